What follows belongs to an exercise in optimizing a design on an open flow for small area, a short achievable clock period and few clock cycles per item; a production flow would make more cautious choices. Function was checked by simulation only, so behaviour that the tests miss may differ from the original. Runs are listed by start time; runs that overlapped did not see each other's results, and the first one shown may already differ from the original design. Not every run is shown, and edits may drop behaviour that the tests do not exercise. The clock port is modelled as an ideal driver; clocking choices that lean on that would not hold on a real chip. Power and IR drop assume default switching activity.

$ cat flow/constraint.sdc
create_clock -name core_clock -period 100.0 [get_ports {clk}]
set_input_delay 20.0000 -clock core_clock [delete_from_list [all_inputs] [get_ports {clk}]]
set_output_delay 20.0000 -clock core_clock [all_outputs]
set_load 0.01 [all_outputs]
$ cat flow/run.sh
#!/bin/bash
# synth_recipe.tcl (not shown) runs the flow's synth.tcl, then flattens the netlist and writes it again
# the make line also repeats each setting of config.mk as NAME=value (left out here)
make -C /OpenROAD-flow-scripts/flow DESIGN_CONFIG=/design/flow/config.mk WORK_HOME=/design/flow/orfs CLKGATE_MAP_FILE= SYNTH_SCRIPT=/design/flow/synth_recipe.tcl finish
$ cat flow/design.v
`timescale 1ns / 1ps
`default_nettype none
module MUX2_1(
    input wire S,
    input wire D0,
    input wire D1,
    output wire Out
);
    assign Out = (S == 0) ? D0 : D1;
endmodule
module MUX2_5(
    input wire S,
    input wire [4:0] D0,
    input wire [4:0] D1,
    output wire [4:0] Out
);
    assign Out = (S == 0) ? D0 : D1;
endmodule
module MUX2_32(
    input wire S,
    input wire [31:0] D0,
    input wire [31:0] D1,
    output wire [31:0] Out
);
    assign Out = (S == 0) ? D0 : D1;
endmodule
module MUX4_5(
    input wire [1:0] S,
    input wire [4:0] D0,
    input wire [4:0] D1,
    input wire [4:0] D2,
    input wire [4:0] D3,
    output wire [4:0] Out
);
    assign Out = (S[0] == 0 && S[1] == 0) ? D0 :
    (S[0] == 1 && S[1] == 0) ? D1 :
    (S[0] == 0 && S[1] == 1) ? D2 :
    D3 ;
endmodule
module MUX4_32(
    input wire [1:0] S,
    input wire [31:0] D0,
    input wire [31:0] D1,
    input wire [31:0] D2,
    input wire [31:0] D3,
    output wire [31:0] Out
);
    assign Out = (S[0] == 0 && S[1] == 0) ? D0 :
    (S[0] == 1 && S[1] == 0) ? D1 :
    (S[0] == 0 && S[1] == 1) ? D2 :
    D3 ;
endmodule
`timescale 1ns / 1ps
`default_nettype none
module F_PC(input wire clk,
          input wire reset,
          input wire en,
          input wire [31:0] NPC,
          output reg [31:0] PC);
    always @(posedge clk) begin
        if (reset == 1) begin
            PC <= 32'h0000_3000;
        end
        else begin
            if (en == 1) begin
                PC <= NPC;
            end
        end
    end
endmodule
`timescale 1ns / 1ps
`default_nettype none
module D_REG(input wire clk,
             input wire reset,
             input wire WE,
             input wire [31:0] IR_in,
             input wire [31:0] WPC_in,
             input wire [31:0] PC4_in,
             output reg [31:0] IR_out,
             output reg [31:0] WPC_out,
             output reg [31:0] PC4_out);
    always @(posedge clk) begin
        if (reset) begin
            IR_out  <= 0;
            WPC_out <= 0;
            PC4_out <= 0;
        end
        else begin
            if (WE) begin
                IR_out  <= IR_in;
                WPC_out <= WPC_in;
                PC4_out <= PC4_in;
            end
        end
    end
endmodule
`timescale 1ns / 1ps
`default_nettype none
module D_GRF(input wire [4:0] A1,
           input wire [4:0] A2,
           input wire [4:0] A3,
           input wire [31:0] WD,
           output wire [31:0] RD1,
           output wire [31:0] RD2,
           input wire clk,
           input wire reset,
           input wire WE,
           input wire [31:0] WPC);
reg [31:0] rf [0:31];
assign RD1 = rf[A1];
assign RD2 = rf[A2];
integer i;
always @(posedge clk) begin
    if (reset == 1) begin
        for(i = 0;i<32;i = i+1) begin
            rf[i] <= 32'b0;
        end
    end
    else begin
        if (WE == 1 && A3 != 0) begin
            rf[A3]             <= WD;
        end
    end
end
endmodule
`timescale 1ns / 1ps
`default_nettype none
module D_EXT(input wire [15:0] imm16,
           input wire [1:0] EXTop,
           output reg [31:0] ext_imm16);
always @(*) begin
    case(EXTop)
        2'b00: ext_imm16 = {{16{1'b0}},imm16[15:0]};
        2'b01: ext_imm16 = {{16{imm16[15]}},imm16[15:0]};
        2'b10: ext_imm16 = {imm16[15:0],{16{1'b0}}};
        default: ext_imm16 = 32'b0;
    endcase
end
endmodule
`timescale 1ns / 1ps
`default_nettype none
module D_NPC(input wire [31:0] PC_F,
             input wire [31:0] PC4_D,
             input wire [15:0] I16,
             input wire [25:0] I26,
             input wire [2:0] D_NPC_sel,
             input wire b_jump,
             output reg [31:0] NPC_out);
    wire [31:0] PC_D;
    assign PC_D = PC4_D - 4;
    always @(*) begin
        case(D_NPC_sel)
            3'b001: begin
                NPC_out = {PC_D[31:28], I26, 2'b0};
            end
            3'b010: begin
                if(b_jump) begin
                    NPC_out = PC_D + 4 + {{14{I16[15]}}, I16, 2'b0};
                end
                else begin
                    NPC_out = PC_F + 4;
                end
            end
            default: NPC_out = PC_F + 4;
        endcase
    end
endmodule
`timescale 1ns / 1ps
`default_nettype none
module D_CMP(input wire [31:0] D1,
             input wire [31:0] D2,
             input wire [2:0] cmp_type,
             output reg b_jump);
always @(*) begin
    b_jump = 0;
    case(cmp_type)
        3'd1: begin
            if(D1 == D2) begin
                b_jump = 1;
            end
            else begin
                b_jump = 0;
            end
        end
        3'd2: begin
            if(D1 != D2) begin
                b_jump = 1;
            end
            else begin
                b_jump = 0;
            end
        end
        3'd3: begin
            if($signed(D1) <= 0) begin
                b_jump = 1;
            end
            else begin
                b_jump = 0;
            end
        end
        3'd4: begin
            if($signed(D1) > 0) begin
                b_jump = 1;
            end
            else begin
                b_jump = 0;
            end
        end
        3'd5: begin
            if($signed(D1) < 0) begin
                b_jump = 1;
            end
            else begin
                b_jump = 0;
            end
        end
        3'd6: begin
            if($signed(D1) >= 0) begin
                b_jump = 1;
            end
            else begin
                b_jump = 0;
            end
        end
    endcase
end
endmodule
`timescale 1ns / 1ps
`default_nettype none
module Control_Unit(input wire [5:0] opcode,
                    input wire [5:0] funct,
                    input wire [4:0] rt,
                    output reg RegWrite,
                    output reg [2:0] DMop_R,
                    output reg [2:0] DMop_S,
                    output reg [3:0] ALU_Control,
                    output reg [2:0] CMP_type,
                    output reg [2:0] NPC_sel,
                    output reg [1:0] EXTop,
                    output reg [1:0] PC_sel,
                    output reg ALU_Asel,
                    output reg ALU_Bsel,
                    output reg start,
                    output reg M_D_sel,
                    output reg [1:0] A3_RFsel,
                    output reg [1:0] RF_WDsel
            );
always@(*) begin
    RegWrite         = 1'b0;
    DMop_R           = 3'b000;
    DMop_S           = 3'b000;
    ALU_Control      = 4'b0010;
    CMP_type         = 3'b000;
    NPC_sel          = 3'b000;
    EXTop            = 2'b00;
    PC_sel           = 2'b00;
    ALU_Asel         = 1'b0;
    ALU_Bsel         = 1'b0;
    start            = 1'b0;
    M_D_sel          = 1'b0;
    A3_RFsel         = 2'b00;
    RF_WDsel         = 2'b00;
    case(opcode)
        6'b000000: begin
            case(funct)
                6'b100000: begin
                    RegWrite         = 1'b1;
                    DMop_S           = 3'b000;
                    ALU_Control      = 4'b0010;
                    PC_sel           = 2'b00;
                    ALU_Asel         = 1'b0;
                    ALU_Bsel         = 1'b0;
                    M_D_sel          = 1'b0;
                    A3_RFsel         = 2'b01;
                    RF_WDsel         = 2'b00;
                end
                6'b100001: begin
                    RegWrite         = 1'b1;
                    DMop_S           = 3'b000;
                    ALU_Control      = 4'b0010;
                    PC_sel           = 2'b00;
                    ALU_Asel         = 1'b0;
                    ALU_Bsel         = 1'b0;
                    M_D_sel          = 1'b0;
                    A3_RFsel         = 2'b01;
                    RF_WDsel         = 2'b00;
                end
                6'b100010: begin
                    RegWrite         = 1'b1;
                    DMop_S           = 3'b000;
                    ALU_Control      = 4'b0110;
                    PC_sel           = 2'b00;
                    ALU_Asel         = 1'b0;
                    ALU_Bsel         = 1'b0;
                    M_D_sel          = 1'b0;
                    A3_RFsel         = 2'b01;
                    RF_WDsel         = 2'b00;
                end
                6'b100011: begin
                    RegWrite         = 1'b1;
                    DMop_S           = 3'b000;
                    ALU_Control      = 4'b0110;
                    PC_sel           = 2'b00;
                    ALU_Asel         = 1'b0;
                    ALU_Bsel         = 1'b0;
                    M_D_sel          = 1'b0;
                    A3_RFsel         = 2'b01;
                    RF_WDsel         = 2'b00;
                end
                6'b100100: begin
                    RegWrite         = 1'b1;
                    DMop_S           = 3'b000;
                    ALU_Control      = 4'b0000;
                    PC_sel           = 2'b00;
                    ALU_Asel         = 1'b0;
                    ALU_Bsel         = 1'b0;
                    M_D_sel          = 1'b0;
                    A3_RFsel         = 2'b01;
                    RF_WDsel         = 2'b00;
                end
                6'b100101: begin
                    RegWrite         = 1'b1;
                    DMop_S           = 3'b000;
                    ALU_Control      = 4'b0001;
                    PC_sel           = 2'b00;
                    ALU_Asel         = 1'b0;
                    ALU_Bsel         = 1'b0;
                    M_D_sel          = 1'b0;
                    A3_RFsel         = 2'b01;
                    RF_WDsel         = 2'b00;
                end
                6'b100110: begin
                    RegWrite         = 1'b1;
                    DMop_S           = 3'b000;
                    ALU_Control      = 4'b0011;
                    PC_sel           = 2'b00;
                    ALU_Asel         = 1'b0;
                    ALU_Bsel         = 1'b0;
                    M_D_sel          = 1'b0;
                    A3_RFsel         = 2'b01;
                    RF_WDsel         = 2'b00;
                end
                6'b100111: begin
                    RegWrite         = 1'b1;
                    DMop_S           = 3'b000;
                    ALU_Control      = 4'b0100;
                    PC_sel           = 2'b00;
                    ALU_Asel         = 1'b0;
                    ALU_Bsel         = 1'b0;
                    M_D_sel          = 1'b0;
                    A3_RFsel         = 2'b01;
                    RF_WDsel         = 2'b00;
                end
                6'b101010: begin
                    RegWrite         = 1'b1;
                    DMop_S           = 3'b000;
                    ALU_Control      = 4'b0101;
                    PC_sel           = 2'b00;
                    ALU_Asel         = 1'b0;
                    ALU_Bsel         = 1'b0;
                    M_D_sel          = 1'b0;
                    A3_RFsel         = 2'b01;
                    RF_WDsel         = 2'b00;
                end
                6'b101011: begin
                    RegWrite         = 1'b1;
                    DMop_S           = 3'b000;
                    ALU_Control      = 4'b0111;
                    PC_sel           = 2'b00;
                    ALU_Asel         = 1'b0;
                    ALU_Bsel         = 1'b0;
                    M_D_sel          = 1'b0;
                    A3_RFsel         = 2'b01;
                    RF_WDsel         = 2'b00;
                end
                6'b001000: begin
                    RegWrite         = 1'b0;
                    DMop_S           = 3'b000;
                    ALU_Control      = 4'b0010;
                    PC_sel           = 2'b10;
                end
                6'b001001: begin
                    RegWrite         = 1'b1;
                    DMop_S           = 3'b000;
                    PC_sel           = 2'b10;
                    ALU_Asel         = 1'b0;
                    ALU_Bsel         = 1'b0;
                    M_D_sel          = 1'b0;
                    A3_RFsel         = 2'b01;
                    RF_WDsel         = 2'b10;
                end
                6'b000000: begin
                    RegWrite         = 1'b1;
                    DMop_S           = 3'b000;
                    ALU_Control      = 4'b1001;
                    PC_sel           = 2'b00;
                    ALU_Asel         = 1'b1;
                    ALU_Bsel         = 1'b0;
                    M_D_sel          = 1'b0;
                    A3_RFsel         = 2'b01;
                    RF_WDsel         = 2'b00;
                end
                6'b000010: begin
                    RegWrite         = 1'b1;
                    DMop_S           = 3'b000;
                    ALU_Control      = 4'b1010;
                    PC_sel           = 2'b00;
                    ALU_Asel         = 1'b1;
                    ALU_Bsel         = 1'b0;
                    M_D_sel          = 1'b0;
                    A3_RFsel         = 2'b01;
                    RF_WDsel         = 2'b00;
                end
                6'b000011: begin
                    RegWrite         = 1'b1;
                    DMop_S           = 3'b000;
                    ALU_Control      = 4'b1011;
                    PC_sel           = 2'b00;
                    ALU_Asel         = 1'b1;
                    ALU_Bsel         = 1'b0;
                    M_D_sel          = 1'b0;
                    A3_RFsel         = 2'b01;
                    RF_WDsel         = 2'b00;
                end
                6'b000100: begin
                    RegWrite         = 1'b1;
                    DMop_S           = 3'b000;
                    ALU_Control      = 4'b1001;
                    PC_sel           = 2'b00;
                    ALU_Asel         = 1'b0;
                    ALU_Bsel         = 1'b0;
                    M_D_sel          = 1'b0;
                    A3_RFsel         = 2'b01;
                    RF_WDsel         = 2'b00;
                end
                6'b000110: begin
                    RegWrite         = 1'b1;
                    DMop_S           = 3'b000;
                    ALU_Control      = 4'b1010;
                    PC_sel           = 2'b00;
                    ALU_Asel         = 1'b0;
                    ALU_Bsel         = 1'b0;
                    M_D_sel          = 1'b0;
                    A3_RFsel         = 2'b01;
                    RF_WDsel         = 2'b00;
                end
                6'b000111: begin
                    RegWrite         = 1'b1;
                    DMop_S           = 3'b000;
                    ALU_Control      = 4'b1011;
                    PC_sel           = 2'b00;
                    ALU_Asel         = 1'b0;
                    ALU_Bsel         = 1'b0;
                    M_D_sel          = 1'b0;
                    A3_RFsel         = 2'b01;
                    RF_WDsel         = 2'b00;
                end
                6'b010001: begin
                    RegWrite         = 1'b0;
                    DMop_S           = 3'b000;
                    PC_sel           = 2'b00;
                    start            = 1'b0;
                end
                6'b010011: begin
                    RegWrite         = 1'b0;
                    DMop_S           = 3'b000;
                    PC_sel           = 2'b00;
                    start            = 1'b0;
                end
                6'b010000: begin
                    RegWrite         = 1'b1;
                    DMop_S           = 3'b000;
                    PC_sel           = 2'b00;
                    start            = 1'b0;
                    M_D_sel          = 1'b1;
                    A3_RFsel         = 2'b01;
                    RF_WDsel         = 2'b00;
                end
                6'b010010: begin
                    RegWrite         = 1'b1;
                    DMop_S           = 3'b000;
                    PC_sel           = 2'b00;
                    start            = 1'b0;
                    M_D_sel          = 1'b1;
                    A3_RFsel         = 2'b01;
                    RF_WDsel         = 2'b00;
                end
                6'b011000: begin
                    RegWrite         = 1'b0;
                    DMop_S           = 3'b000;
                    PC_sel           = 2'b00;
                    start            = 1'b1;
                end
                6'b011001: begin
                    RegWrite         = 1'b0;
                    DMop_S           = 3'b000;
                    PC_sel           = 2'b00;
                    start            = 1'b1;
                end
                6'b011010: begin
                    RegWrite         = 1'b0;
                    DMop_S           = 3'b000;
                    PC_sel           = 2'b00;
                    start            = 1'b1;
                end
                6'b011011: begin
                    RegWrite         = 1'b0;
                    DMop_S           = 3'b000;
                    PC_sel           = 2'b00;
                    start            = 1'b1;
                end
                default: begin
                    RegWrite         = 1'b0;
                    DMop_R           = 3'b000;
                    DMop_S           = 3'b000;
                    ALU_Control      = 4'b0010;
                    CMP_type         = 3'b000;
                    NPC_sel          = 3'b000;
                    EXTop            = 2'b00;
                    PC_sel           = 2'b00;
                    ALU_Asel         = 1'b0;
                    ALU_Bsel         = 1'b0;
                    start            = 1'b0;
                    M_D_sel          = 1'b0;
                    A3_RFsel         = 2'b00;
                    RF_WDsel         = 2'b00;
                end    
            endcase
        end
        6'b100011: begin
            RegWrite         = 1'b1;
            DMop_R           = 3'b000;
            DMop_S           = 3'b000;
            ALU_Control      = 4'b0010;
            EXTop            = 2'b01;
            PC_sel           = 2'b00;
            ALU_Asel         = 1'b0;
            ALU_Bsel         = 1'b1;
            M_D_sel          = 1'b0;
            A3_RFsel         = 2'b00;
            RF_WDsel         = 2'b01;
        end
        6'b100000: begin
            RegWrite         = 1'b1;
            DMop_R           = 3'b010;
            DMop_S           = 3'b000;
            ALU_Control      = 4'b0010;
            EXTop            = 2'b01;
            PC_sel           = 2'b00;
            ALU_Asel         = 1'b0;
            ALU_Bsel         = 1'b1;
            M_D_sel          = 1'b0;
            A3_RFsel         = 2'b00;
            RF_WDsel         = 2'b01;
        end
        6'b100100: begin
            RegWrite         = 1'b1;
            DMop_R           = 3'b001;
            DMop_S           = 3'b000;
            ALU_Control      = 4'b0010;
            EXTop            = 2'b01;
            PC_sel           = 2'b00;
            ALU_Asel         = 1'b0;
            ALU_Bsel         = 1'b1;
            M_D_sel          = 1'b0;
            A3_RFsel         = 2'b00;
            RF_WDsel         = 2'b01;
        end
        6'b100001: begin
            RegWrite         = 1'b1;
            DMop_R           = 3'b100;
            DMop_S           = 3'b000;
            ALU_Control      = 4'b0010;
            EXTop            = 2'b01;
            PC_sel           = 2'b00;
            ALU_Asel         = 1'b0;
            ALU_Bsel         = 1'b1;
            M_D_sel          = 1'b0;
            A3_RFsel         = 2'b00;
            RF_WDsel         = 2'b01;
        end
        6'b100101: begin
            RegWrite         = 1'b1;
            DMop_R           = 3'b011;
            DMop_S           = 3'b000;
            ALU_Control      = 4'b0010;
            EXTop            = 2'b01;
            PC_sel           = 2'b00;
            ALU_Asel         = 1'b0;
            ALU_Bsel         = 1'b1;
            M_D_sel          = 1'b0;
            A3_RFsel         = 2'b00;
            RF_WDsel         = 2'b01;
        end
        6'b101011: begin
            RegWrite         = 1'b0;
            DMop_S           = 3'b001;
            ALU_Control      = 4'b0010;
            EXTop            = 2'b01;
            PC_sel           = 2'b00;
            ALU_Asel         = 1'b0;
            ALU_Bsel         = 1'b1;
            M_D_sel          = 1'b0;
        end
        6'b101000: begin
            RegWrite         = 1'b0;
            DMop_S           = 3'b010;
            ALU_Control      = 4'b0010;
            EXTop            = 2'b01;
            PC_sel           = 2'b00;
            ALU_Asel         = 1'b0;
            ALU_Bsel         = 1'b1;
            M_D_sel          = 1'b0;
        end
        6'b101001: begin
            RegWrite         = 1'b0;
            DMop_S           = 3'b011;
            ALU_Control      = 4'b0010;
            EXTop            = 2'b01;
            PC_sel           = 2'b00;
            ALU_Asel         = 1'b0;
            ALU_Bsel         = 1'b1;
            M_D_sel          = 1'b0;
        end
        6'b001111: begin
            RegWrite         = 1'b1;
            DMop_S           = 3'b000;
            ALU_Control      = 4'b1000;
            EXTop            = 2'b10;
            PC_sel           = 2'b00;
            ALU_Asel         = 1'b0;
            ALU_Bsel         = 1'b1;
            M_D_sel          = 1'b0;
            A3_RFsel         = 2'b00;
            RF_WDsel         = 2'b00;
        end
        6'b000100: begin
            RegWrite         = 1'b0;
            DMop_S           = 3'b000;
            CMP_type         = 3'd1;
            NPC_sel          = 3'b010;
            PC_sel           = 2'b01;
        end
        6'b000101: begin
            RegWrite         = 1'b0;
            DMop_S           = 3'b000;
            CMP_type         = 3'd2;
            NPC_sel          = 3'b010;
            PC_sel           = 2'b01;
        end
        6'b000110: begin
            RegWrite         = 1'b0;
            DMop_S           = 3'b000;
            CMP_type         = 3'd3;
            NPC_sel          = 3'b010;
            PC_sel           = 2'b01;
        end
        6'b000111: begin
            RegWrite         = 1'b0;
            DMop_S           = 3'b000;
            CMP_type         = 3'd4;
            NPC_sel          = 3'b010;
            PC_sel           = 2'b01;
        end
        6'b000001: begin
            if(rt == 5'b00000) begin
                RegWrite         = 1'b0;
                DMop_S           = 3'b000;
                CMP_type         = 3'd5;
                NPC_sel          = 3'b010;
                PC_sel           = 2'b01;
            end
            else if(rt == 5'b00001) begin
                RegWrite         = 1'b0;
                DMop_S           = 3'b000;
                CMP_type         = 3'd6;
                NPC_sel          = 3'b010;
                PC_sel           = 2'b01;
            end
        end
        6'b001000: begin
            RegWrite         = 1'b1;
            DMop_S           = 3'b000;
            ALU_Control      = 4'b0010;
            EXTop            = 2'b01;
            PC_sel           = 2'b00;
            ALU_Asel         = 1'b0;
            ALU_Bsel         = 1'b1;
            M_D_sel          = 1'b0;
            A3_RFsel         = 2'b00;
            RF_WDsel         = 2'b00;
        end
        6'b001001: begin
            RegWrite         = 1'b1;
            DMop_S           = 3'b000;
            ALU_Control      = 4'b0010;
            EXTop            = 2'b01;
            PC_sel           = 2'b00;
            ALU_Asel         = 1'b0;
            ALU_Bsel         = 1'b1;
            M_D_sel          = 1'b0;
            A3_RFsel         = 2'b00;
            RF_WDsel         = 2'b00;
        end
        6'b001100: begin
            RegWrite         = 1'b1;
            DMop_S           = 3'b000;
            ALU_Control      = 4'b0000;
            EXTop            = 2'b00;
            PC_sel           = 2'b00;
            ALU_Asel         = 1'b0;
            ALU_Bsel         = 1'b1;
            M_D_sel          = 1'b0;
            A3_RFsel         = 2'b00;
            RF_WDsel         = 2'b00;
        end
        6'b001101: begin
            RegWrite         = 1'b1;
            DMop_S           = 3'b000;
            ALU_Control      = 4'b0001;
            EXTop            = 2'b00;
            PC_sel           = 2'b00;
            ALU_Asel         = 1'b0;
            ALU_Bsel         = 1'b1;
            M_D_sel          = 1'b0;
            A3_RFsel         = 2'b00;
            RF_WDsel         = 2'b00;
        end
        6'b001110: begin
            RegWrite         = 1'b1;
            DMop_S           = 3'b000;
            ALU_Control      = 4'b0011;
            EXTop            = 2'b00;
            PC_sel           = 2'b00;
            ALU_Asel         = 1'b0;
            ALU_Bsel         = 1'b1;
            M_D_sel          = 1'b0;
            A3_RFsel         = 2'b00;
            RF_WDsel         = 2'b00;
        end
        6'b001010: begin
            RegWrite         = 1'b1;
            DMop_S           = 3'b000;
            ALU_Control      = 4'b0101;
            EXTop            = 2'b01;
            PC_sel           = 2'b00;
            ALU_Asel         = 1'b0;
            ALU_Bsel         = 1'b1;
            M_D_sel          = 1'b0;
            A3_RFsel         = 2'b00;
            RF_WDsel         = 2'b00;
        end
        6'b001011: begin
            RegWrite         = 1'b1;
            DMop_S           = 3'b000;
            ALU_Control      = 4'b0111;
            EXTop            = 2'b01;
            PC_sel           = 2'b00;
            ALU_Asel         = 1'b0;
            ALU_Bsel         = 1'b1;
            M_D_sel          = 1'b0;
            A3_RFsel         = 2'b00;
            RF_WDsel         = 2'b00;
        end
        6'b000010: begin
            RegWrite         = 1'b0;
            DMop_S           = 3'b000;
            NPC_sel          = 3'b001;
            PC_sel           = 2'b01;	
        end
        6'b000011: begin
            RegWrite         = 1'b1;
            DMop_S           = 3'b000;
            NPC_sel          = 3'b001;
            PC_sel           = 2'b01;
            A3_RFsel         = 2'b10;
            RF_WDsel         = 2'b10;
        end
        default: begin
            RegWrite         = 1'b0;
            DMop_R           = 3'b000;
            DMop_S           = 3'b000;
            ALU_Control      = 4'b0010;
            CMP_type         = 3'b000;
            NPC_sel          = 3'b000;
            EXTop            = 2'b00;
            PC_sel           = 2'b00;
            ALU_Asel         =  1'b0;
            ALU_Bsel         = 1'b0;
            start            = 1'b0;
            M_D_sel          = 1'b0;
            A3_RFsel         = 2'b00;
            RF_WDsel         = 2'b00;
        end    
    endcase
end	
endmodule
`timescale 1ns / 1ps
`default_nettype none
module E_REG(input wire clk,
             input wire reset,
             input wire WE,
             input wire clr,
             input wire [31:0] V1_in,
             input wire [31:0] V2_in,
             input wire [31:0] IR_in,
             input wire [31:0] E32_in,
             input wire [31:0] WPC_in,
             input wire [31:0] PC4_in,
             output reg [31:0] V1_out,
             output reg [31:0] V2_out,
             output reg [31:0] IR_out,
             output reg [31:0] E32_out,
             output reg [31:0] WPC_out,
             output reg [31:0] PC4_out);
    always @(posedge clk) begin
        if (reset || clr) begin
            V1_out  <= 0;
            V2_out  <= 0;
            IR_out  <= 0;
            E32_out <= 0;
            WPC_out <= 0;
            PC4_out <= 0;
        end
        else begin
            if (WE) begin
                V1_out  <= V1_in;
                V2_out  <= V2_in;
                IR_out  <= IR_in;
                E32_out <= E32_in;
                WPC_out <= WPC_in;
                PC4_out <= PC4_in;
            end
        end
    end
endmodule
`timescale 1ns / 1ps
`default_nettype none
module E_ALU(
        input wire [31:0] SrcA,
        input wire [31:0] SrcB,
        input wire [3:0] ALU_Control,
        output reg [31:0] ALU_Result
    );
always @(*) begin
    case(ALU_Control)
        4'b0000: ALU_Result = SrcA & SrcB;
        4'b0001: ALU_Result = SrcA | SrcB;
        4'b0010: ALU_Result = SrcA + SrcB;
        4'b0011: ALU_Result = SrcA ^ SrcB;
        4'b0100: ALU_Result = ~(SrcA | SrcB);
        4'b0101: ALU_Result = ($signed(SrcA)<$signed(SrcB)) ? 32'b1 : 32'b0;
        4'b0110: ALU_Result = SrcA - SrcB;
        4'b0111: ALU_Result = (SrcA < SrcB) ? 32'b1 : 32'b0;
        4'b1000: ALU_Result = SrcB;  
        4'b1001: ALU_Result = SrcB << SrcA[4:0];
        4'b1010: ALU_Result = SrcB >> SrcA[4:0];
        4'b1011: ALU_Result = $signed($signed(SrcB) >>> SrcA[4:0]);
        4'b1100: ALU_Result = 32'b0;
        4'b1101: ALU_Result = 32'b0;
        4'b1110: ALU_Result = 32'b0;
        4'b1111: ALU_Result = 32'b0;
    endcase
end
endmodule
`timescale 1ns / 1ps
`default_nettype none
module E_Mult_Div(
	    input wire clk,
	    input wire reset,
        input wire [31:0] IR,
        input wire [31:0] SrcA,
        input wire [31:0] SrcB,
        input wire start,
        output reg Busy,
        output reg [31:0] M_D
    );
reg [31:0] Hi;
reg [31:0] Lo;
reg [31:0] cnt;
reg [63:0] Result;
always @(*) begin
    if(IR[31:26]==6'b000000 & IR[5:0]==6'b010000) begin
        M_D = Hi;
    end
    else if(IR[31:26]==6'b000000 & IR[5:0]==6'b010010) begin
        M_D = Lo;
    end
    else begin
        M_D = 32'b0;
    end
end
always @(posedge clk) begin
    if(reset) begin
        Hi <= 0;
        Lo <= 0;
        cnt <= 32'b0;
        Result <= 64'b0;
        Busy <= 1'b0;
    end
    else if(Busy != 1'b1) begin
        if(IR[31:26]==6'b000000 & IR[5:0]==6'b010001) begin
            Hi <= SrcA;
        end
        if(IR[31:26]==6'b000000 & IR[5:0]==6'b010011) begin
            Lo <= SrcA;
        end
        if(start == 1'b1) begin
            if(IR[31:26]==6'b000000 & IR[5:0]==6'b011000) begin 
                Result <= $signed(SrcA)*$signed(SrcB);
                cnt <= 5;
            end
            if(IR[31:26]==6'b000000 & IR[5:0]==6'b011001) begin 
                Result <= SrcA*SrcB;
                cnt <= 5;
            end
            if(IR[31:26]==6'b000000 & IR[5:0]==6'b011010) begin 
                Result <= {$signed(SrcA)%$signed(SrcB),$signed(SrcA)/$signed(SrcB)};
                cnt <= 10;
            end
            if(IR[31:26]==6'b000000 & IR[5:0]==6'b011011) begin 
                Result <= {SrcA%SrcB,SrcA/SrcB};
                cnt <= 10;
            end
            Busy <= 1;
        end
    end
    else if(Busy == 1) begin
        if(cnt > 0) begin
            if(cnt == 1) begin
                {Hi,Lo} <= Result;
                Busy <= 0;
            end
            cnt <= cnt - 1;
        end
    end
end
endmodule
`timescale 1ns / 1ps
`default_nettype none
module Forward_MUX(
	input wire [31:0] RF_RD1,
	input wire [31:0] RF_RD2,
	input wire [31:0] V1_E,
	input wire [31:0] V2_E,
	input wire [31:0] V2_M,
    input wire [31:0] AO_M,
	input wire [31:0] M4,
	input wire [31:0] PC8_E,
	input wire [31:0] PC8_M,
	input wire [31:0] PC8_W,
	input wire [2:0] F_RS_sel,	
	input wire [2:0] F_RT_sel,	
	input wire [2:0] F_ALUA_Esel,
	input wire [2:0] F_ALUB_Esel,	
	input wire [2:0] F_WD_Msel,
	output reg[31:0] MF_RS_D,
    output reg[31:0] MF_RT_D,
    output reg[31:0] MF_ALUA_E,
    output reg[31:0] MF_ALUB_E,
    output reg[31:0] MF_WD_M
    );
	always@(*) begin
		MF_RS_D = 0;
		MF_RT_D = 0;
		MF_ALUA_E = 0;
		MF_ALUB_E = 0;
		MF_WD_M = 0;
		case(F_RS_sel) 
			3'b000: MF_RS_D = RF_RD1;
			3'b001: MF_RS_D = AO_M;
			3'b010: MF_RS_D = M4;
			3'b011: MF_RS_D = PC8_E;
			3'b100: MF_RS_D = PC8_M;
			3'b101: MF_RS_D = PC8_W;
			default : MF_RS_D = 0;
		endcase
		case(F_RT_sel) 
			3'b000: MF_RT_D = RF_RD2;
			3'b001: MF_RT_D = AO_M;
			3'b010: MF_RT_D = M4;
			3'b011: MF_RT_D = PC8_E;
			3'b100: MF_RT_D = PC8_M;
			3'b101: MF_RT_D = PC8_W;
			default : MF_RT_D = 0;
		endcase
		case(F_ALUA_Esel) 
			3'b000: MF_ALUA_E = V1_E;
			3'b001: MF_ALUA_E = AO_M;
			3'b010: MF_ALUA_E = M4;
			3'b011: MF_ALUA_E = 32'b0;
			3'b100: MF_ALUA_E = PC8_M;
			3'b101: MF_ALUA_E = PC8_W;
			default : MF_ALUA_E = 0;
		endcase
		case(F_ALUB_Esel) 
			3'b000: MF_ALUB_E = V2_E;
			3'b001: MF_ALUB_E = AO_M;
			3'b010: MF_ALUB_E = M4;
			3'b011: MF_ALUB_E = 32'b0;
			3'b100: MF_ALUB_E = PC8_M;
			3'b101: MF_ALUB_E = PC8_W;
			default : MF_ALUB_E = 0;
		endcase
		case(F_WD_Msel) 
			3'b000 : MF_WD_M = V2_M;
			3'b001 : MF_WD_M = 32'b0;
			3'b010 : MF_WD_M = M4;
			3'b011 : MF_WD_M = 32'b0;
			3'b100 : MF_WD_M = 32'b0;
			3'b101 : MF_WD_M = PC8_W;
			default : MF_WD_M = 0;
		endcase
	end
endmodule
`timescale 1ns / 1ps
`default_nettype none
module Hazard_Unit(
		input wire clk,
    	input wire reset,
        input wire [31:0] IR_D,
	    input wire [31:0] IR_E,
	    input wire [31:0] IR_M,
	    input wire [31:0] IR_W,
		input wire start,
		input wire Busy,
	    output wire StallF,
	    output wire StallD,
	    output wire FlushE,
	    output wire [2:0] F_RS_sel,	
	    output wire [2:0] F_RT_sel,
	    output wire [2:0] F_ALUA_Esel,	
	    output wire [2:0] F_ALUB_Esel,	
	    output wire [2:0] F_WD_Msel
    );
wire cal_r_D, cal_r_E, cal_r_M, cal_r_W;
wire cal_i_D, cal_i_E, cal_i_M, cal_i_W;
wire load_D, load_E, load_M, load_W;
wire store_D, store_E, store_M, store_W;
wire b_D, b_E, b_M, b_W;
wire jal_D, jal_E, jal_M, jal_W;
wire jalr_D, jalr_E, jalr_M, jalr_W;
wire jr_D, jr_E, jr_M, jr_W;
wire mf_D, mf_E, mf_M, mf_W;
assign cal_r_D = (IR_D[31:26]==6'b000000 & IR_D[5:0]!=6'b001001 & IR_D[5:0]!=6'b001000 & IR_D!=0);
assign cal_r_E = (IR_E[31:26]==6'b000000 & IR_E[5:0]!=6'b001001 & IR_E[5:0]!=6'b001000 & IR_E!=0);
assign cal_r_M = (IR_M[31:26]==6'b000000 & IR_M[5:0]!=6'b001001 & IR_M[5:0]!=6'b001000 & IR_M!=0);
assign cal_r_W = (IR_W[31:26]==6'b000000 & IR_W[5:0]!=6'b001001 & IR_W[5:0]!=6'b001000 & IR_W!=0);
assign cal_i_D = (IR_D[31:26]==6'b001101 | IR_D[31:26]==6'b001000 | IR_D[31:26]==6'b001001 | IR_D[31:26]==6'b001100 | IR_D[31:26]==6'b001110 | IR_D[31:26]==6'b001010 | IR_D[31:26]==6'b001111 | IR_D[31:26]==6'b001011);
assign cal_i_E = (IR_E[31:26]==6'b001101 | IR_E[31:26]==6'b001000 | IR_E[31:26]==6'b001001 | IR_E[31:26]==6'b001100 | IR_E[31:26]==6'b001110 | IR_E[31:26]==6'b001010 | IR_E[31:26]==6'b001111 | IR_E[31:26]==6'b001011);
assign cal_i_M = (IR_M[31:26]==6'b001101 | IR_M[31:26]==6'b001000 | IR_M[31:26]==6'b001001 | IR_M[31:26]==6'b001100 | IR_M[31:26]==6'b001110 | IR_M[31:26]==6'b001010 | IR_M[31:26]==6'b001111 | IR_M[31:26]==6'b001011);
assign cal_i_W = (IR_W[31:26]==6'b001101 | IR_W[31:26]==6'b001000 | IR_W[31:26]==6'b001001 | IR_W[31:26]==6'b001100 | IR_W[31:26]==6'b001110 | IR_W[31:26]==6'b001010 | IR_W[31:26]==6'b001111 | IR_W[31:26]==6'b001011);
assign load_D = (IR_D[31:26]==6'b100011 | IR_D[31:26]==6'b100000 | IR_D[31:26]==6'b100100 | IR_D[31:26]==6'b100001 | IR_D[31:26]==6'b100101);
assign load_E = (IR_E[31:26]==6'b100011 | IR_E[31:26]==6'b100000 | IR_E[31:26]==6'b100100 | IR_E[31:26]==6'b100001 | IR_E[31:26]==6'b100101);
assign load_M = (IR_M[31:26]==6'b100011 | IR_M[31:26]==6'b100000 | IR_M[31:26]==6'b100100 | IR_M[31:26]==6'b100001 | IR_M[31:26]==6'b100101);
assign load_W = (IR_W[31:26]==6'b100011 | IR_W[31:26]==6'b100000 | IR_W[31:26]==6'b100100 | IR_W[31:26]==6'b100001 | IR_W[31:26]==6'b100101);
assign store_D = (IR_D[31:26]==6'b101011 | IR_D[31:26]==6'b101001 | IR_D[31:26]==6'b101000);
assign store_E = (IR_E[31:26]==6'b101011 | IR_E[31:26]==6'b101001 | IR_E[31:26]==6'b101000);
assign store_M = (IR_M[31:26]==6'b101011 | IR_M[31:26]==6'b101001 | IR_M[31:26]==6'b101000);
assign store_W = (IR_W[31:26]==6'b101011 | IR_W[31:26]==6'b101001 | IR_W[31:26]==6'b101000);
assign b_D = (IR_D[31:26]==6'b000100 | IR_D[31:26]==6'b000101 | IR_D[31:26]==6'b000110 | IR_D[31:26]==6'b000111 | (IR_D[31:26]==6'b000001&&(IR_D[20:16]==5'b00000 | IR_D[20:16]==5'b00001)));
assign b_E = (IR_E[31:26]==6'b000100 | IR_E[31:26]==6'b000101 | IR_E[31:26]==6'b000110 | IR_E[31:26]==6'b000111 | (IR_E[31:26]==6'b000001&&(IR_E[20:16]==5'b00000 | IR_E[20:16]==5'b00001)));
assign b_M = (IR_M[31:26]==6'b000100 | IR_M[31:26]==6'b000101 | IR_M[31:26]==6'b000110 | IR_M[31:26]==6'b000111 | (IR_M[31:26]==6'b000001&&(IR_M[20:16]==5'b00000 | IR_M[20:16]==5'b00001)));
assign b_W = (IR_W[31:26]==6'b000100 | IR_W[31:26]==6'b000101 | IR_W[31:26]==6'b000110 | IR_W[31:26]==6'b000111 | (IR_W[31:26]==6'b000001&&(IR_W[20:16]==5'b00000 | IR_W[20:16]==5'b00001)));
assign jal_D = (IR_D[31:26]==6'b000011);
assign jal_E = (IR_E[31:26]==6'b000011);
assign jal_M = (IR_M[31:26]==6'b000011);
assign jal_W = (IR_W[31:26]==6'b000011);
assign jalr_D = (IR_D[31:26]==6'b000000 & IR_D[5:0]==6'b001001);
assign jalr_E = (IR_E[31:26]==6'b000000 & IR_E[5:0]==6'b001001);
assign jalr_M = (IR_M[31:26]==6'b000000 & IR_M[5:0]==6'b001001);
assign jalr_W = (IR_W[31:26]==6'b000000 & IR_W[5:0]==6'b001001);
assign jr_D = (IR_D[31:26]==6'b000000 & IR_D[5:0]==6'b001000);
assign jr_E = (IR_E[31:26]==6'b000000 & IR_E[5:0]==6'b001000);
assign jr_M = (IR_M[31:26]==6'b000000 & IR_M[5:0]==6'b001000);
assign jr_W = (IR_W[31:26]==6'b000000 & IR_W[5:0]==6'b001000);
wire stall_b,stall_cal_r,stall_cal_i,stall_load,stall_store,stall_jr,stall_jalr,stall_busy;
assign stall_b = (b_D & cal_r_E & (IR_D[25:21]==IR_E[15:11] | IR_D[20:16]==IR_E[15:11])) | 
						(b_D & cal_i_E & (IR_D[25:21]==IR_E[20:16] | IR_D[20:16]==IR_E[20:16])) | 
						(b_D & load_E & (IR_D[25:21]==IR_E[20:16] | IR_D[20:16]==IR_E[20:16])) | 
						(b_D & load_M & (IR_D[25:21]==IR_M[20:16] | IR_D[20:16]==IR_M[20:16]));
assign stall_cal_r = cal_r_D & load_E & (IR_D[25:21]==IR_E[20:16] | IR_D[20:16]==IR_E[20:16]);
assign stall_cal_i = cal_i_D & load_E & IR_D[25:21]==IR_E[20:16];
assign stall_load = load_D & load_E & IR_D[25:21]==IR_E[20:16];
assign stall_store = store_D & load_E & IR_D[25:21]==IR_E[20:16];
assign stall_jr = (jr_D & cal_r_E & IR_D[25:21]==IR_E[15:11]) | 
					(jr_D & cal_i_E & IR_D[25:21]==IR_E[20:16]) | 
					(jr_D & load_E & IR_D[25:21]==IR_E[20:16]) | 
					(jr_D & load_M & IR_D[25:21]==IR_M[20:16]);
assign stall_jalr =  (jalr_D & cal_r_E & IR_D[25:21]==IR_E[15:11]) | 
					(jalr_D & cal_i_E & IR_D[25:21]==IR_E[20:16]) | 
					(jalr_D & load_E & IR_D[25:21]==IR_E[20:16]) | 
					(jalr_D & load_M & IR_D[25:21]==IR_M[20:16]);
assign stall_busy = (IR_D[31:26]==6'b000000 & (IR_D[5:0]==6'b011000 | IR_D[5:0]==6'b011001 | IR_D[5:0]==6'b011010 | IR_D[5:0]==6'b011011 | 
					IR_D[5:0]==6'b010011 | IR_D[5:0]==6'b010001 | IR_D[5:0]==6'b010000 | IR_D[5:0]==6'b010010)) & (Busy | start);
wire stall;							
assign stall = stall_b | stall_cal_r | stall_cal_i | stall_load | stall_store | stall_jr | stall_jalr | stall_busy;
assign StallF = stall;
assign StallD = stall;
assign FlushE = stall;
wire RS_D, RT_D, RS_E, RT_E, RT_M;
assign RS_D = (cal_r_D | cal_i_D | load_D | store_D | b_D  | (IR_D[31:26]==6'b000000 & (IR_D[5:0]==6'b001000 | IR_D[5:0]==6'b001001)));
assign RT_D = (cal_r_D | store_D | b_D);
assign RS_E = (cal_r_E | cal_i_E | load_E | store_E);
assign RT_E = (cal_r_E | store_E);
assign RT_M = (store_M);
assign F_RS_sel = (RS_D & jal_E & IR_D[25:21]==31 & IR_D[25:21]!=0) ? 3 :
				(RS_D & jalr_E & IR_D[25:21]==IR_E[15:11] & IR_D[25:21]!=0) ? 3 :
				(RS_D & cal_r_M & IR_D[25:21]==IR_M[15:11] & IR_D[25:21]!=0) ? 1 :
				(RS_D & cal_i_M & IR_D[25:21]==IR_M[20:16] & IR_D[25:21]!=0) ? 1 :
				(RS_D & jal_M & IR_D[25:21]==31 & IR_D[25:21]!=0) ? 4 :
				(RS_D & jalr_M & IR_D[25:21]==IR_M[15:11] & IR_D[25:21]!=0) ? 4 :
				(RS_D & cal_r_W & IR_D[25:21]==IR_W[15:11] & IR_D[25:21]!=0) ? 2 :
				(RS_D & cal_i_W & IR_D[25:21]==IR_W[20:16] & IR_D[25:21]!=0) ? 2 :
				(RS_D & load_W & IR_D[25:21]==IR_W[20:16] & IR_D[25:21]!=0) ? 2 :
				(RS_D & jal_W & IR_D[25:21]==31 & IR_D[25:21]!=0) ? 5 :
				(RS_D & jalr_W & IR_D[25:21]==IR_W[15:11] & IR_D[25:21]!=0) ? 5 :
				0 ;
assign F_RT_sel = (RT_D & jal_E & IR_D[20:16]==31 & IR_D[20:16]!=0) ? 3 :
				(RT_D & jalr_E & IR_D[20:16]==IR_E[15:11] & IR_D[20:16]!=0) ? 3 :
				(RT_D & cal_r_M & IR_D[20:16]==IR_M[15:11] & IR_D[20:16]!=0) ? 1 :
				(RT_D & cal_i_M & IR_D[20:16]==IR_M[20:16] & IR_D[20:16]!=0) ? 1 :
				(RT_D & jal_M & IR_D[20:16]==31 & IR_D[20:16]!=0) ? 4 :
				(RT_D & jalr_M & IR_D[20:16]==IR_M[15:11] & IR_D[20:16]!=0) ? 4 :
				(RT_D & cal_r_W & IR_D[20:16]==IR_W[15:11] & IR_D[20:16]!=0) ? 2 :
				(RT_D & cal_i_W & IR_D[20:16]==IR_W[20:16] & IR_D[20:16]!=0) ? 2 :
				(RT_D & load_W & IR_D[20:16]==IR_W[20:16] & IR_D[20:16]!=0) ? 2 :
				(RT_D & jal_W & IR_D[20:16]==31 & IR_D[20:16]!=0) ? 5 :
				(RT_D & jalr_W & IR_D[20:16]==IR_W[15:11] & IR_D[20:16]!=0) ? 5 :
				0; 
assign F_ALUA_Esel = (RS_E & cal_r_M & IR_E[25:21]==IR_M[15:11] & IR_E[25:21]!=0) ? 1 :
				(RS_E & cal_i_M & IR_E[25:21]==IR_M[20:16] & IR_E[25:21]!=0) ? 1 :
				(RS_E & jal_M & IR_E[25:21]==31 & IR_E[25:21]!=0) ? 4 :
				(RS_E & jalr_M & IR_E[25:21]==IR_M[15:11] & IR_E[25:21]!=0) ? 4 :
				(RS_E & cal_r_W & IR_E[25:21]==IR_W[15:11] & IR_E[25:21]!=0) ? 2 :
				(RS_E & cal_i_W & IR_E[25:21]==IR_W[20:16] & IR_E[25:21]!=0) ? 2 :
				(RS_E & load_W & IR_E[25:21]==IR_W[20:16] & IR_E[25:21]!=0) ? 2 :
				(RS_E & jal_W & IR_E[25:21]==31 & IR_E[25:21]!=0) ? 5 :
				(RS_E & jalr_W & IR_E[25:21]==IR_W[15:11] & IR_E[25:21]!=0) ? 5 :
				0;
assign F_ALUB_Esel = (RT_E & cal_r_M & IR_E[20:16]==IR_M[15:11] & IR_E[20:16]!=0) ? 1 :
				(RT_E & cal_i_M & IR_E[20:16]==IR_M[20:16] & IR_E[20:16]!=0) ? 1 :
				(RT_E & jal_M & IR_E[20:16]==31 & IR_E[20:16]!=0) ? 4 :
				(RT_E & jalr_M & IR_E[20:16]==IR_M[15:11] & IR_E[20:16]!=0) ? 4 :
				(RT_E & cal_r_W & IR_E[20:16]==IR_W[15:11] & IR_E[20:16]!=0) ? 2 :
				(RT_E & cal_i_W & IR_E[20:16]==IR_W[20:16] & IR_E[20:16]!=0) ? 2 :
				(RT_E & load_W & IR_E[20:16]==IR_W[20:16] & IR_E[20:16]!=0) ? 2 :
				(RT_E & jal_W & IR_E[20:16]==31 & IR_E[20:16]!=0) ? 5 :
				(RT_E & jalr_W & IR_E[20:16]==IR_W[15:11] & IR_E[20:16]!=0) ? 5 :
				0;
assign F_WD_Msel = (RT_M & cal_r_W & IR_M[20:16]==IR_W[15:11] & IR_M[20:16]!=0) ? 2 :
				(RT_M & cal_i_W & IR_M[20:16]==IR_W[20:16] & IR_M[20:16]!=0) ? 2 :
				(RT_M & load_W & IR_M[20:16]==IR_W[20:16] & IR_M[20:16]!=0) ? 2 :
				(RT_M & jal_W & IR_M[20:16]==31 & IR_M[20:16]!=0) ? 5 :
				(RT_M & jalr_W & IR_M[20:16]==IR_W[15:11] & IR_M[20:16]!=0) ? 5 :
				0;
endmodule
`timescale 1ns / 1ps
module M_REG(input wire clk,
             input wire reset,
             input wire WE,
             input wire [31:0] V2_in,
             input wire [31:0] AO_in,
             input wire [31:0] IR_in,
             input wire [31:0] WPC_in,
             input wire [31:0] PC4_in,
             output reg [31:0] V2_out,
             output reg [31:0] AO_out,
             output reg [31:0] IR_out,
             output reg [31:0] WPC_out,
             output reg [31:0] PC4_out);
    always @(posedge clk) begin
        if (reset) begin
            V2_out  <= 0;
            AO_out  <= 0;
            IR_out  <= 0;
            WPC_out <= 0;
            PC4_out <= 0;
        end
        else begin
            if (WE) begin
                V2_out  <= V2_in;
                AO_out  <= AO_in;
                IR_out  <= IR_in;
                WPC_out <= WPC_in;
                PC4_out <= PC4_in;
            end
        end
    end
endmodule
`timescale 1ns / 1ps
`default_nettype none
module BE(
        input wire [1:0] data,
        input wire [31:0] WriteData_in,
        input wire [2:0] Op,
        output reg [3:0] DM_control,
        output reg [31:0] WriteData_out
    );
always @(*) begin
    WriteData_out = 32'b0;
    DM_control = 4'b0000;
    if(Op == 3'b000) begin
        DM_control = 4'b0000;
    end
    else if(Op == 3'b001) begin
        WriteData_out = WriteData_in;
        DM_control = 4'b1111;
    end
    else if(Op == 3'b010) begin
        WriteData_out = {4{WriteData_in[7:0]}};
        case(data)
            2'b00: begin
                DM_control = 4'b0001;
            end
            2'b01: begin
                DM_control = 4'b0010;
            end
            2'b10: begin
                DM_control = 4'b0100;
            end
            2'b11: begin
                DM_control = 4'b1000;
            end
        endcase
    end
    else if(Op == 3'b011) begin
        WriteData_out = {2{WriteData_in[15:0]}};
        casex(data)
            2'b0x: begin
                DM_control = 4'b0011;
            end
            2'b1x: begin
                DM_control = 4'b1100;
            end
        endcase
    end
end
endmodule
`timescale 1ns / 1ps
`default_nettype none
module DataEXT(
        input wire [1:0] A,
        input wire [31:0] Din,
        input wire [2:0] Op,
        output reg [31:0] Dout
    );
always @(*) begin
    Dout = 32'b0;
    if(Op == 3'b000) begin
        Dout = Din;
    end
    else if(Op == 3'b001) begin
        Dout = {{24{1'b0}},Din[(A*8)+:8]};
    end
    else if(Op == 3'b010) begin
        Dout = {{24{Din[(A*8)+7]}},Din[(A*8)+:8]};
    end
    else if(Op == 3'b011) begin
        Dout = {{16{1'b0}},Din[(A[1]*16)+:16]};
    end
    else if(Op == 3'b100) begin
        Dout = {{16{Din[(A[1]*16)+15]}},Din[(A[1]*16)+:16]};
    end
end
endmodule
`timescale 1ns / 1ps
module W_REG(input wire clk,
             input wire reset,
             input wire WE,
             input wire [31:0] IR_in,
             input wire [31:0] AO_in,
             input wire [31:0] DR_in,
             input wire [31:0] WPC_in,
             input wire [31:0] PC4_in,
             output reg [31:0] IR_out,
             output reg [31:0] AO_out,
             output reg [31:0] DR_out,
             output reg [31:0] WPC_out,
             output reg [31:0] PC4_out);
    always @(posedge clk) begin
        if (reset) begin
            IR_out  <= 0;
            AO_out  <= 0;
            DR_out  <= 0;
            WPC_out <= 0;
            PC4_out <= 0;
        end
        else begin
            if (WE) begin
                IR_out  <= IR_in;
                AO_out  <= AO_in;
                DR_out  <= DR_in;
                WPC_out <= WPC_in;
                PC4_out <= PC4_in;
            end
        end
    end
endmodule
`timescale 1ns / 1ps
`default_nettype none
module mips(input wire clk,
            input wire reset,
            input wire [31:0] i_inst_rdata,
            input wire [31:0] m_data_rdata,
            output wire [31:0] i_inst_addr,
            output wire [31:0] m_data_addr,
            output wire [31:0] m_data_wdata,
            output wire [3:0] m_data_byteen,
            output wire [31:0] m_inst_addr,
            output wire w_grf_we,
            output wire [4:0] w_grf_addr,
            output wire [31:0] w_grf_wdata,
            output wire [31:0] w_inst_addr
        );
    wire RegWrite;
    wire [2:0] DMop_R;
    wire [2:0] DMop_S;
    wire [3:0] DM_control;
    wire [1:0] EXTop;
    wire [3:0] ALU_Control;
    wire [2:0] NPC_sel;
    wire [2:0] CMP_type;
    wire [31:0] PC;
    wire [31:0] IM;
    wire [31:0] ADD4;
    wire [31:0] IR_D;
    wire [31:0] WPC_D;
    wire [31:0] PC4_D;
    wire [31:0] RF_RD1;
    wire [31:0] RF_RD2;
    wire [31:0] EXT;
    wire [31:0] NPC;
    wire b_jump;
    wire [31:0] V1_E;
    wire [31:0] V2_E;
    wire [31:0] IR_E;
    wire [31:0] E32_E;
    wire [31:0] WPC_E;
    wire [31:0] PC4_E;
    wire [31:0] ALU;
    wire [31:0] V2_M;
    wire [31:0] AO_M;
    wire [31:0] IR_M;
    wire [31:0] E32_M;
    wire [31:0] WPC_M;
    wire [31:0] PC4_M;
    wire [31:0] WriteData;
    wire [31:0] D; 
    wire [31:0] DM;
    wire [31:0] IR_W;
    wire [31:0] AO_W;
    wire start;
    wire Busy;
    wire [31:0] M_D;
    wire [31:0] E32_W;
    wire [31:0] DR_W;
    wire [31:0] WPC_W;
    wire [31:0] PC4_W;
    wire [1:0] PC_sel;
    wire ALU_Asel;
    wire ALU_Bsel;
    wire M_D_sel;
    wire [1:0] RF_WDsel;
    wire [1:0] A3_RFsel;
    wire [31:0] M_PC;
    wire [31:0] M_ALU_A;
    wire [31:0] M_ALU_B;
    wire [31:0] M_M_D;
    wire [4:0] M_A3_RF;
    wire [31:0] M_RF_WD;
    wire [2:0] F_RS_sel;	
	wire [2:0] F_RT_sel;	
	wire [2:0] F_ALUA_Esel;
	wire [2:0] F_ALUB_Esel;
	wire [2:0] F_WD_Msel;
    wire [31:0] MF_RS_D;
    wire [31:0] MF_RT_D;
    wire [31:0] MF_ALUA_E;
    wire [31:0] MF_ALUB_E;
    wire [31:0] MF_WD_M;
    wire StallF;
    wire StallD;
    wire FlushE;
    MUX4_32 my_M_PC(
        .S(PC_sel),
        .D0(ADD4),
        .D1(NPC),
        .D2(MF_RS_D),
        .D3(32'b0),
        .Out(M_PC)
    );
    MUX2_32 my_M_ALU_A(
        .S(ALU_Asel),
        .D0(MF_ALUA_E),
        .D1({{27{1'b0}},IR_E[10:6]}),
        .Out(M_ALU_A)
    );
    MUX2_32 my_M_ALU_B(
        .S(ALU_Bsel),
        .D0(MF_ALUB_E),
        .D1(E32_E),
        .Out(M_ALU_B)
    );
    MUX2_32 my_M_M_D(
        .S(M_D_sel),
        .D0(ALU),
        .D1(M_D),
        .Out(M_M_D)
    );
    MUX4_5 my_M_A3_RF(
        .S(A3_RFsel),
        .D0(IR_W[20:16]),
        .D1(IR_W[15:11]),
        .D2(5'h1f),
        .D3(5'b0),
        .Out(M_A3_RF)
    );
    MUX4_32 my_M_RF_WD(
        .S(RF_WDsel),
        .D0(AO_W),
        .D1(DR_W),
        .D2(PC4_W + 4),
        .D3(32'b0),
        .Out(M_RF_WD)
    );
    Forward_MUX my_Forward_MUX (
        .RF_RD1(RF_RD1),
        .RF_RD2(RF_RD2),
        .V1_E(V1_E),
        .V2_E(V2_E),
        .V2_M(V2_M),
        .AO_M(AO_M),
        .M4(M_RF_WD),
        .PC8_E(PC4_E + 4),
        .PC8_M(PC4_M + 4),
        .PC8_W(PC4_W + 4),
        .F_RS_sel(F_RS_sel),	
        .F_RT_sel(F_RT_sel),	
        .F_ALUA_Esel(F_ALUA_Esel),
        .F_ALUB_Esel(F_ALUB_Esel),	
        .F_WD_Msel(F_WD_Msel),
        .MF_RS_D(MF_RS_D),
        .MF_RT_D(MF_RT_D),
        .MF_ALUA_E(MF_ALUA_E),
        .MF_ALUB_E(MF_ALUB_E),
        .MF_WD_M(MF_WD_M)
    );
    Hazard_Unit my_Hazard_Unit(
        .clk(clk),
        .reset(reset),
        .IR_D(IR_D),
	    .IR_E(IR_E),
	    .IR_M(IR_M),
	    .IR_W(IR_W),
		.start(start),
		.Busy(Busy),
	    .StallF(StallF),
	    .StallD(StallD),
	    .FlushE(FlushE),
	    .F_RS_sel(F_RS_sel),	
        .F_RT_sel(F_RT_sel),	
        .F_ALUA_Esel(F_ALUA_Esel),
        .F_ALUB_Esel(F_ALUB_Esel),	
        .F_WD_Msel(F_WD_Msel)
    );
    F_PC my_PC(
        .clk(clk),
        .reset(reset),
        .en(!StallF),
        .NPC(M_PC),
        .PC(PC)
    );
    assign i_inst_addr = PC;
    assign IM = i_inst_rdata;
    assign ADD4 = PC + 4;
    D_REG my_D_REG(
        .clk(clk),
        .reset(reset),
        .WE(!StallD),
        .IR_in(IM),
        .WPC_in(PC),
        .PC4_in(ADD4),
        .IR_out(IR_D),
        .WPC_out(WPC_D),
        .PC4_out(PC4_D)
    );
    D_GRF my_RF(
        .A1(IR_D[25:21]),
        .A2(IR_D[20:16]),
        .A3(M_A3_RF),
        .WD(M_RF_WD),
        .RD1(RF_RD1),
        .RD2(RF_RD2),
        .clk(clk),
        .reset(reset),
        .WE(RegWrite),
        .WPC(WPC_W)
    );
    assign w_grf_we = RegWrite;
    assign w_grf_addr = M_A3_RF;
    assign w_grf_wdata = M_RF_WD;
    assign w_inst_addr = WPC_W;
    D_EXT my_EXT(
        .imm16(IR_D[15:0]),
        .EXTop(EXTop),
        .ext_imm16(EXT)
    );
    D_NPC my_NPC(
        .PC_F(PC),
        .PC4_D(PC4_D),
        .I16(IR_D[15:0]),
        .I26(IR_D[25:0]),
        .D_NPC_sel(NPC_sel),
        .b_jump(b_jump),
        .NPC_out(NPC)
    );
    D_CMP my_CMP(
        .D1(MF_RS_D),
        .D2(MF_RT_D),
        .cmp_type(CMP_type),
        .b_jump(b_jump)
    );
    Control_Unit my_Control_Unit_D(
        .opcode(IR_D[31:26]),
        .funct(IR_D[5:0]),
        .rt(IR_D[20:16]),
        .CMP_type(CMP_type),
        .NPC_sel(NPC_sel),
        .EXTop(EXTop),
        .PC_sel(PC_sel)
    );
    E_REG my_E_REG(
        .clk(clk),
        .reset(reset),
        .WE(1'b1),
        .clr(FlushE),
        .V1_in(MF_RS_D),
        .V2_in(MF_RT_D),
        .IR_in(IR_D),
        .E32_in(EXT),
        .WPC_in(WPC_D),
        .PC4_in(PC4_D),
        .V1_out(V1_E),
        .V2_out(V2_E),
        .IR_out(IR_E),
        .E32_out(E32_E),
        .WPC_out(WPC_E),
        .PC4_out(PC4_E)
    );
    E_ALU my_ALU(
        .SrcA(M_ALU_A),
        .SrcB(M_ALU_B),
        .ALU_Control(ALU_Control),
        .ALU_Result(ALU)
    );
    E_Mult_Div my_E_Mult_Div(
	    .clk(clk),
	    .reset(reset),
        .IR(IR_E),
        .SrcA(M_ALU_A),
        .SrcB(M_ALU_B),
        .start(start),
        .Busy(Busy),
        .M_D(M_D)
    );
    Control_Unit my_Control_Unit_E(
        .opcode(IR_E[31:26]),
        .funct(IR_E[5:0]),
        .ALU_Control(ALU_Control),
        .ALU_Asel(ALU_Asel),
        .ALU_Bsel(ALU_Bsel),
        .start(start),
        .M_D_sel(M_D_sel)
    );
    M_REG my_M_REG(
        .clk(clk),
        .reset(reset),
        .WE(1'b1),
        .V2_in(MF_ALUB_E),
        .AO_in(M_M_D),
        .IR_in(IR_E),
        .WPC_in(WPC_E),
        .PC4_in(PC4_E),
        .V2_out(V2_M),
        .AO_out(AO_M),
        .IR_out(IR_M),
        .WPC_out(WPC_M),
        .PC4_out(PC4_M)
    );
    BE my_BE(
        .data(AO_M[1:0]),
        .WriteData_in(MF_WD_M),
        .Op(DMop_S),
        .DM_control(DM_control),
        .WriteData_out(WriteData)
    );
    assign m_data_addr = AO_M;
    assign m_data_wdata = WriteData;
    assign m_data_byteen = DM_control;
    assign m_inst_addr = WPC_M;
    assign D = m_data_rdata;
    DataEXT my_DataEXT(
        .A(AO_M[1:0]),
        .Din(D),
        .Op(DMop_R),
        .Dout(DM)
    );
    Control_Unit my_Control_Unit_M(
        .opcode(IR_M[31:26]),
        .funct(IR_M[5:0]),
        .DMop_R(DMop_R),
        .DMop_S(DMop_S)
    );
    W_REG my_W_REG(
        .clk(clk),
        .reset(reset),
        .WE(1'b1),
        .IR_in(IR_M),
        .AO_in(AO_M),
        .WPC_in(WPC_M),
        .PC4_in(PC4_M),
        .DR_in(DM),
        .IR_out(IR_W),
        .AO_out(AO_W),
        .PC4_out(PC4_W),
        .WPC_out(WPC_W),
        .DR_out(DR_W)
    );
    Control_Unit my_Control_Unit_W(
        .opcode(IR_W[31:26]),
        .funct(IR_W[5:0]),
        .RegWrite(RegWrite),
        .A3_RFsel(A3_RFsel),
        .RF_WDsel(RF_WDsel)
    );
endmodule
$ cat flow/config.mk
export PLATFORM = sky130hd
export DESIGN_NAME = mips
export DESIGN_NICKNAME = mips
export VERILOG_FILES = /design/flow/design.v
export SDC_FILE = /design/flow/constraint.sdc
export NUM_CORES = 8
export LEC_CHECK = 0
export CAP_MARGIN = 20
export CORE_MARGIN = 2
export CORE_UTILIZATION = 40
export SLEW_MARGIN = 20
==> flow_metrics.py, run 1 <==
metrics = {
    "run_status": {
        "outcome": "complete, no violations",
    },
    "die": {
        "initial_utilization_pct": 40.20,
        "core_area_um2": 521200,
        "ioPinCount": 268,
        "die_area_um2": 529700,
        "die_w_um": 727.8,
        "fp.dieH_um": 727.8,
        "rows": 265,
    },
    "route": {
        "via_per_inst": 6.148,
        "wl_um": 1146000,
        "drc": 0,
        "drtIter0Drc": 26530,
        "ant_nets": 0,
        "drt-wirelength-per-cell_um": 33.21,
        "first_pass_iters": 10,
        "vias": 212100,
    },
    "worst_hold_path": {
        "holdPathEnd": "my_M_REG.WPC_out[22]",
        "hp-class": "register to register",
        "hold_path.startpoint": "my_E_REG.WPC_out[22]",
        "hold_path_depth": 1,
    },
    "clock_network": {
        "clockBufferDepth": 4,
        "cts-buffers-inserted": 203,
        "cts_sinks": 1837,
        "cts_hold_buf": 0,
        "path_clk_slew_ns": 0.07,
        "cts_root_buf": "clkbuf_16",
        "cts.htree.levels": 4,
        "clkLatencyLatePin_ns": 0.99,
        "cts_tree": "done",
    },
    "critical_path": {
        "r2r_end": "my_E_Mult_Div.Result[24]",
        "worstPathMaxFanout": 35,
        "rrSetupSlack_ns": 4.74,
        "required_ns": 100.84,
        "rr_startpoint": "my_W_REG.IR_out[29]",
        "slowest_stage": "o21ai_4",
        "endpoint_kind": "register",
        "worst_ep_arrival_time_ns": 96.10,
        "crit_start": "my_W_REG.IR_out[29]",
        "start_kind": "register",
        "r2r_cells": 493,
        "slowest_delay_ns": 0.86,
        "crit_path_frequent_cell": "o21a_1",
        "path_class": "register to register",
    },
    "sta": {
        "setup_viol": 0,
        "tightest_slew_ns": 1.391,
        "fin_skew_ns": 0.1249,
        "fin_crit_sh_pct": 95.26,
        "slew_viol_final": 0,
        "period_minus_slack_ns": 95.26,
        "layout_setup_ws_ns": 4.739,
        "max_slew_margin_pct": 6.581,
        "hold_viol": 0,
        "max_freq_ghz": 0.01050,
        "setup_tns_ns": 0,
    },
    "place": {
        "hpwl_um": 881200,
        "gp_congestion": 1.109,
        "placed_cells": 34000,
        "pre_cts_slack_ns": -1.714,
        "io_buffer_count": 267,
    },
    "synthesis": {
        "synth-async-reset-ratio_pct": 0,
        "ys_warn_count": 25,
        "ys_types": 150,
        "syn_avg_cell_area_um2": 8.744,
        "synth_seq_area_share_pct": 22.44,
        "syn_area_um2": 209600,
        "synth_edf_count": 1024,
        "synth.ff_latch_count": 1837,
        "synth_cells": 23970,
        "ys.flop_type": "edfxtp_1",
    },
    "layout": {
        "final_cell_mix": "4,134 x buf_4, 2,996 x nor2_1, 2,480 x nand2_1",
        "nets": 30460,
        "final_layout_size_suffix_gt1_share_pct": 22.71,
        "area_growth_pct": 23.07,
        "stdcell_count": 34510,
        "fin_util_pct": 49.48,
        "final_common_cell": "buf_4",
    },
    "global_route": {
        "globalRouteTotalUtil_pct": 42.14,
        "grt_pass1_vias": 206100,
        "antenna_found_initial": 180,
        "grt_overflow_total": 0,
        "grt_max_degree": 129,
        "grt_pass1_wl_um": 1581000,
    },
    "job": {
        "maxCapViolations": 0,
    },
}
==> routing by layer <==
layer  share of wire, %  vias to the layer above  track usage (%)
met1                 37                   105100            51.60
met4                8.7                       92            29.68
met5              0.056                        -          0.02721
met2                 42                    12630            62.45
li1                   -                    90980                -
met3                 12                     3300            13.93
==> worst max-delay path by stage <==
stage          cells after the start                        to
2_1_floorplan                    505  my_E_Mult_Div.Result[63]
3_5_place_dp                     497  my_E_Mult_Div.Result[22]
3_3_place_gp                     499  my_E_Mult_Div.Result[57]
6_report                         493  my_E_Mult_Div.Result[24]
==> through the flow <==
stage / hold slack (ns) / cell area (um^2)
final: 0.4339 / 257900
after global routing: 0.4494 / 257700
after CTS: 0.4320 / 256000
after detailed placement: 0.4212 / 249000
after global placement: 0.4170 / 249000
after floorplan: 0.4138 / 209700
==> cell families (layout without fill, tap and decap cells) <==
kind of cell	after synthesis	after routing	synth area share, %
simple gates	8373	8373	18.02
compound gates	5144	5144	16.23
buf+inv	3433	6904	6.240
fa+ha+maj	3098	3098	23.79
flops	1837	1837	22.44
xor+xnor	1094	1094	4.596
mux	985	985	8.680
other cells	1	129	0.001790
==> Yosys cell counts (all sizes together), types with 142 or more instances <==
master,count,area (um^2)
nand2,2540,9547
a21oi,1449,7293
nand4,186,1197
mux2,205,2316
a31oi,220,1416
mux4,644,14500
a21o,301,2260
nor2b,375,2346
or3,197,1242
edfxtp,1024,30750
and3,211,1320
ha,1621,20280
dfxtp,813,16280
buf,309,1348
nand3,415,2087
a211oi,201,1546
clkbuf,1055,3960
o21a,421,3161
nor3,653,3324
o211ai,142,1104
inv,2045,7679
xnor2,684,6040
fa,1477,29570
o21ai,1042,5226
nor2,3037,11420
and2,162,1016
xor2,410,3591
==> flip-flops by register name, summed over array words and instances, names as in the netlist, 32 cells and up, named ones only <==
| register | count |
|---|---|
| my_M_REG.IR_out | 32 |
| my_E_Mult_Div.Lo | 32 |
| my_M_REG.PC4_out | 32 |
| my_E_REG.E32_out | 32 |
| my_E_REG.V1_out | 32 |
| my_E_REG.PC4_out | 32 |
| my_W_REG.IR_out | 32 |
| my_E_Mult_Div.Hi | 32 |
| my_M_REG.V2_out | 32 |
| my_D_REG.PC4_out | 32 |
| my_W_REG.DR_out | 32 |
| my_E_REG.V2_out | 32 |
| my_M_REG.AO_out | 32 |
| my_PC.PC | 32 |
| my_E_Mult_Div.Result | 64 |
| my_RF.rf | 1024 |
| my_W_REG.AO_out | 32 |
| my_E_Mult_Div.cnt | 32 |
| my_W_REG.WPC_out | 32 |
| my_E_REG.IR_out | 32 |
| my_D_REG.IR_out | 32 |
==> what timing repair did <==
item | 4_1_cts | 5_1_grt
resized for setup | 47 | 394
endpoints found under the setup margin | 64 | 64
buffers inserted | 1 | 37
pin swaps | 3 | 85
gates cloned | 0 | 0
endpoints found under the hold margin | 0 | 0
==> final cells by class <==
cell class | count | area (um^2)
Timing Repair Buffer | 4462 | 34750
Multi-Input combinational cell | 18730 | 152600
Fill cell | 50020 | 263300
Clock inverter | 123 | 1413
Antenna cell | 97 | 242.7
Sequential cell | 1837 | 47070
Tap cell | 6942 | 8686
Clock buffer | 250 | 5398
Inverter | 2069 | 7787
==> critical path: cells and delay by family, from the launching register on <==
family / cells / cell delay [ns]
flip-flops: 1 / 0.36
AO/OA/AOI/OAI: 282 / 54.96
AND/OR/NAND/NOR: 116 / 19.36
buffers and inverters: 51 / 8.30
adder cells (fa/ha/maj): 33 / 9.21
multiplexers: 10 / 2.46
XOR/XNOR: 1 / 0.32
Testbench counts, summed over its fixed seeds: cycles 212,367, programs 64.
Power of run 1 is left out: the tool's default activity adds up to more than one toggle a clock period on the data nets, which glitch-free logic cannot reach.
==> run 2, diff against run 1 <==
==> flow/design.v (replaced) <==
`timescale 1ns / 1ps
`default_nettype none
module D_GRF(input wire clk,
             input wire reset,
             input wire [4:0] ra,
             input wire [4:0] rb,
             output wire [31:0] qa,
             output wire [31:0] qb,
             input wire we,
             input wire [4:0] wa,
             input wire [31:0] wd);
    reg [31:0] rf [1:31];
    reg [31:1] valid;
    always @(posedge clk) begin
        if (reset) valid <= 31'b0;
        else if (we) valid[wa] <= 1'b1;
    end
    always @(posedge clk) begin
        if (we) rf[wa] <= wd;
    end
    wire [31:0] valid0 = {valid, 1'b0};
    assign qa = valid0[ra] ? rf[ra] : 32'b0;
    assign qb = valid0[rb] ? rf[rb] : 32'b0;
endmodule
`timescale 1ns / 1ps
`default_nettype none
module E_Mult_Div(input wire clk,
                  input wire reset,
                  input wire start,
                  input wire [1:0] op,        
                  input wire [31:0] a,
                  input wire [31:0] b,
                  input wire wr_hi,
                  input wire wr_lo,
                  output wire busy,
                  output wire [31:0] hi,
                  output wire [31:0] lo);
    reg [32:0] H;        
    reg [31:0] L;        
    reg [31:0] M;        
    reg [3:0]  cnt;
    reg        run, isdiv, sgn, negq, negr;
    assign busy = run;
    assign hi = H[31:0];
    assign lo = L;
    wire [32:0] mext = {sgn & M[31], M};
    wire last = cnt == 4'd0;
    wire [33:0] p0 = {H[32], H};
    wire [33:0] s0 = p0 + (L[0] ? {mext[32], mext} : 34'b0);
    wire [33:0] p1 = {s0[33], s0[33:1]};
    wire [33:0] s1 = p1 + (L[1] ? {mext[32], mext} : 34'b0);
    wire [33:0] p2 = {s1[33], s1[33:1]};
    wire [33:0] s2 = p2 + (L[2] ? {mext[32], mext} : 34'b0);
    wire [33:0] p3 = {s2[33], s2[33:1]};
    wire msub = last & sgn;
    wire [33:0] y3 = L[3] ? {mext[32], mext} : 34'b0;
    wire [33:0] s3 = msub ? p3 - y3 : p3 + y3;
    wire [32:0] d0 = {H[31:0], L[31]};
    wire [33:0] t0 = {1'b0, d0} - {2'b0, M};
    wire        q0 = ~t0[33];
    wire [31:0] r0 = q0 ? t0[31:0] : d0[31:0];
    wire [32:0] d1 = {r0, L[30]};
    wire [33:0] t1 = {1'b0, d1} - {2'b0, M};
    wire        q1 = ~t1[33];
    wire [31:0] r1 = q1 ? t1[31:0] : d1[31:0];
    wire [31:0] qv = {L[29:0], q0, q1};
    wire [31:0] na = (op[1] & ~op[0] & a[31]) ? -a : a;
    wire [31:0] nb = (op[1] & ~op[0] & b[31]) ? -b : b;
    always @(posedge clk) begin
        if (reset) begin
            H <= 33'b0;
            L <= 32'b0;
            run <= 1'b0;
        end else if (start) begin
            H <= 33'b0;
            L <= op[1] ? na : b;
            M <= op[1] ? nb : a;
            sgn <= ~op[0];
            isdiv <= op[1];
            negq <= ~op[0] & (a[31] ^ b[31]);
            negr <= ~op[0] & a[31];
            cnt <= op[1] ? 4'd15 : 4'd7;
            run <= 1'b1;
        end else if (run) begin
            cnt <= cnt - 4'd1;
            if (last) run <= 1'b0;
            if (isdiv) begin
                if (last) begin
                    H <= {1'b0, negr ? -r1 : r1};
                    L <= negq ? -qv : qv;
                end else begin
                    H <= {1'b0, r1};
                    L <= qv;
                end
            end else begin
                H <= s3[33:1];
                L <= {s3[0], s2[0], s1[0], s0[0], L[31:4]};
            end
        end else begin
            if (wr_hi) H <= {1'b0, a};
            if (wr_lo) L <= a;
        end
    end
endmodule
`timescale 1ns / 1ps
`default_nettype none
module mips(input wire clk,
            input wire reset,
            input wire [31:0] i_inst_rdata,
            input wire [31:0] m_data_rdata,
            output wire [31:0] i_inst_addr,
            output wire [31:0] m_data_addr,
            output wire [31:0] m_data_wdata,
            output wire [3:0] m_data_byteen,
            output wire [31:0] m_inst_addr,
            output wire w_grf_we,
            output wire [4:0] w_grf_addr,
            output wire [31:0] w_grf_wdata,
            output wire [31:0] w_inst_addr
        );
    reg [31:2] pc;           
    reg [31:0] ir;           
    reg [31:2] xpc;          
    reg        m_we;         
    reg        m_load;
    reg [2:0]  m_lt;         
    reg [4:0]  m_rd;
    reg [31:0] m_res;        
    reg [31:2] m_pc;
    reg [3:0]  m_be;
    reg [31:0] m_wd;
    reg        w_we;
    reg [4:0]  w_rd;
    reg [31:0] w_wd;
    reg [31:2] w_pc;
    assign i_inst_addr   = {pc, 2'b00};
    assign m_data_addr   = m_res;
    assign m_data_wdata  = m_wd;
    assign m_data_byteen = m_be;
    assign m_inst_addr   = {m_pc, 2'b00};
    assign w_grf_we      = w_we;
    assign w_grf_addr    = w_rd;
    assign w_grf_wdata   = w_wd;
    assign w_inst_addr   = {w_pc, 2'b00};
    wire [5:0] op = ir[31:26];
    wire [5:0] fn = ir[5:0];
    wire [4:0] rs = ir[25:21];
    wire [4:0] rt = ir[20:16];
    wire [4:0] rd = ir[15:11];
    wire [15:0] imm = ir[15:0];
    wire r_type  = op == 6'b000000;
    wire f_shift = r_type & fn[5:3] == 3'b000;           
    wire f_jr    = r_type & fn == 6'b001000;
    wire f_jalr  = r_type & fn == 6'b001001;
    wire f_mfhi  = r_type & fn == 6'b010000;
    wire f_mthi  = r_type & fn == 6'b010001;
    wire f_mflo  = r_type & fn == 6'b010010;
    wire f_mtlo  = r_type & fn == 6'b010011;
    wire f_md    = r_type & fn[5:2] == 4'b0110;         
    wire f_alu   = r_type & fn[5] == 1'b1;               
    wire o_regimm = op == 6'b000001;
    wire o_j     = op == 6'b000010;
    wire o_jal   = op == 6'b000011;
    wire o_beq   = op == 6'b000100;
    wire o_bne   = op == 6'b000101;
    wire o_blez  = op == 6'b000110;
    wire o_bgtz  = op == 6'b000111;
    wire o_alui  = op[5:3] == 3'b001;                    
    wire o_load  = op[5:3] == 3'b100;
    wire o_store = op[5:3] == 3'b101;
    wire use_rs = ~(r_type & fn[5:2] == 4'b0000) & ~f_mfhi & ~f_mflo & ~o_j & ~o_jal;
    wire use_rt = r_type | o_store | o_beq | o_bne;
    wire [4:0] dst = (f_shift | f_alu | f_jalr | f_mfhi | f_mflo) ? rd :
                     (o_alui | o_load) ? rt :
                     o_jal ? 5'd31 : 5'd0;
    wire [31:0] rf_a, rf_b;
    D_GRF grf(.clk(clk), .reset(reset),
              .ra(rs), .rb(rt), .qa(rf_a), .qb(rf_b),
              .we(w_we), .wa(w_rd), .wd(w_wd));
    wire a_m = m_we & m_rd == rs;
    wire b_m = m_we & m_rd == rt;
    wire a_w = w_we & w_rd == rs;
    wire b_w = w_we & w_rd == rt;
    wire [31:0] va = a_m ? m_res : a_w ? w_wd : rf_a;
    wire [31:0] vb = b_m ? m_res : b_w ? w_wd : rf_b;
    wire md_busy;
    wire [31:0] hi, lo;
    wire hilo_op = f_mfhi | f_mflo | f_mthi | f_mtlo;
    wire stall = (m_load & ((use_rs & a_m) | (use_rt & b_m))) | (hilo_op & md_busy);
    wire go = ~stall;
    E_Mult_Div md(.clk(clk), .reset(reset),
                  .start(go & f_md), .op(fn[1:0]), .a(va), .b(vb),
                  .wr_hi(go & f_mthi), .wr_lo(go & f_mtlo),
                  .busy(md_busy), .hi(hi), .lo(lo));
    wire [31:0] simm = {{16{imm[15]}}, imm};
    wire [31:0] zimm = {16'b0, imm};
    wire [2:0] aop = o_alui ? op[2:0] : fn[2:0];
    wire logic_imm = o_alui & op[2];                     
    wire [31:0] bsrc = (o_alui | o_load | o_store) ? (logic_imm ? zimm : simm) : vb;
    wire is_sub = r_type ? (fn[1] | fn[3]) : (o_alui & op[1]);    
    wire [32:0] addb = {1'b0, is_sub ? ~bsrc : bsrc};
    wire [32:0] sum = {1'b0, va} + addb + {32'b0, is_sub};
    wire lt_s = (va[31] ^ bsrc[31]) ? va[31] : sum[31];
    wire lt_u = ~sum[32];
    wire slt_u = o_alui ? op[0] : fn[0];
    reg [31:0] logic_res;
    always @(*) begin
        case (aop[1:0])
            2'b00: logic_res = va & bsrc;
            2'b01: logic_res = va | bsrc;
            2'b10: logic_res = va ^ bsrc;
            default: logic_res = o_alui ? {imm, 16'b0} : ~(va | bsrc);    
        endcase
    end
    wire [4:0] sa = fn[2] ? va[4:0] : ir[10:6];
    wire [31:0] shl = vb << sa;
    wire [31:0] shr = $signed({fn[0] & vb[31], vb}) >>> sa;
    wire is_alu_r = f_alu;
    wire cmp_sel = (r_type & fn[3]) | (o_alui & op[2:1] == 2'b01);   
    wire log_sel = (r_type & fn[2]) | (o_alui & op[2]);               
    wire [31:2] pc_inc = pc + 30'd1;     
    reg [31:0] res;
    always @(*) begin
        if (f_shift) res = fn[1] ? shr : shl;
        else if (f_mfhi) res = hi;
        else if (f_mflo) res = lo;
        else if (f_jalr | o_jal) res = {pc_inc, 2'b00};
        else if (cmp_sel) res = {31'b0, slt_u ? lt_u : lt_s};
        else if (log_sel) res = logic_res;
        else res = sum[31:0];
    end
    wire eq = va == vb;
    wire cond = o_beq ? eq :
                o_bne ? ~eq :
                o_blez ? (va[31] | va == 32'b0) :
                o_bgtz ? ~(va[31] | va == 32'b0) :
                (va[31] ^ rt[0]);                         
    wire br = (o_beq | o_bne | o_blez | o_bgtz | o_regimm) & cond;
    wire [31:2] br_tgt = pc + simm[29:0];
    wire [31:2] npc = (f_jr | f_jalr) ? va[31:2] :
                      (o_j | o_jal) ? {pc[31:28], ir[25:0]} :
                      br ? br_tgt : pc_inc;
    wire [1:0] ea = sum[1:0];
    wire [3:0] be = ~o_store ? 4'b0000 :
                    op[1] ? 4'b1111 :
                    op[0] ? (ea[1] ? 4'b1100 : 4'b0011) :
                    (4'b0001 << ea);
    wire [31:0] sdata = op[1] ? vb : op[0] ? {2{vb[15:0]}} : {4{vb[7:0]}};
    wire [31:0] ld_w = m_data_rdata;
    wire [15:0] ld_h = m_res[1] ? ld_w[31:16] : ld_w[15:0];
    wire [7:0]  ld_b = m_res[0] ? ld_h[15:8] : ld_h[7:0];
    wire [31:0] ld_v = m_lt[0] ? {{24{~m_lt[2] & ld_b[7]}}, ld_b} :
                       m_lt[1] ? {{16{~m_lt[2] & ld_h[15]}}, ld_h} : ld_w;
    always @(posedge clk) begin
        if (reset) begin
            pc <= 30'h0000_0c00;
            ir <= 32'b0;
            m_we <= 1'b0;
            m_load <= 1'b0;
            m_be <= 4'b0;
            w_we <= 1'b0;
        end else begin
            if (go) begin
                pc <= npc;
                ir <= i_inst_rdata;
                xpc <= pc;
            end
            m_we <= go & dst != 5'd0;
            m_load <= go & o_load;
            m_be <= go ? be : 4'b0;
            w_we <= m_we;
        end
        m_lt <= {op[2], op[1:0] == 2'b01, op[1:0] == 2'b00};
        m_rd <= dst;
        m_res <= res;
        m_pc <= xpc;
        m_wd <= sdata;
        w_rd <= m_rd;
        w_wd <= m_load ? ld_v : m_res;
        w_pc <= m_pc;
    end
endmodule
==> flow_metrics.py, run 2 <==
metrics = {
    "run_status": {
        "outcome": "complete, no violations",
    },
    "pwr": {
        "leakage_nw": 37.45,
        "irDropWorstVdd_v": 0.00001667,
        "p_per_area_nw_per_um2": 15.96,
    },
    "critical_path": {
        "endpoint_kind": "output pin",
        "slowest_stage": "dfxtp_1",
        "slowest_delay_ns": 1.02,
        "start_kind": "register",
        "path_class": "register to output pin",
        "path_buf_inv": 1,
        "worstPathMaxFanout": 6,
        "required_ns": 80.00,
        "critical_path.cell_chain": "clkdlybuf4s50_1",
        "worst_ep_arrival_time_ns": 2.60,
        "crit_family": "flip-flops",
    },
    "route": {
        "wl_um": 416300,
        "drtIter0Drc": 10820,
        "vias": 78820,
        "drc": 0,
        "drt-wirelength-per-cell_um": 35.09,
        "ant_nets": 0,
        "first_pass_iters": 9,
        "via_per_inst": 6.644,
    },
    "layout": {
        "nets": 9138,
        "fin_util_pct": 45.49,
        "reg.largest.list": "grf.rf x992, md.H x33",
        "multiInputGateArea_um2": 49440,
        "final_common_cell": "edfxtp_1",
        "largest_reg_flops": 992,
        "fillers": 20960,
        "final_cell_mix": "1,062 x edfxtp_1, 673 x nand2_1, 658 x a21oi_1",
        "area_growth_pct": 13.28,
        "final_layout_size_suffix_gt1_share_pct": 14.98,
        "top_register": "grf.rf",
        "regArea_um2": 38840,
    },
    "synthesis": {
        "synth.ff_latch_count": 1407,
        "synth-async-reset-ratio_pct": 0,
        "synth-xor-area-share_pct": 4.255,
        "yosys-mux-area-fraction_pct": 16.48,
        "syn_area_um2": 91190,
        "synth_cells": 8566,
        "yosysMostFrequentCell": "edfxtp_1",
        "ys.flop_type": "edfxtp_1",
        "yosys-top-cells-area": "edfxtp_1 35%, mux4_2 10%, dfxtp_1 7.6%",
        "yosysTopAreaCell": "edfxtp_1",
        "synth_common_cells": "1,062 x edfxtp_1, 673 x nand2_1, 664 x a21oi_1, 626 x nor2_1, 443 x o21ai_0",
        "synth_seq_area_share_pct": 42.55,
        "synth_edf_count": 1062,
        "synth_top_family_by_area": "compound AO/OA/AOI/OAI gates",
        "netlist.area_leader.share_pct": 34.97,
        "syn_avg_cell_area_um2": 10.65,
        "yosys.area_share.simple_pct": 11.20,
        "ys_warn_count": 3,
        "synth_compound_area_share_pct": 16.78,
        "ys_types": 105,
        "synthAdderAreaFrac_pct": 4.937,
    },
    "clock_network": {
        "cts_sinks": 1407,
        "cts-resized-gates": 0,
        "cts-buffers-inserted": 151,
        "cts_hold_buf": 0,
        "path_clk_slew_ns": 0.06,
        "cts_root_buf": "clkbuf_16",
        "clkLatencyLatePin_ns": 0.87,
        "cts_tree": "done",
        "clockBufferDepth": 3,
        "cts_setup_buffers": 0,
        "cts.htree.levels": 4,
    },
    "global_route": {
        "antenna_found_initial": 40,
        "grt_overflow_total": 0,
        "met3_usage_pct": 9.344,
        "grtUsageMet2_pct": 53.70,
        "grt_pass1_vias": 75160,
        "grt_max_degree": 91,
        "met1_usage_pct": 43.18,
        "grt_pass1_wl_um": 576900,
        "globalRouteTotalUtil_pct": 34.97,
        "grt_most_used_layer": "met2",
    },
    "die": {
        "die_w_um": 481.5,
        "core_area_um2": 227100,
        "rows": 175,
        "initial_utilization_pct": 40.16,
        "die_area_um2": 231800,
        "fp.dieH_um": 481.5,
        "ioPinCount": 268,
    },
    "sta": {
        "period_minus_slack_ns": 22.60,
        "max_slew_margin_pct": 11.19,
        "slew_viol_final": 0,
        "setup_viol": 0,
        "fin_skew_ns": 0.09298,
        "rsz0062_at_grt": "no",
        "tightest_slew_ns": 1.332,
        "setup_tns_ns": 0,
        "max_freq_ghz": 0.04425,
        "fin_crit_sh_pct": 22.60,
        "hold_viol": 0,
    },
    "place": {
        "io_buffer_count": 261,
        "gp_congestion": 1.035,
        "hpwl_um": 285600,
    },
    "job": {
        "maxCapViolations": 0,
    },
    "worst_hold_path": {
        "hp-class": "register to register",
    },
}
-- run 2: layout make-up --
class / count / share of cell area (%)
antenna: 18 / 0.04361
clock buffer: 191 / 3.903
clock inverter: 82 / 1.028
inverter: 251 / 0.9133
multi-input combinational: 6315 / 47.86
sequential: 1407 / 37.60
tap: 3009 / 3.645
timing repair buffer: 591 / 5.005
-- run 2: routing by layer --
metal | vias up | wire length, um
met5 | - | 198
met4 | 26 | 32650
met3 | 1332 | 47020
met2 | 5344 | 184300
met1 | 39040 | 152100
li1 | 33080 | -
-- run 2: path summary, 6_finish.rpt --
path	start	to	slack, ns	cells past startpoint
worst max register to register	md.M[2]	md.L[30]	89.43	37
worst min register to register	m_pc[3]	w_pc[3]	0.32	0
worst min-delay path	m_pc[3]	w_pc[3]	0.32	0
worst max-delay path	w_wd[4]	w_grf_wdata[4]	77.40	1
-- run 2: power by group --
| part | internal, mW | switching (mW) |
|---|---|---|
| combinational | 0.116 | 0.246 |
| clock | 0.329 | 0.255 |
| sequential | 0.674 | 0.0276 |
-- run 2: logic make-up (layout without fill, tap and decap cells) --
group,Yosys count,in the layout
adder cells (fa/ha/maj),355,355
flip-flops,1407,1407
XOR/XNOR,443,443
other,1,24
AO/OA/AOI/OAI,2356,2356
multiplexers,969,969
buffers and inverters,849,1115
AND/OR/NAND/NOR,2186,2186
-- run 2: per-stage QoR --
| step | hold slack (ns) | setup slack [ns] | area, um^2 | power (mW) | instances |
|---|---|---|---|---|---|
| after floorplan | 0.3233 | 77.60 | 91210 | 0.8815 | 8571 |
| after global placement | 0.3236 | 77.95 | 98080 | 1.055 | 11570 |
| after detailed placement | 0.3269 | 77.89 | 98100 | 1.058 | 11570 |
| after CTS | 0.3150 | 77.41 | 103200 | 1.635 | 11840 |
| after global routing | 0.3158 | 77.34 | 103300 | 1.683 | 11850 |
| final | 0.3172 | 77.40 | 103300 | 1.648 | 11860 |
Testbench counts for the RTL of run 2, summed over its fixed seeds: cycles 198,629, programs 64.
==> run 3, diff against run 2 <==
--- a/flow/design.v
+++ b/flow/design.v
@@ -2,2 +2,73 @@
 `default_nettype none
+module rca #(parameter W = 32)
+           (input wire [W-1:0] a,
+            input wire [W-1:0] b,
+            input wire ci,
+            output wire [W-1:0] s,
+            output wire co);
+    wire [W:0] c;
+    assign c[0] = ci;
+    genvar i;
+    generate
+        for (i = 0; i < W; i = i + 1) begin : bit_
+            assign s[i] = a[i] ^ b[i] ^ c[i];
+            assign c[i + 1] = (a[i] & b[i]) | (c[i] & (a[i] ^ b[i]));
+        end
+    endgenerate
+    assign co = c[W];
+endmodule
+module rinc #(parameter W = 32)
+            (input wire [W-1:0] a,
+             input wire ci,
+             output wire [W-1:0] s);
+    wire [W:0] c;
+    assign c[0] = ci;
+    genvar i;
+    generate
+        for (i = 0; i < W; i = i + 1) begin : bit_
+            assign s[i] = a[i] ^ c[i];
+            assign c[i + 1] = a[i] & c[i];
+        end
+    endgenerate
+endmodule
+module cneg #(parameter W = 32)
+            (input wire [W-1:0] a,
+             input wire n,
+             output wire [W-1:0] s);
+    rinc #(W) inc(.a(a ^ {W{n}}), .ci(n), .s(s));
+endmodule
+`timescale 1ns / 1ps
+`default_nettype none
+module aoi222(input wire a, input wire b, input wire c, input wire d,
+              input wire e, input wire f, output wire y);
+    assign y = ~((a & b) | (c & d) | (e & f));
+endmodule
+module nand4x(input wire a, input wire b, input wire c, input wire d, output wire y);
+    assign y = ~(a & b & c & d);
+endmodule
+module nand3x(input wire a, input wire b, input wire c, output wire y);
+    assign y = ~(a & b & c);
+endmodule
+module sel33(input wire [32:0] sel,
+             input wire [33*32-1:0] d,
+             output wire [31:0] q);
+    genvar b, k;
+    generate
+        for (b = 0; b < 32; b = b + 1) begin : bit_
+            wire [10:0] y;
+            for (k = 0; k < 11; k = k + 1) begin : grp
+                aoi222 g(.a(d[(3*k)*32+b]), .b(sel[3*k]),
+                         .c(d[(3*k+1)*32+b]), .d(sel[3*k+1]),
+                         .e(d[(3*k+2)*32+b]), .f(sel[3*k+2]), .y(y[k]));
+            end
+            wire p0, p1, p2;
+            nand4x n0(.a(y[0]), .b(y[1]), .c(y[2]), .d(y[3]), .y(p0));
+            nand4x n1(.a(y[4]), .b(y[5]), .c(y[6]), .d(y[7]), .y(p1));
+            nand3x n2(.a(y[8]), .b(y[9]), .c(y[10]), .y(p2));
+            assign q[b] = p0 | p1 | p2;
+        end
+    endgenerate
+endmodule
+`timescale 1ns / 1ps
+`default_nettype none
 module D_GRF(input wire clk,
@@ -6,2 +77,7 @@
              input wire [4:0] rb,
+             input wire a_m,             
+             input wire a_w,             
+             input wire b_m,
+             input wire b_w,
+             input wire [31:0] m_val,
              output wire [31:0] qa,
@@ -20,5 +96,20 @@
     end
-    wire [31:0] valid0 = {valid, 1'b0};
-    assign qa = valid0[ra] ? rf[ra] : 32'b0;
-    assign qb = valid0[rb] ? rf[rb] : 32'b0;
+    wire [32:0] sa, sb;
+    wire [33*32-1:0] d;
+    assign sa[0] = a_m;
+    assign sa[1] = a_w & ~a_m;
+    assign sb[0] = b_m;
+    assign sb[1] = b_w & ~b_m;
+    assign d[31:0] = m_val;
+    assign d[63:32] = wd;
+    genvar i;
+    generate
+        for (i = 1; i < 32; i = i + 1) begin : reg_
+            assign sa[i + 1] = valid[i] & ra == i & ~a_m & ~a_w;
+            assign sb[i + 1] = valid[i] & rb == i & ~b_m & ~b_w;
+            assign d[(i + 1) * 32 + 31:(i + 1) * 32] = rf[i];
+        end
+    endgenerate
+    sel33 pa(.sel(sa), .d(d), .q(qa));
+    sel33 pb(.sel(sb), .d(d), .q(qb));
 endmodule
@@ -36,3 +127,5 @@
                   output wire [31:0] hi,
-                  output wire [31:0] lo);
+                  output wire [31:0] lo,
+                  output reg hi_neg,
+                  output reg lo_neg);
     reg [32:0] H;        
@@ -41,3 +134,3 @@
     reg [3:0]  cnt;
-    reg        run, isdiv, sgn, negq, negr;
+    reg        run, isdiv, sgn;
     assign busy = run;
@@ -45,25 +138,25 @@
     assign lo = L;
-    wire [32:0] mext = {sgn & M[31], M};
-    wire last = cnt == 4'd0;
-    wire [33:0] p0 = {H[32], H};
-    wire [33:0] s0 = p0 + (L[0] ? {mext[32], mext} : 34'b0);
-    wire [33:0] p1 = {s0[33], s0[33:1]};
-    wire [33:0] s1 = p1 + (L[1] ? {mext[32], mext} : 34'b0);
-    wire [33:0] p2 = {s1[33], s1[33:1]};
-    wire [33:0] s2 = p2 + (L[2] ? {mext[32], mext} : 34'b0);
-    wire [33:0] p3 = {s2[33], s2[33:1]};
+    wire sdiv = op == 2'b10;
+    wire [31:0] a_in, b_in;
+    cneg #(32) na(.a(a), .n(sdiv & a[31]), .s(a_in));
+    cneg #(32) nb(.a(b), .n(sdiv & b[31]), .s(b_in));
+    wire [33:0] mext = {{2{sgn & M[31]}}, M};
+    wire last = cnt == 4'd7;             
     wire msub = last & sgn;
-    wire [33:0] y3 = L[3] ? {mext[32], mext} : 34'b0;
-    wire [33:0] s3 = msub ? p3 - y3 : p3 + y3;
-    wire [32:0] d0 = {H[31:0], L[31]};
-    wire [33:0] t0 = {1'b0, d0} - {2'b0, M};
-    wire        q0 = ~t0[33];
-    wire [31:0] r0 = q0 ? t0[31:0] : d0[31:0];
-    wire [32:0] d1 = {r0, L[30]};
-    wire [33:0] t1 = {1'b0, d1} - {2'b0, M};
-    wire        q1 = ~t1[33];
-    wire [31:0] r1 = q1 ? t1[31:0] : d1[31:0];
-    wire [31:0] qv = {L[29:0], q0, q1};
-    wire [31:0] na = (op[1] & ~op[0] & a[31]) ? -a : a;
-    wire [31:0] nb = (op[1] & ~op[0] & b[31]) ? -b : b;
+    wire [33:0] s0, s1, s2, s3;
+    rca #(34) m0(.a({H[32], H}), .b(mext & {34{L[0]}}), .ci(1'b0), .s(s0), .co());
+    rca #(34) m1(.a({s0[33], s0[33:1]}), .b(mext & {34{L[1]}}), .ci(1'b0), .s(s1), .co());
+    rca #(34) m2(.a({s1[33], s1[33:1]}), .b(mext & {34{L[2]}}), .ci(1'b0), .s(s2), .co());
+    rca #(34) m3(.a({s2[33], s2[33:1]}), .b((mext & {34{L[3]}}) ^ {34{msub}}), .ci(msub), .s(s3), .co());
+    wire [32:0] x0  = {H[31:0], L[31]};
+    wire [33:0] t0;
+    rca #(34) d0(.a({1'b0, x0}), .b(~{2'b0, M}), .ci(1'b1), .s(t0), .co());
+    wire q0 = ~t0[33];
+    wire [32:0] x1a = {t0[31:0], L[30]};
+    wire [32:0] x1b = {x0[31:0], L[30]};
+    wire [33:0] t1a, t1b;
+    rca #(34) d1a(.a({1'b0, x1a}), .b(~{2'b0, M}), .ci(1'b1), .s(t1a), .co());
+    rca #(34) d1b(.a({1'b0, x1b}), .b(~{2'b0, M}), .ci(1'b1), .s(t1b), .co());
+    wire q1 = q0 ? ~t1a[33] : ~t1b[33];
+    wire [31:0] r1 = q0 ? (q1 ? t1a[31:0] : x1a[31:0]) : (q1 ? t1b[31:0] : x1b[31:0]);
     always @(posedge clk) begin
@@ -73,23 +166,20 @@
             run <= 1'b0;
+            hi_neg <= 1'b0;
+            lo_neg <= 1'b0;
         end else if (start) begin
             H <= 33'b0;
-            L <= op[1] ? na : b;
-            M <= op[1] ? nb : a;
+            L <= a_in;
+            M <= b_in;
             sgn <= ~op[0];
             isdiv <= op[1];
-            negq <= ~op[0] & (a[31] ^ b[31]);
-            negr <= ~op[0] & a[31];
-            cnt <= op[1] ? 4'd15 : 4'd7;
+            hi_neg <= sdiv & a[31];
+            lo_neg <= sdiv & (a[31] ^ b[31]);
+            cnt <= 4'd0;
             run <= 1'b1;
         end else if (run) begin
-            cnt <= cnt - 4'd1;
-            if (last) run <= 1'b0;
+            cnt <= cnt + 4'd1;
             if (isdiv) begin
-                if (last) begin
-                    H <= {1'b0, negr ? -r1 : r1};
-                    L <= negq ? -qv : qv;
-                end else begin
-                    H <= {1'b0, r1};
-                    L <= qv;
-                end
+                H <= {1'b0, r1};
+                L <= {L[29:0], q0, q1};
+                if (cnt == 4'd15) run <= 1'b0;
             end else begin
@@ -97,6 +187,13 @@
                 L <= {s3[0], s2[0], s1[0], s0[0], L[31:4]};
+                if (last) run <= 1'b0;
             end
         end else begin
-            if (wr_hi) H <= {1'b0, a};
-            if (wr_lo) L <= a;
+            if (wr_hi) begin
+                H <= {1'b0, a};
+                hi_neg <= 1'b0;
+            end
+            if (wr_lo) begin
+                L <= a;
+                lo_neg <= 1'b0;
+            end
         end
@@ -175,6 +272,2 @@
                      o_jal ? 5'd31 : 5'd0;
-    wire [31:0] rf_a, rf_b;
-    D_GRF grf(.clk(clk), .reset(reset),
-              .ra(rs), .rb(rt), .qa(rf_a), .qb(rf_b),
-              .we(w_we), .wa(w_rd), .wd(w_wd));
     wire a_m = m_we & m_rd == rs;
@@ -183,6 +276,10 @@
     wire b_w = w_we & w_rd == rt;
-    wire [31:0] va = a_m ? m_res : a_w ? w_wd : rf_a;
-    wire [31:0] vb = b_m ? m_res : b_w ? w_wd : rf_b;
+    wire [31:0] va, vb;
+    D_GRF grf(.clk(clk), .reset(reset),
+              .ra(rs), .rb(rt), .a_m(a_m), .a_w(a_w), .b_m(b_m), .b_w(b_w),
+              .m_val(m_res), .qa(va), .qb(vb),
+              .we(w_we), .wa(w_rd), .wd(w_wd));
     wire md_busy;
     wire [31:0] hi, lo;
+    wire hi_neg, lo_neg;
     wire hilo_op = f_mfhi | f_mflo | f_mthi | f_mtlo;
@@ -193,3 +290,5 @@
                   .wr_hi(go & f_mthi), .wr_lo(go & f_mtlo),
-                  .busy(md_busy), .hi(hi), .lo(lo));
+                  .busy(md_busy), .hi(hi), .lo(lo), .hi_neg(hi_neg), .lo_neg(lo_neg));
+    wire [31:0] mf_val;
+    cneg #(32) mfn(.a(fn[1] ? lo : hi), .n(fn[1] ? lo_neg : hi_neg), .s(mf_val));
     wire [31:0] simm = {{16{imm[15]}}, imm};
@@ -200,4 +299,4 @@
     wire is_sub = r_type ? (fn[1] | fn[3]) : (o_alui & op[1]);    
-    wire [32:0] addb = {1'b0, is_sub ? ~bsrc : bsrc};
-    wire [32:0] sum = {1'b0, va} + addb + {32'b0, is_sub};
+    wire [32:0] sum;
+    rca #(32) alu_add(.a(va), .b(is_sub ? ~bsrc : bsrc), .ci(is_sub), .s(sum[31:0]), .co(sum[32]));
     wire lt_s = (va[31] ^ bsrc[31]) ? va[31] : sum[31];
@@ -220,3 +319,4 @@
     wire log_sel = (r_type & fn[2]) | (o_alui & op[2]);               
-    wire [31:2] pc_inc = pc + 30'd1;     
+    wire [31:2] pc_inc;
+    rinc #(30) pc_add(.a(pc), .ci(1'b1), .s(pc_inc));     
     reg [31:0] res;
@@ -224,4 +324,3 @@
         if (f_shift) res = fn[1] ? shr : shl;
-        else if (f_mfhi) res = hi;
-        else if (f_mflo) res = lo;
+        else if (f_mfhi | f_mflo) res = mf_val;
         else if (f_jalr | o_jal) res = {pc_inc, 2'b00};
@@ -238,3 +337,4 @@
     wire br = (o_beq | o_bne | o_blez | o_bgtz | o_regimm) & cond;
-    wire [31:2] br_tgt = pc + simm[29:0];
+    wire [31:2] br_tgt;
+    rca #(30) br_add(.a(pc), .b(simm[29:0]), .ci(1'b0), .s(br_tgt), .co());
     wire [31:2] npc = (f_jr | f_jalr) ? va[31:2] :
@@ -256,3 +356,4 @@
             pc <= 30'h0000_0c00;
-            ir <= 32'b0;
+            ir[31:26] <= 6'b001111;      
+            ir[20:16] <= 5'd0;
             m_we <= 1'b0;
@@ -264,4 +365,4 @@
                 pc <= npc;
-                ir <= i_inst_rdata;
-                xpc <= pc;
+                ir[31:26] <= i_inst_rdata[31:26];
+                ir[20:16] <= i_inst_rdata[20:16];
             end
@@ -272,2 +373,9 @@
         end
+    end
+    always @(posedge clk) begin
+        if (go) begin
+            ir[25:21] <= i_inst_rdata[25:21];
+            ir[15:0] <= i_inst_rdata[15:0];
+            xpc <= pc;
+        end
         m_lt <= {op[2], op[1:0] == 2'b01, op[1:0] == 2'b00};
--- a/flow/config.mk
+++ b/flow/config.mk
@@ -11 +11,3 @@
 export SLEW_MARGIN = 20
+export SYNTH_HIERARCHICAL = 1
+export SYNTH_MINIMUM_KEEP_SIZE = 0
==> flow_metrics.py, run 3 <==
metrics = {
    "critical_path": {
        "slowest_delay_ns": 0.64,
        "worstPathMaxFanout": 34,
        "start_kind": "register",
        "required_ns": 80.00,
        "slowest_stage": "clkdlybuf4s50_1",
        "rr_startpoint": "ir[19]",
        "path_class": "register to output pin",
        "worst_ep_arrival_time_ns": 2.45,
        "critical_path.cell_chain": "buf_4 -> clkdlybuf4s50_1",
        "r2r_end": "m_res[0]",
        "r2r_cells": 56,
        "endpoint_kind": "output pin",
        "rrSetupSlack_ns": 80.58,
    },
    "sta": {
        "layout_setup_ws_ns": 77.55,
        "max_freq_ghz": 0.04455,
        "setup_viol": 0,
        "hold_viol": 0,
        "slew_viol_final": 0,
        "max_slew_margin_pct": 24.53,
        "fin_crit_sh_pct": 22.45,
        "period_minus_slack_ns": 22.45,
        "tightest_slew_ns": 1.129,
        "fin_skew_ns": 0.08270,
        "setup_tns_ns": 0,
        "rsz0062_at_grt": "no",
    },
    "layout": {
        "final_cell_mix": "1,081 x edfxtp_1, 706 x a222oi_1, 339 x buf_4",
        "final_common_cell": "edfxtp_1",
        "top_register": "grf.rf",
        "area_growth_pct": 16.29,
        "reg.largest.list": "grf.rf x992, md.H x33",
        "nets": 6745,
        "final_layout_size_suffix_gt1_share_pct": 13.23,
        "fin_util_pct": 46.72,
        "largest_reg_flops": 992,
    },
    "die": {
        "initial_utilization_pct": 40.18,
        "ioPinCount": 268,
        "die_area_um2": 191700,
        "die_w_um": 437.9,
        "rows": 159,
        "fp.dieH_um": 437.9,
        "core_area_um2": 187400,
    },
    "global_route": {
        "grt_pass1_vias": 58090,
        "globalRouteTotalUtil_pct": 31.86,
        "antenna_found_initial": 25,
        "grt_pass1_wl_um": 438900,
        "grt_max_degree": 77,
        "grt_overflow_total": 0,
    },
    "worst_hold_path": {
        "hold_path.startpoint": "xpc[19]",
        "hp-class": "register to register",
        "hold_path_depth": 0,
        "holdPathEnd": "m_pc[19]",
    },
    "place": {
        "pre_cts_slack_ns": 77.84,
        "io_buffer_count": 261,
        "hpwl_um": 211500,
        "gp_congestion": 0.9911,
    },
    "route": {
        "drt-wirelength-per-cell_um": 35.53,
        "vias": 60560,
        "first_pass_iters": 14,
        "via_per_inst": 6.870,
        "wl_um": 313300,
        "ant_nets": 0,
        "drc": 0,
        "drtIter0Drc": 11980,
    },
    "clock_network": {
        "cts-resized-gates": 0,
        "clockBufferDepth": 3,
        "cts-buffers-inserted": 153,
        "cts.htree.levels": 4,
        "path_clk_slew_ns": 0.06,
        "cts_root_buf": "clkbuf_16",
        "cts_hold_buf": 0,
        "cts_setup_buffers": 0,
        "cts_tree": "done",
        "clkLatencyLatePin_ns": 0.87,
        "cts_sinks": 1397,
    },
    "synthesis": {
        "synth_cells": 5751,
        "ys_warn_count": 9,
        "syn_avg_cell_area_um2": 13.09,
        "syn_area_um2": 75290,
    },
    "pwr": {
        "p_per_area_nw_per_um2": 16.51,
        "total_power_mw": 1.446,
        "swShare_pct": 26.87,
        "p_int_mw": 1.057,
        "power.clock.fraction_pct": 40.9,
        "p_comb_share_pct": 12.3,
        "power.share.sequential_pct": 46.8,
        "leakage_nw": 32.97,
        "irDropWorstVdd_v": 0.00001445,
        "switchingPower_mw": 0.3885,
    },
    "job": {
        "maxCapViolations": 0,
    },
    "run_status": {
        "outcome": "complete, no violations",
    },
}
## run 3: through the flow
| stage | hold WS [ns] | area [um^2] | instances |
|---|---|---|---|
| floorplan | 0.3233 | 75360 | 5770 |
| global placement | 0.3236 | 82160 | 8518 |
| detailed placement | 0.3269 | 82160 | 8518 |
| CTS | 0.3358 | 87460 | 8799 |
| global route | 0.3382 | 87520 | 8803 |
| finish | 0.3394 | 87550 | 8816 |
## run 3: layer usage
metal	part of all wire (%)	global-route usage, %	vias to the layer above
met5	0.036	0	-
met4	8.0	21.91	16
met3	13	9.630	1090
met2	45	49.22	4838
met1	34	38.22	30120
li1	-	-	24500
## run 3: worst max-delay path: cells and delay by family (launching register included)
kind,cells,cell delay [ns]
buf+inv,2,1.07
flops,1,0.51
## run 3: worst max-delay path by stage
stage	startpoint	to	slack, ns	depth (start not counted)
after floorplan	reset	md.M[0]	77.80	2
after global placement	m_data_rdata[23]	w_wd[28]	77.49	6
after detailed placement	reset	md.H[2]	77.84	5
after CTS	w_rd[0]	w_grf_addr[0]	77.60	1
after global routing	w_wd[13]	w_grf_wdata[13]	77.54	2
final	w_wd[13]	w_grf_wdata[13]	77.55	2
## run 3: power by group through the flow
stage                     Combinational (mW)  Clock (mW)  Sequential, mW
after floorplan                       0.0678           0           0.701
after global placement                 0.168           0           0.688
after detailed placement               0.170           0           0.689
after CTS                              0.171       0.596           0.677
after global routing                   0.185       0.620           0.678
final                                  0.178       0.591           0.677
## run 3: layout make-up
type	instances	area [um^2]
clock inverters	80	1062
repair buffers	602	5215
multi-input cells	3798	34240
clock buffers	201	4235
diodes	15	37.54
flip-flops and latches	1397	38790
well taps	2495	3122
inverters	228	855.8
fillers	16690	99850
Testbench counts for the RTL of run 3, summed over its fixed seeds: cycles 198,629, programs 64.
==> run 4, diff against run 3 <==
==> flow/flow/run.sh (new file) <==
#!/bin/bash
# Layout flow: the standard ORFS flow (standard.sh, unchanged synthesis), with two changes
# to how the layout is made:
#  - the port buffers are sky130_fd_sc_hd__buf_4 instead of the delay-cell buffers that
#    buffer_ports picks by default;
#  - timing repair aims at a setup slack margin, so that it optimises the paths that set the
#    achieved period (period less worst slack) instead of stopping at zero slack.
# The clock, the SDC and every other setting are the standard flow's.
set -euo pipefail
MARGIN=79
bash standard.sh "BUFFER_PORTS_ARGS=-buffer_cell sky130_fd_sc_hd__buf_4" \
    "SETUP_SLACK_MARGIN=$MARGIN" finish > flow_make.log 2>&1
==> flow/standard.sh (new file) <==
#!/bin/bash
# synth_recipe.tcl (not shown) runs the flow's synth.tcl, then flattens the netlist and writes it again
# the make line also repeats each setting of config.mk as NAME=value (left out here)
make -C /OpenROAD-flow-scripts/flow DESIGN_CONFIG=/design/flow/config.mk WORK_HOME=/design/flow/orfs CLKGATE_MAP_FILE= SYNTH_SCRIPT=/design/flow/synth_recipe.tcl "${@:-finish}"
removed: flow/run.sh
==> flow_metrics.py, run 4 <==
metrics = {
    "worst_hold_path": {
        "hold_path_depth": 0,
        "holdPathEnd": "m_pc[26]",
        "hold_path.startpoint": "xpc[26]",
        "hp-class": "register to register",
    },
    "global_route": {
        "antenna_found_initial": 32,
        "globalRouteTotalUtil_pct": 34.20,
        "grt_max_degree": 75,
        "grt_pass1_vias": 60030,
        "grt_pass1_wl_um": 465300,
        "grt_overflow_total": 0,
    },
    "critical_path": {
        "worst_ep_arrival_time_ns": 1.51,
        "start_kind": "register",
        "worstPathMaxFanout": 3,
        "crit_family": "flip-flops",
        "endpoint_kind": "output pin",
        "path_class": "register to output pin",
        "path_buf_inv": 2,
        "r2r_end": "m_res[31]",
        "r2r_cells": 53,
        "slowest_stage": "dfxtp_4",
        "slowest_delay_ns": 0.35,
        "rr_startpoint": "ir[18]",
        "required_ns": 80.00,
        "critical_path.cell_chain": "buf_12 -> buf_8",
        "rrSetupSlack_ns": 80.74,
    },
    "synthesis": {
        "syn_avg_cell_area_um2": 13.09,
        "synth_cells": 5751,
        "ys_warn_count": 9,
        "syn_area_um2": 75290,
    },
    "layout": {
        "final_cell_mix": "1,081 x edfxtp_1, 706 x a222oi_1, 507 x buf_4",
        "reg.largest.list": "grf.rf x992, md.H x33",
        "top_register": "grf.rf",
        "area_growth_pct": 19.83,
        "final_layout_size_suffix_gt1_share_pct": 22.20,
        "final_common_cell": "edfxtp_1",
        "fin_util_pct": 48.14,
        "nets": 6907,
        "largest_reg_flops": 992,
    },
    "job": {
        "maxCapViolations": 0,
    },
    "run_status": {
        "outcome": "complete, no violations",
    },
    "sta": {
        "setup_viol": 0,
        "rsz0062_at_grt": "yes",
        "fin_skew_ns": 0.06190,
        "hold_viol": 0,
        "fin_crit_sh_pct": 21.51,
        "setup_tns_ns": 0,
        "tightest_slew_ns": 1.429,
        "period_minus_slack_ns": 21.51,
        "hold_ws_ns": 0.3355,
        "slew_viol_final": 0,
        "max_freq_ghz": 0.04649,
        "max_slew_margin_pct": 4.742,
    },
    "pwr": {
        "irDropWorstVdd_v": 0.00001438,
        "total_power_mw": 1.510,
        "leakage_nw": 34.80,
        "p_per_area_nw_per_um2": 16.74,
    },
    "die": {
        "ioPinCount": 268,
        "core_area_um2": 187400,
        "fp.dieH_um": 437.9,
        "initial_utilization_pct": 40.18,
        "die_w_um": 437.9,
        "die_area_um2": 191700,
        "rows": 159,
    },
    "clock_network": {
        "cts-buffers-inserted": 151,
        "cts.htree.levels": 4,
        "cts_hold_buf": 0,
        "clockBufferDepth": 3,
        "path_clk_slew_ns": 0.06,
        "cts_tree": "done",
        "cts_sinks": 1397,
        "cts_root_buf": "clkbuf_16",
        "clkLatencyLatePin_ns": 0.87,
    },
    "route": {
        "drtIter0Drc": 12330,
        "via_per_inst": 6.949,
        "drt-wirelength-per-cell_um": 37.36,
        "vias": 62400,
        "drc": 0,
        "first_pass_iters": 15,
        "wl_um": 335500,
        "ant_nets": 0,
    },
    "place": {
        "io_buffer_count": 261,
        "hpwl_um": 217700,
        "gp_congestion": 1.001,
    },
}
## run 4: routing by layer
layer	global-route usage (%)	part of all wire, %	wire length, um	up-vias
li1	-	-	-	24830
met1	41.11	34	113200	31260
met2	52.06	44	147600	5078
met3	10.78	13	45240	1208
met4	24.22	8.7	29200	24
met5	0	0.050	169	-
## run 4: worst reg2reg max path: cells and delay by family (launching register included)
family	cells	cell delay, ns
fa+ha+maj	32	12.96
simple gates	8	2.27
compound gates	3	1.31
buf+inv	7	1.06
flops	1	0.83
mux	1	0.42
xor+xnor	2	0.31
## run 4: power by group
part	leakage [nW]	switching, mW	internal, mW
logic	19.8	0.150	0.0991
clock network	2.44	0.254	0.326
registers	12.6	0.0165	0.664
## run 4: final cells by class
class                   instances  area, um^2
fillers                     16530       97180
flip-flops and latches       1397       39270
multi-input cells            3799       34260
repair buffers                765        7576
clock buffers                 208        4105
well taps                    2495        3122
clock inverters                71       980.9
inverters                     228       857.1
diodes                         17       42.54
## run 4: per-stage QoR
stage | worst slack (ns) | instance area, um^2 | std cells
2_1_floorplan | 78.90 | 75420 | 5770
3_3_place_gp | 78.10 | 81480 | 8513
3_5_place_dp | 78.07 | 81480 | 8513
4_1_cts | 78.45 | 90040 | 8956
5_1_grt | 78.45 | 90180 | 8964
6_report | 78.49 | 90220 | 8980
## run 4: repair_timing
item	CTS	global route
resized for setup	562	30
setup buffers	137	7
setup endpoints to repair	217	217
cloned	27	0
endpoints found under the hold margin	0	0
## run 4: worst max path at each step
stage	startpoint	end	slack, ns	cells past startpoint
after floorplan	m_data_rdata[31]	w_wd[11]	78.90	5
after global placement	reset	md.M[16]	78.10	3
after detailed placement	reset	md.M[13]	78.07	3
after CTS	w_wd[5]	w_grf_wdata[5]	78.45	2
after global routing	w_wd[5]	w_grf_wdata[5]	78.45	2
final	w_wd[5]	w_grf_wdata[5]	78.49	2
==> run 5, diff against run 4 <==
--- a/flow/design.v
+++ b/flow/design.v
@@ -39,2 +39,21 @@
 endmodule
+module booth_pp(input wire [34:0] m,
+                input wire b2,
+                input wire b1,
+                input wire b0,
+                output wire [34:0] pp,
+                output wire neg);
+    wire one = b1 ^ b0;
+    wire two = (b2 & ~b1 & ~b0) | (~b2 & b1 & b0);
+    assign neg = b2 & ~(b1 & b0);
+    wire [34:0] m2 = {m[33:0], 1'b0};
+    genvar i;
+    generate
+        for (i = 0; i < 35; i = i + 1) begin : bit_
+            wire y;
+            a22oi_c g(.a(m[i]), .b(one), .c(m2[i]), .d(two), .y(y));
+            xnor2_c x(.a(y), .b(neg), .y(pp[i]));
+        end
+    endgenerate
+endmodule
 `timescale 1ns / 1ps
@@ -51,4 +70,4 @@
 endmodule
-module sel33(input wire [32:0] sel,
-             input wire [33*32-1:0] d,
+module sel32(input wire [31:0] sel,
+             input wire [32*32-1:0] d,
              output wire [31:0] q);
@@ -58,3 +77,3 @@
             wire [10:0] y;
-            for (k = 0; k < 11; k = k + 1) begin : grp
+            for (k = 0; k < 10; k = k + 1) begin : grp
                 aoi222 g(.a(d[(3*k)*32+b]), .b(sel[3*k]),
@@ -63,2 +82,3 @@
             end
+            a22oi_c g10(.a(d[30*32+b]), .b(sel[30]), .c(d[31*32+b]), .d(sel[31]), .y(y[10]));
             wire p0, p1, p2;
@@ -71,2 +91,27 @@
 endmodule
+module mux2i_c(input wire a0, input wire a1, input wire s, output wire y);
+    assign y = ~(s ? a1 : a0);
+endmodule
+module mux4_c(input wire a0, input wire a1, input wire a2, input wire a3,
+              input wire s0, input wire s1, output wire y);
+    assign y = s1 ? (s0 ? a3 : a2) : (s0 ? a1 : a0);
+endmodule
+module a22oi_c(input wire a, input wire b, input wire c, input wire d, output wire y);
+    assign y = ~((a & b) | (c & d));
+endmodule
+module o21ai_c(input wire a, input wire b, input wire c, output wire y);
+    assign y = ~((a | b) & c);
+endmodule
+module nand2_c(input wire a, input wire b, output wire y);
+    assign y = ~(a & b);
+endmodule
+module xnor2_c(input wire a, input wire b, output wire y);
+    assign y = ~(a ^ b);
+endmodule
+module rgate #(parameter W = 1, parameter [W-1:0] INIT = {W{1'b0}})
+             (input wire [W-1:0] d,
+              input wire rst,
+              output wire [W-1:0] y);
+    assign y = rst ? INIT : d;
+endmodule
 `timescale 1ns / 1ps
@@ -78,5 +123,3 @@
              input wire a_m,             
-             input wire a_w,             
              input wire b_m,
-             input wire b_w,
              input wire [31:0] m_val,
@@ -89,27 +132,77 @@
     reg [31:1] valid;
+    wire [31:1] valid_d;
+    genvar i;
+    generate
+        for (i = 1; i < 32; i = i + 1) begin : v_
+            rgate #(1) r(.d(valid[i] | (we & wa == i)), .rst(reset), .y(valid_d[i]));
+        end
+    endgenerate
     always @(posedge clk) begin
-        if (reset) valid <= 31'b0;
-        else if (we) valid[wa] <= 1'b1;
-    end
-    always @(posedge clk) begin
+        valid <= valid_d;
         if (we) rf[wa] <= wd;
     end
-    wire [32:0] sa, sb;
-    wire [33*32-1:0] d;
+    wire [31:0] sa, sb;
+    wire [32*32-1:0] d;
     assign sa[0] = a_m;
-    assign sa[1] = a_w & ~a_m;
     assign sb[0] = b_m;
-    assign sb[1] = b_w & ~b_m;
     assign d[31:0] = m_val;
-    assign d[63:32] = wd;
-    genvar i;
     generate
         for (i = 1; i < 32; i = i + 1) begin : reg_
-            assign sa[i + 1] = valid[i] & ra == i & ~a_m & ~a_w;
-            assign sb[i + 1] = valid[i] & rb == i & ~b_m & ~b_w;
-            assign d[(i + 1) * 32 + 31:(i + 1) * 32] = rf[i];
+            assign sa[i] = valid[i] & ra == i & ~a_m;
+            assign sb[i] = valid[i] & rb == i & ~b_m;
+            assign d[i * 32 + 31:i * 32] = rf[i];
+        end
+    endgenerate
+    sel32 pa(.sel(sa), .d(d), .q(qa));
+    sel32 pb(.sel(sb), .d(d), .q(qb));
+endmodule
+`timescale 1ns / 1ps
+`default_nettype none
+module E_SHIFT(input wire [31:0] x,
+               input wire [4:0] sa,
+               input wire right,
+               input wire arith,
+               output wire [31:0] y);
+    wire [4:0] ra = right ? sa : (~sa + 5'd1);
+    wire [31:0] r [0:5];
+    assign r[0] = x;
+    genvar k, i;
+    generate
+        for (k = 0; k < 5; k = k + 1) begin : lvl
+            for (i = 0; i < 32; i = i + 1) begin : bit_
+                wire [31:0] p = r[k];
+                mux2i_c m(.a0(p[i]), .a1(p[(i + (1 << k)) % 32]), .s(ra[k]), .y(r[k + 1][i]));
+            end
+        end
+    endgenerate
+    wire [31:0] top = ~(32'hffffffff >> sa);     
+    wire [31:0] low = ~(32'hffffffff << sa);     
+    wire [31:0] m = right ? top : low;
+    wire fill = right & arith & x[31];
+    generate
+        for (i = 0; i < 32; i = i + 1) begin : out_
+            o21ai_c o(.a(r[5][i]), .b(m[i]), .c(~(fill & m[i])), .y(y[i]));
+        end
+    endgenerate
+endmodule
+module E_ALU(input wire [31:0] a,
+             input wire [31:0] b,
+             input wire sub,             
+             input wire [3:0] lt,        
+             input wire slt_u,           
+             output wire [31:0] sum,
+             output wire [31:0] lg,
+             output wire slt,
+             output wire zero);
+    wire co;
+    rca #(32) add(.a(a), .b(b ^ {32{sub}}), .ci(sub), .s(sum), .co(co));
+    wire lt_s = (a[31] ^ b[31]) ? a[31] : sum[31];
+    assign slt = slt_u ? ~co : lt_s;
+    genvar i;
+    generate
+        for (i = 0; i < 32; i = i + 1) begin : lg_
+            mux4_c m(.a0(lt[0]), .a1(lt[1]), .a2(lt[2]), .a3(lt[3]), .s0(b[i]), .s1(a[i]), .y(lg[i]));
         end
     endgenerate
-    sel33 pa(.sel(sa), .d(d), .q(qa));
-    sel33 pb(.sel(sb), .d(d), .q(qb));
+    assign zero = sum == 32'b0;
 endmodule
@@ -129,3 +222,5 @@
                   output reg hi_neg,
-                  output reg lo_neg);
+                  output reg lo_neg,
+                  output reg hi_z,        
+                  output reg lo_z);
     reg [32:0] H;        
@@ -134,3 +229,3 @@
     reg [3:0]  cnt;
-    reg        run, isdiv, sgn;
+    reg        run, isdiv, sgn, lb, fix;
     assign busy = run;
@@ -142,10 +237,11 @@
     cneg #(32) nb(.a(b), .n(sdiv & b[31]), .s(b_in));
-    wire [33:0] mext = {{2{sgn & M[31]}}, M};
+    wire [34:0] mx = {{3{sgn & M[31]}}, M};
+    wire [34:0] s0, s1;
+    wire n0, n1;
+    wire [34:0] pp0, pp1;
+    booth_pp bp0(.m(mx), .b2(L[1] & ~fix), .b1(L[0] & ~fix), .b0(lb | fix), .pp(pp0), .neg(n0));
+    booth_pp bp1(.m(mx), .b2(L[3]), .b1(L[2]), .b0(L[1]), .pp(pp1), .neg(n1));
+    rca #(35) m0(.a({H[32], H[32], H}), .b(pp0), .ci(n0), .s(s0), .co());
+    rca #(35) m1(.a({s0[34], s0[34], s0[34:2]}), .b(pp1), .ci(n1), .s(s1), .co());
     wire last = cnt == 4'd7;             
-    wire msub = last & sgn;
-    wire [33:0] s0, s1, s2, s3;
-    rca #(34) m0(.a({H[32], H}), .b(mext & {34{L[0]}}), .ci(1'b0), .s(s0), .co());
-    rca #(34) m1(.a({s0[33], s0[33:1]}), .b(mext & {34{L[1]}}), .ci(1'b0), .s(s1), .co());
-    rca #(34) m2(.a({s1[33], s1[33:1]}), .b(mext & {34{L[2]}}), .ci(1'b0), .s(s2), .co());
-    rca #(34) m3(.a({s2[33], s2[33:1]}), .b((mext & {34{L[3]}}) ^ {34{msub}}), .ci(msub), .s(s3), .co());
     wire [32:0] x0  = {H[31:0], L[31]};
@@ -161,10 +257,41 @@
     wire [31:0] r1 = q0 ? (q1 ? t1a[31:0] : x1a[31:0]) : (q1 ? t1b[31:0] : x1b[31:0]);
+    reg run_n, hneg_n, lneg_n, hz_n, lz_n;
+    always @(*) begin
+        run_n = run;
+        hneg_n = hi_neg;
+        lneg_n = lo_neg;
+        hz_n = hi_z;
+        lz_n = lo_z;
+        if (start) begin
+            run_n = 1'b1;
+            hneg_n = sdiv & a[31];
+            lneg_n = sdiv & (a[31] ^ b[31]);
+            hz_n = 1'b0;
+            lz_n = 1'b0;
+        end else if (run) begin
+            if (isdiv) begin
+                if (cnt == 4'd15) run_n = 1'b0;
+            end else if (fix) begin
+                run_n = 1'b0;
+            end else if (last) begin
+                run_n = ~sgn & L[3];     
+            end
+        end else begin
+            if (wr_hi) begin
+                hneg_n = 1'b0;
+                hz_n = 1'b0;
+            end
+            if (wr_lo) begin
+                lneg_n = 1'b0;
+                lz_n = 1'b0;
+            end
+        end
+    end
+    wire [4:0] st_d;
+    rgate #(5, 5'b00011) r_st(.d({run_n, hneg_n, lneg_n, hz_n, lz_n}), .rst(reset), .y(st_d));
     always @(posedge clk) begin
-        if (reset) begin
-            H <= 33'b0;
-            L <= 32'b0;
-            run <= 1'b0;
-            hi_neg <= 1'b0;
-            lo_neg <= 1'b0;
-        end else if (start) begin
+        {run, hi_neg, lo_neg, hi_z, lo_z} <= st_d;
+    end
+    always @(posedge clk) begin
+        if (start) begin
             H <= 33'b0;
@@ -174,6 +301,5 @@
             isdiv <= op[1];
-            hi_neg <= sdiv & a[31];
-            lo_neg <= sdiv & (a[31] ^ b[31]);
             cnt <= 4'd0;
-            run <= 1'b1;
+            lb <= 1'b0;
+            fix <= 1'b0;
         end else if (run) begin
@@ -183,17 +309,14 @@
                 L <= {L[29:0], q0, q1};
-                if (cnt == 4'd15) run <= 1'b0;
+            end else if (fix) begin
+                H <= s0[32:0];
+                fix <= 1'b0;
             end else begin
-                H <= s3[33:1];
-                L <= {s3[0], s2[0], s1[0], s0[0], L[31:4]};
-                if (last) run <= 1'b0;
+                H <= s1[34:2];
+                L <= {s1[1:0], s0[1:0], L[31:4]};
+                lb <= L[3];
+                if (last) fix <= ~sgn & L[3];
             end
         end else begin
-            if (wr_hi) begin
-                H <= {1'b0, a};
-                hi_neg <= 1'b0;
-            end
-            if (wr_lo) begin
-                L <= a;
-                lo_neg <= 1'b0;
-            end
+            if (wr_hi) H <= {1'b0, a};
+            if (wr_lo) L <= a;
         end
@@ -274,12 +397,11 @@
     wire b_m = m_we & m_rd == rt;
-    wire a_w = w_we & w_rd == rs;
-    wire b_w = w_we & w_rd == rt;
     wire [31:0] va, vb;
+    wire [31:0] m_wdata;
     D_GRF grf(.clk(clk), .reset(reset),
-              .ra(rs), .rb(rt), .a_m(a_m), .a_w(a_w), .b_m(b_m), .b_w(b_w),
+              .ra(rs), .rb(rt), .a_m(a_m), .b_m(b_m),
               .m_val(m_res), .qa(va), .qb(vb),
-              .we(w_we), .wa(w_rd), .wd(w_wd));
+              .we(m_we), .wa(m_rd), .wd(m_wdata));
     wire md_busy;
     wire [31:0] hi, lo;
-    wire hi_neg, lo_neg;
+    wire hi_neg, lo_neg, hi_z, lo_z;
     wire hilo_op = f_mfhi | f_mflo | f_mthi | f_mtlo;
@@ -290,49 +412,54 @@
                   .wr_hi(go & f_mthi), .wr_lo(go & f_mtlo),
-                  .busy(md_busy), .hi(hi), .lo(lo), .hi_neg(hi_neg), .lo_neg(lo_neg));
+                  .busy(md_busy), .hi(hi), .lo(lo), .hi_neg(hi_neg), .lo_neg(lo_neg),
+                  .hi_z(hi_z), .lo_z(lo_z));
     wire [31:0] mf_val;
-    cneg #(32) mfn(.a(fn[1] ? lo : hi), .n(fn[1] ? lo_neg : hi_neg), .s(mf_val));
-    wire [31:0] simm = {{16{imm[15]}}, imm};
-    wire [31:0] zimm = {16'b0, imm};
-    wire [2:0] aop = o_alui ? op[2:0] : fn[2:0];
+    cneg #(32) mfn(.a(fn[1] ? (lo & {32{~lo_z}}) : (hi & {32{~hi_z}})), .n(fn[1] ? lo_neg : hi_neg), .s(mf_val));
+    wire o_lui = op == 6'b001111;
     wire logic_imm = o_alui & op[2];                     
-    wire [31:0] bsrc = (o_alui | o_load | o_store) ? (logic_imm ? zimm : simm) : vb;
-    wire is_sub = r_type ? (fn[1] | fn[3]) : (o_alui & op[1]);    
-    wire [32:0] sum;
-    rca #(32) alu_add(.a(va), .b(is_sub ? ~bsrc : bsrc), .ci(is_sub), .s(sum[31:0]), .co(sum[32]));
-    wire lt_s = (va[31] ^ bsrc[31]) ? va[31] : sum[31];
-    wire lt_u = ~sum[32];
-    wire slt_u = o_alui ? op[0] : fn[0];
-    reg [31:0] logic_res;
-    always @(*) begin
-        case (aop[1:0])
-            2'b00: logic_res = va & bsrc;
-            2'b01: logic_res = va | bsrc;
-            2'b10: logic_res = va ^ bsrc;
-            default: logic_res = o_alui ? {imm, 16'b0} : ~(va | bsrc);    
-        endcase
-    end
-    wire [4:0] sa = fn[2] ? va[4:0] : ir[10:6];
-    wire [31:0] shl = vb << sa;
-    wire [31:0] shr = $signed({fn[0] & vb[31], vb}) >>> sa;
-    wire is_alu_r = f_alu;
+    wire [31:0] bsrc = o_lui ? {imm, 16'b0} :
+                       (o_alui | o_load | o_store) ? {{16{~logic_imm & imm[15]}}, imm} : vb;
+    wire is_sub = r_type ? fn[1] : ((o_alui & op[1]) | o_beq | o_bne);
     wire cmp_sel = (r_type & fn[3]) | (o_alui & op[2:1] == 2'b01);   
     wire log_sel = (r_type & fn[2]) | (o_alui & op[2]);               
+    wire [1:0] lop = o_alui ? op[1:0] : fn[1:0];
+    wire [3:0] ltab = lop == 2'b00 ? 4'b1000 :
+                      lop == 2'b01 ? 4'b1110 :
+                      lop == 2'b10 ? 4'b0110 :
+                      o_alui ? 4'b1010 : 4'b0001;
+    wire [31:0] sum, lg;
+    wire slt, zero;
+    E_ALU alu(.a(va), .b(bsrc), .sub(is_sub), .lt(ltab), .slt_u(o_alui ? op[0] : fn[0]),
+              .sum(sum), .lg(lg), .slt(slt), .zero(zero));
+    wire [31:0] sh_y;
+    E_SHIFT shf(.x(vb), .sa(fn[2] ? va[4:0] : ir[10:6]), .right(fn[1]), .arith(fn[0]), .y(sh_y));
     wire [31:2] pc_inc;
     rinc #(30) pc_add(.a(pc), .ci(1'b1), .s(pc_inc));     
-    reg [31:0] res;
-    always @(*) begin
-        if (f_shift) res = fn[1] ? shr : shl;
-        else if (f_mfhi | f_mflo) res = mf_val;
-        else if (f_jalr | o_jal) res = {pc_inc, 2'b00};
-        else if (cmp_sel) res = {31'b0, slt_u ? lt_u : lt_s};
-        else if (log_sel) res = logic_res;
-        else res = sum[31:0];
-    end
-    wire eq = va == vb;
-    wire cond = o_beq ? eq :
-                o_bne ? ~eq :
-                o_blez ? (va[31] | va == 32'b0) :
-                o_bgtz ? ~(va[31] | va == 32'b0) :
+    wire s_sh = f_shift;
+    wire s_mf = f_mfhi | f_mflo;
+    wire s_lk = f_jalr | o_jal;
+    wire s_cmp = cmp_sel & ~s_sh & ~s_mf & ~s_lk;
+    wire s_lg = log_sel & ~cmp_sel & ~s_sh & ~s_mf & ~s_lk;
+    wire s_sum = ~log_sel & ~cmp_sel & ~s_sh & ~s_mf & ~s_lk;
+    wire [31:0] lk = {pc_inc, 2'b00};
+    wire [31:0] res;
+    genvar gi;
+    generate
+        for (gi = 0; gi < 32; gi = gi + 1) begin : res_
+            wire y0, y1;
+            aoi222 g0(.a(sum[gi]), .b(s_sum), .c(lg[gi]), .d(s_lg), .e(sh_y[gi]), .f(s_sh), .y(y0));
+            if (gi == 0) begin : b0
+                a22oi_c g1(.a(mf_val[gi]), .b(s_mf), .c(slt), .d(s_cmp), .y(y1));
+            end else begin : bn
+                a22oi_c g1(.a(mf_val[gi]), .b(s_mf), .c(lk[gi]), .d(s_lk), .y(y1));
+            end
+            nand2_c g2(.a(y0), .b(y1), .y(res[gi]));
+        end
+    endgenerate
+    wire cond = o_beq ? zero :
+                o_bne ? ~zero :
+                o_blez ? (va[31] | zero) :
+                o_bgtz ? ~(va[31] | zero) :
                 (va[31] ^ rt[0]);                         
     wire br = (o_beq | o_bne | o_blez | o_bgtz | o_regimm) & cond;
+    wire [31:0] simm = {{16{imm[15]}}, imm};
     wire [31:2] br_tgt;
@@ -353,24 +480,21 @@
                        m_lt[1] ? {{16{~m_lt[2] & ld_h[15]}}, ld_h} : ld_w;
+    assign m_wdata = m_load ? ld_v : m_res;
+    wire [31:2] pc_d;
+    wire [10:0] irc_d;
+    wire m_we_d, m_load_d, w_we_d;
+    wire [3:0] m_be_d;
+    rgate #(30, 30'h0000_0c00) r_pc(.d(go ? npc : pc), .rst(reset), .y(pc_d));
+    rgate #(11, 11'b001111_00000) r_ir(.d(go ? {i_inst_rdata[31:26], i_inst_rdata[20:16]} : {ir[31:26], ir[20:16]}),
+                                      .rst(reset), .y(irc_d));
+    rgate #(1) r_mwe(.d(go & dst != 5'd0), .rst(reset), .y(m_we_d));
+    rgate #(1) r_mld(.d(go & o_load), .rst(reset), .y(m_load_d));
+    rgate #(4) r_mbe(.d(go ? be : 4'b0), .rst(reset), .y(m_be_d));
+    rgate #(1) r_wwe(.d(m_we), .rst(reset), .y(w_we_d));
     always @(posedge clk) begin
-        if (reset) begin
-            pc <= 30'h0000_0c00;
-            ir[31:26] <= 6'b001111;      
-            ir[20:16] <= 5'd0;
-            m_we <= 1'b0;
-            m_load <= 1'b0;
-            m_be <= 4'b0;
-            w_we <= 1'b0;
-        end else begin
-            if (go) begin
-                pc <= npc;
-                ir[31:26] <= i_inst_rdata[31:26];
-                ir[20:16] <= i_inst_rdata[20:16];
-            end
-            m_we <= go & dst != 5'd0;
-            m_load <= go & o_load;
-            m_be <= go ? be : 4'b0;
-            w_we <= m_we;
-        end
-    end
-    always @(posedge clk) begin
+        pc <= pc_d;
+        {ir[31:26], ir[20:16]} <= irc_d;
+        m_we <= m_we_d;
+        m_load <= m_load_d;
+        m_be <= m_be_d;
+        w_we <= w_we_d;
         if (go) begin
@@ -386,3 +510,3 @@
         w_rd <= m_rd;
-        w_wd <= m_load ? ld_v : m_res;
+        w_wd <= m_wdata;
         w_pc <= m_pc;
==> flow/flow/run.sh (replaced) <==
#!/bin/bash
# Layout flow: the standard ORFS flow (standard.sh, with its synthesis unchanged), with two
# changes to how the layout is made:
#  - the port buffers are sky130_fd_sc_hd__buf_1 instead of the delay cells that buffer_ports
#    picks by default (repair may upsize them);
set -euo pipefail
MARGIN=78.6
bash standard.sh "BUFFER_PORTS_ARGS=-buffer_cell sky130_fd_sc_hd__buf_1" \
    "SETUP_SLACK_MARGIN=$MARGIN" finish > flow_make.log 2>&1
--- a/flow/config.mk
+++ b/flow/config.mk
@@ -10,2 +10,4 @@
 export CORE_UTILIZATION = 40
+export CTS_CLUSTER_DIAMETER = 70
+export CTS_CLUSTER_SIZE = 22
 export SLEW_MARGIN = 20
==> flow_metrics.py, run 5 <==
metrics = {
    "place": {
        "io_buffer_count": 261,
        "placed_cells": 7873,
        "dpl-instance-area_um2": 77820,
        "pre_cts_slack_ns": 77.59,
        "hpwl_um": 219200,
        "gp_congestion": 1.077,
    },
    "route": {
        "via_per_inst": 7.250,
        "ant_nets": 0,
        "first_pass_iters": 14,
        "vias": 58740,
        "drt-wirelength-per-cell_um": 41.84,
        "drc": 0,
        "wl_um": 339000,
        "drtIter0Drc": 12440,
    },
    "worst_hold_path": {
        "hold_path.startpoint": "xpc[6]",
        "holdPathEnd": "m_pc[6]",
        "hold_path_depth": 0,
        "hp-class": "register to register",
    },
    "global_route": {
        "grt_pass1_wl_um": 459100,
        "globalRouteTotalUtil_pct": 36.00,
        "antenna_found_initial": 39,
        "grt_max_degree": 87,
        "grt_pass1_vias": 55920,
        "grt_overflow_total": 0,
    },
    "critical_path": {
        "worstPathMaxFanout": 32,
        "worst_ep_arrival_time_ns": 21.95,
        "rrSetupSlack_ns": 79.75,
        "r2r_end": "pc[4]",
        "rr_startpoint": "ir[17]",
        "path_class": "input port to register",
        "r2r_cells": 60,
        "start_kind": "input port",
        "endpoint_kind": "register",
        "required_ns": 100.51,
    },
    "pwr": {
        "total_power_mw": 1.291,
        "irDropWorstVdd_v": 0.00001433,
        "leakage_nw": 28.75,
        "p_per_area_nw_per_um2": 15.74,
    },
    "layout": {
        "largest_reg_flops": 992,
        "top_register": "grf.rf",
        "fin_util_pct": 45.81,
        "final_area_um2": 82000,
        "final_common_cell": "edfxtp_1",
        "reg.largest.list": "grf.rf x992, md.H x33",
        "area_growth_pct": 13.52,
        "final_cell_mix": "1,109 x edfxtp_1, 672 x a222oi_1, 342 x buf_4",
        "nets": 6067,
        "fillers": 15900,
        "final_layout_size_suffix_gt1_share_pct": 19.32,
        "stdcell_count": 8102,
    },
    "clock_network": {
        "cts_tree": "done",
        "cts_sinks": 1401,
        "clkLatencyLatePin_ns": 0.83,
        "cts-buffers-inserted": 100,
        "path_clk_slew_ns": 0.09,
        "cts.htree.levels": 3,
        "clockBufferDepth": 3,
        "cts_root_buf": "clkbuf_16",
    },
    "sta": {
        "max_slew_margin_pct": 19.73,
        "layout_setup_ws_ns": 78.56,
        "fin_skew_ns": 0.09989,
        "max_freq_ghz": 0.04664,
        "setup_tns_ns": 0,
        "period_minus_slack_ns": 21.44,
        "hold_viol": 0,
        "slew_viol_final": 0,
        "fin_crit_sh_pct": 21.44,
        "rsz0062_at_grt": "yes",
        "hold_ws_ns": 0.3411,
        "setup_viol": 0,
        "tightest_slew_ns": 1.204,
    },
    "synthesis": {
        "ys_warn_count": 10,
        "synth_cells": 5138,
        "syn_avg_cell_area_um2": 14.06,
        "syn_area_um2": 72240,
    },
    "die": {
        "die_area_um2": 184000,
        "die_w_um": 429.0,
        "initial_utilization_pct": 40.35,
        "ioPinCount": 268,
        "core_area_um2": 179000,
        "fp.dieH_um": 429.0,
        "rows": 155,
    },
    "job": {
        "maxCapViolations": 0,
    },
    "run_status": {
        "outcome": "complete, no violations",
    },
}
==> run 5: cell type report <==
| type | count | area [um^2] | area share (%) |
|---|---|---|---|
| flip-flops and latches | 1401 | 39390 | 48.04 |
| clock buffers | 128 | 2690 | 3.281 |
| diodes | 28 | 70.07 | 0.08545 |
| well taps | 2355 | 2947 | 3.593 |
| repair buffers | 598 | 3750 | 4.573 |
| inverters | 147 | 554.3 | 0.6760 |
| multi-input cells | 3385 | 31780 | 38.76 |
| clock inverters | 60 | 815.8 | 0.9949 |
==> run 5: repair_timing <==
item	in CTS	in global routing
hold buffers	0	0
gates resized for setup	197	31
endpoints found under the setup margin	175	33
buffers inserted	5	5
==> run 5: how the worst max path moves through the flow <==
| stage | start | to | slack (ns) |
|---|---|---|---|
| after CTS | m_res[1] | m_data_addr[1] | 78.50 |
| after global placement | m_data_rdata[21] | grf.rf[18][5] | 77.65 |
| after detailed placement | m_data_rdata[21] | grf.rf[18][5] | 77.59 |
| after floorplan | m_data_rdata[31] | grf.rf[10][12] | 78.57 |
| after global routing | m_res[1] | m_data_addr[1] | 78.58 |
| final | m_data_rdata[31] | grf.rf[13][10] | 78.56 |
==> run 5: critical path, cell delays in order <==
cell and delay [ns]:
buf_1 0.16, mux4_2 0.30, nand3b_1 0.10, nand2_2 0.10, buf_4 0.57, o22a_2 0.65
==> run 5: power by group <==
part           internal (mW)  switching, mW  leakage (nW)  total (mW)
Combinational         0.0474          0.105          14.4       0.153
Clock                  0.216          0.237          1.68       0.453
Sequential             0.667         0.0182          12.7       0.685
==> run 5: metal layers <==
metal | global-route usage [%] | wire length [um]
met1 | 40.05 | 107500
met2 | 52.07 | 142100
met3 | 17.21 | 52790
met4 | 29.89 | 36300
met5 | 0.1041 | 239
Testbench counts for the RTL of run 5, summed over its fixed seeds: cycles 198,764, programs 64.
==> run 6, diff against run 5 <==
--- a/flow/design.v
+++ b/flow/design.v
@@ -218,3 +218,4 @@
                   input wire wr_lo,
-                  output wire busy,
+                  output wire busy,       
+                  output wire pend,       
                   output wire [31:0] hi,
@@ -230,3 +231,11 @@
     reg        run, isdiv, sgn, lb, fix;
-    assign busy = run;
+    reg [31:0] pv;       
+    reg        pend_v, pend_hi;
+    assign busy = run | pend_v;
+    assign pend = pend_v;
+    wire apply = ~run & pend_v;                  
+    wire put = run & ~pend_v & (wr_hi | wr_lo);  
+    wire set_hi = (~run & ~pend_v & wr_hi) | (apply & pend_hi);
+    wire set_lo = (~run & ~pend_v & wr_lo) | (apply & ~pend_hi);
+    wire [31:0] wv = pend_v ? pv : a;
     assign hi = H[31:0];
@@ -278,17 +287,21 @@
             end
-        end else begin
-            if (wr_hi) begin
-                hneg_n = 1'b0;
-                hz_n = 1'b0;
-            end
-            if (wr_lo) begin
-                lneg_n = 1'b0;
-                lz_n = 1'b0;
-            end
+        end
+        if (set_hi) begin
+            hneg_n = 1'b0;
+            hz_n = 1'b0;
+        end
+        if (set_lo) begin
+            lneg_n = 1'b0;
+            lz_n = 1'b0;
         end
     end
-    wire [4:0] st_d;
-    rgate #(5, 5'b00011) r_st(.d({run_n, hneg_n, lneg_n, hz_n, lz_n}), .rst(reset), .y(st_d));
+    wire pend_n = ~start & (put | (pend_v & ~apply));
+    wire [5:0] st_d;
+    rgate #(6, 6'b000110) r_st(.d({run_n, hneg_n, lneg_n, hz_n, lz_n, pend_n}), .rst(reset), .y(st_d));
     always @(posedge clk) begin
-        {run, hi_neg, lo_neg, hi_z, lo_z} <= st_d;
+        {run, hi_neg, lo_neg, hi_z, lo_z, pend_v} <= st_d;
+        if (put) begin
+            pv <= a;
+            pend_hi <= wr_hi;
+        end
     end
@@ -319,4 +332,4 @@
         end else begin
-            if (wr_hi) H <= {1'b0, a};
-            if (wr_lo) L <= a;
+            if (set_hi) H <= {1'b0, wv};
+            if (set_lo) L <= wv;
         end
@@ -403,7 +416,7 @@
               .we(m_we), .wa(m_rd), .wd(m_wdata));
-    wire md_busy;
+    wire md_busy, md_pend;
     wire [31:0] hi, lo;
     wire hi_neg, lo_neg, hi_z, lo_z;
-    wire hilo_op = f_mfhi | f_mflo | f_mthi | f_mtlo;
-    wire stall = (m_load & ((use_rs & a_m) | (use_rt & b_m))) | (hilo_op & md_busy);
+    wire stall = (m_load & ((use_rs & a_m) | (use_rt & b_m))) |
+                 ((f_mfhi | f_mflo) & md_busy) | ((f_mthi | f_mtlo) & md_pend);
     wire go = ~stall;
@@ -412,3 +425,3 @@
                   .wr_hi(go & f_mthi), .wr_lo(go & f_mtlo),
-                  .busy(md_busy), .hi(hi), .lo(lo), .hi_neg(hi_neg), .lo_neg(lo_neg),
+                  .busy(md_busy), .pend(md_pend), .hi(hi), .lo(lo), .hi_neg(hi_neg), .lo_neg(lo_neg),
                   .hi_z(hi_z), .lo_z(lo_z));
==> flow/flow/run.sh (replaced) <==
#!/bin/bash
# Layout flow: the standard ORFS flow (standard.sh, with its synthesis unchanged), with these
# changes to how the layout is made:
#  - the port buffers are sky130_fd_sc_hd__buf_1 instead of the delay cells that buffer_ports
#    picks by default (repair may upsize them);
#  - timing repair aims at a setup slack margin, so that it works on the paths that set the
#    achieved period (the clock period less the worst slack) instead of stopping at zero slack;
set -euo pipefail
HERE=$(pwd)
MARGIN=78.6
bash standard.sh "BUFFER_PORTS_ARGS=-buffer_cell sky130_fd_sc_hd__buf_1" \
    "SETUP_SLACK_MARGIN=$MARGIN" "POST_CTS_TCL=$HERE/flow/post_cts.tcl" finish > flow_make.log 2>&1
==> flow/flow/post_cts.tcl (new file) <==
# Area recovery after CTS: downsize cells (recover_power), then repair setup again to the
# same slack margin the flow uses, then legalize.
log_cmd estimate_parasitics -placement
log_cmd repair_timing -recover_power 100 -verbose
log_cmd repair_timing -setup -setup_margin $::env(SETUP_SLACK_MARGIN) -repair_tns 100 -verbose
log_cmd detailed_placement
check_placement -verbose
==> flow_metrics.py, run 6 <==
metrics = {
    "run_status": {
        "outcome": "complete, no violations",
    },
    "layout": {
        "nets": 6161,
        "fillers": 16560,
        "fin_util_pct": 45.74,
        "largest_reg_flops": 992,
        "top_register": "grf.rf",
        "stdcell_count": 8289,
        "final_cell_mix": "1,142 x edfxtp_1, 672 x a222oi_1, 285 x mux2i_1",
        "reg.largest.list": "grf.rf x992, md.H x33",
        "area_growth_pct": 13.69,
        "final_layout_size_suffix_gt1_share_pct": 20.15,
        "final_common_cell": "edfxtp_1",
    },
    "sta": {
        "rsz0062_at_grt": "yes",
        "slew_viol_final": 0,
        "fin_crit_sh_pct": 21.40,
        "fin_skew_ns": 0.1100,
        "max_freq_ghz": 0.04673,
        "setup_tns_ns": 0,
        "max_slew_margin_pct": 14.45,
        "setup_viol": 0,
        "tightest_slew_ns": 1.281,
        "period_minus_slack_ns": 21.40,
        "hold_viol": 0,
    },
    "worst_hold_path": {
        "hold_path_depth": 0,
        "hold_path.startpoint": "xpc[13]",
        "holdPathEnd": "m_pc[13]",
        "hp-class": "register to register",
    },
    "route": {
        "ant_nets": 0,
        "first_pass_iters": 14,
        "via_per_inst": 7.066,
        "wl_um": 328400,
        "drtIter0Drc": 11680,
        "vias": 58570,
        "drt-wirelength-per-cell_um": 39.62,
        "drc": 0,
    },
    "critical_path": {
        "critical_path.cell_chain": "buf_6",
        "start_kind": "register",
        "worst_ep_arrival_time_ns": 1.40,
        "r2r_end": "pc[29]",
        "slowest_stage": "dfxtp_4",
        "r2r_cells": 58,
        "rrSetupSlack_ns": 79.37,
        "crit_family": "flip-flops",
        "worstPathMaxFanout": 1,
        "rr_startpoint": "m_rd[3]",
        "required_ns": 80.00,
        "slowest_delay_ns": 0.43,
        "path_buf_inv": 1,
        "endpoint_kind": "output pin",
        "path_class": "register to output pin",
    },
    "global_route": {
        "grt_overflow_total": 0,
        "antenna_found_initial": 29,
        "globalRouteTotalUtil_pct": 34.17,
        "grt_max_degree": 79,
        "grt_pass1_wl_um": 445300,
        "grt_pass1_vias": 55710,
    },
    "die": {
        "die_area_um2": 187600,
        "rows": 157,
        "initial_utilization_pct": 40.23,
        "die_w_um": 433.1,
        "fp.dieH_um": 433.1,
        "ioPinCount": 268,
        "core_area_um2": 183100,
    },
    "synthesis": {
        "syn_area_um2": 73650,
        "ys_warn_count": 10,
        "synth_cells": 5186,
        "syn_avg_cell_area_um2": 14.20,
    },
    "clock_network": {
        "cts_sinks": 1435,
        "clkLatencyLatePin_ns": 0.84,
        "cts_tree": "done",
        "path_clk_slew_ns": 0.09,
    },
    "place": {
        "gp_congestion": 1.048,
        "io_buffer_count": 261,
        "placed_cells": 8040,
        "hpwl_um": 223900,
    },
    "job": {
        "maxCapViolations": 0,
    },
    "pwr": {
        "irDropWorstVdd_v": 0.00001895,
        "leakage_nw": 29.53,
        "p_per_area_nw_per_um2": 15.22,
    },
}
## run 6: final cells by class
cell class | instances | area, um^2 | share of cell area, %
antenna | 18 | 45.04 | 0.05379
sequential | 1435 | 40330 | 48.16
tap | 2464 | 3083 | 3.682
timing repair buffer | 663 | 4618 | 5.515
multi-input combinational | 3420 | 32030 | 38.25
clock inverter | 51 | 698.2 | 0.8337
clock buffer | 124 | 2506 | 2.993
inverter | 114 | 427.9 | 0.5110
## run 6: metal layers
layer	vias to the layer above	wire length, um	track usage (%)
li1	22800	-	-
met1	29170	106600	38.80
met2	5181	138600	49.96
met3	1404	50640	15.25
met4	20	32330	26.85
met5	-	315	0.7806
## run 6: where the power goes
| group | switching, mW | internal [mW] | leakage (nW) |
|---|---|---|---|
| logic | 0.103 | 0.0465 | 15.1 |
| clock network | 0.231 | 0.193 | 1.53 |
| registers | 0.0181 | 0.682 | 12.9 |
## run 6: worst max-delay path by stage
stage / startpoint / to / depth (start not counted)
final: w_wd[13] / w_grf_wdata[13] / 1
after global routing: w_wd[17] / w_grf_wdata[17] / 1
after detailed placement: m_data_rdata[31] / grf.rf[12][8] / 5
after global placement: m_data_rdata[31] / grf.rf[18][8] / 5
after floorplan: m_data_rdata[31] / grf.rf[10][11] / 5
## run 6: through the flow
stage	worst slack, ns	power (mW)	hold slack [ns]	instance area, um^2
after global placement	77.58	0.8460	0.3243	79440
after global routing	78.59	1.304	0.3427	83700
after floorplan	78.59	0.7843	0.3233	73930
final	78.60	1.274	0.3440	83740
after detailed placement	77.60	0.8485	0.3269	79470
Testbench counts for the RTL of run 6, summed over its fixed seeds: cycles 193,207, programs 64.
==> run 7, diff against run 6 <==
--- a/flow/design.v
+++ b/flow/design.v
@@ -76,3 +76,3 @@
         for (b = 0; b < 32; b = b + 1) begin : bit_
-            wire [10:0] y;
+            wire [9:0] y;
             for (k = 0; k < 10; k = k + 1) begin : grp
@@ -82,3 +82,5 @@
             end
-            a22oi_c g10(.a(d[30*32+b]), .b(sel[30]), .c(d[31*32+b]), .d(sel[31]), .y(y[10]));
+            wire y30, y31;
+            nand2_c g30(.a(d[30*32+b]), .b(sel[30]), .y(y30));
+            nand2_c g31(.a(d[31*32+b]), .b(sel[31]), .y(y31));
             wire p0, p1, p2;
@@ -86,3 +88,3 @@
             nand4x n1(.a(y[4]), .b(y[5]), .c(y[6]), .d(y[7]), .y(p1));
-            nand3x n2(.a(y[8]), .b(y[9]), .c(y[10]), .y(p2));
+            nand4x n2(.a(y[8]), .b(y[9]), .c(y30), .d(y31), .y(p2));
             assign q[b] = p0 | p1 | p2;
@@ -165,2 +167,3 @@
                output wire [31:0] y);
+    wire nfill;
     wire [4:0] ra = right ? sa : (~sa + 5'd1);
@@ -177,11 +180,18 @@
     endgenerate
-    wire [31:0] top = ~(32'hffffffff >> sa);     
-    wire [31:0] low = ~(32'hffffffff << sa);     
-    wire [31:0] m = right ? top : low;
-    wire fill = right & arith & x[31];
+    wire [31:0] t;
+    wire [31:0] mn;
     generate
         for (i = 0; i < 32; i = i + 1) begin : out_
-            o21ai_c o(.a(r[5][i]), .b(m[i]), .c(~(fill & m[i])), .y(y[i]));
+            assign t[i] = sa > i;
+            if (i == 0) begin : e0
+                assign mn[i] = ~(~right & t[0]);        
+            end else if (i == 31) begin : e31
+                assign mn[i] = ~(right & t[0]);
+            end else begin : em
+                mux2i_c mm(.a0(t[i]), .a1(t[31 - i]), .s(right), .y(mn[i]));
+            end
+            mux2i_c o(.a0(nfill), .a1(r[5][i]), .s(mn[i]), .y(y[i]));
         end
     endgenerate
+    assign nfill = ~(right & arith & x[31]);
 endmodule
@@ -264,4 +274,44 @@
     rca #(34) d1b(.a({1'b0, x1b}), .b(~{2'b0, M}), .ci(1'b1), .s(t1b), .co());
-    wire q1 = q0 ? ~t1a[33] : ~t1b[33];
-    wire [31:0] r1 = q0 ? (q1 ? t1a[31:0] : x1a[31:0]) : (q1 ? t1b[31:0] : x1b[31:0]);
+    wire q1a = ~t1a[33];
+    wire q1b = ~t1b[33];
+    wire q1 = q0 ? q1a : q1b;
+    wire rn = run & ~start;
+    wire e_wv = set_hi & ~start;
+    wire e_s1 = rn & ~isdiv & ~fix;
+    wire e_s0 = rn & ~isdiv & fix;
+    wire e_t1a = rn & isdiv & q0 & q1a;
+    wire e_x1a = rn & isdiv & q0 & ~q1a;
+    wire e_t1b = rn & isdiv & ~q0 & q1b;
+    wire e_x1b = rn & isdiv & ~q0 & ~q1b;
+    wire [32:0] h_d;
+    wire [31:0] x1a_w = x1a[31:0];
+    wire [31:0] x1b_w = x1b[31:0];
+    genvar i;
+    generate
+        for (i = 0; i < 32; i = i + 1) begin : hb
+            wire y0, y1, y2;
+            aoi222 g0(.a(wv[i]), .b(e_wv), .c(s1[i + 2]), .d(e_s1), .e(s0[i]), .f(e_s0), .y(y0));
+            aoi222 g1(.a(t1a[i]), .b(e_t1a), .c(x1a_w[i]), .d(e_x1a), .e(t1b[i]), .f(e_t1b), .y(y1));
+            nand2_c g2(.a(x1b_w[i]), .b(e_x1b), .y(y2));
+            nand3x g3(.a(y0), .b(y1), .c(y2), .y(h_d[i]));
+        end
+    endgenerate
+    assign h_d[32] = (s1[34] & e_s1) | (s0[32] & e_s0);
+    wire h_en = start | set_hi | run;
+    wire e_ls = start;
+    wire e_lw = set_lo & ~start;
+    wire e_lm = rn & ~isdiv & ~fix;
+    wire e_ld = rn & isdiv;
+    wire [31:0] lm = {s1[1:0], s0[1:0], L[31:4]};
+    wire [31:0] ld = {L[29:0], q0, q1};
+    wire [31:0] l_d;
+    generate
+        for (i = 0; i < 32; i = i + 1) begin : lb_
+            wire y0, y1;
+            aoi222 g0(.a(a_in[i]), .b(e_ls), .c(wv[i]), .d(e_lw), .e(lm[i]), .f(e_lm), .y(y0));
+            nand2_c g1(.a(ld[i]), .b(e_ld), .y(y1));
+            nand2_c g2(.a(y0), .b(y1), .y(l_d[i]));
+        end
+    endgenerate
+    wire l_en = start | set_lo | (run & ~(~isdiv & fix));
     reg run_n, hneg_n, lneg_n, hz_n, lz_n;
@@ -308,5 +358,5 @@
     always @(posedge clk) begin
+        if (h_en) H <= h_d;
+        if (l_en) L <= l_d;
         if (start) begin
-            H <= 33'b0;
-            L <= a_in;
             M <= b_in;
@@ -319,17 +369,8 @@
             cnt <= cnt + 4'd1;
-            if (isdiv) begin
-                H <= {1'b0, r1};
-                L <= {L[29:0], q0, q1};
-            end else if (fix) begin
-                H <= s0[32:0];
-                fix <= 1'b0;
-            end else begin
-                H <= s1[34:2];
-                L <= {s1[1:0], s0[1:0], L[31:4]};
+            if (~isdiv & ~fix) begin
                 lb <= L[3];
                 if (last) fix <= ~sgn & L[3];
+            end else if (fix) begin
+                fix <= 1'b0;
             end
-        end else begin
-            if (set_hi) H <= {1'b0, wv};
-            if (set_lo) L <= wv;
         end
@@ -460,10 +501,14 @@
         for (gi = 0; gi < 32; gi = gi + 1) begin : res_
-            wire y0, y1;
+            wire y0, y1, y2;
             aoi222 g0(.a(sum[gi]), .b(s_sum), .c(lg[gi]), .d(s_lg), .e(sh_y[gi]), .f(s_sh), .y(y0));
+            nand2_c g1(.a(mf_val[gi]), .b(s_mf), .y(y1));
             if (gi == 0) begin : b0
-                a22oi_c g1(.a(mf_val[gi]), .b(s_mf), .c(slt), .d(s_cmp), .y(y1));
+                nand2_c g2(.a(slt), .b(s_cmp), .y(y2));
+                nand3x g3(.a(y0), .b(y1), .c(y2), .y(res[gi]));
+            end else if (gi == 1) begin : b1
+                nand2_c g3(.a(y0), .b(y1), .y(res[gi]));   
             end else begin : bn
-                a22oi_c g1(.a(mf_val[gi]), .b(s_mf), .c(lk[gi]), .d(s_lk), .y(y1));
+                nand2_c g2(.a(lk[gi]), .b(s_lk), .y(y2));
+                nand3x g3(.a(y0), .b(y1), .c(y2), .y(res[gi]));
             end
-            nand2_c g2(.a(y0), .b(y1), .y(res[gi]));
         end
@@ -479,5 +524,21 @@
     rca #(30) br_add(.a(pc), .b(simm[29:0]), .ci(1'b0), .s(br_tgt), .co());
-    wire [31:2] npc = (f_jr | f_jalr) ? va[31:2] :
-                      (o_j | o_jal) ? {pc[31:28], ir[25:0]} :
-                      br ? br_tgt : pc_inc;
+    wire t_jr = f_jr | f_jalr;
+    wire t_j = o_j | o_jal;
+    wire e_jr = go & t_jr;
+    wire e_j = go & t_j;
+    wire e_br = go & br;
+    wire e_inc = go & ~t_jr & ~t_j & ~br;
+    wire e_hold = ~go;
+    wire [31:2] jt = {pc[31:28], ir[25:0]};
+    wire [31:2] npc;
+    genvar pi;
+    generate
+        for (pi = 2; pi < 32; pi = pi + 1) begin : npc_
+            wire y0, y1, y2;
+            aoi222 g0(.a(va[pi]), .b(e_jr), .c(jt[pi]), .d(e_j), .e(br_tgt[pi]), .f(e_br), .y(y0));
+            nand2_c g1(.a(pc_inc[pi]), .b(e_inc), .y(y1));
+            nand2_c g2(.a(pc[pi]), .b(e_hold), .y(y2));
+            nand3x g3(.a(y0), .b(y1), .c(y2), .y(npc[pi]));
+        end
+    endgenerate
     wire [1:0] ea = sum[1:0];
@@ -489,7 +550,45 @@
     wire [31:0] ld_w = m_data_rdata;
-    wire [15:0] ld_h = m_res[1] ? ld_w[31:16] : ld_w[15:0];
-    wire [7:0]  ld_b = m_res[0] ? ld_h[15:8] : ld_h[7:0];
-    wire [31:0] ld_v = m_lt[0] ? {{24{~m_lt[2] & ld_b[7]}}, ld_b} :
-                       m_lt[1] ? {{16{~m_lt[2] & ld_h[15]}}, ld_h} : ld_w;
-    assign m_wdata = m_load ? ld_v : m_res;
+    wire ld_b = m_load & m_lt[0];                        
+    wire ld_h = m_load & m_lt[1];                        
+    wire ld_wd = m_load & ~m_lt[0] & ~m_lt[1];           
+    wire [1:0] ea_m = m_res[1:0];
+    wire e_b0 = ld_wd | (ld_h & ~ea_m[1]) | (ld_b & ea_m == 2'd0);
+    wire e_b1 = ld_b & ea_m == 2'd1;
+    wire e_b2 = (ld_h & ea_m[1]) | (ld_b & ea_m == 2'd2);
+    wire e_b3 = ld_b & ea_m == 2'd3;
+    wire e_h1 = ld_wd | (ld_h & ~ea_m[1]);
+    wire e_h3 = ld_h & ea_m[1];
+    wire e_hs = ld_b;
+    wire e_u = ld_wd;
+    wire e_us = ld_b | ld_h;
+    wire e_r = ~m_load;
+    wire sg = ~m_lt[2];
+    wire s7 = sg & ld_b & ea_m == 2'd0;
+    wire s15 = sg & ((ld_b & ea_m == 2'd1) | (ld_h & ~ea_m[1]));
+    wire s23 = sg & ld_b & ea_m == 2'd2;
+    wire s31 = sg & ((ld_b & ea_m == 2'd3) | (ld_h & ea_m[1]));
+    wire sy0, sy1, ld_sign;
+    aoi222 sg0(.a(ld_w[7]), .b(s7), .c(ld_w[15]), .d(s15), .e(ld_w[23]), .f(s23), .y(sy0));
+    nand2_c sg1(.a(ld_w[31]), .b(s31), .y(sy1));
+    nand2_c sg2(.a(sy0), .b(sy1), .y(ld_sign));
+    genvar li;
+    generate
+        for (li = 0; li < 32; li = li + 1) begin : wd_
+            wire y0, y1;
+            if (li < 8) begin : lo
+                wire y2;
+                aoi222 g0(.a(ld_w[li]), .b(e_b0), .c(ld_w[li + 8]), .d(e_b1), .e(ld_w[li + 16]), .f(e_b2), .y(y0));
+                nand2_c g1(.a(ld_w[li + 24]), .b(e_b3), .y(y1));
+                nand2_c g2(.a(m_res[li]), .b(e_r), .y(y2));
+                nand3x g3(.a(y0), .b(y1), .c(y2), .y(m_wdata[li]));
+            end else if (li < 16) begin : mid
+                nand2_c g2(.a(y0), .b(y1), .y(m_wdata[li]));
+                aoi222 g0(.a(ld_w[li]), .b(e_h1), .c(ld_w[li + 16]), .d(e_h3), .e(ld_sign), .f(e_hs), .y(y0));
+                nand2_c g1(.a(m_res[li]), .b(e_r), .y(y1));
+            end else begin : hi
+                aoi222 g0(.a(ld_w[li]), .b(e_u), .c(ld_sign), .d(e_us), .e(m_res[li]), .f(e_r), .y(y0));
+                assign m_wdata[li] = ~y0;
+            end
+        end
+    endgenerate
     wire [31:2] pc_d;
@@ -498,3 +597,3 @@
     wire [3:0] m_be_d;
-    rgate #(30, 30'h0000_0c00) r_pc(.d(go ? npc : pc), .rst(reset), .y(pc_d));
+    rgate #(30, 30'h0000_0c00) r_pc(.d(npc), .rst(reset), .y(pc_d));
     rgate #(11, 11'b001111_00000) r_ir(.d(go ? {i_inst_rdata[31:26], i_inst_rdata[20:16]} : {ir[31:26], ir[20:16]}),
==> flow_metrics.py, run 7 <==
metrics = {
    "die": {
        "die_area_um2": 181000,
        "initial_utilization_pct": 40.30,
        "fp.dieH_um": 425.5,
        "core_area_um2": 176300,
        "ioPinCount": 268,
        "rows": 154,
        "die_w_um": 425.5,
    },
    "route": {
        "wl_um": 331300,
        "drc": 0,
        "first_pass_iters": 15,
        "via_per_inst": 7.208,
        "drt-wirelength-per-cell_um": 41.08,
        "drtIter0Drc": 14360,
        "ant_nets": 0,
        "vias": 58130,
    },
    "synthesis": {
        "synth_cells": 4917,
        "syn_area_um2": 71050,
        "ys_warn_count": 10,
        "syn_avg_cell_area_um2": 14.45,
    },
    "layout": {
        "largest_reg_flops": 992,
        "final_layout_size_suffix_gt1_share_pct": 18.44,
        "stdcell_count": 8064,
        "reg.largest.list": "grf.rf x992, md.H x33",
        "nets": 6056,
        "area_growth_pct": 16.22,
        "top_register": "grf.rf",
        "final_common_cell": "edfxtp_1",
        "final_cell_mix": "1,175 x edfxtp_1, 831 x a222oi_1, 458 x nand2_1",
    },
    "critical_path": {
        "required_ns": 100.33,
        "worst_ep_arrival_time_ns": 21.84,
        "path_buf_inv": 2,
        "slowest_stage": "a222oi_1",
        "slowest_delay_ns": 0.87,
        "r2r_cells": 59,
        "rr_startpoint": "ir[25]",
        "path_class": "input port to register",
        "critical_path.cell_chain": "clkbuf_1 -> a222oi_1 -> nand3_1 -> clkbuf_2",
        "r2r_end": "pc[26]",
        "start_kind": "input port",
        "endpoint_kind": "register",
        "rrSetupSlack_ns": 79.77,
        "crit_family": "compound AO/OA/AOI/OAI gates",
        "worstPathMaxFanout": 32,
    },
    "run_status": {
        "outcome": "complete, no violations",
    },
    "worst_hold_path": {
        "hold_path_depth": 0,
        "hold_path.startpoint": "xpc[11]",
        "holdPathEnd": "m_pc[11]",
        "hp-class": "register to register",
    },
    "place": {
        "gp_congestion": 1.042,
        "placed_cells": 7742,
        "hpwl_um": 211900,
        "io_buffer_count": 261,
    },
    "pwr": {
        "irDropWorstVdd_v": 0.00001473,
        "total_power_mw": 1.307,
        "p_per_area_nw_per_um2": 15.82,
        "leakage_nw": 30.05,
    },
    "sta": {
        "rsz0062_at_grt": "yes",
        "fin_crit_sh_pct": 21.52,
        "hold_viol": 0,
        "setup_viol": 0,
        "setup_tns_ns": 0,
        "max_freq_ghz": 0.04647,
        "max_slew_margin_pct": 9.342,
        "period_minus_slack_ns": 21.52,
        "slew_viol_final": 0,
        "tightest_slew_ns": 1.360,
        "fin_skew_ns": 0.09193,
    },
    "clock_network": {
        "clkLatencyLatePin_ns": 0.84,
        "cts_sinks": 1435,
        "cts_tree": "done",
        "path_clk_slew_ns": 0.08,
    },
    "global_route": {
        "grt_overflow_total": 0,
        "globalRouteTotalUtil_pct": 35.40,
        "grt_pass1_wl_um": 444500,
        "grt_most_used_layer": "met2",
        "grtUsageMet2_pct": 49.96,
        "met3_usage_pct": 15.72,
        "grt_pass1_vias": 54830,
        "antenna_found_initial": 26,
        "grt_max_degree": 65,
        "met1_usage_pct": 41.37,
    },
    "job": {
        "maxCapViolations": 0,
    },
}
## run 7: stage by stage
| step | setup slack [ns] | util (%) | cell area [um^2] | hold WS (ns) |
|---|---|---|---|---|
| after floorplan | 78.44 | - | 71130 | 0.3233 |
| after global placement | 76.64 | 43.68 | 77010 | 0.3235 |
| after detailed placement | 76.88 | 43.68 | 77010 | 0.3269 |
| after global routing | 78.49 | 46.81 | 82540 | 0.3519 |
| final | 78.48 | 46.84 | 82570 | 0.3445 |
## run 7: area by class of cell
cell class	count	area [um^2]
Clock inverter	63	909.6
Antenna cell	15	37.54
Timing Repair Buffer	688	5030
Tap cell	2340	2928
Inverter	135	553.0
Clock buffer	124	2611
Sequential cell	1435	40680
Timing Repair inverter	17	127.6
Multi-Input combinational cell	3247	29690
Fill cell	15580	93730
## run 7: how the worst max path moves through the flow
stage                           from              to  slack [ns]  depth (start not counted)
floorplan            m_data_rdata[7]  grf.rf[10][10]       78.44                          4
global placement    m_data_rdata[23]  grf.rf[27][11]       76.64                          5
detailed placement  m_data_rdata[23]   grf.rf[1][15]       76.88                          5
global route         m_data_rdata[7]   grf.rf[11][8]       78.49                          7
finish              m_data_rdata[13]   grf.rf[13][5]       78.48                          4
## run 7: worst register-to-register path: cells and delay by family (launching register included)
kind / cells / cell delay [ns]
compound gates: 4 / 1.24
xor+xnor: 2 / 0.37
fa+ha+maj: 32 / 12.57
buf+inv: 9 / 2.41
flops: 1 / 0.90
simple gates: 12 / 2.61
## run 7: layer usage
| metal | vias to the layer above | part of all wire, % |
|---|---|---|
| li1 | 22330 | - |
| met1 | 28640 | 33 |
| met3 | 1488 | 16 |
| met4 | 16 | 9.9 |
| met5 | - | 0.12 |
| met2 | 5654 | 41 |
## run 7: where the power goes
group / switching [mW] / leakage [nW] / internal, mW / total [mW]
registers: 0.0170 / 13.1 / 0.683 / 0.700
logic: 0.107 / 15.3 / 0.0458 / 0.153
clock network: 0.243 / 1.70 / 0.210 / 0.453
Testbench counts for the RTL of run 7, summed over its fixed seeds: cycles 193,207, programs 64.
==> run 8, diff against run 7 <==
--- a/flow/design.v
+++ b/flow/design.v
@@ -380,2 +380,67 @@
 `default_nettype none
+module ld_ext #(parameter HAS_RES = 1)
+             (input wire [31:0] w,
+              input wire ld,             
+              input wire [2:0] lt,       
+              input wire [1:0] ea,
+              input wire [31:0] res,
+              input wire res_en,
+              output wire [31:0] y);
+    wire ld_b = ld & lt[0];                      
+    wire ld_h = ld & lt[1];                      
+    wire ld_w = ld & ~lt[0] & ~lt[1];            
+    wire sg = ~lt[2];
+    wire e_b0 = ld_w | (ld_h & ~ea[1]) | (ld_b & ea == 2'd0);
+    wire e_b1 = ld_b & ea == 2'd1;
+    wire e_b2 = (ld_h & ea[1]) | (ld_b & ea == 2'd2);
+    wire e_b3 = ld_b & ea == 2'd3;
+    wire e_h1 = ld_w | (ld_h & ~ea[1]);
+    wire e_h3 = ld_h & ea[1];
+    wire e_hs = ld_b;
+    wire e_u = ld_w;
+    wire e_us = ld_b | ld_h;
+    wire s7 = sg & ld_b & ea == 2'd0;
+    wire s15 = sg & ((ld_b & ea == 2'd1) | (ld_h & ~ea[1]));
+    wire s23 = sg & ld_b & ea == 2'd2;
+    wire s31 = sg & ((ld_b & ea == 2'd3) | (ld_h & ea[1]));
+    wire sy0, sy1, sign;
+    aoi222 sg0(.a(w[7]), .b(s7), .c(w[15]), .d(s15), .e(w[23]), .f(s23), .y(sy0));
+    nand2_c sg1(.a(w[31]), .b(s31), .y(sy1));
+    nand2_c sg2(.a(sy0), .b(sy1), .y(sign));
+    genvar i;
+    generate
+        for (i = 0; i < 32; i = i + 1) begin : b_
+            wire y0, y1, y2;
+            if (i < 8) begin : lo
+                aoi222 g0(.a(w[i]), .b(e_b0), .c(w[i + 8]), .d(e_b1), .e(w[i + 16]), .f(e_b2), .y(y0));
+                nand2_c g1(.a(w[i + 24]), .b(e_b3), .y(y1));
+                if (HAS_RES) begin : r
+                    nand2_c g2(.a(res[i]), .b(res_en), .y(y2));
+                    nand3x g3(.a(y0), .b(y1), .c(y2), .y(y[i]));
+                end else begin : n
+                    nand2_c g3(.a(y0), .b(y1), .y(y[i]));
+                end
+            end else if (i < 16) begin : mid
+                aoi222 g0(.a(w[i]), .b(e_h1), .c(w[i + 16]), .d(e_h3), .e(sign), .f(e_hs), .y(y0));
+                if (HAS_RES) begin : r
+                    nand2_c g1(.a(res[i]), .b(res_en), .y(y1));
+                    nand2_c g2(.a(y0), .b(y1), .y(y[i]));
+                end else begin : n
+                    assign y[i] = ~y0;
+                end
+            end else begin : hi
+                if (HAS_RES) begin : r
+                    aoi222 g0(.a(w[i]), .b(e_u), .c(sign), .d(e_us), .e(res[i]), .f(res_en), .y(y0));
+                    assign y[i] = ~y0;
+                end else begin : n
+                    nand2_c g0(.a(w[i]), .b(e_u), .y(y0));
+                    nand2_c g1(.a(sign), .b(e_us), .y(y1));
+                    nand2_c g2(.a(y0), .b(y1), .y(y[i]));
+                end
+            end
+        end
+    endgenerate
+endmodule
+`timescale 1ns / 1ps
+`default_nettype none
 module mips(input wire clk,
@@ -397,2 +462,4 @@
     reg [31:2] xpc;          
+    reg [31:2] mar;          
+    reg        xe;           
     reg        m_we;         
@@ -410,3 +477,3 @@
     assign i_inst_addr   = {pc, 2'b00};
-    assign m_data_addr   = m_res;
+    assign m_data_addr   = {mar, 2'b00};
     assign m_data_wdata  = m_wd;
@@ -495,3 +562,4 @@
     wire s_lg = log_sel & ~cmp_sel & ~s_sh & ~s_mf & ~s_lk;
-    wire s_sum = ~log_sel & ~cmp_sel & ~s_sh & ~s_mf & ~s_lk;
+    wire s_sum = ~log_sel & ~cmp_sel & ~s_sh & ~s_mf & ~s_lk & ~xe;
+    wire s_ld = xe;
     wire [31:0] lk = {pc_inc, 2'b00};
@@ -502,12 +570,14 @@
             wire y0, y1, y2;
+            wire y3;
             aoi222 g0(.a(sum[gi]), .b(s_sum), .c(lg[gi]), .d(s_lg), .e(sh_y[gi]), .f(s_sh), .y(y0));
             nand2_c g1(.a(mf_val[gi]), .b(s_mf), .y(y1));
+            nand2_c g4(.a(ldv[gi]), .b(s_ld), .y(y3));
             if (gi == 0) begin : b0
                 nand2_c g2(.a(slt), .b(s_cmp), .y(y2));
-                nand3x g3(.a(y0), .b(y1), .c(y2), .y(res[gi]));
+                nand4x g3(.a(y0), .b(y1), .c(y2), .d(y3), .y(res[gi]));
             end else if (gi == 1) begin : b1
-                nand2_c g3(.a(y0), .b(y1), .y(res[gi]));   
+                nand3x g3(.a(y0), .b(y1), .c(y3), .y(res[gi]));   
             end else begin : bn
                 nand2_c g2(.a(lk[gi]), .b(s_lk), .y(y2));
-                nand3x g3(.a(y0), .b(y1), .c(y2), .y(res[gi]));
+                nand4x g3(.a(y0), .b(y1), .c(y2), .d(y3), .y(res[gi]));
             end
@@ -549,46 +619,6 @@
     wire [31:0] sdata = op[1] ? vb : op[0] ? {2{vb[15:0]}} : {4{vb[7:0]}};
-    wire [31:0] ld_w = m_data_rdata;
-    wire ld_b = m_load & m_lt[0];                        
-    wire ld_h = m_load & m_lt[1];                        
-    wire ld_wd = m_load & ~m_lt[0] & ~m_lt[1];           
-    wire [1:0] ea_m = m_res[1:0];
-    wire e_b0 = ld_wd | (ld_h & ~ea_m[1]) | (ld_b & ea_m == 2'd0);
-    wire e_b1 = ld_b & ea_m == 2'd1;
-    wire e_b2 = (ld_h & ea_m[1]) | (ld_b & ea_m == 2'd2);
-    wire e_b3 = ld_b & ea_m == 2'd3;
-    wire e_h1 = ld_wd | (ld_h & ~ea_m[1]);
-    wire e_h3 = ld_h & ea_m[1];
-    wire e_hs = ld_b;
-    wire e_u = ld_wd;
-    wire e_us = ld_b | ld_h;
-    wire e_r = ~m_load;
-    wire sg = ~m_lt[2];
-    wire s7 = sg & ld_b & ea_m == 2'd0;
-    wire s15 = sg & ((ld_b & ea_m == 2'd1) | (ld_h & ~ea_m[1]));
-    wire s23 = sg & ld_b & ea_m == 2'd2;
-    wire s31 = sg & ((ld_b & ea_m == 2'd3) | (ld_h & ea_m[1]));
-    wire sy0, sy1, ld_sign;
-    aoi222 sg0(.a(ld_w[7]), .b(s7), .c(ld_w[15]), .d(s15), .e(ld_w[23]), .f(s23), .y(sy0));
-    nand2_c sg1(.a(ld_w[31]), .b(s31), .y(sy1));
-    nand2_c sg2(.a(sy0), .b(sy1), .y(ld_sign));
-    genvar li;
-    generate
-        for (li = 0; li < 32; li = li + 1) begin : wd_
-            wire y0, y1;
-            if (li < 8) begin : lo
-                wire y2;
-                aoi222 g0(.a(ld_w[li]), .b(e_b0), .c(ld_w[li + 8]), .d(e_b1), .e(ld_w[li + 16]), .f(e_b2), .y(y0));
-                nand2_c g1(.a(ld_w[li + 24]), .b(e_b3), .y(y1));
-                nand2_c g2(.a(m_res[li]), .b(e_r), .y(y2));
-                nand3x g3(.a(y0), .b(y1), .c(y2), .y(m_wdata[li]));
-            end else if (li < 16) begin : mid
-                nand2_c g2(.a(y0), .b(y1), .y(m_wdata[li]));
-                aoi222 g0(.a(ld_w[li]), .b(e_h1), .c(ld_w[li + 16]), .d(e_h3), .e(ld_sign), .f(e_hs), .y(y0));
-                nand2_c g1(.a(m_res[li]), .b(e_r), .y(y1));
-            end else begin : hi
-                aoi222 g0(.a(ld_w[li]), .b(e_u), .c(ld_sign), .d(e_us), .e(m_res[li]), .f(e_r), .y(y0));
-                assign m_wdata[li] = ~y0;
-            end
-        end
-    endgenerate
+    wire [31:0] ldv;
+    ld_ext lm(.w(m_data_rdata), .ld(m_load), .lt(m_lt), .ea(m_res[1:0]), .res(m_res), .res_en(~m_load), .y(m_wdata));
+    ld_ext #(0) lx(.w(m_data_rdata), .ld(xe), .lt({op[2], op[1:0] == 2'b01, op[1:0] == 2'b00}), .ea(ir[1:0]),
+              .res(32'b0), .res_en(1'b0), .y(ldv));
     wire [31:2] pc_d;
@@ -601,3 +631,7 @@
     rgate #(1) r_mwe(.d(go & dst != 5'd0), .rst(reset), .y(m_we_d));
-    rgate #(1) r_mld(.d(go & o_load), .rst(reset), .y(m_load_d));
+    rgate #(1) r_mld(.d(go & o_load & ~xe), .rst(reset), .y(m_load_d));
+    wire x_port = (o_load & ~xe) | o_store;      
+    wire in_ld0 = i_inst_rdata[31:29] == 3'b100 & i_inst_rdata[25:21] == 5'd0;
+    wire xe_d;
+    rgate #(1) r_xe(.d(go ? (~x_port & in_ld0) : xe), .rst(reset), .y(xe_d));
     rgate #(4) r_mbe(.d(go ? be : 4'b0), .rst(reset), .y(m_be_d));
@@ -609,2 +643,5 @@
         m_load <= m_load_d;
+        xe <= xe_d;
+        if (go & x_port) mar <= sum[31:2];
+        else if (go & in_ld0) mar <= {{16{i_inst_rdata[15]}}, i_inst_rdata[15:2]};
         m_be <= m_be_d;
==> flow_metrics.py, run 8 <==
metrics = {
    "place": {
        "gp_congestion": 1.003,
        "io_buffer_count": 259,
        "dpl-instance-area_um2": 79070,
        "hpwl_um": 214500,
    },
    "sta": {
        "fin_crit_sh_pct": 21.41,
        "setup_tns_ns": 0,
        "fin_skew_ns": 0.1274,
        "setup_viol": 0,
        "rsz0062_at_grt": "yes",
        "period_minus_slack_ns": 21.41,
        "tightest_slew_ns": 1.347,
        "hold_viol": 0,
        "max_freq_ghz": 0.04670,
        "max_slew_margin_pct": 10.21,
        "slew_viol_final": 0,
    },
    "critical_path": {
        "path_class": "input port to register",
        "worst_ep_arrival_time_ns": 21.80,
        "required_ns": 100.39,
        "start_kind": "input port",
        "endpoint_kind": "register",
        "worstPathMaxFanout": 16,
    },
    "die": {
        "die_w_um": 431.7,
        "initial_utilization_pct": 40.35,
        "rows": 156,
        "core_area_um2": 181300,
        "fp.dieH_um": 431.7,
        "ioPinCount": 268,
        "die_area_um2": 186300,
    },
    "pwr": {
        "total_power_mw": 1.312,
        "leakage_nw": 31.61,
        "p_per_area_nw_per_um2": 15.57,
        "irDropWorstVdd_v": 0.00001873,
    },
    "layout": {
        "top_register": "grf.rf",
        "nets": 6267,
        "area_growth_pct": 15.21,
        "final_common_cell": "edfxtp_1",
        "largest_reg_flops": 992,
        "final_layout_size_suffix_gt1_share_pct": 16.73,
        "reg.largest.list": "grf.rf x992, md.H x33",
        "fillers": 16170,
        "final_cell_mix": "1,205 x edfxtp_1, 848 x a222oi_1, 562 x nand2_1",
        "final_area_um2": 84290,
    },
    "route": {
        "drc": 0,
        "drt-wirelength-per-cell_um": 39.90,
        "wl_um": 331600,
        "first_pass_iters": 15,
        "via_per_inst": 7.172,
        "drtIter0Drc": 14270,
        "vias": 59600,
        "ant_nets": 0,
    },
    "run_status": {
        "outcome": "complete, no violations",
    },
    "global_route": {
        "grt_max_degree": 65,
        "grt_overflow_total": 0,
        "antenna_found_initial": 30,
        "grt_pass1_wl_um": 450300,
        "globalRouteTotalUtil_pct": 34.50,
        "grt_pass1_vias": 57010,
    },
    "job": {
        "maxCapViolations": 0,
    },
    "synthesis": {
        "syn_area_um2": 73160,
        "ys_warn_count": 10,
        "synth_cells": 5152,
        "syn_avg_cell_area_um2": 14.20,
    },
    "clock_network": {
        "cts_tree": "done",
        "clkLatencyLatePin_ns": 0.82,
        "path_clk_slew_ns": 0.08,
        "cts_sinks": 1466,
    },
    "worst_hold_path": {
        "hp-class": "register to register",
    },
}
==> run 8: final cells by class <==
class                           instances  area [um^2]  share of cell area [%]
Sequential cell                      1466        41520                   49.26
Inverter                              150        600.6                  0.7125
Timing Repair inverter                 13        95.09                  0.1128
Multi-Input combinational cell       3434        30760                   36.49
Tap cell                             2370         2965                   3.518
Clock inverter                         55        750.7                  0.8907
Antenna cell                           21        52.55                 0.06235
Clock buffer                          133         2730                   3.239
Timing Repair Buffer                  668         4813                   5.711
==> run 8: stage by stage <==
step           hold slack (ns)  cells  setup slack [ns]  util [%]
2_1_floorplan           0.3233   5170             78.44         -
3_3_place_gp            0.3244   7975             76.99     43.59
3_5_place_dp            0.3269   7976             76.86     43.61
5_1_grt                 0.3367   8305             78.53     46.48
6_report                0.3072   8310             78.59     46.48
==> run 8: metal layers <==
layer	wire, um	vias to the layer above	GRT usage, %
met5	649	-	2.160
met4	27370	18	24.18
met3	53220	1292	15.22
met2	138400	5421	49.40
met1	111900	29720	41.25
li1	-	23150	-
==> run 8: worst max-delay path, cell delays in order <==
cell and delay (ns):
buf_8 0.11, a222oi_1 0.29, buf_4 0.19, nand2_4 0.14, a222oi_1 0.34, clkbuf_1 0.40
nand2_2 0.32
==> run 8: worst paths after layout <==
kind / end / startpoint / slack [ns] / depth (start not counted)
hold reg to reg: w_pc[4] / m_pc[4] / 0.31 / 0
hold / removal: w_pc[4] / m_pc[4] / 0.31 / 0
setup / recovery: grf.rf[24][8] / m_data_rdata[23] / 78.59 / 7
setup reg to reg: pc[18] / ir[19] / 80.06 / 63
==> run 8: power breakdown <==
group	switching, mW	internal [mW]	leakage [nW]
combinational	0.0973	0.0404	16.7
clock	0.241	0.217	1.67
sequential	0.0192	0.697	13.3
total	0.357	0.955	31.6
Testbench counts for the RTL of run 8, summed over its fixed seeds: cycles 185,332, programs 64.
==> run 9, diff against run 8 <==
--- a/flow/design.v
+++ b/flow/design.v
@@ -239,3 +239,3 @@
     reg [31:0] M;        
-    reg [3:0]  cnt;
+    reg [4:0]  cnt;
     reg        run, isdiv, sgn, lb, fix;
@@ -264,3 +264,3 @@
     rca #(35) m1(.a({s0[34], s0[34], s0[34:2]}), .b(pp1), .ci(n1), .s(s1), .co());
-    wire last = cnt == 4'd7;             
+    wire last = cnt == 5'd7;             
     wire [32:0] x0  = {H[31:0], L[31]};
@@ -269,21 +269,12 @@
     wire q0 = ~t0[33];
-    wire [32:0] x1a = {t0[31:0], L[30]};
-    wire [32:0] x1b = {x0[31:0], L[30]};
-    wire [33:0] t1a, t1b;
-    rca #(34) d1a(.a({1'b0, x1a}), .b(~{2'b0, M}), .ci(1'b1), .s(t1a), .co());
-    rca #(34) d1b(.a({1'b0, x1b}), .b(~{2'b0, M}), .ci(1'b1), .s(t1b), .co());
-    wire q1a = ~t1a[33];
-    wire q1b = ~t1b[33];
-    wire q1 = q0 ? q1a : q1b;
     wire rn = run & ~start;
     wire e_wv = set_hi & ~start;
-    wire e_s1 = rn & ~isdiv & ~fix;
+    wire jmp = rn & ~isdiv & ~fix & cnt == 5'd4 & L[15:0] == {16{lb}};
+    wire e_hj = jmp;
+    wire [32:0] hj = {{16{H[32]}}, H[32:16]};
+    wire e_s1 = rn & ~isdiv & ~fix & ~jmp;
     wire e_s0 = rn & ~isdiv & fix;
-    wire e_t1a = rn & isdiv & q0 & q1a;
-    wire e_x1a = rn & isdiv & q0 & ~q1a;
-    wire e_t1b = rn & isdiv & ~q0 & q1b;
-    wire e_x1b = rn & isdiv & ~q0 & ~q1b;
+    wire e_t0 = rn & isdiv & q0;
+    wire e_x0 = rn & isdiv & ~q0;
     wire [32:0] h_d;
-    wire [31:0] x1a_w = x1a[31:0];
-    wire [31:0] x1b_w = x1b[31:0];
     genvar i;
@@ -291,17 +282,26 @@
         for (i = 0; i < 32; i = i + 1) begin : hb
-            wire y0, y1, y2;
+            wire y0, y1;
             aoi222 g0(.a(wv[i]), .b(e_wv), .c(s1[i + 2]), .d(e_s1), .e(s0[i]), .f(e_s0), .y(y0));
-            aoi222 g1(.a(t1a[i]), .b(e_t1a), .c(x1a_w[i]), .d(e_x1a), .e(t1b[i]), .f(e_t1b), .y(y1));
-            nand2_c g2(.a(x1b_w[i]), .b(e_x1b), .y(y2));
-            nand3x g3(.a(y0), .b(y1), .c(y2), .y(h_d[i]));
+            aoi222 g1(.a(t0[i]), .b(e_t0), .c(x0[i]), .d(e_x0), .e(hj[i]), .f(e_hj), .y(y1));
+            nand2_c g3(.a(y0), .b(y1), .y(h_d[i]));
         end
     endgenerate
-    assign h_d[32] = (s1[34] & e_s1) | (s0[32] & e_s0);
+    assign h_d[32] = (s1[34] & e_s1) | (s0[32] & e_s0) | (H[32] & e_hj);
     wire h_en = start | set_hi | run;
-    wire e_ls = start;
+    wire op_div = op[1];
+    wire z3 = a_in[31:24] == 8'd0;
+    wire z2 = z3 & a_in[23:16] == 8'd0;
+    wire z1 = z2 & a_in[15:8] == 8'd0;
+    wire [1:0] sk = ~op_div ? 2'd0 : z1 ? 2'd3 : z2 ? 2'd2 : z3 ? 2'd1 : 2'd0;
+    wire e_ls = start & sk == 2'd0;
+    wire e_ls1 = start & sk == 2'd1;
+    wire e_ls2 = start & sk == 2'd2;
+    wire e_ls3 = start & sk == 2'd3;
     wire e_lw = set_lo & ~start;
-    wire e_lm = rn & ~isdiv & ~fix;
+    wire e_lm = rn & ~isdiv & ~fix & ~jmp;
+    wire e_lj = jmp;
+    wire [31:0] lj = {H[15:0], L[31:16]};
     wire e_ld = rn & isdiv;
     wire [31:0] lm = {s1[1:0], s0[1:0], L[31:4]};
-    wire [31:0] ld = {L[29:0], q0, q1};
+    wire [31:0] ld = {L[30:0], q0};
     wire [31:0] l_d;
@@ -311,4 +311,21 @@
             aoi222 g0(.a(a_in[i]), .b(e_ls), .c(wv[i]), .d(e_lw), .e(lm[i]), .f(e_lm), .y(y0));
-            nand2_c g1(.a(ld[i]), .b(e_ld), .y(y1));
-            nand2_c g2(.a(y0), .b(y1), .y(l_d[i]));
+            wire yj;
+            nand2_c gj(.a(lj[i]), .b(e_lj), .y(yj));
+            if (i < 8) begin : s0_
+                nand2_c g1(.a(ld[i]), .b(e_ld), .y(y1));
+                nand3x g2(.a(y0), .b(y1), .c(yj), .y(l_d[i]));
+            end else if (i < 16) begin : s1_
+                wire y2;
+                nand2_c g1(.a(ld[i]), .b(e_ld), .y(y1));
+                nand2_c g3(.a(a_in[i - 8]), .b(e_ls1), .y(y2));
+                nand4x g2(.a(y0), .b(y1), .c(y2), .d(yj), .y(l_d[i]));
+            end else if (i < 24) begin : s2_
+                aoi222 g1(.a(ld[i]), .b(e_ld), .c(a_in[i - 8]), .d(e_ls1), .e(a_in[i - 16]), .f(e_ls2), .y(y1));
+                nand3x g2(.a(y0), .b(y1), .c(yj), .y(l_d[i]));
+            end else begin : s3_
+                wire y2;
+                aoi222 g1(.a(ld[i]), .b(e_ld), .c(a_in[i - 8]), .d(e_ls1), .e(a_in[i - 16]), .f(e_ls2), .y(y1));
+                nand2_c g3(.a(a_in[i - 24]), .b(e_ls3), .y(y2));
+                nand4x g2(.a(y0), .b(y1), .c(y2), .d(yj), .y(l_d[i]));
+            end
         end
@@ -331,3 +348,3 @@
             if (isdiv) begin
-                if (cnt == 4'd15) run_n = 1'b0;
+                if (cnt == 5'd31) run_n = 1'b0;
             end else if (fix) begin
@@ -336,2 +353,4 @@
                 run_n = ~sgn & L[3];     
+            end else if (jmp) begin
+                run_n = ~sgn & L[15];
             end
@@ -364,3 +383,3 @@
             isdiv <= op[1];
-            cnt <= 4'd0;
+            cnt <= {sk, 3'b000};         
             lb <= 1'b0;
@@ -368,4 +387,6 @@
         end else if (run) begin
-            cnt <= cnt + 4'd1;
-            if (~isdiv & ~fix) begin
+            cnt <= cnt + 5'd1;
+            if (jmp) begin
+                fix <= ~sgn & L[15];
+            end else if (~isdiv & ~fix) begin
                 lb <= L[3];
@@ -471,3 +492,2 @@
     reg [3:0]  m_be;
-    reg [31:0] m_wd;
     reg        w_we;
@@ -478,3 +498,3 @@
     assign m_data_addr   = {mar, 2'b00};
-    assign m_data_wdata  = m_wd;
+    assign m_data_wdata  = m_res;        
     assign m_data_byteen = m_be;
@@ -557,2 +577,3 @@
     rinc #(30) pc_add(.a(pc), .ci(1'b1), .s(pc_inc));     
+    wire [31:0] sdata = op[1] ? vb : op[0] ? {2{vb[15:0]}} : {4{vb[7:0]}};
     wire s_sh = f_shift;
@@ -562,3 +583,4 @@
     wire s_lg = log_sel & ~cmp_sel & ~s_sh & ~s_mf & ~s_lk;
-    wire s_sum = ~log_sel & ~cmp_sel & ~s_sh & ~s_mf & ~s_lk & ~xe;
+    wire s_st = o_store;
+    wire s_sum = ~log_sel & ~cmp_sel & ~s_sh & ~s_mf & ~s_lk & ~xe & ~o_store;
     wire s_ld = xe;
@@ -570,14 +592,12 @@
             wire y0, y1, y2;
-            wire y3;
             aoi222 g0(.a(sum[gi]), .b(s_sum), .c(lg[gi]), .d(s_lg), .e(sh_y[gi]), .f(s_sh), .y(y0));
-            nand2_c g1(.a(mf_val[gi]), .b(s_mf), .y(y1));
-            nand2_c g4(.a(ldv[gi]), .b(s_ld), .y(y3));
+            aoi222 g1(.a(mf_val[gi]), .b(s_mf), .c(ldv[gi]), .d(s_ld), .e(sdata[gi]), .f(s_st), .y(y1));
             if (gi == 0) begin : b0
                 nand2_c g2(.a(slt), .b(s_cmp), .y(y2));
-                nand4x g3(.a(y0), .b(y1), .c(y2), .d(y3), .y(res[gi]));
+                nand3x g3(.a(y0), .b(y1), .c(y2), .y(res[gi]));
             end else if (gi == 1) begin : b1
-                nand3x g3(.a(y0), .b(y1), .c(y3), .y(res[gi]));   
+                nand2_c g3(.a(y0), .b(y1), .y(res[gi]));   
             end else begin : bn
                 nand2_c g2(.a(lk[gi]), .b(s_lk), .y(y2));
-                nand4x g3(.a(y0), .b(y1), .c(y2), .d(y3), .y(res[gi]));
+                nand3x g3(.a(y0), .b(y1), .c(y2), .y(res[gi]));
             end
@@ -618,3 +638,2 @@
                     (4'b0001 << ea);
-    wire [31:0] sdata = op[1] ? vb : op[0] ? {2{vb[15:0]}} : {4{vb[7:0]}};
     wire [31:0] ldv;
@@ -657,3 +676,2 @@
         m_pc <= xpc;
-        m_wd <= sdata;
         w_rd <= m_rd;
--- a/flow/config.mk
+++ b/flow/config.mk
@@ -9,3 +9,3 @@
 export CORE_MARGIN = 2
-export CORE_UTILIZATION = 40
+export CORE_UTILIZATION = 65
 export CTS_CLUSTER_DIAMETER = 70
==> flow_metrics.py, run 9 <==
metrics = {
    "run_status": {
        "outcome": "complete, no violations",
    },
    "synthesis": {
        "syn_area_um2": 71790,
        "synth_cells": 5074,
        "syn_avg_cell_area_um2": 14.15,
        "ys_warn_count": 10,
    },
    "layout": {
        "fin_util_pct": 74.04,
        "stdcell_count": 7246,
        "final_common_cell": "edfxtp_1",
        "area_growth_pct": 12.58,
        "reg.largest.list": "grf.rf x992, md.H x33",
        "largest_reg_flops": 992,
        "top_register": "grf.rf",
        "final_cell_mix": "1,207 x edfxtp_1, 896 x a222oi_1, 496 x nand2_1",
        "nets": 6047,
        "final_layout_size_suffix_gt1_share_pct": 15.90,
        "fillers": 7205,
    },
    "critical_path": {
        "endpoint_kind": "output pin",
        "slowest_delay_ns": 0.45,
        "crit_family": "flip-flops",
        "r2r_end": "pc[20]",
        "required_ns": 80.00,
        "worst_ep_arrival_time_ns": 1.42,
        "rr_startpoint": "ir[16]",
        "slowest_stage": "dfxtp_4",
        "start_kind": "register",
        "rrSetupSlack_ns": 78.98,
        "r2r_cells": 62,
        "path_class": "register to output pin",
        "path_buf_inv": 1,
        "worstPathMaxFanout": 4,
        "critical_path.cell_chain": "buf_4",
    },
    "sta": {
        "fin_skew_ns": 0.03122,
        "rsz0062_at_grt": "yes",
        "layout_setup_ws_ns": 78.58,
        "tightest_slew_ns": 1.272,
        "fin_crit_sh_pct": 21.42,
        "period_minus_slack_ns": 21.42,
        "max_slew_margin_pct": 15.21,
        "max_freq_ghz": 0.04669,
        "setup_tns_ns": 0,
        "slew_viol_final": 0,
        "hold_viol": 0,
        "setup_viol": 0,
    },
    "worst_hold_path": {
        "holdPathEnd": "m_pc[24]",
        "hold_path_depth": 0,
        "hp-class": "register to register",
        "hold_path.startpoint": "xpc[24]",
    },
    "die": {
        "die_w_um": 336.3,
        "ioPinCount": 268,
        "initial_utilization_pct": 65.77,
        "fp.dieH_um": 336.3,
        "rows": 121,
        "die_area_um2": 113100,
        "core_area_um2": 109200,
    },
    "place": {
        "io_buffer_count": 259,
        "gp_congestion": 1.046,
        "pre_cts_slack_ns": 77.08,
        "hpwl_um": 192300,
        "placed_cells": 6969,
    },
    "route": {
        "via_per_inst": 8.207,
        "vias": 59470,
        "drc": 0,
        "drtIter0Drc": 15050,
        "wl_um": 285400,
        "drt-wirelength-per-cell_um": 39.38,
        "first_pass_iters": 22,
        "ant_nets": 0,
    },
    "clock_network": {
        "clkLatencyLatePin_ns": 0.75,
        "cts_tree": "done",
        "path_clk_slew_ns": 0.08,
        "cts_sinks": 1435,
    },
    "pwr": {
        "leakage_nw": 29.50,
        "p_per_area_nw_per_um2": 15.64,
        "irDropWorstVdd_v": 0.00002169,
    },
    "job": {
        "maxCapViolations": 0,
    },
    "global_route": {
        "antenna_found_initial": 21,
        "grt_overflow_total": 0,
        "globalRouteTotalUtil_pct": 49.58,
        "grt_pass1_wl_um": 398400,
        "grt_max_degree": 65,
        "grt_pass1_vias": 55520,
    },
}
-- run 9: cell type report --
| type | count | area [um^2] | share of cell area [%] |
|---|---|---|---|
| tap | 1476 | 1847 | 2.285 |
| inverter | 131 | 558.0 | 0.6905 |
| antenna | 15 | 37.54 | 0.04644 |
| clock buffer | 121 | 2450 | 3.031 |
| timing repair buffer | 617 | 4001 | 4.951 |
| sequential | 1435 | 40940 | 50.66 |
| timing repair inverter | 5 | 37.54 | 0.04644 |
| clock inverter | 47 | 716.9 | 0.8871 |
| multi-input combinational | 3399 | 30230 | 37.40 |
-- run 9: worst max-delay path by stage --
stage | startpoint | to | slack (ns) | cells after the start
detailed placement | m_data_rdata[23] | grf.rf[12][9] | 77.08 | 6
global placement | m_data_rdata[23] | grf.rf[12][9] | 77.16 | 6
floorplan | m_data_rdata[7] | grf.rf[10][10] | 78.44 | 4
finish | m_res[6] | m_data_wdata[6] | 78.58 | 1
global route | m_data_rdata[23] | grf.rf[15][23] | 78.59 | 10
-- run 9: per-layer routing --
metal	wire, um	GRT usage (%)	up-vias
met5	279	0.2979	-
met4	27950	36.13	20
met3	48200	18.54	1661
met2	121800	73.05	6300
met1	87090	60.00	28470
li1	-	-	23020
-- run 9: power breakdown --
group / leakage [nW] / internal, mW / switching, mW
clock: 1.53 / 0.201 / 0.221
combinational: 15.0 / 0.0409 / 0.0981
sequential: 13.0 / 0.684 / 0.0190
total: 29.5 / 0.926 / 0.338
-- run 9: through the flow --
step | instance area [um^2] | hold slack [ns] | total power, mW
after global placement | 76270 | 0.3251 | 0.8288
after floorplan | 71860 | 0.3233 | 0.7740
final | 80820 | 0.3405 | 1.264
after detailed placement | 76270 | 0.3269 | 0.8316
after global routing | 80790 | 0.3463 | 1.286
Testbench counts for the RTL of run 9, summed over its fixed seeds: cycles 183,109, programs 64.
==> run 10, diff against run 9 <==
--- a/flow/design.v
+++ b/flow/design.v
@@ -132,15 +132,13 @@
              input wire [31:0] wd);
-    reg [31:0] rf [1:31];
-    reg [31:1] valid;
-    wire [31:1] valid_d;
+    wire [31:0] rf [1:31];
     genvar i;
     generate
-        for (i = 1; i < 32; i = i + 1) begin : v_
-            rgate #(1) r(.d(valid[i] | (we & wa == i)), .rst(reset), .y(valid_d[i]));
+        for (i = 1; i < 32; i = i + 1) begin : r_
+            reg [31:0] q;
+            always @(posedge clk) begin
+                if ((we & wa == i) | reset) q <= wd;
+            end
+            assign rf[i] = q;
         end
     endgenerate
-    always @(posedge clk) begin
-        valid <= valid_d;
-        if (we) rf[wa] <= wd;
-    end
     wire [31:0] sa, sb;
@@ -152,4 +150,4 @@
         for (i = 1; i < 32; i = i + 1) begin : reg_
-            assign sa[i] = valid[i] & ra == i & ~a_m;
-            assign sb[i] = valid[i] & rb == i & ~b_m;
+            assign sa[i] = ra == i & ~a_m;
+            assign sb[i] = rb == i & ~b_m;
             assign d[i * 32 + 31:i * 32] = rf[i];
@@ -443,19 +441,18 @@
                 end
+            end else if (HAS_RES && i < 16) begin : midr
+                aoi222 g0(.a(w[i]), .b(e_h1), .c(w[i + 16]), .d(e_h3), .e(res[i]), .f(res_en), .y(y0));
+                aoi222 g1(.a(w[7]), .b(s7 & e_hs), .c(w[15]), .d(s15 & e_hs), .e(w[23]), .f(s23 & e_hs), .y(y1));
+                nand2_c g2(.a(w[31]), .b(s31 & e_hs), .y(y2));
+                nand3x g3(.a(y0), .b(y1), .c(y2), .y(y[i]));
+            end else if (HAS_RES) begin : hir
+                aoi222 g0(.a(w[i]), .b(e_u), .c(res[i]), .d(res_en), .e(w[7]), .f(s7), .y(y0));
+                aoi222 g1(.a(w[15]), .b(s15), .c(w[23]), .d(s23), .e(w[31]), .f(s31), .y(y1));
+                nand2_c g2(.a(y0), .b(y1), .y(y[i]));
             end else if (i < 16) begin : mid
                 aoi222 g0(.a(w[i]), .b(e_h1), .c(w[i + 16]), .d(e_h3), .e(sign), .f(e_hs), .y(y0));
-                if (HAS_RES) begin : r
-                    nand2_c g1(.a(res[i]), .b(res_en), .y(y1));
-                    nand2_c g2(.a(y0), .b(y1), .y(y[i]));
-                end else begin : n
-                    assign y[i] = ~y0;
-                end
+                assign y[i] = ~y0;
             end else begin : hi
-                if (HAS_RES) begin : r
-                    aoi222 g0(.a(w[i]), .b(e_u), .c(sign), .d(e_us), .e(res[i]), .f(res_en), .y(y0));
-                    assign y[i] = ~y0;
-                end else begin : n
-                    nand2_c g0(.a(w[i]), .b(e_u), .y(y0));
-                    nand2_c g1(.a(sign), .b(e_us), .y(y1));
-                    nand2_c g2(.a(y0), .b(y1), .y(y[i]));
-                end
+                nand2_c g0(.a(w[i]), .b(e_u), .y(y0));
+                nand2_c g1(.a(sign), .b(e_us), .y(y1));
+                nand2_c g2(.a(y0), .b(y1), .y(y[i]));
             end
@@ -639,3 +636,4 @@
     wire [31:0] ldv;
-    ld_ext lm(.w(m_data_rdata), .ld(m_load), .lt(m_lt), .ea(m_res[1:0]), .res(m_res), .res_en(~m_load), .y(m_wdata));
+    ld_ext lm(.w(m_data_rdata), .ld(m_load & ~reset), .lt(m_lt), .ea(m_res[1:0]), .res(m_res),
+              .res_en(~m_load & ~reset), .y(m_wdata));
     ld_ext #(0) lx(.w(m_data_rdata), .ld(xe), .lt({op[2], op[1:0] == 2'b01, op[1:0] == 2'b00}), .ea(ir[1:0]),
--- a/flow/flow/post_cts.tcl
+++ b/flow/flow/post_cts.tcl
@@ -1,3 +1,4 @@
 # Area recovery after CTS: downsize cells (recover_power), then repair setup again to the
-# same slack margin the flow uses, then legalize.
+# same slack margin the flow uses, then legalize. Delay cells are kept out of both steps.
+set_dont_use [get_lib_cells {*/sky130_fd_sc_hd__clkdlybuf* */sky130_fd_sc_hd__dlygate* */sky130_fd_sc_hd__dlymetal* */sky130_fd_sc_hd__dlyb*}]
 log_cmd estimate_parasitics -placement
==> flow_metrics.py, run 10 <==
metrics = {
    "run_status": {
        "outcome": "complete, no violations",
    },
    "job": {
        "maxCapViolations": 0,
    },
    "route": {
        "vias": 58900,
        "wl_um": 289000,
        "drc": 0,
        "ant_nets": 0,
        "drt-wirelength-per-cell_um": 41.17,
        "first_pass_iters": 22,
        "drtIter0Drc": 17120,
        "via_per_inst": 8.391,
    },
    "clock_network": {
        "path_clk_slew_ns": 0.09,
        "clkLatencyLatePin_ns": 0.75,
        "cts_sinks": 1404,
        "cts_tree": "done",
    },
    "layout": {
        "top_register": "grf.r_.q",
        "area_growth_pct": 11.59,
        "stdcell_count": 7020,
        "final_layout_size_suffix_gt1_share_pct": 15.73,
        "final_common_cell": "edfxtp_1",
        "final_area_um2": 78850,
        "nets": 5907,
        "reg.largest.list": "grf.r_.q x992, md.H x33",
        "final_cell_mix": "1,207 x edfxtp_1, 919 x a222oi_1, 491 x nand2_1",
        "fin_util_pct": 73.34,
        "largest_reg_flops": 992,
    },
    "synthesis": {
        "syn_avg_cell_area_um2": 14.15,
        "syn_area_um2": 70660,
        "ys_warn_count": 10,
        "synth_cells": 4995,
    },
    "sta": {
        "setup_tns_ns": 0,
        "max_freq_ghz": 0.04667,
        "fin_crit_sh_pct": 21.43,
        "fin_skew_ns": 0.06663,
        "hold_viol": 0,
        "slew_viol_final": 0,
        "period_minus_slack_ns": 21.43,
        "layout_setup_ws_ns": 78.57,
        "max_slew_margin_pct": 7.759,
        "tightest_slew_ns": 1.384,
        "setup_viol": 0,
        "rsz0062_at_grt": "yes",
    },
    "critical_path": {
        "critical_path.cell_chain": "buf_2",
        "required_ns": 80.00,
        "rrSetupSlack_ns": 78.98,
        "path_buf_inv": 1,
        "worstPathMaxFanout": 4,
        "slowest_delay_ns": 0.45,
        "path_class": "register to output pin",
        "crit_family": "flip-flops",
        "rr_startpoint": "m_rd[3]",
        "r2r_cells": 61,
        "slowest_stage": "dfxtp_2",
        "worst_ep_arrival_time_ns": 1.43,
        "r2r_end": "pc[13]",
        "start_kind": "register",
        "endpoint_kind": "output pin",
    },
    "place": {
        "dpl-instance-area_um2": 74990,
        "gp_congestion": 1.077,
        "hpwl_um": 192300,
        "placed_cells": 6778,
        "pre_cts_slack_ns": 77.33,
        "io_buffer_count": 259,
    },
    "pwr": {
        "swShare_pct": 34.85,
        "power.clock.fraction_pct": 24.0,
        "p_int_mw": 1.049,
        "switchingPower_mw": 0.5614,
        "leakage_nw": 29.69,
        "p_comb_share_pct": 24.1,
        "irDropWorstVdd_v": 0.00001985,
        "p_per_area_nw_per_um2": 20.43,
        "power.share.sequential_pct": 51.9,
    },
    "worst_hold_path": {
        "hold_path_depth": 0,
        "hp-class": "register to register",
        "holdPathEnd": "m_pc[27]",
        "hold_path.startpoint": "xpc[27]",
    },
    "global_route": {
        "grt_overflow_total": 0,
        "grt_pass1_vias": 54750,
        "antenna_found_initial": 22,
        "grt_max_degree": 65,
        "grt_pass1_wl_um": 398200,
        "globalRouteTotalUtil_pct": 50.07,
    },
    "die": {
        "die_area_um2": 111400,
        "ioPinCount": 268,
        "core_area_um2": 107500,
        "fp.dieH_um": 333.7,
        "rows": 120,
        "die_w_um": 333.7,
        "initial_utilization_pct": 65.73,
    },
}
-- run 10: cell count changes in the layout (fill, tap and decap cells not counted), moves of 21 or more --
cell	previous run	this run
mux2_1	36	8
nor2_2	15	75
buf_12	38	17
o21bai_1	29	1
nor2b_4	37	6
dfxtp_1	167	134
a222oi_1	896	919
mux2_2	62	90
and3_1	65	6
nor2_4	30	6
buf_4	230	204
-- run 10: cell type report --
class / count / area, um^2
Multi-Input combinational cell: 3377 / 30170
Clock inverter: 40 / 506.7
Timing Repair Buffer: 554 / 3279
Sequential cell: 1404 / 40340
Tap cell: 1403 / 1755
Inverter: 115 / 431.7
Fill cell: 7167 / 28660
Clock buffer: 123 / 2354
Antenna cell: 4 / 10.01
-- run 10: through the flow --
step | total power [mW] | hold slack (ns)
2_1_floorplan | 0.9946 | 0.3233
3_3_place_gp | 1.169 | 0.3244
3_5_place_dp | 1.181 | 0.3269
5_1_grt | 1.630 | 0.3493
6_report | 1.611 | 0.3392
-- run 10: power by group through the flow --
stage                     clock, mW  sequential (mW)  combinational (mW)
after floorplan                   0            0.808               0.186
after global placement            0            0.833               0.337
after detailed placement          0            0.839               0.341
after global routing          0.405            0.839               0.386
final                         0.387            0.836               0.388
-- run 10: worst max path at each step --
stage | end | cells after the start | start | slack [ns]
floorplan | grf.r_[10].q[0] | 5 | reset | 78.47
global placement | grf.r_[13].q[0] | 6 | reset | 77.39
detailed placement | grf.r_[13].q[0] | 6 | reset | 77.33
global route | grf.r_[3].q[1] | 7 | reset | 78.46
finish | m_data_wdata[5] | 1 | m_res[5] | 78.57
-- run 10: metal layers --
layer,GRT usage [%],vias up,routed length [um]
met1,59.22,28160,87010
met2,73.37,6267,119600
met3,20.21,1752,50150
met4,37.86,22,31930
li1,-,22710,-
met5,2.388,-,344
Testbench counts for the RTL of run 10, summed over its fixed seeds: cycles 183,109, programs 64.
==> run 11, diff against run 10 <==
--- a/flow/design.v
+++ b/flow/design.v
@@ -231,5 +231,3 @@
                   output reg hi_neg,
-                  output reg lo_neg,
-                  output reg hi_z,        
-                  output reg lo_z);
+                  output reg lo_neg);
     reg [32:0] H;        
@@ -267,4 +265,5 @@
     wire q0 = ~t0[33];
-    wire rn = run & ~start;
-    wire e_wv = set_hi & ~start;
+    wire st = start & ~reset;
+    wire rn = run & ~start & ~reset;
+    wire e_wv = set_hi & ~start & ~reset;
     wire jmp = rn & ~isdiv & ~fix & cnt == 5'd4 & L[15:0] == {16{lb}};
@@ -287,3 +286,3 @@
     assign h_d[32] = (s1[34] & e_s1) | (s0[32] & e_s0) | (H[32] & e_hj);
-    wire h_en = start | set_hi | run;
+    wire h_en = start | set_hi | run | reset;
     wire op_div = op[1];
@@ -293,7 +292,7 @@
     wire [1:0] sk = ~op_div ? 2'd0 : z1 ? 2'd3 : z2 ? 2'd2 : z3 ? 2'd1 : 2'd0;
-    wire e_ls = start & sk == 2'd0;
-    wire e_ls1 = start & sk == 2'd1;
-    wire e_ls2 = start & sk == 2'd2;
-    wire e_ls3 = start & sk == 2'd3;
-    wire e_lw = set_lo & ~start;
+    wire e_ls = st & sk == 2'd0;
+    wire e_ls1 = st & sk == 2'd1;
+    wire e_ls2 = st & sk == 2'd2;
+    wire e_ls3 = st & sk == 2'd3;
+    wire e_lw = set_lo & ~start & ~reset;
     wire e_lm = rn & ~isdiv & ~fix & ~jmp;
@@ -330,4 +329,4 @@
     endgenerate
-    wire l_en = start | set_lo | (run & ~(~isdiv & fix));
-    reg run_n, hneg_n, lneg_n, hz_n, lz_n;
+    wire l_en = start | set_lo | (run & ~(~isdiv & fix)) | reset;
+    reg run_n, hneg_n, lneg_n;
     always @(*) begin
@@ -336,4 +335,2 @@
         lneg_n = lo_neg;
-        hz_n = hi_z;
-        lz_n = lo_z;
         if (start) begin
@@ -342,4 +339,2 @@
             lneg_n = sdiv & (a[31] ^ b[31]);
-            hz_n = 1'b0;
-            lz_n = 1'b0;
         end else if (run) begin
@@ -357,3 +352,2 @@
             hneg_n = 1'b0;
-            hz_n = 1'b0;
         end
@@ -361,3 +355,2 @@
             lneg_n = 1'b0;
-            lz_n = 1'b0;
         end
@@ -365,6 +358,6 @@
     wire pend_n = ~start & (put | (pend_v & ~apply));
-    wire [5:0] st_d;
-    rgate #(6, 6'b000110) r_st(.d({run_n, hneg_n, lneg_n, hz_n, lz_n, pend_n}), .rst(reset), .y(st_d));
+    wire [3:0] st_d;
+    rgate #(4) r_st(.d({run_n, hneg_n, lneg_n, pend_n}), .rst(reset), .y(st_d));
     always @(posedge clk) begin
-        {run, hi_neg, lo_neg, hi_z, lo_z, pend_v} <= st_d;
+        {run, hi_neg, lo_neg, pend_v} <= st_d;
         if (put) begin
@@ -543,3 +536,3 @@
     wire [31:0] hi, lo;
-    wire hi_neg, lo_neg, hi_z, lo_z;
+    wire hi_neg, lo_neg;
     wire stall = (m_load & ((use_rs & a_m) | (use_rt & b_m))) |
@@ -550,6 +543,5 @@
                   .wr_hi(go & f_mthi), .wr_lo(go & f_mtlo),
-                  .busy(md_busy), .pend(md_pend), .hi(hi), .lo(lo), .hi_neg(hi_neg), .lo_neg(lo_neg),
-                  .hi_z(hi_z), .lo_z(lo_z));
+                  .busy(md_busy), .pend(md_pend), .hi(hi), .lo(lo), .hi_neg(hi_neg), .lo_neg(lo_neg));
     wire [31:0] mf_val;
-    cneg #(32) mfn(.a(fn[1] ? (lo & {32{~lo_z}}) : (hi & {32{~hi_z}})), .n(fn[1] ? lo_neg : hi_neg), .s(mf_val));
+    cneg #(32) mfn(.a(fn[1] ? lo : hi), .n(fn[1] ? lo_neg : hi_neg), .s(mf_val));
     wire o_lui = op == 6'b001111;
--- a/flow/config.mk
+++ b/flow/config.mk
@@ -9,3 +9,3 @@
 export CORE_MARGIN = 2
-export CORE_UTILIZATION = 65
+export CORE_UTILIZATION = 55
 export CTS_CLUSTER_DIAMETER = 70
==> flow_metrics.py, run 11 <==
metrics = {
    "critical_path": {
        "endpoint_kind": "register",
        "worstPathMaxFanout": 32,
        "path_class": "input port to register",
        "crit_start": "reset",
        "rrSetupSlack_ns": 79.06,
        "r2r_end": "pc[13]",
        "critPathCapture": "grf.r_[1].q[3]",
        "required_ns": 100.55,
        "worst_ep_arrival_time_ns": 22.10,
        "r2r_cells": 58,
        "rr_startpoint": "m_rd[1]",
        "start_kind": "input port",
    },
    "die": {
        "rows": 131,
        "fp.dieH_um": 362.2,
        "die_w_um": 362.2,
        "core_area_um2": 127500,
        "initial_utilization_pct": 55.35,
        "ioPinCount": 268,
        "die_area_um2": 131200,
    },
    "route": {
        "drt-wirelength-per-cell_um": 40.63,
        "ant_nets": 0,
        "wl_um": 297500,
        "via_per_inst": 7.863,
        "drtIter0Drc": 14690,
        "first_pass_iters": 19,
        "vias": 57570,
        "drc": 0,
    },
    "run_status": {
        "outcome": "complete, no violations",
    },
    "clock_network": {
        "cts_sinks": 1402,
        "path_clk_slew_ns": 0.09,
        "cts_tree": "done",
        "clkLatencyLatePin_ns": 0.80,
    },
    "pwr": {
        "power.clock.fraction_pct": 26.7,
        "power.share.sequential_pct": 47.9,
        "p_per_area_nw_per_um2": 21.55,
        "switchingPower_mw": 0.6165,
        "p_int_mw": 1.111,
        "leakage_nw": 29.94,
        "irDropWorstVdd_v": 0.00002035,
        "swShare_pct": 35.69,
        "p_comb_share_pct": 25.4,
    },
    "layout": {
        "reg.largest.list": "grf.r_.q x992, md.H x33",
        "area_growth_pct": 13.58,
        "largest_reg_flops": 992,
        "final_layout_size_suffix_gt1_share_pct": 17.51,
        "nets": 5924,
        "final_common_cell": "edfxtp_1",
        "top_register": "grf.r_.q",
        "final_cell_mix": "1,207 x edfxtp_1, 919 x a222oi_1, 498 x nand2_1",
    },
    "place": {
        "io_buffer_count": 259,
        "hpwl_um": 200600,
        "pre_cts_slack_ns": 77.38,
        "gp_congestion": 1.082,
    },
    "global_route": {
        "globalRouteTotalUtil_pct": 43.93,
        "grt_overflow_total": 0,
        "grt_max_degree": 65,
        "grt_pass1_wl_um": 407800,
        "antenna_found_initial": 17,
        "grt_pass1_vias": 53550,
    },
    "sta": {
        "slew_viol_final": 0,
        "rsz0062_at_grt": "yes",
        "max_slew_margin_pct": 12.34,
        "setup_viol": 0,
        "max_freq_ghz": 0.04640,
        "layout_setup_ws_ns": 78.45,
        "setup_tns_ns": 0,
        "tightest_slew_ns": 1.315,
        "fin_crit_sh_pct": 21.55,
        "period_minus_slack_ns": 21.55,
        "hold_viol": 0,
        "fin_skew_ns": 0.05735,
    },
    "synthesis": {
        "syn_area_um2": 70590,
        "synth_cells": 4974,
        "syn_avg_cell_area_um2": 14.19,
        "ys_warn_count": 10,
    },
    "job": {
        "maxCapViolations": 0,
    },
    "worst_hold_path": {
        "hp-class": "register to register",
    },
}
==> run 11: cell types whose count changed in the layout (fill, tap and decap cells not counted), moves of 7 or more <==
| cell | previous run | this run |
|---|---|---|
| nand2_1 | 491 | 498 |
| inv_6 | 7 | 18 |
| clkinvlp_4 | 2 | 9 |
| buf_6 | 2 | 15 |
| buf_2 | 17 | 27 |
| buf_1 | 247 | 226 |
| a22o_1 | 33 | 1 |
| mux2_2 | 90 | 123 |
| nand2b_1 | 23 | 16 |
| clkbuf_16 | 88 | 109 |
| nor2_2 | 75 | 64 |
==> run 11: per-layer routing <==
metal | track usage [%] | share of wire [%] | wire [um]
met5 | 1.036 | 0.12 | 354
met4 | 26.81 | 8.0 | 23910
met3 | 13.31 | 14 | 42140
met2 | 67.82 | 44 | 132200
met1 | 54.38 | 33 | 98870
==> run 11: power groups by stage <==
stage / sequential [mW] / clock (mW) / combinational (mW)
2_1_floorplan: 0.810 / 0 / 0.206
3_3_place_gp: 0.833 / 0 / 0.390
3_5_place_dp: 0.837 / 0 / 0.391
5_1_grt: 0.834 / 0.482 / 0.441
6_report: 0.828 / 0.461 / 0.439
==> run 11: cell type report <==
type / instances / area (um^2)
Antenna cell: 10 / 25.02
Clock buffer: 128 / 2775
Clock inverter: 71 / 907.1
Fill cell: 9848 / 47340
Inverter: 117 / 439.2
Multi-Input combinational cell: 3351 / 30060
Sequential cell: 1402 / 40300
Tap cell: 1662 / 2079
Timing Repair Buffer: 580 / 3588
==> run 11: worst min path at each step <==
stage	depth (start not counted)	endpoint	start	slack, ns
after global routing	0	m_pc[12]	xpc[12]	0.35
after floorplan	0	m_pc[10]	xpc[10]	0.32
after global placement	0	m_pc[22]	xpc[22]	0.32
final	0	m_pc[27]	xpc[27]	0.34
after detailed placement	0	m_pc[28]	xpc[28]	0.33
==> run 11: worst max-delay path: stages <==
cell and delay [ns]:
buf_8 0.14, nor2_4 0.71, nand2_1 0.68, nand3_4 0.50
==> run 11: per-stage QoR <==
stage | cells | hold WS, ns | instance area, um^2 | power, mW | util (%)
6_report | 7321 | 0.3406 | 80180 | 1.728 | 62.87
5_1_grt | 7313 | 0.3503 | 80160 | 1.756 | 62.86
3_5_place_dp | 7038 | 0.3269 | 75470 | 1.228 | 59.18
3_3_place_gp | 7037 | 0.3239 | 75440 | 1.223 | 59.16
2_1_floorplan | 4984 | 0.3233 | 70950 | 1.016 | -
Testbench counts for the RTL of run 11, summed over its fixed seeds: cycles 183,109, programs 64.
==> run 12, diff against run 11 <==
--- a/flow/config.mk
+++ b/flow/config.mk
@@ -9,3 +9,3 @@
 export CORE_MARGIN = 2
-export CORE_UTILIZATION = 55
+export CORE_UTILIZATION = 65
 export CTS_CLUSTER_DIAMETER = 70
==> flow_metrics.py, run 12 <==
metrics = {
    "critical_path": {
        "slowest_stage": "a222oi_1",
        "r2r_cells": 57,
        "endpoint_kind": "register",
        "critical_path.cell_chain": "buf_16 -> buf_6 -> nor2_4 -> nor3b_2 -> o21bai_4 -> a222oi_1 -> buf_4 -> nand3_2",
        "worstPathMaxFanout": 16,
        "worst_ep_arrival_time_ns": 21.86,
        "slowest_delay_ns": 0.44,
        "required_ns": 100.40,
        "path_class": "input port to register",
        "start_kind": "input port",
    },
    "route": {
        "drc": 0,
        "drt-wirelength-per-cell_um": 41.92,
        "drtIter0Drc": 17880,
        "wl_um": 297300,
        "vias": 60100,
        "first_pass_iters": 22,
        "via_per_inst": 8.475,
        "ant_nets": 0,
    },
    "sta": {
        "max_freq_ghz": 0.04659,
        "fin_skew_ns": 0.08474,
        "setup_tns_ns": 0,
        "slew_viol_final": 0,
        "setup_viol": 0,
        "hold_viol": 0,
        "tightest_slew_ns": 1.307,
        "period_minus_slack_ns": 21.47,
        "max_slew_margin_pct": 12.84,
        "rsz0062_at_grt": "yes",
        "fin_crit_sh_pct": 21.47,
    },
    "layout": {
        "final_area_um2": 79900,
        "reg.largest.list": "grf.r_.q x992, md.H x33",
        "area_growth_pct": 13.20,
        "top_register": "grf.r_.q",
        "fin_util_pct": 74.43,
        "fillers": 6924,
        "nets": 5969,
        "largest_reg_flops": 992,
        "final_common_cell": "edfxtp_1",
        "final_layout_size_suffix_gt1_share_pct": 17.72,
        "final_cell_mix": "1,207 x edfxtp_1, 919 x a222oi_1, 487 x nand2_1",
    },
    "synthesis": {
        "synth_cells": 4974,
        "ys_warn_count": 10,
        "syn_area_um2": 70590,
        "syn_avg_cell_area_um2": 14.19,
    },
    "place": {
        "hpwl_um": 190800,
        "dpl-instance-area_um2": 74980,
        "gp_congestion": 1.102,
        "io_buffer_count": 259,
    },
    "pwr": {
        "p_per_area_nw_per_um2": 20.99,
        "leakage_nw": 30.03,
        "total_power_mw": 1.677,
        "irDropWorstVdd_v": 0.00001894,
    },
    "run_status": {
        "outcome": "complete, no violations",
    },
    "clock_network": {
        "cts_sinks": 1402,
        "cts_tree": "done",
        "path_clk_slew_ns": 0.09,
        "clkLatencyLatePin_ns": 0.77,
    },
    "worst_hold_path": {
        "hold_path_depth": 0,
        "hp-class": "register to register",
    },
    "die": {
        "rows": 120,
        "ioPinCount": 268,
        "initial_utilization_pct": 65.75,
        "die_w_um": 333.5,
        "fp.dieH_um": 333.5,
        "core_area_um2": 107400,
        "die_area_um2": 111200,
    },
    "global_route": {
        "grt_pass1_vias": 56220,
        "globalRouteTotalUtil_pct": 52.09,
        "grt_pass1_wl_um": 412000,
        "grt_overflow_total": 0,
        "antenna_found_initial": 24,
        "grt_max_degree": 68,
    },
    "job": {
        "maxCapViolations": 0,
    },
}
[run 12: area by class of cell]
type	instances	area (um^2)	share of cell area, %
tap	1403	1755	2.197
timing repair buffer	617	3876	4.851
inverter	117	439.2	0.5496
antenna	12	30.03	0.03758
multi-input combinational	3374	30500	38.17
clock inverter	43	613.1	0.7673
clock buffer	123	2397	3.000
sequential	1402	40290	50.42
[run 12: final timing paths]
path,startpoint,endpoint,slack [ns]
setup / recovery,reset,grf.r_[13].q[1],78.53
hold / removal,xpc[18],m_pc[18],0.34
setup reg to reg,m_rd[0],pc[6],79.26
hold reg to reg,xpc[18],m_pc[18],0.34
[run 12: power by group]
part           total, mW  internal (mW)  switching [mW]
clock network      0.404          0.186           0.218
logic              0.437          0.130           0.307
registers          0.836          0.760          0.0761
[run 12: worst max-delay path: cells and delay by family]
family | cells | cell delay, ns
compound gates | 2 | 0.68
buf+inv | 3 | 0.57
simple gates | 3 | 0.59
[run 12: stage by stage]
step | setup slack (ns) | hold slack [ns] | instances
final | 78.53 | 0.3410 | 7091
after global routing | 78.53 | 0.3528 | 7082
after detailed placement | 76.78 | 0.3269 | 6759
after global placement | 76.83 | 0.3245 | 6758
after floorplan | 77.47 | 0.3233 | 4984
[run 12: metal layers]
metal | share of wire [%] | routed length [um] | GRT usage [%] | vias to the layer above
li1 | - | - | - | 22840
met2 | 41 | 122500 | 75.35 | 6635
met5 | 0.16 | 464 | 0.8250 | -
met4 | 10 | 31060 | 37.08 | 32
met3 | 18 | 54970 | 24.07 | 1872
met1 | 30 | 88260 | 61.45 | 28720
==> run 13, diff against run 12 <==
--- a/flow/design.v
+++ b/flow/design.v
@@ -202,4 +202,3 @@
              output wire [31:0] lg,
-             output wire slt,
-             output wire zero);
+             output wire slt);
     wire co;
@@ -214,3 +213,2 @@
     endgenerate
-    assign zero = sum == 32'b0;
 endmodule
@@ -550,3 +548,3 @@
                        (o_alui | o_load | o_store) ? {{16{~logic_imm & imm[15]}}, imm} : vb;
-    wire is_sub = r_type ? fn[1] : ((o_alui & op[1]) | o_beq | o_bne);
+    wire is_sub = r_type ? fn[1] : (o_alui & op[1]);
     wire cmp_sel = (r_type & fn[3]) | (o_alui & op[2:1] == 2'b01);   
@@ -559,5 +557,5 @@
     wire [31:0] sum, lg;
-    wire slt, zero;
+    wire slt;
     E_ALU alu(.a(va), .b(bsrc), .sub(is_sub), .lt(ltab), .slt_u(o_alui ? op[0] : fn[0]),
-              .sum(sum), .lg(lg), .slt(slt), .zero(zero));
+              .sum(sum), .lg(lg), .slt(slt));
     wire [31:0] sh_y;
@@ -594,2 +592,3 @@
     endgenerate
+    wire zero = (va ^ vb) == 32'b0;
     wire cond = o_beq ? zero :
==> flow_metrics.py, run 13 <==
metrics = {
    "sta": {
        "max_slew_margin_pct": 7.037,
        "rsz0062_at_grt": "yes",
        "hold_viol": 0,
        "max_freq_ghz": 0.04641,
        "fin_crit_sh_pct": 21.55,
        "period_minus_slack_ns": 21.55,
        "slew_viol_final": 0,
        "setup_viol": 0,
        "setup_tns_ns": 0,
        "fin_skew_ns": 0.06857,
        "tightest_slew_ns": 1.394,
        "hold_ws_ns": 0.3412,
    },
    "route": {
        "ant_nets": 0,
        "via_per_inst": 8.394,
        "drc": 0,
        "drt-wirelength-per-cell_um": 41.36,
        "first_pass_iters": 22,
        "wl_um": 293100,
        "drtIter0Drc": 15890,
        "vias": 59490,
    },
    "job": {
        "maxCapViolations": 0,
    },
    "critical_path": {
        "endpoint_kind": "register",
        "worst_ep_arrival_time_ns": 22.08,
        "path_class": "input port to register",
        "required_ns": 100.53,
        "worstPathMaxFanout": 8,
        "start_kind": "input port",
    },
    "global_route": {
        "antenna_found_initial": 35,
        "grt_pass1_wl_um": 404100,
        "grt_max_degree": 65,
        "grt_pass1_vias": 55450,
        "grt_overflow_total": 0,
        "globalRouteTotalUtil_pct": 51.16,
    },
    "place": {
        "gp_congestion": 1.096,
        "io_buffer_count": 259,
        "placed_cells": 6819,
        "hpwl_um": 186400,
    },
    "clock_network": {
        "cts_sinks": 1402,
        "path_clk_slew_ns": 0.09,
        "cts_tree": "done",
        "clkLatencyLatePin_ns": 0.76,
    },
    "synthesis": {
        "synth_cells": 5008,
        "syn_area_um2": 70760,
        "syn_avg_cell_area_um2": 14.13,
        "ys_warn_count": 10,
    },
    "layout": {
        "final_cell_mix": "1,207 x edfxtp_1, 919 x a222oi_1, 503 x nand2_1",
        "final_common_cell": "edfxtp_1",
        "area_growth_pct": 11.98,
        "stdcell_count": 7087,
        "final_layout_size_suffix_gt1_share_pct": 16.11,
        "top_register": "grf.r_.q",
        "nets": 5931,
        "reg.largest.list": "grf.r_.q x992, md.H x33",
        "regArea_um2": 40290,
        "fin_util_pct": 73.10,
        "fillers": 7209,
        "largest_reg_flops": 992,
        "multiInputGateArea_um2": 30250,
    },
    "pwr": {
        "p_per_area_nw_per_um2": 20.80,
        "power.clock.fraction_pct": 24.2,
        "power.share.sequential_pct": 50.6,
        "switchingPower_mw": 0.5806,
        "p_comb_share_pct": 25.2,
        "p_int_mw": 1.068,
        "leakage_nw": 29.55,
        "swShare_pct": 35.22,
        "irDropWorstVdd_v": 0.00001820,
    },
    "die": {
        "ioPinCount": 268,
        "rows": 121,
        "fp.dieH_um": 333.9,
        "core_area_um2": 108400,
        "die_w_um": 333.9,
        "initial_utilization_pct": 65.28,
        "die_area_um2": 111500,
    },
    "run_status": {
        "outcome": "complete, no violations",
    },
    "worst_hold_path": {
        "hp-class": "register to register",
    },
}
-- run 13: changes by cell type in the layout (fill, tap and decap cells not counted), moves of 11 or more --
cell / change
a21o_1: +11
xnor2_1: +37
nand3_4: -13
mux2_2: -14
buf_4: -20
diode_2: +20
clkbuf_4: +14
buf_2: -23
nand2_1: +16
-- run 13: per-stage QoR --
step | power, mW | setup WS (ns) | area (um^2)
3_3_place_gp | 1.199 | 77.27 | 75240
5_1_grt | 1.672 | 78.46 | 79170
6_report | 1.649 | 78.45 | 79240
3_5_place_dp | 1.209 | 77.21 | 75250
2_1_floorplan | 1.017 | 77.47 | 71120
-- run 13: path summary, 6_finish.rpt --
kind         startpoint        endpoint  slack (ns)  depth (start not counted)
max               reset  grf.r_[9].q[6]       78.45                          6
min             xpc[15]        m_pc[15]        0.34                          0
max reg2reg     m_rd[1]        m_res[0]       81.07                         57
min reg2reg     xpc[15]        m_pc[15]        0.34                          0
-- run 13: power by group through the flow --
stage | logic, mW | clock network [mW] | registers [mW]
global route | 0.417 | 0.417 | 0.838
detailed placement | 0.372 | 0 | 0.838
finish | 0.415 | 0.399 | 0.834
floorplan | 0.208 | 0 | 0.810
global placement | 0.367 | 0 | 0.832
-- run 13: layout make-up --
class | instances | share of cell area, %
sequential | 1402 | 50.85
antenna | 32 | 0.1011
clock buffer | 129 | 3.158
tap | 1414 | 2.233
inverter | 121 | 0.5748
multi-input combinational | 3386 | 38.18
clock inverter | 41 | 0.6111
timing repair buffer | 562 | 4.293
-- run 13: critical path: stages --
cell     delay [ns]
buf_16         0.14
nor2b_2        0.27
nand3_1        0.19
nor2_1         0.51
nand2_1        0.52
nand3_4        0.43
-- run 13: metal layers --
metal	wire length, um	up-vias	track usage [%]
met3	53320	1876	23.86
met1	86890	28390	60.01
met5	614	-	3.170
met2	120600	6425	72.51
met4	31650	24	39.65
li1	-	22780	-
Testbench counts for the RTL of run 13, summed over its fixed seeds: cycles 183,109, programs 64.
==> run 14, diff against run 13 <==
--- a/flow/design.v
+++ b/flow/design.v
@@ -528,3 +528,5 @@
     wire [31:0] m_wdata;
-    D_GRF grf(.clk(clk), .reset(reset),
+    reg rf_clr;
+    always @(posedge clk) rf_clr <= reset;
+    D_GRF grf(.clk(clk), .reset(rf_clr),
               .ra(rs), .rb(rt), .a_m(a_m), .b_m(b_m),
@@ -627,4 +629,4 @@
     wire [31:0] ldv;
-    ld_ext lm(.w(m_data_rdata), .ld(m_load & ~reset), .lt(m_lt), .ea(m_res[1:0]), .res(m_res),
-              .res_en(~m_load & ~reset), .y(m_wdata));
+    ld_ext lm(.w(m_data_rdata), .ld(m_load & ~rf_clr), .lt(m_lt), .ea(m_res[1:0]), .res(m_res),
+              .res_en(~m_load & ~rf_clr), .y(m_wdata));
     ld_ext #(0) lx(.w(m_data_rdata), .ld(xe), .lt({op[2], op[1:0] == 2'b01, op[1:0] == 2'b00}), .ea(ir[1:0]),
==> flow_metrics.py, run 14 <==
metrics = {
    "global_route": {
        "met3_usage_pct": 19.13,
        "globalRouteTotalUtil_pct": 50.77,
        "grtUsageMet2_pct": 73.61,
        "grt_most_used_layer": "met2",
        "antenna_found_initial": 21,
        "grt_pass1_wl_um": 402900,
        "grt_overflow_total": 0,
        "grt_max_degree": 84,
        "met1_usage_pct": 62.12,
        "grt_pass1_vias": 54840,
    },
    "die": {
        "rows": 121,
        "core_area_um2": 108400,
        "fp.dieH_um": 334.0,
        "die_area_um2": 111500,
        "initial_utilization_pct": 65.30,
        "ioPinCount": 268,
        "die_w_um": 334.0,
    },
    "sta": {
        "fin_skew_ns": 0.05601,
        "max_freq_ghz": 0.04666,
        "rsz0062_at_grt": "yes",
        "fin_crit_sh_pct": 21.43,
        "tightest_slew_ns": 1.307,
        "max_slew_margin_pct": 12.86,
        "slew_viol_final": 0,
        "setup_tns_ns": 0,
        "setup_viol": 0,
        "hold_viol": 0,
        "hold_ws_ns": 0.3421,
        "period_minus_slack_ns": 21.43,
        "layout_setup_ws_ns": 78.57,
    },
    "place": {
        "pre_cts_slack_ns": 77.20,
        "placed_cells": 6847,
        "dpl-instance-area_um2": 75320,
        "hpwl_um": 191400,
        "io_buffer_count": 259,
        "gp_congestion": 1.069,
    },
    "route": {
        "via_per_inst": 8.305,
        "vias": 58890,
        "drt-wirelength-per-cell_um": 40.99,
        "ant_nets": 0,
        "wl_um": 290600,
        "drtIter0Drc": 16820,
        "first_pass_iters": 22,
        "drc": 0,
    },
    "critical_path": {
        "crit_path_frequent_cell": "a222oi_1",
        "critical_path.cell_chain": "buf_1 -> buf_2 -> a222oi_1 -> buf_4 -> nand2_4 -> a222oi_1 -> inv_1 -> a222oi_1 -> nand3_1",
        "required_ns": 100.56,
        "start_kind": "input port",
        "path_class": "input port to register",
        "slowest_delay_ns": 0.41,
        "worstPathMaxFanout": 27,
        "slowest_stage": "a222oi_1",
        "endpoint_kind": "register",
        "worst_ep_arrival_time_ns": 21.99,
    },
    "clock_network": {
        "cts_tree": "done",
        "clkLatencyLatePin_ns": 0.75,
        "cts_sinks": 1403,
        "path_clk_slew_ns": 0.08,
    },
    "layout": {
        "final_area_um2": 79380,
        "top_register": "grf.r_.q",
        "final_cell_mix": "1,207 x edfxtp_1, 919 x a222oi_1, 509 x nand2_1",
        "area_growth_pct": 12.15,
        "fillers": 7181,
        "final_layout_size_suffix_gt1_share_pct": 16.16,
        "nets": 5962,
        "largest_reg_flops": 992,
        "final_common_cell": "edfxtp_1",
        "reg.largest.list": "grf.r_.q x992, md.H x33",
        "stdcell_count": 7090,
    },
    "pwr": {
        "leakage_nw": 29.62,
        "p_per_area_nw_per_um2": 20.79,
        "irDropWorstVdd_v": 0.00001769,
    },
    "synthesis": {
        "ys_warn_count": 10,
        "synth_cells": 5009,
        "syn_avg_cell_area_um2": 14.13,
        "syn_area_um2": 70780,
    },
    "worst_hold_path": {
        "hp-class": "register to register",
    },
    "run_status": {
        "outcome": "complete, no violations",
    },
    "job": {
        "maxCapViolations": 0,
    },
}
==> run 14: critical path, delay by kind of cell <==
kind	cells	cell delay [ns]
AND/OR/NAND/NOR	2	0.26
buffers and inverters	4	0.65
AO/OA/AOI/OAI	3	1.05
==> run 14: through the flow <==
| step | util [%] | power, mW |
|---|---|---|
| final | 73.23 | 1.650 |
| after detailed placement | 69.49 | 1.225 |
| after floorplan | - | 1.019 |
| after global routing | 73.22 | 1.672 |
| after global placement | 69.45 | 1.214 |
==> run 14: path summary, 6_finish.rpt <==
| kind | startpoint | end | cells after the start | slack (ns) |
|---|---|---|---|---|
| setup / recovery | m_data_rdata[7] | m_res[12] | 9 | 78.57 |
| hold / removal | xpc[5] | m_pc[5] | 0 | 0.34 |
| setup reg to reg | ir[24] | m_res[0] | 52 | 81.11 |
| hold reg to reg | xpc[5] | m_pc[5] | 0 | 0.34 |
==> run 14: area by class of cell <==
cell class | count | area (um^2) | share of cell area, %
diodes | 9 | 22.52 | 0.02837
clock buffers | 130 | 2454 | 3.091
clock inverters | 30 | 425.4 | 0.5359
inverters | 121 | 455.4 | 0.5738
multi-input cells | 3377 | 29930 | 37.70
flip-flops and latches | 1403 | 40310 | 50.78
well taps | 1414 | 1769 | 2.229
repair buffers | 606 | 4020 | 5.064
==> run 14: report_power, final <==
part	internal, mW	switching [mW]
Sequential	0.761	0.0756
Clock	0.182	0.207
Combinational	0.127	0.297
Total	1.07	0.580
==> run 14: metal layers <==
metal  vias to the layer above  share of wire [%]
met5                         -              0.077
met4                        24                 11
met3                      1644                 17
met2                      6350                 42
met1                     28110                 31
li1                      22760                  -
Testbench counts for the RTL of run 14, summed over its fixed seeds: cycles 183,109, programs 64.
==> run 15, diff against run 14 <==
--- a/flow/design.v
+++ b/flow/design.v
@@ -251,10 +251,8 @@
     wire [34:0] mx = {{3{sgn & M[31]}}, M};
-    wire [34:0] s0, s1;
-    wire n0, n1;
-    wire [34:0] pp0, pp1;
+    wire [34:0] s0;
+    wire n0;
+    wire [34:0] pp0;
     booth_pp bp0(.m(mx), .b2(L[1] & ~fix), .b1(L[0] & ~fix), .b0(lb | fix), .pp(pp0), .neg(n0));
-    booth_pp bp1(.m(mx), .b2(L[3]), .b1(L[2]), .b0(L[1]), .pp(pp1), .neg(n1));
     rca #(35) m0(.a({H[32], H[32], H}), .b(pp0), .ci(n0), .s(s0), .co());
-    rca #(35) m1(.a({s0[34], s0[34], s0[34:2]}), .b(pp1), .ci(n1), .s(s1), .co());
-    wire last = cnt == 5'd7;             
+    wire last = cnt == 5'd15;            
     wire [32:0] x0  = {H[31:0], L[31]};
@@ -266,5 +264,9 @@
     wire e_wv = set_hi & ~start & ~reset;
-    wire jmp = rn & ~isdiv & ~fix & cnt == 5'd4 & L[15:0] == {16{lb}};
-    wire e_hj = jmp;
+    wire jmp16 = rn & ~isdiv & ~fix & cnt == 5'd8 & L[15:0] == {16{lb}};
+    wire jmp24 = rn & ~isdiv & ~fix & cnt == 5'd4 & L[23:0] == {24{lb}};
+    wire jmp = jmp16 | jmp24;
+    wire e_hj = jmp16;
+    wire e_hj24 = jmp24;
     wire [32:0] hj = {{16{H[32]}}, H[32:16]};
+    wire [32:0] hj24 = {{24{H[32]}}, H[32:24]};
     wire e_s1 = rn & ~isdiv & ~fix & ~jmp;
@@ -277,9 +279,10 @@
         for (i = 0; i < 32; i = i + 1) begin : hb
-            wire y0, y1;
-            aoi222 g0(.a(wv[i]), .b(e_wv), .c(s1[i + 2]), .d(e_s1), .e(s0[i]), .f(e_s0), .y(y0));
+            wire y0, y1, y2;
+            aoi222 g0(.a(wv[i]), .b(e_wv), .c(s0[i + 2]), .d(e_s1), .e(s0[i]), .f(e_s0), .y(y0));
             aoi222 g1(.a(t0[i]), .b(e_t0), .c(x0[i]), .d(e_x0), .e(hj[i]), .f(e_hj), .y(y1));
-            nand2_c g3(.a(y0), .b(y1), .y(h_d[i]));
+            nand2_c g2(.a(hj24[i]), .b(e_hj24), .y(y2));
+            nand3x g3(.a(y0), .b(y1), .c(y2), .y(h_d[i]));
         end
     endgenerate
-    assign h_d[32] = (s1[34] & e_s1) | (s0[32] & e_s0) | (H[32] & e_hj);
+    assign h_d[32] = (s0[34] & e_s1) | (s0[32] & e_s0) | (H[32] & (e_hj | e_hj24));
     wire h_en = start | set_hi | run | reset;
@@ -296,6 +299,8 @@
     wire e_lm = rn & ~isdiv & ~fix & ~jmp;
-    wire e_lj = jmp;
+    wire e_lj = jmp16;
     wire [31:0] lj = {H[15:0], L[31:16]};
+    wire e_lj24 = jmp24;
+    wire [31:0] lj24 = {H[23:0], L[31:24]};
     wire e_ld = rn & isdiv;
-    wire [31:0] lm = {s1[1:0], s0[1:0], L[31:4]};
+    wire [31:0] lm = {s0[1:0], L[31:2]};
     wire [31:0] ld = {L[30:0], q0};
@@ -306,7 +311,9 @@
             aoi222 g0(.a(a_in[i]), .b(e_ls), .c(wv[i]), .d(e_lw), .e(lm[i]), .f(e_lm), .y(y0));
-            wire yj;
+            wire yj, yk, yjk;
             nand2_c gj(.a(lj[i]), .b(e_lj), .y(yj));
+            nand2_c gk(.a(lj24[i]), .b(e_lj24), .y(yk));
+            assign yjk = yj & yk;
             if (i < 8) begin : s0_
                 nand2_c g1(.a(ld[i]), .b(e_ld), .y(y1));
-                nand3x g2(.a(y0), .b(y1), .c(yj), .y(l_d[i]));
+                nand3x g2(.a(y0), .b(y1), .c(yjk), .y(l_d[i]));
             end else if (i < 16) begin : s1_
@@ -315,6 +322,6 @@
                 nand2_c g3(.a(a_in[i - 8]), .b(e_ls1), .y(y2));
-                nand4x g2(.a(y0), .b(y1), .c(y2), .d(yj), .y(l_d[i]));
+                nand4x g2(.a(y0), .b(y1), .c(y2), .d(yjk), .y(l_d[i]));
             end else if (i < 24) begin : s2_
                 aoi222 g1(.a(ld[i]), .b(e_ld), .c(a_in[i - 8]), .d(e_ls1), .e(a_in[i - 16]), .f(e_ls2), .y(y1));
-                nand3x g2(.a(y0), .b(y1), .c(yj), .y(l_d[i]));
+                nand3x g2(.a(y0), .b(y1), .c(yjk), .y(l_d[i]));
             end else begin : s3_
@@ -323,3 +330,3 @@
                 nand2_c g3(.a(a_in[i - 24]), .b(e_ls3), .y(y2));
-                nand4x g2(.a(y0), .b(y1), .c(y2), .d(yj), .y(l_d[i]));
+                nand4x g2(.a(y0), .b(y1), .c(y2), .d(yjk), .y(l_d[i]));
             end
@@ -343,5 +350,7 @@
             end else if (last) begin
-                run_n = ~sgn & L[3];     
-            end else if (jmp) begin
+                run_n = ~sgn & L[1];     
+            end else if (jmp16) begin
                 run_n = ~sgn & L[15];
+            end else if (jmp24) begin
+                run_n = ~sgn & L[23];
             end
@@ -378,6 +387,6 @@
             if (jmp) begin
-                fix <= ~sgn & L[15];
+                fix <= ~sgn & (jmp16 ? L[15] : L[23]);
             end else if (~isdiv & ~fix) begin
-                lb <= L[3];
-                if (last) fix <= ~sgn & L[3];
+                lb <= L[1];
+                if (last) fix <= ~sgn & L[1];
             end else if (fix) begin
==> flow_metrics.py, run 15 <==
metrics = {
    "run_status": {
        "outcome": "complete, no violations",
    },
    "critical_path": {
        "endpoint_kind": "register",
        "slowest_delay_ns": 0.56,
        "crit_family": "compound AO/OA/AOI/OAI gates",
        "path_buf_inv": 3,
        "rr_startpoint": "ir[20]",
        "path_class": "input port to register",
        "start_kind": "input port",
        "required_ns": 100.56,
        "critical_path.cell_chain": "buf_1 -> clkbuf_4 -> a222oi_1 -> buf_4 -> nand2_4 -> nand2_1 -> nand2_1 -> a222oi_1 -> nand3_1",
        "worst_ep_arrival_time_ns": 22.06,
        "slowest_stage": "a222oi_1",
        "worstPathMaxFanout": 29,
        "crit_start": "m_data_rdata[23]",
    },
    "layout": {
        "final_common_cell": "edfxtp_1",
        "final_cell_mix": "1,207 x edfxtp_1, 919 x a222oi_1, 543 x nand2_1",
        "largest_reg_flops": 992,
        "nets": 5910,
        "top_register": "grf.r_.q",
        "area_growth_pct": 11.97,
        "reg.largest.list": "grf.r_.q x992, md.H x33",
        "final_layout_size_suffix_gt1_share_pct": 15.12,
    },
    "synthesis": {
        "ys_warn_count": 10,
        "syn_area_um2": 69820,
        "synth_cells": 5008,
        "syn_avg_cell_area_um2": 13.94,
    },
    "place": {
        "io_buffer_count": 259,
        "hpwl_um": 190600,
        "gp_congestion": 1.089,
    },
    "die": {
        "die_area_um2": 110100,
        "fp.dieH_um": 331.8,
        "ioPinCount": 268,
        "rows": 120,
        "initial_utilization_pct": 65.41,
        "core_area_um2": 106800,
        "die_w_um": 331.8,
    },
    "sta": {
        "hold_viol": 0,
        "max_slew_margin_pct": 7.104,
        "fin_crit_sh_pct": 21.50,
        "fin_skew_ns": 0.05786,
        "tightest_slew_ns": 1.393,
        "max_freq_ghz": 0.04651,
        "rsz0062_at_grt": "no",
        "setup_tns_ns": 0,
        "slew_viol_final": 0,
        "setup_viol": 0,
        "hold_ws_ns": 0.3471,
        "period_minus_slack_ns": 21.50,
    },
    "global_route": {
        "grt_pass1_wl_um": 401500,
        "grt_pass1_vias": 54680,
        "grt_overflow_total": 0,
        "globalRouteTotalUtil_pct": 50.86,
        "antenna_found_initial": 23,
        "grt_max_degree": 65,
    },
    "pwr": {
        "p_per_area_nw_per_um2": 21.07,
        "leakage_nw": 29.10,
        "irDropWorstVdd_v": 0.00003545,
    },
    "clock_network": {
        "clkLatencyLatePin_ns": 0.76,
        "path_clk_slew_ns": 0.09,
        "cts_tree": "done",
        "cts_sinks": 1403,
    },
    "route": {
        "vias": 59160,
        "ant_nets": 0,
        "drt-wirelength-per-cell_um": 41.03,
        "drc": 0,
        "wl_um": 289600,
        "via_per_inst": 8.380,
        "first_pass_iters": 23,
        "drtIter0Drc": 16380,
    },
    "job": {
        "maxCapViolations": 0,
    },
    "worst_hold_path": {
        "hold_path.startpoint": "xpc[7]",
        "hp-class": "register to register",
    },
}
==> run 15: cell types whose count changed in the layout (fill, tap and decap cells not counted), sizes merged, moves of 3 or more <==
cell | before | now
nor3 | 27 | 32
nand3 | 106 | 141
clkbuf | 205 | 200
fa | 166 | 131
xnor2 | 113 | 78
nand2 | 525 | 557
inv | 128 | 124
diode | 9 | 6
and2 | 12 | 41
buf | 531 | 513
a22oi | 74 | 40
nor4 | 25 | 28
nor2 | 131 | 139
o211a | 0 | 5
==> run 15: where the power goes <==
part | switching [mW] | total, mW | leakage [nW] | internal, mW
Clock | 0.215 | 0.395 | 1.38 | 0.180
Sequential | 0.0786 | 0.841 | 13.9 | 0.762
Combinational | 0.289 | 0.411 | 13.8 | 0.122
Total | 0.582 | 1.65 | 29.1 | 1.06
==> run 15: routing by layer <==
metal	global-route usage [%]	share of wire, %
met4	35.50	10
met5	0.7382	0.098
met2	73.66	41
met3	20.50	18
met1	62.35	30
==> run 15: path summary, 6_finish.rpt <==
path          endpoint  cells after the start  slack [ns]
min            m_pc[7]                      0        0.35
min reg2reg    m_pc[7]                      0        0.35
max          m_res[25]                      9       78.50
max reg2reg   m_res[0]                     55       81.04
==> run 15: through the flow <==
step / instance area [um^2] / util (%) / worst slack [ns] / power (mW) / std cells
finish: 78180 / 73.24 / 78.50 / 1.647 / 7059
global route: 78170 / 73.22 / 78.60 / 1.666 / 7053
detailed placement: 74180 / 69.48 / 77.27 / 1.214 / 6820
global placement: 74170 / 69.48 / 77.39 / 1.203 / 6820
floorplan: 69930 / - / 77.99 / 1.014 / 5018
==> run 15: final cells by class <==
| type | count | area (um^2) |
|---|---|---|
| clock buffers | 128 | 2384 |
| repair buffers | 585 | 3794 |
| inverters | 111 | 417.9 |
| multi-input cells | 3389 | 29020 |
| clock inverters | 34 | 491.7 |
| diodes | 6 | 15.01 |
| flip-flops and latches | 1403 | 40300 |
| well taps | 1403 | 1755 |
| fillers | 6921 | 28570 |
Testbench counts for the RTL of run 15, summed over its fixed seeds: cycles 185,724, programs 64.

what the ideal ports hide:
How much do the figures lean on ideal ports? The routed layouts below were timed once more, with nothing changed but the port constraints. Step 1: set_driving_cell puts a clkbuf_16 on clk and a buf_2 on each other input, an assumption about the parent block. Step 2 also shifts input and output timing later by t, the mid clock arrival at the registers, as if the neighbouring blocks saw the same clock. Three values: ideal, step 1, step 2; two values: the first two.
run | t (ns) | setup WS [ns] | worst hold slack (ns) | worst setup path at the end | worst register clock-pin slew, ns
run 1 | 1.034 | 4.739 / 4.739 / 4.739 | 0.434 / 0.434 / 0.434 | register to register | 0.09 / 0.09
run 2 | 0.903 | 77.399 / 77.319 / 77.837 | 0.317 / 0.317 / 0.317 | input to register | 0.07 / 0.07
run 3 | 0.911 | 77.554 / 77.470 / 77.670 | 0.339 / 0.339 / 0.339 | input to register | 0.07 / 0.07
run 4 | 0.924 | 78.492 / 78.407 / 78.187 | 0.336 / 0.336 / 0.336 | input to register | 0.07 / 0.07
run 5 | 0.869 | 78.561 / 78.487 / 77.755 | 0.341 / 0.341 / 0.341 | input to register | 0.10 / 0.10
run 6 | 0.869 | 78.598 / 78.509 / 77.888 | 0.344 / 0.344 / 0.344 | input to register | 0.10 / 0.10
run 7 | 0.871 | 78.482 / 78.505 / 77.669 | 0.344 / 0.344 / 0.344 | input to register | 0.10 / 0.10
run 8 | 0.836 | 78.585 / 78.526 / 77.743 | 0.307 / 0.307 / 0.307 | input to register | 0.10 / 0.10
run 9 | 0.810 | 78.581 / 78.506 / 77.915 | 0.340 / 0.340 / 0.340 | input to register | 0.10 / 0.10
run 10 | 0.801 | 78.572 / 78.475 / 77.673 | 0.339 / 0.339 / 0.339 | input to register | 0.09 / 0.09
run 11 | 0.851 | 78.450 / 78.490 / 77.639 | 0.341 / 0.341 / 0.341 | input to register | 0.09 / 0.09
run 12 | 0.802 | 78.535 / 78.416 / 77.614 | 0.341 / 0.341 / 0.341 | input to register | 0.09 / 0.09
run 13 | 0.807 | 78.451 / 78.417 / 77.610 | 0.341 / 0.341 / 0.341 | input to register | 0.10 / 0.10
run 14 | 0.800 | 78.570 / 78.508 / 77.822 | 0.342 / 0.342 / 0.342 | input to register | 0.10 / 0.10
run 15 | 0.808 | 78.500 / 78.507 / 77.746 | 0.347 / 0.347 / 0.347 | input to register | 0.10 / 0.10
After both steps every run listed still meets setup and hold. For run 12, which loses most, drivers alone change the setup slack by -0.119 ns; drivers and shift together by -0.921 ns.
